Source: an optimization exercise on an open RTL-to-GDS flow (aim: small area). Production flows keep margins and buffers that such runs may drop. RTL that was checked went through simulation tests only; none was proved equivalent to the original. Order is by start time. A run may have started before the one above it ended, and the first run may already hold edits. Not every run is shown, and edits may drop behaviour that the tests do not exercise. No functional check of the RTL was part of runs 13, 14 and 18 to 20. No driver is modelled on the clock port, so clock power and skew are understated where the tree is cut down; a real chip needs a root buffer or a tree. Power is estimated from default activity; no workload was simulated.

==> config.mk <==
export PLATFORM = sky130hd
export DESIGN_NAME = elevator_controller
export DESIGN_NICKNAME = elevator_controller
export VERILOG_FILES = /design/flow/design.v
export SDC_FILE = /design/flow/constraint.sdc
export NUM_CORES = 4
export LEC_CHECK = 0
export CAP_MARGIN = 20
export CORE_MARGIN = 2
export CORE_UTILIZATION = 40
export SLEW_MARGIN = 20
==> constraint.sdc <==
create_clock -name core_clock -period 10.0 [get_ports {clk}]
set_input_delay 2.0000 -clock core_clock [delete_from_list [all_inputs] [get_ports {clk}]]
set_output_delay 2.0000 -clock core_clock [all_outputs]
set_load 0.01 [all_outputs]
==> design.v <==
module elevator_controller #(
  parameter N = 8,
  parameter NUM_CLK_DELAY = 1024
  )(
  input                    clk,     
  input                    rst_n,   
  input  [N-1:0]           button_up,
  input  [N-1:0]           button_down,
  input                    button_close,
  input                    button_open,
  input  [N-1:0]           button_select_floor,
  input  [N-1:0]           floor_sensor,
  input                    overweight_sensor,
  input                    fire_alert,
  output                   close_door,
  output                   open_door,
  output                   motor_up,
  output                   motor_down,
  output reg               direction_up,
  output reg               direction_down
);
  localparam CHECK = 2'b00, UP = 2'b01, DOWN = 2'b10, OPEN = 2'b11;
  localparam CW = $clog2(NUM_CLK_DELAY);
  reg  [1:0] state;
  reg  [2:0] floor_reg;
  reg  [CW-1:0] elapsed;
  reg           done;
  reg  [2:0] cf;
  integer i;
  always @(*) begin
    cf = floor_reg;
    for (i = 0; i < N; i = i + 1)
      if (floor_sensor[i]) cf = i;
  end
  wire [N-1:0] rq = button_select_floor | button_up | button_down;
  reg higher, lower;
  always @(*) begin
    higher = 1'b0;
    lower  = 1'b0;
    for (i = 0; i < N; i = i + 1) begin
      if (i > cf) higher = higher | rq[i];
      if (i < cf) lower  = lower  | rq[i];
    end
  end
  wire rq_c   = rq[cf];
  wire up_c   = button_up[cf];
  wire down_c = button_down[cf];
  wire up_floor   = ({1'b0, cf} == {1'b0, floor_reg} + 4'd1);
  wire down_floor = ({1'b0, cf} + 4'd1 == {1'b0, floor_reg});
  wire s_check = (state == CHECK);
  wire s_open  = (state == OPEN);
  assign motor_up   = (state == UP);
  assign motor_down = (state == DOWN);
  wire hold = overweight_sensor | button_open;
  assign close_door = s_open & ~hold & (button_close | done);
  assign open_door  = s_open & ~close_door;
  wire dec = s_open & ~hold & ~button_close & ~done;
  wire open_req = rq_c & (up_c ? ~direction_down : (~down_c | ~direction_up));
  wire init = s_check & ~fire_alert & open_req;
  reg [1:0] next_state;
  always @(*) begin
    case (state)
      CHECK:
        if (fire_alert | open_req)               next_state = OPEN;
        else if (higher & ~direction_down)       next_state = UP;
        else if (lower & ~higher & ~direction_up) next_state = DOWN;
        else                                     next_state = CHECK;
      UP:   next_state = up_floor   ? CHECK : UP;
      DOWN: next_state = down_floor ? CHECK : DOWN;
      default: next_state = close_door ? CHECK : OPEN;
    endcase
  end
  always @(posedge clk or negedge rst_n) begin
    if (~rst_n) begin
      state          <= CHECK;
      floor_reg      <= 3'd0;
      direction_up   <= 1'b0;
      direction_down <= 1'b0;
      done           <= 1'b1;
    end else begin
      state     <= next_state;
      floor_reg <= cf;
      if (up_floor) begin
        direction_up   <= (cf != N-1);
        direction_down <= 1'b0;
      end else if (down_floor) begin
        direction_up   <= 1'b0;
        direction_down <= (cf != 0);
      end else begin
        direction_up   <= direction_up & (up_c | higher);
        direction_down <= direction_down & (down_c | lower);
      end
      if (init)
        done <= 1'b0;
      else if (dec)
        done <= &elapsed;
    end
  end
  always @(posedge clk) begin
    if (init)
      elapsed <= {CW{1'b0}};
    else if (dec)
      elapsed <= elapsed + 1'b1;
  end
endmodule
==> run.sh <==
#!/bin/bash
# synth_recipe.tcl (not shown) runs the flow's synth.tcl, then flattens the netlist and writes it again
# the make line also repeats each setting of config.mk as NAME=value (left out here)
make -C /OpenROAD-flow-scripts/flow DESIGN_CONFIG=/design/flow/config.mk WORK_HOME=/design/flow/orfs CLKGATE_MAP_FILE= SYNTH_SCRIPT=/design/flow/synth_recipe.tcl finish
==> results by group, run 1 <==
Finish
  • Max reg flops: 10
  • Multi-input gate area: 1180 µm²
  • N_diodes: 0
  • Filler cell count: 369
  • Nets: 287
  • P&R area growth vs syn: 32.8%
  • Final Util: 55.1%
  • Reg area: 402 µm²
  • Layout cells sized above 1: 14.5%

Yosys
  • Top cell type's share of synthesized area: 12.2%
  • Synth Flop Type: dfxtp_1
  • Syn Std Cell Area: 1650 µm²
  • Area leader, netlist: dfxtp_1
  • Post-synthesis cell type count: 63
  • Seq/Total Area, Yosys: 24.4%
  • Yosys warning count: 1
  • Cells after Synth: 197
  • Flops & latches, synth: 18
  • Mapped Nets: 241
  • Post-synth EDFFs: 0
  • Syn Area/Cell: 8.36 µm²
  • Top area cells in the synthesized netlist: dfxtp_1 12%, dfrtp_1 11%, ha_1 4.6%
  • Post-synth ARST share: 44.4%

Floorplanning
  • Die Wd: 68.2 µm
  • Core Region: 3970 µm²
  • Top-level I/O count: 44
  • Rows: 23
  • Initial Util: 41.5%
  • Die Ht: 68.2 µm
  • Die area: 4650 µm²

Clock tree
  • Clock Path Buffers: 2
  • CTS resizes: 0
  • Setup Buffers After CTS: 0
  • CTS Buf Count: 3
  • H-tree depth: 1
  • CTS root buffer: clkbuf_8
  • CTS tree: built
  • Clock tree sinks: 18
  • Clk slew on worst S/H paths: 0.07 ns
  • Hold_buf cts: 0
  • Clock Latency Late Sink: 0.25 ns

Global routing
  • Global Route Usage Sum: 20.0%
  • Grt total ovfl: 0
  • First-pass GRT wire length: 7170 µm
  • Vias in the first global route: 1,617
  • Largest net degree at the start of global routing: 12
  • Initial antenna violation count: 0

STA
  • Final Slew Violations: 0
  • Max Fclk: 182 MHz
  • RSZ-0062 raised after global routing: false
  • Final worst path period need: 5.49 ns
  • Clock skew: 0.000699 ns
  • Setup TNS: 0 ns
  • Endpoints failing setup: 0
  • Max-slew headroom: 31.0%
  • Hold Fails Final Rpt: 0
  • Worst Tran Pin Value: 1.02 ns
  • Final worst path period share: 54.9%

Setup path
  • Critical-path cell list: clkdlybuf4s50_1 -> nor2_1 -> nor4_1 -> or2_2 -> inv_1 -> clkdlybuf4s50_1
  • Crit path buf inv count: 3
  • Critical Path Sink: open_door
  • Critical path peak fanout: 3
  • Top cell family by delay on the critical path: buffers and inverters
  • Crit path top cell by count: clkdlybuf4s50_1
  • Critical path data required time: 8.00 ns
  • Reg2reg start: floor_reg[1]
  • Flop-to-flop setup slack: 7.08 ns
  • Arr. time, crit path: 3.49 ns
  • FF-to-FF End: direction_up
  • Kind of critical path: input pin to output pin
  • CP startpoint: button_close
  • CP Capture Type: output pin
  • Delay of the slowest critical-path stage: 0.52 ns
  • Startpoint Class: input pin
  • Crit path depth: 6
  • Reg2reg path depth: 11
  • Slowest CP cell: clkdlybuf4s50_1

Min path
  • HP Class: flip-flop to flip-flop

Drt
  • Remaining antenna violation count: 0
  • Residual DRC: 0
  • Via Count: 1,658
  • DRT Wirelength: 4260 µm
  • Routed vias/inst: 5.68
  • Drt first pass iters: 5
  • DRT iter0 DRCs: 117
  • WL/cell: 14.6 µm

Place
  • Routability Congestion: 0.825
  • Post-DP HPWL: 3490 µm
  • PortBufs: 43

Run
  • Max cap viols: 0

Power and ir drop
  • P per Cell Area: 128 nW/µm²
  • Leak: 0.000800 µW
  • Peak VDD IR: 0.000134 V

Outcome
  • Outcome: timing/DRC/antenna clean
## final cells by class
class / instances / area share, %
clock buffers: 4 / 2.52
inverters: 14 / 2.40
multi-input cells: 163 / 54.2
flip-flops and latches: 18 / 18.4
well taps: 50 / 2.86
repair buffers: 43 / 19.7
## worst min-delay path by stage
stage	end	from	slack, ns	cells past startpoint
6_report	elapsed[9]	elapsed[9]	0.53	2
5_1_grt	elapsed[6]	elapsed[6]	0.56	2
4_1_cts	elapsed[9]	elapsed[9]	0.53	2
3_5_place_dp	elapsed[9]	elapsed[9]	0.51	2
3_3_place_gp	elapsed[9]	elapsed[9]	0.50	2
2_1_floorplan	elapsed[9]	elapsed[9]	0.48	2
## per-stage QoR
stage	setup WS, ns	cell area, µm²	hold WS, ns	total power [µW]	instances
3_5_place_dp	4.54	2120	0.511	219	288
5_1_grt	4.41	2190	0.561	299	292
6_report	4.51	2190	0.526	279	292
2_1_floorplan	5.23	1650	0.484	166	197
4_1_cts	4.52	2180	0.534	280	292
3_3_place_gp	4.51	2120	0.502	216	288
## cell usage in the layout, fill, tap and decap left out, types with 2 or more instances in the layout
master	instances
clkbuf_8	4
o22ai_1	8
xnor2_1	6
dfrtp_1	7
nor4b_1	3
nand2_1	12
a31oi_1	2
nor2b_1	3
ha_1	6
nor3_1	12
mux2i_1	3
nor2_2	10
or2_1	2
nor4_4	2
nand2b_1	2
nand3_1	6
inv_1	13
a22oi_1	2
o21ai_0	11
a211o_1	2
xor2_1	8
a211oi_1	2
nor2_1	18
clkdlybuf4s50_1	43
dfxtp_1	10
a21oi_1	8
## where the power goes
group / switching, µW / internal (µW)
Combinational: 58.2 / 62.8
Clock: 24.3 / 35.0
Sequential: 14.4 / 84.5
Total: 96.9 / 182
## synthesized netlist by cell type, drive strengths merged (6+ instances only)
cell type and n:
o22ai 8, nor3 12, xor2 8, xnor2 6, dfrtp 7, nand3 6
o21ai 12, a21oi 8, nand2 13, ha 6, inv 14, nor2 28
dfxtp 10
## worst min-delay path, cell delays in order (launching register included)
cell and delay, ns:
dfxtp_1 0.34, xnor2_1 0.07, nor2_1 0.07
## metal layers
layer,up-vias,GRT usage [%],wire (µm)
met3,4,2.63,172
met5,-,0,0
met1,771,27.2,2040
met2,60,33.6,2020
li1,823,-,-
met4,0,4.75,31
## cell families after synthesis
kind of cell	synth area share, %
AND/OR/NAND/NOR	27.3
flip-flops	24.4
buffers and inverters	4.33
adder cells (fa/ha/maj)	4.56
AO/OA/AOI/OAI	28.6
multiplexers	3.42
XOR/XNOR	7.45
==> run 2, diff against run 1 <==
--- a/config.mk
+++ b/config.mk
@@ -5,7 +5,10 @@
 export SDC_FILE = /design/flow/constraint.sdc
 export NUM_CORES = 4
 export LEC_CHECK = 0
+export ABC_AREA = 1
 export CAP_MARGIN = 20
 export CORE_MARGIN = 2
-export CORE_UTILIZATION = 40
+export CORE_UTILIZATION = 70
+export CTS_BUF_LIST = sky130_fd_sc_hd__clkbuf_1 sky130_fd_sc_hd__clkbuf_2
+export PLACE_DENSITY = 0.8
 export SLEW_MARGIN = 20
==> run 2 against run 1 <==
Synthesized cell count rose by 39%; area after synthesis rose by 3.2%; the flow now stops in 3_3_place_gp.
==> results by group, run 2 <==
Outcome
  • Outcome: stopped before the end
  • Stopped at: 3_3_place_gp
  • Err: [ERROR GPL-0301] Utilization 104.407 % exceeds 100%.

Yosys
  • Count leader, synth: nand2_1
  • Cells after Synth: 273 (+39%)
  • Compound-Gate Fraction of Synth Area: 7.44% (-21 points)
  • Area share of and/or/nand/nor cells after synthesis: 42.0% (+15 points)
  • Largest family of logic cells by synthesized area: simple AND/OR/NAND/NOR gates
  • Flops & latches, synth: 18 (unchanged)
  • Mapped Nets: 317 (+32%)
  • Synth Flop Type: dfxtp_1
  • Top area cells in the synthesized netlist: nand2_1 15%, inv_1 12%, dfxtp_1 12%
  • Post-synth EDFFs: 0 (unchanged)
  • Yosys warning count: 1 (unchanged)
  • Post-synth ARST share: 44.4% (unchanged)
  • Post-synthesis cell type count: 31 (-51%)
  • Post-synth top cells: 70 x nand2_1, 55 x inv_1, 28 x nand3_1
  • Area leader, netlist: nand2_1
  • Area share of fa/ha/maj cells after synthesis: 4.42% (-0.14 points)
  • Top cell type's share of synthesized area: 15.5% (+3.3 points)
  • Xor/xnor share of the synthesized area: 7.22% (-0.23 points)
  • Mux contribution to synthesized area: 0% (-3.4 points)
  • Syn Std Cell Area: 1700 µm² (+3.2%)
  • Seq/Total Area, Yosys: 23.6% (-0.75 points)
  • Syn Area/Cell: 6.22 µm² (-26%)

Floorplanning
  • Die Ht: 53.3 µm (-22%)
  • Top-level I/O count: 44 (unchanged)
  • Initial Util: 75.4% (+34 points)
  • Die Wd: 53.3 µm (-22%)
  • Rows: 17 (-26%)

Place
  • PortBufs: 43 (unchanged)
run 2: cell count changes after synthesis, moves of 4 or more:
cell,delta
nor2_2,-6
nor2_1,+4
nand3_1,+22
nand4_1,+8
o22ai_1,-8
o21ai_0,-6
nand2_1,+58
inv_1,+42
run 2: kinds of logic after synthesis:
family,Yosys count
AND/OR/NAND/NOR,153
buffers and inverters,62
AO/OA/AOI/OAI,20
flip-flops,18
XOR/XNOR,14
adder cells (fa/ha/maj),6
==> run 3, diff against run 2 <==
--- a/config.mk
+++ b/config.mk
@@ -8,7 +8,5 @@
 export ABC_AREA = 1
 export CAP_MARGIN = 20
 export CORE_MARGIN = 2
-export CORE_UTILIZATION = 70
-export CTS_BUF_LIST = sky130_fd_sc_hd__clkbuf_1 sky130_fd_sc_hd__clkbuf_2
-export PLACE_DENSITY = 0.8
+export CORE_UTILIZATION = 40
 export SLEW_MARGIN = 20
==> run 3 against run 2 <==
Now clean on timing, DRC and antenna; area after synthesis did not move; synthesized cell count did not move.
==> results by group, run 3 <==
STA
  • Final worst path period need: 5.41 ns
  • Max-slew headroom: 66.7%
  • RSZ-0062 raised after global routing: false
  • Final worst path period share: 54.1%
  • Endpoints failing setup: 0
  • Final Slew Violations: 0
  • Hold Fails Final Rpt: 0
  • Clock skew: 0.00595 ns
  • Setup TNS: 0 ns
  • Max Fclk: 185 MHz
  • Worst Tran Pin Value: 0.498 ns
  • Hold Slack: 0.502 ns

Yosys
  • Top area cells in the synthesized netlist: nand2_1 15%, inv_1 12%, dfxtp_1 12%
  • Cells after Synth: 273 (unchanged)
  • Post-synth top cells: 70 x nand2_1, 55 x inv_1, 28 x nand3_1
  • Seq/Total Area, Yosys: 23.6% (unchanged)
  • Synth Flop Type: dfxtp_1
  • Post-synthesis cell type count: 31 (unchanged)
  • Flops & latches, synth: 18 (unchanged)
  • Post-synth EDFFs: 0 (unchanged)
  • Syn Std Cell Area: 1700 µm² (unchanged)
  • Post-synth ARST share: 44.4% (unchanged)
  • Yosys warning count: 1 (unchanged)
  • Count leader, synth: nand2_1
  • Mapped Nets: 317 (unchanged)
  • Top cell type's share of synthesized area: 15.5% (unchanged)
  • Syn Area/Cell: 6.22 µm² (unchanged)
  • Area leader, netlist: nand2_1

Clock tree
  • H-tree depth: 1
  • Setup Buffers After CTS: 0
  • CTS resizes: 0
  • Clk slew on worst S/H paths: 0.07 ns
  • Clock Latency Late Sink: 0.25 ns
  • CTS tree: built
  • Clock Path Buffers: 2
  • CTS root buffer: clkbuf_8
  • CTS Buf Count: 3
  • Hold_buf cts: 0
  • Clock tree sinks: 18

Drt
  • DRT Wirelength: 4050 µm
  • Routed vias/inst: 4.71
  • Drt first pass iters: 4
  • DRT iter0 DRCs: 94
  • Residual DRC: 0
  • WL/cell: 11.1 µm
  • Remaining antenna violation count: 0
  • Via Count: 1,719

Setup path
  • Reg2reg start: floor_reg[0]
  • CP Capture Type: output pin
  • Crit path buf inv count: 3
  • FF-to-FF End: state[1]
  • Startpoint Class: input pin
  • Critical-path cell list: clkdlybuf4s50_1 -> nor3_2 -> inv_1 -> nor2_1 -> nor2_1 -> clkdlybuf4s50_1
  • Critical path peak fanout: 3
  • Arr. time, crit path: 3.41 ns
  • Kind of critical path: input pin to output pin
  • Top cell family by delay on the critical path: buffers and inverters
  • Crit path depth: 6
  • Reg2reg path depth: 19
  • Delay of the slowest critical-path stage: 0.57 ns
  • Flop-to-flop setup slack: 7.18 ns
  • Critical path data required time: 8.00 ns
  • Slowest CP cell: clkdlybuf4s50_1

Floorplanning
  • Die area: 4790 µm²
  • Core Region: 4060 µm²
  • Rows: 23 (+6)
  • Die Wd: 69.2 µm (+30%)
  • Top-level I/O count: 44 (unchanged)
  • Die Ht: 69.2 µm (+30%)
  • Initial Util: 41.9% (-33 points)

Place
  • Post-DP HPWL: 3280 µm
  • PortBufs: 43 (unchanged)
  • Routability Congestion: 0.780
  • Placed insts: 361

Min path
  • Hold Crit Endpoint: done
  • HP Class: flip-flop to flip-flop
  • Hold_sp: elapsed[9]
  • Worst hold stages: 4

Finish
  • Max reg flops: 10
  • P&R area growth vs syn: 29.5%
  • Nets: 360
  • Most common cell after layout, fill and taps aside: nand2_1
  • Commonest cells after routing, fill and taps aside: 70 x nand2_1, 55 x inv_1, 43 x clkdlybuf4s50_1
  • N_diodes: 0
  • Non-filler instance count after layout: 365
  • Layout cells sized above 1: 7.62%

Global routing
  • Grt total ovfl: 0
  • Vias in the first global route: 1,587
  • Global Route Usage Sum: 17.5%
  • Initial antenna violation count: 0
  • First-pass GRT wire length: 7040 µm
  • Largest net degree at the start of global routing: 20

Run
  • Max cap viols: 0

Power and ir drop
  • Leak: 0.00109 µW
  • Peak VDD IR: 0.0000849 V
  • P per Cell Area: 142 nW/µm²

Outcome
  • Outcome: timing/DRC/antenna clean
## run 3: cell counts after synthesis
Identical to the previous run, type by type.
## run 3: final cells by class
class / count / area [µm²]
tap: 50 / 62.6
fill: 403 / 1860
inverter: 57 / 214
multi-input combinational: 193 / 1040
timing repair buffer: 43 / 430
sequential: 18 / 402
clock buffer: 4 / 55.1
## run 3: worst max-delay path by stage
stage | startpoint | to | slack (ns)
2_1_floorplan | button_open | open_door | 5.44
3_3_place_gp | overweight_sensor | open_door | 4.61
3_5_place_dp | overweight_sensor | open_door | 4.58
4_1_cts | overweight_sensor | open_door | 4.58
5_1_grt | button_open | open_door | 4.50
6_report | overweight_sensor | open_door | 4.59
## run 3: through the flow
| stage | area, µm² | setup slack (ns) | total power (µW) | util (%) |
|---|---|---|---|---|
| 5_1_grt | 2200 | 4.50 | 341 | 54.2 |
| 3_3_place_gp | 2150 | 4.61 | 258 | 52.9 |
| 4_1_cts | 2200 | 4.58 | 316 | 54.2 |
| 2_1_floorplan | 1700 | 5.44 | 204 | - |
| 6_report | 2200 | 4.59 | 313 | 54.2 |
| 3_5_place_dp | 2150 | 4.58 | 256 | 52.9 |
## run 3: cells by family after synthesis
family,after synthesis,synth area share [%]
AND/OR/NAND/NOR,153,42.0
AO/OA/AOI/OAI,20,7.44
adder cells (fa/ha/maj),6,4.42
flip-flops,18,23.6
XOR/XNOR,14,7.22
buffers and inverters,62,15.3
## run 3: worst min-delay path, cell delays in order (launching register included)
cell	delay (ns)
dfxtp_1	0.32
nand2_1	0.06
nand2_1	0.04
nand2_1	0.05
inv_1	0.03
## run 3: per-layer routing
metal  vias up  share of wire, %  GRT usage [%]
li1        934                 -              -
met1       749                52           25.0
met2        32                43           28.0
met3         4               4.3           3.34
met4         0              0.67           2.61
met5         -                 0              0
## run 3: power by group
| part | leakage (µW) | internal, µW | switching, µW |
|---|---|---|---|
| Clock | 0.0000288 | 35.0 | 23.7 |
| Combinational | 0.000886 | 65.8 | 74.1 |
| Sequential | 0.000170 | 96.1 | 18.5 |
| Total | 0.00109 | 197 | 116 |
==> run 4, diff against run 3 <==
==> flow/run.sh (new file) <==
#!/bin/bash
# Own layout flow: the standard ORFS flow, with three changes:
#  - synthesis maps logic with an area-oriented ABC script (flow/abc.script)
#  - port buffers use the smallest buffer cell
#  - clock tree built from small clock buffers
set -euo pipefail
W=$PWD
rm -rf "$W/scripts"
cp -r "$FLOW_HOME/scripts" "$W/scripts"
cp "$W/flow/abc.script" "$W/scripts/abc_speed.script"
CTS="-sink_clustering_enable -repair_clock_nets -buf_list {sky130_fd_sc_hd__clkbuf_2 sky130_fd_sc_hd__clkbuf_4} -root_buf sky130_fd_sc_hd__clkbuf_4 -dont_use_dummy_load"
bash standard.sh "SCRIPTS_DIR=$W/scripts" \
  "BUFFER_PORTS_ARGS=-buffer_cell sky130_fd_sc_hd__buf_1" \
  "CTS_ARGS=$CTS" finish > "$W/flow.log" 2>&1
==> flow/abc.script (new file) <==
strash
&get -n
&deepsyn -T 30
&put
&get -n
&nf -R 1000
&put
==> standard.sh (new file) <==
#!/bin/bash
# synth_recipe.tcl (not shown) runs the flow's synth.tcl, then flattens the netlist and writes it again
# the make line also repeats each setting of config.mk as NAME=value (left out here)
make -C /OpenROAD-flow-scripts/flow DESIGN_CONFIG=/design/flow/config.mk WORK_HOME=/design/flow/orfs CLKGATE_MAP_FILE= SYNTH_SCRIPT=/design/flow/synth_recipe.tcl "${@:-finish}"
--- a/config.mk
+++ b/config.mk
@@ -5,7 +5,6 @@
 export SDC_FILE = /design/flow/constraint.sdc
 export NUM_CORES = 4
 export LEC_CHECK = 0
-export ABC_AREA = 1
 export CAP_MARGIN = 20
 export CORE_MARGIN = 2
 export CORE_UTILIZATION = 40
removed: run.sh
==> run 4 against run 3 <==
Via count fell by 23%; flip-flop and latch count stayed put; still clean on timing, DRC and antenna; hold slack better by 0.020 ns; cell area shrank 32%; die area down 25%; non-clock buffer count is 2 higher; final cell count down 35%; core utilization down 4.6 points; clock-buffer cell count is 1 lower; register-to-register slack lost 0.21 ns; area after synthesis decreased by 26%.
==> results by group, run 4 <==
Outcome
  • Outcome: timing/DRC/antenna clean

Finish
  • Most common cell after layout, fill and taps aside: buf_1
  • Nets: 250 (-31%)
  • Max reg flops: 10 (unchanged)
  • Commonest cells after routing, fill and taps aside: 43 x buf_1, 29 x nor2_1, 14 x nor3_1
  • Non-filler instance count after layout: 237 (-35%)
  • Layout cells sized above 1: 3.43% (-4.2 points)
  • P&R area growth vs syn: 19.2%
  • Final Util: 49.7% (-4.6 points)
  • N_diodes: 0 (unchanged)
  • Filler cell count: 307 (-24%)

Global routing
  • Initial antenna violation count: 0 (unchanged)
  • Vias in the first global route: 1,194 (-25%)
  • First-pass GRT wire length: 5160 µm (-27%)
  • Global Route Usage Sum: 18.7% (+1.2 points)
  • Largest net degree at the start of global routing: 12 (-40%)
  • Grt total ovfl: 0 (unchanged)

Yosys
  • Seq/Total Area, Yosys: 32.1% (+8.5 points)
  • Synth Flop Type: dfxtp_1
  • Top cell type's share of synthesized area: 16.0% (+0.54 points)
  • Post-synth top cells: 29 x nor2_1, 14 x nor3_1, 13 x nand2_1
  • Mapped Nets: 200 (-37%)
  • Area leader, netlist: dfxtp_1
  • Syn Area/Cell: 8.02 µm² (+29%)
  • Yosys warning count: 1 (unchanged)
  • Post-synth EDFFs: 0 (unchanged)
  • Top area cells in the synthesized netlist: dfxtp_1 16%, dfrtp_1 14%, nor2_1 8.7%
  • Post-synthesis cell type count: 37 (+19%)
  • Syn Std Cell Area: 1250 µm² (-26%)
  • Post-synth ARST share: 44.4% (unchanged)
  • Cells after Synth: 156 (-43%)
  • Count leader, synth: nor2_1
  • Flops & latches, synth: 18 (unchanged)

Power and ir drop
  • Peak VDD IR: 0.000143 V (+68%)
  • P per Cell Area: 142 nW/µm² (-0.55%)
  • Leak: 0.000558 µW (-49%)

Place
  • Post-DP HPWL: 2600 µm (-21%)
  • Routability Congestion: 0.910 (+17%)
  • PortBufs: 43 (unchanged)
  • Placed insts: 234 (-35%)

Clock tree
  • H-tree depth: 1 (unchanged)
  • CTS root buffer: clkbuf_4
  • Clock Latency Late Sink: 0.28 ns (+0.03 ns)
  • CTS tree: built
  • Clock tree sinks: 18 (unchanged)
  • Clk slew on worst S/H paths: 0.10 ns (+0.03 ns)
  • Hold_buf cts: 0 (unchanged)
  • CTS resizes: 0 (unchanged)
  • CTS Buf Count: 3 (unchanged)
  • Setup Buffers After CTS: 0 (unchanged)
  • Clock Path Buffers: 2 (unchanged)

STA
  • Max Fclk: 212 MHz (+15%)
  • Setup TNS: 0 ns (unchanged)
  • Hold Fails Final Rpt: 0 (unchanged)
  • Final worst path period share: 47.1% (-7.1 points)
  • Clock skew: 0.00153 ns (-0.00442 ns)
  • RSZ-0062 raised after global routing: false
  • Final Slew Violations: 0 (unchanged)
  • Max-slew headroom: 39.6% (-27 points)
  • Endpoints failing setup: 0 (unchanged)
  • Final worst path period need: 4.71 ns (-0.706 ns)
  • Worst Tran Pin Value: 0.893 ns (+0.394 ns)

Setup path
  • Reg2reg path depth: 16 (-3)
  • Arr. time, crit path: 2.71 ns (-0.70 ns)
  • Startpoint Class: input pin
  • CP Capture Type: output pin
  • Critical path peak fanout: 3 (unchanged)
  • Kind of critical path: input pin to output pin
  • Critical path data required time: 8.00 ns (about the same)

Run
  • Max cap viols: 0 (unchanged)

Floorplanning
  • Rows: 20 (-13%)
  • Die Wd: 59.9 µm (-13%)
  • Die area: 3590 µm² (-25%)
  • Initial Util: 41.7% (-0.21 points)
  • Die Ht: 59.9 µm (-13%)
  • Top-level I/O count: 44 (unchanged)
  • Core Region: 3000 µm² (-26%)

Drt
  • WL/cell: 13.3 µm (+20%)
  • Residual DRC: 0 (unchanged)
  • DRT Wirelength: 3150 µm (-22%)
  • Remaining antenna violation count: 0 (unchanged)
  • Routed vias/inst: 5.57 (+18%)
  • DRT iter0 DRCs: 60 (-36%)
  • Drt first pass iters: 4 (unchanged)
  • Via Count: 1,319 (-23%)

Min path
  • HP Class: flip-flop to flip-flop
  • Worst hold stages: 2 (-2)
run 4: where the power goes:
group	total [µW]	internal (µW)	switching (µW)
clock	35.7	14.0	21.7
combinational	78.5	34.6	43.9
sequential	96.9	84.3	12.7
run 4: worst paths after layout:
check / from / end / slack [ns]
worst max-delay path: button_open / open_door / 5.29
worst min-delay path: elapsed[9] / elapsed[9] / 0.52
worst max register to register: floor_reg[0] / state[0] / 6.97
worst min register to register: elapsed[9] / elapsed[9] / 0.52
max in group asynchronous: rst_n / done / 8.02
min in group asynchronous: rst_n / direction_down / 1.63
run 4: worst max-delay path: stages:
cell and delay, ns:
buf_1 0.08, nor4_1 0.35, nor2_1 0.12, buf_1 0.15
run 4: layer usage:
layer  GRT usage (%)  up-vias  share of wire, %
li1                -      675                 -
met4            3.49        0                 0
met1            27.5      592                50
met2            28.0       52                42
met3            4.33        0               7.9
met5               0        -                 0
run 4: cells by family (layout without fill, tap and decap cells):
family                   after synthesis  after routing  share of synthesized area, %
AND/OR/NAND/NOR                       76             76                          28.2
AO/OA/AOI/OAI                         34             34                          19.1
flip-flops                            18             18                          32.1
XOR/XNOR                               9              9                          6.30
buffers and inverters                  7             55                          2.10
adder cells (fa/ha/maj)                6              6                          6.00
multiplexers                           6              6                          6.20
run 4: area by class of cell:
class	instances	area, µm²	area share (%)
multi-input cells	131	823	55.2
flip-flops and latches	18	402	26.9
repair buffers	45	176	11.8
well taps	33	41.3	2.77
inverters	7	26.3	1.76
clock buffers	3	22.5	1.51
run 4: per-stage QoR:
step / instance area, µm² / hold slack [ns] / setup WS (ns) / power [µW]
2_1_floorplan: 1250 / 0.478 / 4.92 / 149
3_3_place_gp: 1470 / 0.497 / 5.27 / 175
3_5_place_dp: 1470 / 0.502 / 5.25 / 176
4_1_cts: 1490 / 0.527 / 5.28 / 213
5_1_grt: 1490 / 0.560 / 5.23 / 227
6_report: 1490 / 0.522 / 5.29 / 211
==> run 5, diff against run 4 <==
==> flow/run.sh (replaced) <==
#!/bin/bash
# Own layout flow: the standard ORFS flow (standard.sh), with these changes:
#  - synthesis maps logic with an area-oriented ABC script (flow/abc.script)
#    and without the half/full-adder extraction step
#  - port buffers use the smallest buffer cell
#  - the clock tree uses small clock buffers and no dummy loads
# Each tool's full output goes to the ORFS logs under orfs/logs; make's own
# output goes to flow.log.
set -euo pipefail
W=$PWD
rm -rf "$W/scripts"
cp -r "$FLOW_HOME/scripts" "$W/scripts"
cp "$W/flow/abc.script" "$W/scripts/abc_speed.script"
CTS="-sink_clustering_enable -repair_clock_nets -buf_list {sky130_fd_sc_hd__clkbuf_2 sky130_fd_sc_hd__clkbuf_4} -root_buf sky130_fd_sc_hd__clkbuf_4 -sink_clustering_size 30 -sink_clustering_max_diameter 200 -dont_use_dummy_load"
bash standard.sh "SCRIPTS_DIR=$W/scripts" "ADDER_MAP_FILE=" \
  "BUFFER_PORTS_ARGS=-buffer_cell sky130_fd_sc_hd__buf_1" \
  "CTS_ARGS=$CTS" finish > "$W/flow.log" 2>&1
==> flow/abc.script (replaced) <==
strash
&get -n
&deepsyn -T 60
&put
&get -n
&dch -f
&nf -R 1000
&put
--- a/config.mk
+++ b/config.mk
@@ -8,4 +8,5 @@
 export CAP_MARGIN = 20
 export CORE_MARGIN = 2
 export CORE_UTILIZATION = 40
+export GPL_TIMING_DRIVEN = 0
 export SLEW_MARGIN = 20
==> run 5 against run 4 <==
Sequential share of layout area up 1.9 points; clock skew about the same; non-clock buffer count down 1; clock power down 7.0%; critical endpoint unchanged; register-to-register slack worse by 0.20 ns; clock-buffer cell count unchanged; still clean; hold slack worse by 0.028 ns; highest routed layer is now met4; global-route usage down 0.33 points.
==> results by group, run 5 <==
Finish
  • Nets: 247 (-1.2%)
  • P&R area growth vs syn: 20.2%
  • Filler cell count: 298 (-2.9%)
  • Commonest cells after routing, fill and taps aside: 43 x buf_1, 36 x nor2_1, 16 x nand2_1, 16 x nor3_1, 13 x a21oi_1
  • Non-filler instance count after layout: 238 (+0.42%)
  • N_diodes: 0 (unchanged)
  • Most common cell after layout, fill and taps aside: buf_1
  • Max reg flops: 10 (unchanged)
  • Final Util: 50.6% (+0.92 points)
  • Layout cells sized above 1: 2.90% (-0.53 points)
  • Final Instance Area: 1400 µm² (-6.5%)

Yosys
  • Cells after Synth: 160 (+2.6%)
  • Syn Area/Cell: 7.26 µm² (-9.5%)
  • Post-synthesis cell type count: 31 (-16%)
  • Area leader, netlist: dfxtp_1
  • Synth Flop Type: dfxtp_1
  • Count leader, synth: nor2_1
  • Yosys warning count: 1 (unchanged)
  • Flops & latches, synth: 18 (unchanged)
  • Top cell type's share of synthesized area: 17.2% (+1.2 points)
  • Top area cells in the synthesized netlist: dfxtp_1 17%, dfrtp_1 15%, nor2_1 12%
  • Syn Std Cell Area: 1160 µm² (-7.2%)
  • Post-synth ARST share: 44.4% (unchanged)
  • Post-synth EDFFs: 0 (unchanged)
  • Seq/Total Area, Yosys: 34.6% (+2.5 points)
  • Post-synth top cells: 36 x nor2_1, 16 x nand2_1, 16 x nor3_1
  • Mapped Nets: 198 (-1.0%)

Outcome
  • Outcome: timing/DRC/antenna clean

Setup path
  • FF-to-FF End: elapsed[5]
  • Startpoint Class: input pin
  • Delay of the slowest critical-path stage: 0.33 ns (-0.02 ns)
  • Arr. time, crit path: 2.83 ns (+0.12 ns)
  • Reg2reg path depth: 12 (-4)
  • Crit path top cell by count: buf_1
  • Critical-path cell list: buf_1 -> nor4_1 -> or2_0 -> clkinv_1 -> buf_1
  • Slowest CP cell: nor4_1
  • Reg2reg start: floor_reg[1]
  • Critical path data required time: 8.00 ns (about the same)
  • Critical path peak fanout: 3 (unchanged)
  • Kind of critical path: input pin to output pin
  • CP Capture Type: output pin
  • Flop-to-flop setup slack: 6.77 ns (-0.20 ns)
  • Critical Path Sink: open_door
  • CP startpoint: button_open

Clock tree
  • Hold_buf cts: 0 (unchanged)
  • Clock Path Buffers: 2 (unchanged)
  • H-tree depth: 1 (unchanged)
  • CTS resizes: 0 (unchanged)
  • CTS root buffer: clkbuf_4
  • Clock tree sinks: 18 (unchanged)
  • Clk slew on worst S/H paths: 0.09 ns (about the same)
  • Setup Buffers After CTS: 0 (unchanged)
  • Clock Latency Late Sink: 0.27 ns (about the same)
  • CTS tree: built
  • CTS Buf Count: 3 (unchanged)

Power and ir drop
  • Sw Share: 36.8% (-0.25 points)
  • Logic gate share of total power: 34.6% (-2.6 points)
  • P per Cell Area: 140 nW/µm² (-0.86%)
  • Leak: 0.000513 µW (-8.0%)
  • Seq pwr share: 48.4% (+2.5 points)
  • Peak VDD IR: 0.0000992 V (-31%)
  • Clock share of power: 17.0% (about the same)
  • Internal power: 124 µW (-6.9%)
  • Sw power: 72.1 µW (-7.9%)

STA
  • Max Fclk: 207 MHz (-2.6%)
  • Worst Tran Pin Value: 0.766 ns (-0.127 ns)
  • Endpoints failing setup: 0 (unchanged)
  • RSZ-0062 raised after global routing: false
  • Final worst path period share: 48.3% (+1.2 points)
  • Final Slew Violations: 0 (unchanged)
  • Final worst path period need: 4.83 ns (+0.124 ns)
  • Hold Fails Final Rpt: 0 (unchanged)
  • Setup TNS: 0 ns (unchanged)
  • Max-slew headroom: 48.5% (+8.8 points)
  • Clock skew: 0.00181 ns (+0.000281 ns)

Place
  • Post-Place Cell Area: 1370 µm² (-6.6%)
  • PortBufs: 43 (unchanged)
  • Post-DP HPWL: 2480 µm (-4.3%)
  • Placed insts: 235 (+0.43%)
  • Routability Congestion: 0.855 (-6.0%)

Global routing
  • Grt total ovfl: 0 (unchanged)
  • Largest net degree at the start of global routing: 12 (unchanged)
  • Global Route Usage Sum: 18.3% (-0.33 points)
  • Initial antenna violation count: 0 (unchanged)
  • Vias in the first global route: 1,254 (+5.0%)
  • First-pass GRT wire length: 4910 µm (-5.0%)

Floorplanning
  • Top-level I/O count: 44 (unchanged)
  • Die area: 3350 µm² (-6.7%)
  • Core Region: 2760 µm² (-8.2%)
  • Initial Util: 42.1% (+0.44 points)
  • Die Wd: 57.9 µm (-3.4%)
  • Die Ht: 57.9 µm (-3.4%)
  • Rows: 19 (-5.0%)

Run
  • Max cap viols: 0 (unchanged)

Drt
  • Residual DRC: 0 (unchanged)
  • WL/cell: 12.7 µm (-4.7%)
  • Via Count: 1,352 (+2.5%)
  • Remaining antenna violation count: 0 (unchanged)
  • Routed vias/inst: 5.68 (+2.1%)
  • Drt first pass iters: 4 (unchanged)
  • DRT Wirelength: 3010 µm (-4.3%)
  • DRT iter0 DRCs: 92 (+53%)

Min path
  • HP Class: flip-flop to flip-flop
## run 5: cell count changes after synthesis, sizes merged, moves of 3 or more
cell    previous run  this run
a221oi             2         5
nand2             13        16
ha                 6         0
mux2               4         0
nor2              29        36
xor2               5         1
nand2b             0         4
a22oi              0         5
a21oi             10        13
## run 5: worst max-delay path: cells and delay by family
family        cells  cell delay, ns
simple gates      2            0.55
buf+inv           3            0.27
## run 5: power groups by stage
stage	Combinational [µW]	Sequential [µW]	Clock (µW)
6_report	67.7	94.8	33.2
5_1_grt	78.1	96.1	38.4
2_1_floorplan	44.0	93.6	0
3_5_place_dp	67.7	96.1	0
4_1_cts	68.1	94.5	34.9
3_3_place_gp	65.0	94.4	0
## run 5: final cells by class
type / instances / area [µm²] / share of cell area [%]
multi-input cells: 137 / 747 / 53.5
flip-flops and latches: 18 / 402 / 28.8
well taps: 31 / 38.8 / 2.78
inverters: 5 / 18.8 / 1.35
repair buffers: 44 / 166 / 11.9
clock buffers: 3 / 22.5 / 1.61
## run 5: worst min path at each step
stage               cells past startpoint          to  startpoint
floorplan                               2  elapsed[5]  elapsed[5]
global placement                        2  elapsed[8]  elapsed[8]
detailed placement                      2        done  elapsed[9]
CTS                                     2        done  elapsed[9]
global route                            2  elapsed[8]  elapsed[8]
finish                                  2  elapsed[8]  elapsed[8]
## run 5: cells by family after synthesis
| group | Yosys count | share of synthesized area (%) |
|---|---|---|
| compound gates | 40 | 23.4 |
| flops | 18 | 34.6 |
| buf+inv | 5 | 1.62 |
| simple gates | 92 | 36.6 |
| xor+xnor | 5 | 3.77 |
## run 5: per-layer routing
metal,track usage (%),up-vias,wire [µm]
li1,-,687,-
met1,21.1,631,1310
met2,34.6,28,1510
met3,2.46,6,139
met4,5.98,0,57
met5,0,-,0
## run 5: stage by stage
| step | hold slack (ns) | setup WS (ns) | total power [µW] |
|---|---|---|---|
| global placement | 0.474 | 4.21 | 159 |
| floorplan | 0.465 | 5.16 | 138 |
| detailed placement | 0.485 | 4.89 | 164 |
| finish | 0.494 | 5.17 | 196 |
| global route | 0.518 | 4.80 | 213 |
| CTS | 0.497 | 5.16 | 197 |
==> run 6, diff against run 5 <==
--- a/design.v
+++ b/design.v
@@ -54,7 +54,7 @@
   wire hold = overweight_sensor | button_open;
   assign close_door = s_open & ~hold & (button_close | done);
   assign open_door  = s_open & ~close_door;
-  wire dec = s_open & ~hold & ~button_close & ~done;
+  wire inc = s_open & ~hold & ~button_close;
   wire open_req = rq_c & (up_c ? ~direction_down : (~down_c | ~direction_up));
   wire init = s_check & ~fire_alert & open_req;
   reg [1:0] next_state;
@@ -90,16 +90,13 @@
         direction_up   <= direction_up & (up_c | higher);
         direction_down <= direction_down & (down_c | lower);
       end
-      if (init)
-        done <= 1'b0;
-      else if (dec)
-        done <= &elapsed;
+      done <= ~init & (done | (inc & (&elapsed)));
     end
   end
   always @(posedge clk) begin
     if (init)
       elapsed <= {CW{1'b0}};
-    else if (dec)
+    else if (inc)
       elapsed <= elapsed + 1'b1;
   end
 endmodule
==> flow/abc.script (replaced) <==
strash
&get -n
&deepsyn -T 60
&put
&get -n
&dch -f
&nf -R 1000 -p
&put
--- a/config.mk
+++ b/config.mk
@@ -5,8 +5,8 @@
 export SDC_FILE = /design/flow/constraint.sdc
 export NUM_CORES = 4
 export LEC_CHECK = 0
-export CAP_MARGIN = 20
+export CAP_MARGIN = 0
 export CORE_MARGIN = 2
 export CORE_UTILIZATION = 40
 export GPL_TIMING_DRIVEN = 0
-export SLEW_MARGIN = 20
+export SLEW_MARGIN = 0
==> run 6 against run 5 <==
Still clean on timing, DRC and antenna; area after synthesis decreased by 2.3%; sequential share of layout area increased by 0.66 points; setup slack got worse by 0.30 ns; global-route usage decreased by 0.51 points; power increased by 3.9%; critical path type is now input pin to flip-flop; largest cell class unchanged; largest power group unchanged.
==> results by group, run 6 <==
Setup path
  • Slowest CP cell: or4b_1
  • Kind of critical path: input pin to flip-flop
  • CP Capture Type: flip-flop
  • Startpoint Class: input pin
  • Reg2reg path depth: 13 (+1)
  • Critical Path Sink: state[1]
  • Arr. time, crit path: 5.30 ns (+2.47 ns)
  • Flop-to-flop setup slack: 6.43 ns (-0.34 ns)
  • Delay of the slowest critical-path stage: 0.52 ns (+0.19 ns)
  • Critical path data required time: 10.17 ns (+2.17 ns)
  • FF-to-FF End: state[1]
  • Reg2reg start: floor_reg[1]
  • Critical path peak fanout: 11 (+8)
  • Crit path top cell by count: o22a_1
  • Critical-path cell list: buf_1 -> nor2_1 -> a21boi_0 -> or3_1 -> and2_0 -> clkinv_1 -> nand2_1 -> o22a_1 -> o221ai_1 -> o22a_1 -> or4b_1 -> o2111ai_1 -> nor2b_1 -> o31ai_1 -> a221o_1
  • CP startpoint: floor_sensor[2]

Yosys
  • Area share of fa/ha/maj cells after synthesis: 0% (unchanged)
  • Post-synthesis cell type count: 34 (+9.7%)
  • Post-synth ARST share: 44.4% (unchanged)
  • Area leader, netlist: dfxtp_1
  • Largest family of logic cells by synthesized area: simple AND/OR/NAND/NOR gates
  • Flops & latches, synth: 18 (unchanged)
  • Cells after Synth: 150 (-6.3%)
  • Top area cells in the synthesized netlist: dfxtp_1 18%, dfrtp_1 15%, nor2_1 8.6%
  • Count leader, synth: nor2_1
  • Area share of and/or/nand/nor cells after synthesis: 34.5% (-2.1 points)
  • Xor/xnor share of the synthesized area: 5.40% (+1.6 points)
  • Post-synth top cells: 26 x nor2_1, 15 x nor3_1, 13 x nand2_1
  • Post-synth EDFFs: 0 (unchanged)
  • Top cell type's share of synthesized area: 17.6% (+0.40 points)
  • Yosys warning count: 1 (unchanged)
  • Mux contribution to synthesized area: 0.882% (+0.88 points)
  • Synth Flop Type: dfxtp_1
  • Compound-Gate Fraction of Synth Area: 22.5% (-0.89 points)
  • Syn Area/Cell: 7.57 µm² (+4.3%)
  • Syn Std Cell Area: 1130 µm² (-2.3%)
  • Seq/Total Area, Yosys: 35.4% (+0.80 points)
  • Mapped Nets: 188 (-5.1%)

Floorplanning
  • Die Ht: 57.3 µm (-1.1%)
  • Top-level I/O count: 44 (unchanged)
  • Rows: 19 (unchanged)
  • Die area: 3280 µm² (-2.1%)
  • Initial Util: 41.5% (-0.59 points)
  • Die Wd: 57.3 µm (-1.1%)
  • Core Region: 2730 µm² (-0.86%)

Drt
  • Routed vias/inst: 5.57 (-1.9%)
  • Drt first pass iters: 4 (unchanged)
  • Via Count: 1,265 (-6.4%)
  • Remaining antenna violation count: 0 (unchanged)
  • WL/cell: 13.0 µm (+2.3%)
  • DRT Wirelength: 2940 µm (-2.4%)
  • Residual DRC: 0 (unchanged)
  • DRT iter0 DRCs: 43 (-53%)

Clock tree
  • CTS resizes: 0 (unchanged)
  • CTS root buffer: clkbuf_4
  • Clock tree sinks: 18 (unchanged)
  • Setup Buffers After CTS: 0 (unchanged)
  • Clock Latency Late Sink: 0.29 ns (+0.02 ns)
  • CTS tree: built
  • CTS Buf Count: 3 (unchanged)
  • Clk slew on worst S/H paths: 0.10 ns (about the same)
  • H-tree depth: 1 (unchanged)
  • Clock Path Buffers: 2 (unchanged)
  • Hold_buf cts: 0 (unchanged)

Finish
  • N_diodes: 0 (unchanged)
  • Final Instance Area: 1360 µm² (-2.2%)
  • Max reg flops: 10 (unchanged)
  • P&R area growth vs syn: 20.2% (about the same)
  • Commonest cells after routing, fill and taps aside: 43 x buf_1, 26 x nor2_1, 15 x nor3_1
  • Layout cells sized above 1: 2.55% (-0.35 points)
  • Nets: 236 (-4.5%)
  • Most common cell after layout, fill and taps aside: buf_1

STA
  • Clock skew: 0.00799 ns (+0.00617 ns)
  • Final worst path period share: 51.3% (+3.0 points)
  • Final Slew Violations: 0 (unchanged)
  • PnR worst setup slack: 4.87 ns (-0.296 ns)
  • Hold Fails Final Rpt: 0 (unchanged)
  • Endpoints failing setup: 0 (unchanged)
  • Worst Tran Pin Value: 0.987 ns (+0.221 ns)
  • Max Fclk: 195 MHz (-5.8%)
  • Hold Slack: 0.491 ns (-0.00302 ns)
  • RSZ-0062 raised after global routing: false
  • Max-slew headroom: 33.6% (-15 points)
  • Final worst path period need: 5.13 ns (+0.296 ns)
  • Setup TNS: 0 ns (unchanged)

Place
  • Post-DP HPWL: 2370 µm (-4.7%)
  • Routability Congestion: 0.896 (+4.8%)
  • Post-Place Cell Area: 1340 µm² (-2.3%)
  • Setup slack at placement: 4.60 ns (-0.296 ns)
  • PortBufs: 43 (unchanged)

Global routing
  • Grt total ovfl: 0 (unchanged)
  • Global Route Usage Sum: 17.8% (-0.51 points)
  • Initial antenna violation count: 0 (unchanged)
  • Vias in the first global route: 1,111 (-11%)
  • Largest net degree at the start of global routing: 12 (unchanged)
  • First-pass GRT wire length: 4680 µm (-4.6%)

Power and ir drop
  • Peak VDD IR: 0.000111 V (+12%)
  • P per Cell Area: 149 nW/µm² (+6.3%)
  • Pwr Total: 203 µW (+3.9%)
  • Leak: 0.000485 µW (-5.5%)

Outcome
  • Outcome: timing/DRC/antenna clean

Min path
  • HP Class: flip-flop to flip-flop

Run
  • Max cap viols: 0 (unchanged)
run 6: cell types whose count changed in the layout (fill, tap and decap cells not counted), sizes merged, moves of 3 or more:
cell,delta
a22oi,-5
a21oi,-4
nand2,-3
nor2,-10
o21ai,+3
o22ai,+5
a221oi,-5
nand2b,-3
run 6: per-stage QoR:
step	util [%]	cells
floorplan	-	150
global placement	48.8	224
detailed placement	49.1	224
CTS	49.9	227
global route	49.9	227
finish	49.9	227
run 6: worst max-delay path: cells and delay by family:
family | cells | cell delay (ns)
AO/OA/AOI/OAI | 7 | 1.35
buffers and inverters | 2 | 0.28
AND/OR/NAND/NOR | 6 | 1.65
run 6: worst min path at each step:
stage	from	to	slack (ns)	cells past startpoint
final	elapsed[0]	elapsed[0]	0.49	2
after global routing	elapsed[9]	elapsed[9]	0.53	2
after CTS	elapsed[0]	elapsed[0]	0.50	2
after detailed placement	elapsed[0]	elapsed[0]	0.48	2
after global placement	elapsed[5]	elapsed[5]	0.47	2
after floorplan	elapsed[5]	elapsed[5]	0.46	2
run 6: cell families after synthesis:
family	after synthesis
and+or+nand+nor	81
AOI/OAI and AO/OA	39
DFF	18
xor gates and xnor gates	7
buffers and inverters	4
muxes	1
run 6: area by class of cell:
type | instances | area [µm²]
timing repair buffer | 43 | 161
clock buffer | 3 | 22.5
fill | 280 | 1370
tap | 31 | 38.8
sequential | 18 | 402
inverter | 4 | 15.0
multi-input combinational | 128 | 724
run 6: power breakdown:
| part | internal, µW | switching, µW |
|---|---|---|
| Sequential | 84.3 | 11.2 |
| Combinational | 30.5 | 42.1 |
| Clock | 14.0 | 21.3 |
| Total | 129 | 74.6 |
run 6: per-layer routing:
metal  routed length (µm)  vias up  global-route usage, %
li1                     -      662                      -
met2                 1310       28                   28.6
met1                 1480      573                   25.5
met3                  139        2                   2.04
met4                   11        0                   4.98
met5                    0        -                      0
==> run 7, diff against run 6 <==
==> flow/run.sh (replaced) <==
#!/bin/bash
# Own layout flow: the standard ORFS flow (standard.sh), with these changes:
#  - synthesis maps logic with an area-oriented ABC script (flow/abc.script)
#    and without the half/full-adder extraction step
#  - port buffers use the smallest buffer cell
#  - the clock tree is one clock buffer driving all flip-flops
#    (flow/post_cts.tcl collapses the tree CTS builds)
# Each tool's full output goes to the ORFS logs under orfs/logs; make's own
# output goes to flow.log.
set -euo pipefail
W=$PWD
rm -rf "$W/scripts"
cp -r "$FLOW_HOME/scripts" "$W/scripts"
cp "$W/flow/abc.script" "$W/scripts/abc_speed.script"
CTS="-sink_clustering_enable -repair_clock_nets -buf_list {sky130_fd_sc_hd__clkbuf_4} -root_buf sky130_fd_sc_hd__clkbuf_4 -dont_use_dummy_load"
bash standard.sh "SCRIPTS_DIR=$W/scripts" "ADDER_MAP_FILE=" \
  "BUFFER_PORTS_ARGS=-buffer_cell sky130_fd_sc_hd__buf_1" \
  "CTS_ARGS=$CTS" "POST_CTS_TCL=$W/flow/post_cts.tcl" \
  "POST_CTS_ROOT_CELL=sky130_fd_sc_hd__clkbuf_4" finish > "$W/flow.log" 2>&1
==> flow/post_cts.tcl (new file) <==
# Collapse the clock tree that CTS built (a root buffer feeding a few leaf
# buffers) into the root buffer alone, driving every flip-flop directly.
# Every flip-flop still gets its clock through the same single buffer.
set block [ord::get_db_block]
set clk_port_net [$block findNet clk]
set root ""
foreach it [$clk_port_net getITerms] {
  if { [[$it getMTerm] getIoType] == "INPUT" } {
    set inst [$it getInst]
    if { [string match "sky130_fd_sc_hd__clkbuf_*" [[$inst getMaster] getName]] } {
      if { $root != "" } { puts "post_cts: more than one buffer on clk, leaving the tree"; set root "x" }
      if { $root == "" } { set root $inst }
    }
  }
}
if { $root != "" && $root != "x" } {
  set rnet [[$root findITerm X] getNet]
  set leaves {}
  foreach it [$rnet getITerms] {
    set inst [$it getInst]
    if { $inst == $root } { continue }
    if { [string match "sky130_fd_sc_hd__clkbuf_*" [[$inst getMaster] getName]] } {
      lappend leaves $inst
    }
  }
  foreach leaf $leaves {
    set lnet [[$leaf findITerm X] getNet]
    set sinks {}
    foreach it [$lnet getITerms] {
      if { [$it getInst] != $leaf } { lappend sinks $it }
    }
    foreach it $sinks {
      $it disconnect
      $it connect $rnet
    }
    puts "post_cts: removed [$leaf getName], moved [llength $sinks] sinks to [$rnet getName]"
    odb::dbInst_destroy $leaf
    odb::dbNet_destroy $lnet
  }
  replace_cell $root $::env(POST_CTS_ROOT_CELL)
  detailed_placement
  check_placement -verbose
  estimate_parasitics -placement
  report_clock_skew
  report_checks -path_delay min_max
}
--- a/config.mk
+++ b/config.mk
@@ -5,8 +5,8 @@
 export SDC_FILE = /design/flow/constraint.sdc
 export NUM_CORES = 4
 export LEC_CHECK = 0
-export CAP_MARGIN = 0
+export CAP_MARGIN = 20
 export CORE_MARGIN = 2
 export CORE_UTILIZATION = 40
 export GPL_TIMING_DRIVEN = 0
-export SLEW_MARGIN = 0
+export SLEW_MARGIN = 20
==> run 7 against run 6 <==
The flow now stops in 4_1_cts; area after synthesis down 0.22%; synthesized cell count rose by 2.0%.
==> results by group, run 7 <==
Yosys
  • Post-synth EDFFs: 0 (unchanged)
  • Mapped Nets: 191 (+1.6%)
  • Seq/Total Area, Yosys: 35.5% (+0.078 points)
  • Post-synth top cells: 32 x nor2_1, 17 x nor3_1, 15 x nand2_1
  • Flops & latches, synth: 18 (unchanged)
  • Post-synthesis cell type count: 30 (-12%)
  • Syn Std Cell Area: 1130 µm² (-0.22%)
  • Area leader, netlist: dfxtp_1
  • Top cell type's share of synthesized area: 17.7% (+0.039 points)
  • Top area cells in the synthesized netlist: dfxtp_1 18%, dfrtp_1 15%, nor2_1 11%
  • Synth Flop Type: dfxtp_1
  • Post-synth ARST share: 44.4% (unchanged)
  • Count leader, synth: nor2_1
  • Syn Area/Cell: 7.40 µm² (-2.2%)
  • Cells after Synth: 153 (+2.0%)
  • Yosys warning count: 1 (unchanged)

Floorplanning
  • Top-level I/O count: 44 (unchanged)
  • Die Wd: 57.2 µm (-0.10%)
  • Die Ht: 57.2 µm (-0.10%)
  • Rows: 19 (unchanged)
  • Initial Util: 41.4% (-0.092 points)

Outcome
  • Stopped at: 4_1_cts
  • Err: [ERROR STA-0124] instance type 'odb__dbInst' is not an instance.
  • Outcome: stopped before the end

Place
  • Routability Congestion: 0.863 (-3.7%)
  • PortBufs: 43 (unchanged)
  • Post-DP HPWL: 2350 µm (-0.82%)

Clock tree
  • Clock tree sinks: 18 (unchanged)
## run 7: worst max-delay path by stage
stage                     from         end  slack [ns]  cells after the start
2_1_floorplan  floor_sensor[0]  elapsed[1]        5.20                     15
3_3_place_gp   floor_sensor[0]  elapsed[6]        4.23                     16
3_5_place_dp   floor_sensor[0]  elapsed[5]        4.96                     17
## run 7: power groups by stage
stage	Sequential [µW]	Clock [µW]	Combinational (µW)
after floorplan	96.3	0	41.1
after global placement	97.9	0	59.9
after detailed placement	99.6	0	61.7
## run 7: metrics by stage
stage	cell area, µm²	hold WS (ns)	setup slack (ns)	total power, µW	cells
3_5_place_dp	1340	0.480	4.96	161	228
2_1_floorplan	1130	0.465	5.20	137	153
3_3_place_gp	1330	0.474	4.23	158	227
## run 7: cells by family after synthesis
group | share of synthesized area [%]
and+or+nand+nor | 33.6
buffers and inverters | 1.99
DFF | 35.5
muxes | 4.75
AOI/OAI and AO/OA | 20.3
xor gates and xnor gates | 3.87
==> run 8, diff against run 7 <==
==> flow/run.sh (replaced) <==
#!/bin/bash
# Own layout flow: the standard ORFS flow (standard.sh), with these changes:
#  - synthesis maps logic with an area-oriented ABC script (flow/abc.script)
#    and without the half/full-adder extraction step
#  - port buffers use the smallest buffer cell
#  - the clock tree uses small clock buffers and no dummy loads
# Each tool's full output goes to the ORFS logs under orfs/logs; make's own
# output goes to flow.log.
set -euo pipefail
W=$PWD
rm -rf "$W/scripts"
cp -r "$FLOW_HOME/scripts" "$W/scripts"
cp "$W/flow/abc.script" "$W/scripts/abc_speed.script"
CTS="-sink_clustering_enable -repair_clock_nets -buf_list {sky130_fd_sc_hd__clkbuf_2 sky130_fd_sc_hd__clkbuf_4} -root_buf sky130_fd_sc_hd__clkbuf_4 -sink_clustering_size 30 -sink_clustering_max_diameter 200 -dont_use_dummy_load"
bash standard.sh "SCRIPTS_DIR=$W/scripts" "ADDER_MAP_FILE=" \
  "BUFFER_PORTS_ARGS=-buffer_cell sky130_fd_sc_hd__buf_1" \
  "CTS_ARGS=$CTS" finish > "$W/flow.log" 2>&1
--- a/config.mk
+++ b/config.mk
@@ -7,6 +7,6 @@
 export LEC_CHECK = 0
 export CAP_MARGIN = 20
 export CORE_MARGIN = 2
-export CORE_UTILIZATION = 40
+export CORE_UTILIZATION = 25
 export GPL_TIMING_DRIVEN = 0
 export SLEW_MARGIN = 20
removed: flow/post_cts.tcl
==> run 8 against run 7 <==
Now clean on timing, DRC and antenna; synthesized cell count stayed put; area after synthesis unchanged.
==> results by group, run 8 <==
Setup path
  • Crit path top cell by count: buf_1
  • Critical path peak fanout: 4
  • Crit path buf inv count: 2
  • Reg2reg start: floor_reg[0]
  • Kind of critical path: input pin to output pin
  • Critical-path cell list: buf_1 -> nor2_1 -> nand3_1 -> o21bai_1 -> and3_1 -> buf_1
  • Critical path data required time: 8.00 ns
  • Slowest CP cell: o21bai_1
  • Delay of the slowest critical-path stage: 0.24 ns
  • Top cell family by delay on the critical path: simple AND/OR/NAND/NOR gates
  • Arr. time, crit path: 2.84 ns
  • CP Capture Type: output pin
  • CP startpoint: button_open
  • Startpoint Class: input pin

Drt
  • DRT iter0 DRCs: 37
  • Routed vias/inst: 4.94
  • Via Count: 1,245
  • Remaining antenna violation count: 0
  • DRT Wirelength: 2950 µm
  • Drt first pass iters: 4
  • Residual DRC: 0
  • WL/cell: 11.7 µm

Yosys
  • Flops & latches, synth: 18 (unchanged)
  • Post-synth EDFFs: 0 (unchanged)
  • Seq/Total Area, Yosys: 35.5% (unchanged)
  • Syn Std Cell Area: 1130 µm² (unchanged)
  • Xor/xnor share of the synthesized area: 3.87% (unchanged)
  • Cells after Synth: 153 (unchanged)
  • Post-synthesis cell type count: 30 (unchanged)
  • Mux contribution to synthesized area: 4.75% (unchanged)
  • Top cell type's share of synthesized area: 17.7% (unchanged)
  • Area share of fa/ha/maj cells after synthesis: 0% (unchanged)
  • Largest family of logic cells by synthesized area: simple AND/OR/NAND/NOR gates
  • Post-synth top cells: 32 x nor2_1, 17 x nor3_1, 15 x nand2_1
  • Top area cells in the synthesized netlist: dfxtp_1 18%, dfrtp_1 15%, nor2_1 11%
  • Area share of and/or/nand/nor cells after synthesis: 33.6% (unchanged)
  • Mapped Nets: 191 (unchanged)
  • Syn Area/Cell: 7.40 µm² (unchanged)
  • Compound-Gate Fraction of Synth Area: 20.3% (unchanged)
  • Synth Flop Type: dfxtp_1
  • Post-synth ARST share: 44.4% (unchanged)
  • Yosys warning count: 1 (unchanged)
  • Area leader, netlist: dfxtp_1
  • Count leader, synth: nor2_1

Power and ir drop
  • Peak VDD IR: 0.0000659 V
  • Clock share of power: 17.9%
  • P per Cell Area: 140 nW/µm²
  • Sw Share: 35.8%
  • Logic gate share of total power: 31.8%
  • Sw power: 69.9 µW
  • Internal power: 126 µW
  • Leak: 0.000499 µW
  • Seq pwr share: 50.3%

Clock tree
  • Clock Latency Late Sink: 0.29 ns
  • H-tree depth: 1
  • CTS resizes: 0
  • Hold_buf cts: 0
  • CTS Buf Count: 3
  • Clk slew on worst S/H paths: 0.09 ns
  • CTS tree: built
  • Clock tree sinks: 18 (unchanged)
  • Setup Buffers After CTS: 0
  • CTS root buffer: clkbuf_4
  • Clock Path Buffers: 2

Finish
  • Nets: 240
  • Final Instance Area: 1400 µm²
  • Layout cells sized above 1: 3.50%
  • N_diodes: 0
  • Filler cell count: 476
  • Max reg flops: 10
  • P&R area growth vs syn: 23.2%
  • Most common cell after layout, fill and taps aside: buf_1
  • Commonest cells after routing, fill and taps aside: 43 x buf_1, 32 x nor2_1, 17 x nor3_1

Min path
  • HP Class: flip-flop to flip-flop
  • Hold_sp: elapsed[0]

Outcome
  • Outcome: timing/DRC/antenna clean

STA
  • Worst Tran Pin Value: 0.792 ns
  • Max-slew headroom: 46.8%
  • Hold Fails Final Rpt: 0
  • Final Slew Violations: 0
  • Endpoints failing setup: 0
  • Hold Slack: 0.492 ns
  • Setup TNS: 0 ns
  • RSZ-0062 raised after global routing: false
  • Clock skew: 0.00144 ns
  • Final worst path period need: 4.84 ns
  • Final worst path period share: 48.4%
  • Max Fclk: 207 MHz
  • PnR worst setup slack: 5.16 ns

Floorplanning
  • Die Ht: 71.3 µm (+25%)
  • Rows: 24 (+5)
  • Die Wd: 71.3 µm (+25%)
  • Core Region: 4350 µm²
  • Initial Util: 26.0% (-15 points)
  • Top-level I/O count: 44 (unchanged)
  • Die area: 5080 µm²

Global routing
  • First-pass GRT wire length: 4870 µm
  • Largest net degree at the start of global routing: 10
  • Initial antenna violation count: 0
  • Grt total ovfl: 0
  • Global Route Usage Sum: 11.8%
  • Vias in the first global route: 1,140

Place
  • Post-Place Cell Area: 1370 µm² (+2.1%)
  • Setup slack at placement: 4.85 ns (-0.104 ns)
  • PortBufs: 43 (unchanged)
  • Post-DP HPWL: 2440 µm (+3.7%)
  • Routability Congestion: 0.885 (+2.5%)

Run
  • Max cap viols: 0
## run 8: cell counts after synthesis
Identical to the previous run, type by type.
## run 8: layout make-up
type                            count  area, µm²  share of cell area [%]
Multi-Input combinational cell    129        714                    51.2
Sequential cell                    18        402                    28.8
Timing Repair Buffer               44        169                    12.1
Tap cell                           52       65.1                    4.66
Clock buffer                        3       22.5                    1.61
Inverter                            6       22.5                    1.61
## run 8: per-stage QoR
step / utilization, % / cells / total power (µW)
after floorplan: - / 153 / 137
after global placement: 31.2 / 248 / 160
after detailed placement: 31.5 / 249 / 163
after CTS: 32.0 / 252 / 198
after global routing: 32.0 / 252 / 210
final: 32.0 / 252 / 196
## run 8: final timing paths
check / endpoint / slack, ns / depth (start not counted)
max in group asynchronous: done / 8.09 / 1
min in group asynchronous: state[0] / 1.59 / 1
min reg2reg: elapsed[0] / 0.49 / 2
max reg2reg: elapsed[5] / 6.64 / 15
max: open_door / 5.16 / 6
min: elapsed[0] / 0.49 / 2
## run 8: cells by family after synthesis
kind of cell    after synthesis
simple gates                 84
compound gates               36
flops                        18
xor+xnor                      5
buf+inv                       6
mux                           4
## run 8: worst register-to-register path, delay by kind of cell (launching register included)
family          cells  cell delay [ns]
flops               1             0.41
simple gates        9             1.58
buf+inv             2             0.58
compound gates      4             0.69
## run 8: routing by layer
metal | GRT usage, % | up-vias | part of all wire [%]
met1 | 15.2 | 562 | 46
met4 | 2.52 | 0 | 1.2
li1 | - | 649 | -
met5 | 0 | - | 0
met3 | 3.38 | 4 | 5.0
met2 | 19.7 | 30 | 47
## run 8: power by group through the flow
stage / logic (µW) / registers, µW / clock network (µW)
after floorplan: 41.1 / 96.3 / 0
after global placement: 60.5 / 99.2 / 0
after detailed placement: 62.7 / 99.8 / 0
after CTS: 63.1 / 98.3 / 36.4
after global routing: 70.5 / 101 / 39.2
final: 62.3 / 98.4 / 34.9
==> run 9, diff against run 8 <==
==> flow/run.sh (replaced) <==
#!/bin/bash
# Own layout flow: the standard ORFS flow (standard.sh), with these changes:
#  - synthesis maps logic with an area-oriented ABC script (flow/abc.script)
#    and without the half/full-adder extraction step
#  - port buffers use the smallest buffer cell
#  - the clock tree is one clock buffer driving all flip-flops
#    (flow/post_cts.tcl collapses the tree CTS builds)
# Each tool's full output goes to the ORFS logs under orfs/logs; make's own
# output goes to flow.log.
set -euo pipefail
W=$PWD
rm -rf "$W/scripts"
cp -r "$FLOW_HOME/scripts" "$W/scripts"
cp "$W/flow/abc.script" "$W/scripts/abc_speed.script"
CTS="-sink_clustering_enable -repair_clock_nets -buf_list {sky130_fd_sc_hd__clkbuf_4} -root_buf sky130_fd_sc_hd__clkbuf_4 -dont_use_dummy_load"
bash standard.sh "SCRIPTS_DIR=$W/scripts" "ADDER_MAP_FILE=" \
  "BUFFER_PORTS_ARGS=-buffer_cell sky130_fd_sc_hd__buf_1" \
  "CTS_ARGS=$CTS" "POST_CTS_TCL=$W/flow/post_cts.tcl" \
  "POST_CTS_ROOT_CELL=sky130_fd_sc_hd__clkbuf_8" finish > "$W/flow.log" 2>&1
==> flow/post_cts.tcl (new file) <==
# Collapse the clock tree that CTS built (a root buffer feeding a few leaf
# buffers) into the root buffer alone, driving every flip-flop directly.
# Every flip-flop still gets its clock through the same single buffer.
set block [ord::get_db_block]
set clk_port_net [$block findNet clk]
set root ""
foreach it [$clk_port_net getITerms] {
  if { [[$it getMTerm] getIoType] == "INPUT" } {
    set inst [$it getInst]
    if { [string match "sky130_fd_sc_hd__clkbuf_*" [[$inst getMaster] getName]] } {
      if { $root != "" } { puts "post_cts: more than one buffer on clk, leaving the tree"; set root "x" }
      if { $root == "" } { set root $inst }
    }
  }
}
if { $root != "" && $root != "x" } {
  set rnet [[$root findITerm X] getNet]
  set leaves {}
  foreach it [$rnet getITerms] {
    set inst [$it getInst]
    if { $inst == $root } { continue }
    if { [string match "sky130_fd_sc_hd__clkbuf_*" [[$inst getMaster] getName]] } {
      lappend leaves $inst
    }
  }
  foreach leaf $leaves {
    set lnet [[$leaf findITerm X] getNet]
    set sinks {}
    foreach it [$lnet getITerms] {
      if { [$it getInst] != $leaf } { lappend sinks $it }
    }
    foreach it $sinks {
      $it disconnect
      $it connect $rnet
    }
    puts "post_cts: removed [$leaf getName], moved [llength $sinks] sinks to [$rnet getName]"
    odb::dbInst_destroy $leaf
    odb::dbNet_destroy $lnet
  }
  if { [[$root getMaster] getName] != $::env(POST_CTS_ROOT_CELL) } {
    replace_cell [$root getName] $::env(POST_CTS_ROOT_CELL)
  }
  detailed_placement
  check_placement -verbose
  estimate_parasitics -placement
  report_clock_skew
  report_checks -path_delay min_max
}
==> run 9 against run 8 <==
Core utilization shrank 0.20 points; area after synthesis did not move; largest power group unchanged; synthesized cell count unchanged; still clean; cell area is 0.63% lower.
==> results by group, run 9 <==
Outcome
  • Outcome: timing/DRC/antenna clean

Global routing
  • Largest net degree at the start of global routing: 19 (+9)
  • Vias in the first global route: 1,124 (-1.4%)
  • Global Route Usage Sum: 12.8% (+1.0 points)
  • Grt total ovfl: 0 (unchanged)
  • Initial antenna violation count: 0 (unchanged)
  • First-pass GRT wire length: 4850 µm (-0.43%)

Yosys
  • Flops & latches, synth: 18 (unchanged)
  • Post-synth ARST share: 44.4% (unchanged)
  • Top cell type's share of synthesized area: 17.7% (unchanged)
  • Post-synth EDFFs: 0 (unchanged)
  • Top area cells in the synthesized netlist: dfxtp_1 18%, dfrtp_1 15%, nor2_1 11%
  • Seq/Total Area, Yosys: 35.5% (unchanged)
  • Yosys warning count: 1 (unchanged)
  • Syn Std Cell Area: 1130 µm² (unchanged)
  • Syn Area/Cell: 7.40 µm² (unchanged)
  • Area leader, netlist: dfxtp_1
  • Post-synthesis cell type count: 30 (unchanged)
  • Synth Flop Type: dfxtp_1
  • Count leader, synth: nor2_1
  • Post-synth top cells: 32 x nor2_1, 17 x nor3_1, 15 x nand2_1
  • Mapped Nets: 191 (unchanged)
  • Cells after Synth: 153 (unchanged)

Power and ir drop
  • Peak VDD IR: 0.0000381 V (-42%)
  • P per Cell Area: 136 nW/µm² (-3.1%)
  • Leak: 0.000492 µW (-1.3%)

Setup path
  • Crit path buf inv count: 4 (+2)
  • Crit path top cell by count: nor2_1
  • Slowest CP cell: nor2_1
  • Arr. time, crit path: 4.99 ns (+2.15 ns)
  • Critical-path cell list: buf_1 -> clkinv_1 -> a21oi_1 -> nor2_1 -> nor2_1 -> nor2_1 -> nor2_1 -> nor2_1 -> nor2_1 -> clkinv_1 -> nand2_1 -> a21oi_1 -> a221oi_1 -> o21ai_0 -> nor4_2 -> buf_4 -> nor3_1
  • Critical path peak fanout: 8 (+4)
  • Top cell family by delay on the critical path: simple AND/OR/NAND/NOR gates
  • Critical path data required time: 10.06 ns (+2.06 ns)
  • Startpoint Class: input pin
  • Delay of the slowest critical-path stage: 0.39 ns (+0.15 ns)
  • Kind of critical path: input pin to flip-flop
  • CP Capture Type: flip-flop

Floorplanning
  • Die area: 5080 µm² (unchanged)
  • Initial Util: 26.0% (unchanged)
  • Top-level I/O count: 44 (unchanged)
  • Rows: 24 (unchanged)
  • Core Region: 4350 µm² (unchanged)
  • Die Ht: 71.3 µm (unchanged)
  • Die Wd: 71.3 µm (unchanged)

Place
  • Routability Congestion: 0.885 (unchanged)
  • Placed insts: 249 (unchanged)
  • Post-DP HPWL: 2440 µm (unchanged)
  • Post-Place Cell Area: 1370 µm² (unchanged)
  • PortBufs: 43 (unchanged)

Run
  • Max cap viols: 0 (unchanged)

Drt
  • Via Count: 1,256 (+0.88%)
  • Drt first pass iters: 5 (+1)
  • DRT iter0 DRCs: 100 (+170%)
  • Routed vias/inst: 5.02 (+1.7%)
  • Residual DRC: 0 (unchanged)
  • DRT Wirelength: 2950 µm (unchanged)
  • Remaining antenna violation count: 0 (unchanged)
  • WL/cell: 11.8 µm (+0.80%)

Min path
  • HP Class: flip-flop to flip-flop

STA
  • Max Fclk: 203 MHz (-1.8%)
  • Final worst path period need: 4.93 ns (+0.0872 ns)
  • Worst Tran Pin Value: 0.737 ns (-0.0551 ns)
  • RSZ-0062 raised after global routing: false
  • Hold Fails Final Rpt: 0 (unchanged)
  • Final worst path period share: 49.3% (+0.87 points)
  • Max-slew headroom: 50.5% (+3.7 points)
  • Final Slew Violations: 0 (unchanged)
  • Setup TNS: 0 ns (unchanged)
  • Clock skew: 0.00122 ns (-0.000227 ns)
  • Endpoints failing setup: 0 (unchanged)

Finish
  • Final Instance Area: 1390 µm² (-0.63%)
  • Layout cells sized above 1: 2.53% (-0.97 points)
  • P&R area growth vs syn: 22.4%
  • Commonest cells after routing, fill and taps aside: 43 x buf_1, 32 x nor2_1, 17 x nor3_1
  • Most common cell after layout, fill and taps aside: buf_1
  • Non-filler instance count after layout: 250 (-0.79%)
  • Max reg flops: 10 (unchanged)
  • N_diodes: 0 (unchanged)
  • Nets: 238 (-0.83%)
  • Filler cell count: 479 (+0.63%)

Clock tree
  • Clk slew on worst S/H paths: 0.11 ns (+0.02 ns)
  • Clock tree sinks: 18 (unchanged)
  • Clock Latency Late Sink: 0.16 ns (-0.13 ns)
-- run 9: cell counts after synthesis --
No cell type changed its count.
-- run 9: tightest hold or removal path: stages, from the launching register on --
cell and delay (ns):
dfxtp_1 0.32, nor2_1 0.09, nor3_1 0.05
-- run 9: final timing paths --
path | startpoint | to | slack, ns | cells past startpoint
worst max-delay path | floor_sensor[0] | elapsed[5] | 5.07 | 17
worst min-delay path | elapsed[0] | elapsed[0] | 0.49 | 2
worst max register to register | floor_reg[0] | elapsed[5] | 6.65 | 15
worst min register to register | elapsed[0] | elapsed[0] | 0.49 | 2
max in group asynchronous | rst_n | done | 7.97 | 1
min in group asynchronous | rst_n | state[0] | 1.71 | 1
-- run 9: layout make-up --
cell class,instances,area [µm²],share of cell area [%]
timing repair buffer,44,169,12.2
inverter,6,22.5,1.62
sequential,18,402,29.0
multi-input combinational,129,714,51.5
clock buffer,1,13.8,0.993
tap,52,65.1,4.69
-- run 9: cell families (layout without fill, tap and decap cells) --
family / count (synthesis) / after routing / share of synthesized area [%]
compound gates: 36 / 36 / 20.3
flops: 18 / 18 / 35.5
simple gates: 84 / 84 / 33.6
xor+xnor: 5 / 5 / 3.87
mux: 4 / 4 / 4.75
buf+inv: 6 / 51 / 1.99
-- run 9: power breakdown --
group | total [µW] | switching (µW) | internal (µW)
sequential | 98.3 | 14.8 | 83.5
combinational | 62.3 | 34.2 | 28.1
clock | 27.7 | 18.4 | 9.35
-- run 9: layer usage --
layer / global-route usage [%] / up-vias / part of all wire, %
met3: 2.11 / 2 / 5.7
met5: 0 / - / 0
met2: 21.0 / 42 / 48
met4: 1.26 / 0 / 0.92
li1: - / 643 / -
met1: 18.3 / 569 / 46
-- run 9: stage by stage --
step	utilization (%)	hold WS (ns)	setup WS [ns]	power (µW)
after detailed placement	31.5	0.482	4.85	163
after global placement	31.2	0.473	4.11	160
after global routing	31.8	0.516	4.65	203
final	31.8	0.495	5.07	188
after floorplan	-	0.465	5.20	137
==> run 10, diff against run 9 <==
--- a/config.mk
+++ b/config.mk
@@ -5,8 +5,8 @@
 export SDC_FILE = /design/flow/constraint.sdc
 export NUM_CORES = 4
 export LEC_CHECK = 0
-export CAP_MARGIN = 20
+export CAP_MARGIN = 0
 export CORE_MARGIN = 2
 export CORE_UTILIZATION = 25
 export GPL_TIMING_DRIVEN = 0
-export SLEW_MARGIN = 20
+export SLEW_MARGIN = 0
==> run 10 against run 9 <==
Non-clock buffer count shrank 1; sequential power about the same; core utilization fell by 0.17 points; area after synthesis unchanged; synthesized cell count unchanged; die area unchanged; first-iteration DRC count shrank 19%; highest routed layer unchanged.
==> results by group, run 10 <==
Setup path
  • Crit path depth: 16 (-1)
  • Kind of critical path: input pin to flip-flop
  • Arr. time, crit path: 5.14 ns (+0.15 ns)
  • Critical-path cell list: buf_1 -> clkinv_1 -> a21oi_1 -> nor2_1 -> nor2_1 -> nor2_1 -> nor2_1 -> nor2_1 -> nor2_1 -> clkinv_1 -> nand2_1 -> a21oi_1 -> a221oi_1 -> o21ai_0 -> nor4_2 -> nor3_1
  • Crit path buf inv count: 3 (-1)
  • CP Capture Type: flip-flop
  • Slowest CP cell: nor4_2
  • Critical path peak fanout: 11 (+3)
  • Delay of the slowest critical-path stage: 0.73 ns (+0.34 ns)
  • Top cell family by delay on the critical path: simple AND/OR/NAND/NOR gates
  • Flop-to-flop setup slack: 6.46 ns (-0.19 ns)
  • Reg2reg path depth: 14 (-1)
  • Crit path top cell by count: nor2_1
  • Critical path data required time: 10.02 ns (-0.04 ns)
  • Startpoint Class: input pin

Finish
  • Commonest cells after routing, fill and taps aside: 43 x buf_1, 32 x nor2_1, 17 x nor3_1
  • P&R area growth vs syn: 21.8%
  • Nets: 237 (-0.42%)
  • Reg area: 402 µm² (unchanged)
  • Layout cells sized above 1: 2.03% (-0.49 points)
  • Filler cell count: 472 (-1.5%)
  • Max reg flops: 10 (unchanged)
  • Final Instance Area: 1380 µm² (-0.54%)
  • Multi-input gate area: 714 µm² (unchanged)
  • Most common cell after layout, fill and taps aside: buf_1
  • N_diodes: 0 (unchanged)

Yosys
  • Area leader, netlist: dfxtp_1
  • Count leader, synth: nor2_1
  • Top area cells in the synthesized netlist: dfxtp_1 18%, dfrtp_1 15%, nor2_1 11%
  • Post-synth top cells: 32 x nor2_1, 17 x nor3_1, 15 x nand2_1
  • Post-synth ARST share: 44.4% (unchanged)
  • Top cell type's share of synthesized area: 17.7% (unchanged)
  • Syn Area/Cell: 7.40 µm² (unchanged)
  • Mapped Nets: 191 (unchanged)
  • Cells after Synth: 153 (unchanged)
  • Flops & latches, synth: 18 (unchanged)
  • Synth Flop Type: dfxtp_1
  • Seq/Total Area, Yosys: 35.5% (unchanged)
  • Post-synthesis cell type count: 30 (unchanged)
  • Yosys warning count: 1 (unchanged)
  • Syn Std Cell Area: 1130 µm² (unchanged)
  • Post-synth EDFFs: 0 (unchanged)

Place
  • PortBufs: 43 (unchanged)
  • Setup slack at placement: 4.61 ns (-0.243 ns)
  • Post-DP HPWL: 2430 µm (-0.43%)
  • Routability Congestion: 0.885 (unchanged)
  • Post-Place Cell Area: 1370 µm² (-0.55%)

Floorplanning
  • Core Region: 4350 µm² (unchanged)
  • Top-level I/O count: 44 (unchanged)
  • Initial Util: 26.0% (unchanged)
  • Die Wd: 71.3 µm (unchanged)
  • Die area: 5080 µm² (unchanged)
  • Rows: 24 (unchanged)
  • Die Ht: 71.3 µm (unchanged)

STA
  • Clock skew: 0.00227 ns (+0.00105 ns)
  • Hold Fails Final Rpt: 0 (unchanged)
  • Final worst path period share: 51.2% (+2.0 points)
  • Final Slew Violations: 0 (unchanged)
  • PnR worst setup slack: 4.88 ns (-0.196 ns)
  • Max-slew headroom: 36.8% (-14 points)
  • Final worst path period need: 5.12 ns (+0.196 ns)
  • RSZ-0062 raised after global routing: false
  • Endpoints failing setup: 0 (unchanged)
  • Max Fclk: 195 MHz (-3.8%)
  • Setup TNS: 0 ns (unchanged)
  • Worst Tran Pin Value: 0.940 ns (+0.203 ns)

Global routing
  • First-pass GRT wire length: 4850 µm (unchanged)
  • Largest net degree at the start of global routing: 19 (unchanged)
  • GR Layer Usage met2: 21.5% (+0.51 points)
  • GRT met3 Usage: 2.67% (+0.56 points)
  • Grt total ovfl: 0 (unchanged)
  • GRT met1 Usage: 17.1% (-1.2 points)
  • Vias in the first global route: 1,138 (+1.2%)
  • Initial antenna violation count: 0 (unchanged)
  • GRT busiest layer: met2
  • Global Route Usage Sum: 12.7% (-0.055 points)

Power and ir drop
  • Peak VDD IR: 0.0000411 V (+7.9%)
  • P per Cell Area: 135 nW/µm² (-0.30%)
  • Leak: 0.000487 µW (-1.1%)

Drt
  • WL/cell: 11.6 µm (-1.6%)
  • Drt first pass iters: 5 (unchanged)
  • Residual DRC: 0 (unchanged)
  • DRT Wirelength: 2890 µm (-2.0%)
  • Via Count: 1,246 (-0.80%)
  • Routed vias/inst: 5.00 (-0.40%)
  • DRT iter0 DRCs: 81 (-19%)
  • Remaining antenna violation count: 0 (unchanged)

Clock tree
  • Clk slew on worst S/H paths: 0.11 ns (about the same)
  • Clock Latency Late Sink: 0.16 ns (about the same)
  • Clock tree sinks: 18 (unchanged)

Run
  • Max cap viols: 0 (unchanged)

Outcome
  • Outcome: timing/DRC/antenna clean

Min path
  • HP Class: flip-flop to flip-flop
  • Worst hold stages: 2 (unchanged)
[run 10: layout make-up]
class / count / area share (%)
Multi-Input combinational cell: 129 / 51.8
Sequential cell: 18 / 29.1
Timing Repair Buffer: 43 / 11.7
Tap cell: 52 / 4.72
Inverter: 6 / 1.63
Clock buffer: 1 / 0.998
[run 10: power breakdown]
group          internal [µW]  switching (µW)
registers               83.6            14.7
logic                   27.4            34.0
clock network           9.33            17.8
[run 10: worst paths after layout]
check,start,end
min in group asynchronous,rst_n,state[0]
max in group asynchronous,rst_n,done
setup / recovery,floor_sensor[0],elapsed[7]
hold / removal,elapsed[8],elapsed[8]
setup reg to reg,floor_reg[0],elapsed[7]
hold reg to reg,elapsed[8],elapsed[8]
[run 10: kinds of logic after synthesis]
family | synth area share (%)
AND/OR/NAND/NOR | 33.6
multiplexers | 4.75
AO/OA/AOI/OAI | 20.3
XOR/XNOR | 3.87
buffers and inverters | 1.99
flip-flops | 35.5
[run 10: tightest hold or removal path, stage by stage, from the launching register on]
cell and delay [ns]:
dfxtp_1 0.32, nor2_1 0.09, nor3_1 0.05
[run 10: stage by stage]
step,total power (µW),utilization [%],cells,hold slack [ns]
after global placement,160,31.2,248,0.473
after detailed placement,162,31.4,248,0.479
after floorplan,137,-,153,0.465
final,187,31.7,249,0.496
after global routing,202,31.7,249,0.508
[run 10: metal layers]
layer  routed length (µm)  part of all wire [%]
met5                    0                     0
met4                   46                   1.6
met3                  175                   6.1
met2                 1370                    47
met1                 1300                    45
==> run 11, diff against run 10 <==
==> flow/abc.script (replaced) <==
strash
&get -n
&deepsyn -J 300 -T 600
&put
&get -n
&dch -f
&nf -R 1000 -p -F 10 -C 32
&put
==> run 11 against run 10 <==
Still clean; synthesized cell count increased by 1.3%; clock power about the same; wire length increased by 3.1%; hold slack about the same; sequential power decreased by 2%; clock skew decreased by 0.0019 ns; flip-flop and latch count unchanged; area after synthesis increased by 0.11%; first-iteration DRC count increased by 73%; cell area increased by 1.0%; power increased by 5.4%; core utilization increased by 0.32 points; largest cell class unchanged; highest routed layer unchanged.
==> results by group, run 11 <==
Drt
  • Routed vias/inst: 5.07 (+1.3%)
  • WL/cell: 11.8 µm (+1.9%)
  • DRT Wirelength: 2980 µm (+3.1%)
  • Via Count: 1,278 (+2.6%)
  • DRT iter0 DRCs: 140 (+73%)
  • Drt first pass iters: 6 (+1)
  • Remaining antenna violation count: 0 (unchanged)
  • Residual DRC: 0 (unchanged)

Power and ir drop
  • Clock share of power: 13.8% (-0.7 points)
  • P per Cell Area: 141 nW/µm² (+4.3%)
  • Seq pwr share: 49.1% (-3.5 points)
  • Peak VDD IR: 0.000162 V (+290%)
  • Sw power: 73.6 µW (+11%)
  • Internal power: 123 µW (+2.4%)
  • Leak: 0.000497 µW (+2.1%)
  • Sw Share: 37.4% (+1.8 points)
  • Pwr Total: 197 µW (+5.4%)
  • Logic gate share of total power: 37.1% (+4.2 points)

Floorplanning
  • Die area: 5090 µm² (about the same)
  • Top-level I/O count: 44 (unchanged)
  • Die Wd: 71.3 µm (about the same)
  • Initial Util: 26.0% (+0.029 points)
  • Core Region: 4350 µm² (unchanged)
  • Die Ht: 71.3 µm (about the same)
  • Rows: 24 (unchanged)

STA
  • Final worst path period share: 47.4% (-3.8 points)
  • Worst Tran Pin Value: 0.789 ns (-0.151 ns)
  • Max-slew headroom: 47.1% (+10 points)
  • RSZ-0062 raised after global routing: false
  • Final Slew Violations: 0 (unchanged)
  • Hold Fails Final Rpt: 0 (unchanged)
  • Final worst path period need: 4.74 ns (-0.383 ns)
  • Max Fclk: 211 MHz (+8.1%)
  • Clock skew: 0.000323 ns (-0.00195 ns)
  • Setup TNS: 0 ns (unchanged)
  • Endpoints failing setup: 0 (unchanged)

Finish
  • P&R area growth vs syn: 22.8%
  • N_diodes: 0 (unchanged)
  • Nets: 240 (+1.3%)
  • Final Instance Area: 1390 µm² (+1.0%)
  • Max reg flops: 10 (unchanged)
  • Final Util: 32.0% (+0.32 points)
  • Filler cell count: 485 (+2.8%)
  • Non-filler instance count after layout: 252 (+1.2%)
  • Layout cells sized above 1: 2.50% (+0.47 points)
  • Most common cell after layout, fill and taps aside: buf_1
  • Commonest cells after routing, fill and taps aside: 43 x buf_1, 31 x nor2_1, 17 x nand2_1

Setup path
  • Kind of critical path: input pin to flip-flop
  • FF-to-FF End: elapsed[5]
  • Reg2reg start: floor_reg[0]
  • CP Capture Type: flip-flop
  • Flop-to-flop setup slack: 6.84 ns (+0.38 ns)
  • Arr. time, crit path: 4.80 ns (-0.34 ns)
  • Reg2reg path depth: 15 (+1)
  • Critical path data required time: 10.06 ns (+0.04 ns)
  • Startpoint Class: input pin
  • Critical path peak fanout: 11 (unchanged)

Yosys
  • Count leader, synth: nor2_1
  • Top cell type's share of synthesized area: 17.7% (-0.020 points)
  • Area leader, netlist: dfxtp_1
  • Post-synth top cells: 31 x nor2_1, 17 x nand2_1, 16 x a21oi_1
  • Top area cells in the synthesized netlist: dfxtp_1 18%, dfrtp_1 15%, nor2_1 10%
  • Flops & latches, synth: 18 (unchanged)
  • Seq/Total Area, Yosys: 35.4% (-0.039 points)
  • Syn Area/Cell: 7.31 µm² (-1.2%)
  • Mapped Nets: 193 (+1.0%)
  • Post-synthesis cell type count: 30 (unchanged)
  • Cells after Synth: 155 (+1.3%)
  • Post-synth ARST share: 44.4% (unchanged)
  • Syn Std Cell Area: 1130 µm² (+0.11%)
  • Yosys warning count: 1 (unchanged)
  • Post-synth EDFFs: 0 (unchanged)
  • Synth Flop Type: dfxtp_1

Place
  • Post-DP HPWL: 2420 µm (-0.16%)
  • PortBufs: 43 (unchanged)
  • Placed insts: 251 (+1.2%)
  • Post-Place Cell Area: 1370 µm² (+0.64%)
  • Routability Congestion: 0.812 (-8.3%)

Min path
  • Worst hold stages: 2 (unchanged)
  • HP Class: flip-flop to flip-flop
  • Hold_sp: elapsed[0]
  • Hold Crit Endpoint: elapsed[0]

Clock tree
  • Clock tree sinks: 18 (unchanged)
  • Clk slew on worst S/H paths: 0.11 ns (about the same)
  • Clock Latency Late Sink: 0.16 ns (about the same)

Global routing
  • Largest net degree at the start of global routing: 19 (unchanged)
  • Grt total ovfl: 0 (unchanged)
  • Initial antenna violation count: 0 (unchanged)
  • Vias in the first global route: 1,103 (-3.1%)
  • Global Route Usage Sum: 12.6% (-0.081 points)
  • First-pass GRT wire length: 4880 µm (+0.58%)

Run
  • Max cap viols: 0 (unchanged)

Outcome
  • Outcome: timing/DRC/antenna clean
==> run 11: cell types whose count changed after synthesis, sizes merged, moves of 2 or more <==
| cell | previous run | this run |
|---|---|---|
| nor4 | 2 | 5 |
| mux2i | 2 | 0 |
| nand3 | 5 | 1 |
| nor3 | 17 | 13 |
| nand2 | 15 | 17 |
| and2 | 5 | 2 |
| clkinv | 6 | 4 |
| xor2 | 0 | 2 |
| o31ai | 2 | 4 |
| and3 | 4 | 7 |
| o211ai | 3 | 0 |
| a21oi | 10 | 16 |
| o221ai | 1 | 3 |
==> run 11: worst max-delay path by stage <==
stage / from / endpoint / cells after the start
final: floor_sensor[0] / elapsed[5] / 17
after global routing: floor_sensor[0] / elapsed[2] / 17
after detailed placement: floor_sensor[0] / elapsed[5] / 11
after global placement: floor_sensor[0] / elapsed[9] / 10
after floorplan: floor_sensor[0] / elapsed[0] / 15
==> run 11: power by group through the flow <==
stage          registers (µW)  logic (µW)  clock network (µW)
2_1_floorplan            96.1        46.4                   0
3_3_place_gp             97.6        71.1                   0
3_5_place_dp             98.4        73.4                   0
5_1_grt                  99.1        82.8                31.0
6_report                 96.6        73.1                27.2
==> run 11: stage by stage <==
stage	hold WS, ns	worst slack, ns
after floorplan	0.465	5.29
after global routing	0.530	4.86
after detailed placement	0.476	4.94
after global placement	0.474	4.09
final	0.497	5.26
==> run 11: cells by family (layout without fill, tap and decap cells) <==
group                  Yosys count  count (layout)  synth area share [%]
XOR/XNOR                         7               7                  5.41
buffers and inverters            4              49                  1.32
flip-flops                      18              18                  35.4
AO/OA/AOI/OAI                   42              42                  23.3
AND/OR/NAND/NOR                 84              84                  34.5
==> run 11: worst max-delay path, stage by stage <==
cell,delay (ns)
buf_1,0.09
clkinv_1,0.04
a21oi_1,0.05
nor2_1,0.08
nor2_1,0.04
nor2_1,0.08
nor2_1,0.07
o21bai_1,0.45
nand2_1,0.38
o221ai_1,0.28
nor2_1,0.09
o21ai_0,0.15
o311a_1,0.17
o21ai_0,0.13
nor4_2,0.38
buf_4,0.25
nor3_1,0.06
==> run 11: cell type report <==
cell class / count / area, µm² / share of cell area [%]
tap: 52 / 65.1 / 4.67
sequential: 18 / 402 / 28.8
timing repair buffer: 44 / 169 / 12.1
multi-input combinational: 133 / 728 / 52.3
clock buffer: 1 / 13.8 / 0.988
inverter: 4 / 15.0 / 1.08
==> run 11: routing by layer <==
metal / vias to the layer above / GRT usage (%) / part of all wire [%]
met5: - / 0 / 0
met4: 0 / 1.26 / 0.40
met3: 2 / 1.27 / 8.8
met2: 52 / 20.3 / 44
met1: 561 / 19.1 / 47
li1: 663 / - / -
==> run 12, diff against run 11 <==
--- a/config.mk
+++ b/config.mk
@@ -6,7 +6,7 @@
 export NUM_CORES = 4
 export LEC_CHECK = 0
 export CAP_MARGIN = 0
-export CORE_MARGIN = 2
-export CORE_UTILIZATION = 25
+export CORE_AREA = 2.3 2.72 59.8 59.84
+export DIE_AREA = 0 0 62 62
 export GPL_TIMING_DRIVEN = 0
 export SLEW_MARGIN = 0
==> run 12 against run 11 <==
Wire length shrank 8.5%; flip-flop and latch count stayed put; via count down 0.16%; critical path depth shrank 12; setup slack gained 0.052 ns; critical endpoint is now open_door; combinational power fell by 2%; maximum frequency grew 1.1%; die area decreased by 24%; highest routed layer unchanged.
==> results by group, run 12 <==
Setup path
  • Startpoint Class: input pin
  • Flop-to-flop setup slack: 6.99 ns (+0.15 ns)
  • Crit path buf inv count: 2 (-1)
  • Reg2reg path depth: 15 (unchanged)
  • Arr. time, crit path: 2.69 ns (-2.11 ns)
  • Slowest CP cell: nor4_1
  • Top cell family by delay on the critical path: simple AND/OR/NAND/NOR gates
  • FF-to-FF End: elapsed[0]
  • Critical-path cell list: buf_1 -> nor2_1 -> nor4_1 -> nor2_1 -> buf_1
  • Critical path peak fanout: 3 (-8)
  • CP Capture Type: output pin
  • Critical path data required time: 8.00 ns (-2.06 ns)
  • Kind of critical path: input pin to output pin
  • Delay of the slowest critical-path stage: 0.29 ns (-0.16 ns)
  • Reg2reg start: floor_reg[0]

Power and ir drop
  • P per Cell Area: 142 nW/µm² (+0.23%)
  • Clock share of power: 13.9% (about the same)
  • Pwr Total: 195 µW (-0.67%)
  • Sw power: 72.2 µW (-1.8%)
  • Sw Share: 37.0% (-0.43 points)
  • Seq pwr share: 49.5% (+0.4 points)
  • Peak VDD IR: 0.000126 V (-22%)
  • Leak: 0.000497 µW (about the same)
  • Internal power: 123 µW (about the same)
  • Logic gate share of total power: 36.6% (-0.5 points)

Floorplanning
  • Die Wd: 62 µm (-13%)
  • Die Ht: 62 µm (-13%)
  • Die area: 3840 µm² (-24%)
  • Top-level I/O count: 44 (unchanged)
  • Core Region: 3280 µm² (-25%)
  • Rows: 21 (-13%)
  • Initial Util: 34.5% (+8.5 points)

Yosys
  • Post-synth ARST share: 44.4% (unchanged)
  • Yosys warning count: 1 (unchanged)
  • Count leader, synth: nor2_1
  • Top cell type's share of synthesized area: 17.7% (unchanged)
  • Post-synth top cells: 31 x nor2_1, 17 x nand2_1, 16 x a21oi_1
  • Top area cells in the synthesized netlist: dfxtp_1 18%, dfrtp_1 15%, nor2_1 10%
  • Syn Std Cell Area: 1130 µm² (unchanged)
  • Post-synth EDFFs: 0 (unchanged)
  • Cells after Synth: 155 (unchanged)
  • Syn Area/Cell: 7.31 µm² (unchanged)
  • Area leader, netlist: dfxtp_1
  • Flops & latches, synth: 18 (unchanged)
  • Post-synthesis cell type count: 30 (unchanged)
  • Seq/Total Area, Yosys: 35.4% (unchanged)
  • Synth Flop Type: dfxtp_1
  • Mapped Nets: 193 (unchanged)

Global routing
  • Initial antenna violation count: 0 (unchanged)
  • Grt total ovfl: 0 (unchanged)
  • Largest net degree at the start of global routing: 19 (unchanged)
  • First-pass GRT wire length: 4130 µm (-15%)
  • Global Route Usage Sum: 15.2% (+2.5 points)
  • Vias in the first global route: 933 (-15%)

Drt
  • Routed vias/inst: 5.19 (+2.3%)
  • WL/cell: 11.1 µm (-6.3%)
  • Residual DRC: 0 (unchanged)
  • Drt first pass iters: 4 (-2)
  • DRT Wirelength: 2720 µm (-8.5%)
  • Via Count: 1,276 (-0.16%)
  • Remaining antenna violation count: 0 (unchanged)
  • DRT iter0 DRCs: 90 (-36%)

STA
  • Max-slew headroom: 13.7% (-33 points)
  • Clock skew: 0.00146 ns (+0.00113 ns)
  • Max Fclk: 213 MHz (+1.1%)
  • RSZ-0062 raised after global routing: false
  • Final worst path period share: 46.9% (-0.52 points)
  • Final worst path period need: 4.69 ns (-0.0522 ns)
  • Setup TNS: 0 ns (unchanged)
  • Worst Tran Pin Value: 1.28 ns (+0.494 ns)
  • Final Slew Violations: 0 (unchanged)
  • Hold Fails Final Rpt: 0 (unchanged)
  • Endpoints failing setup: 0 (unchanged)

Min path
  • Hold Crit Endpoint: elapsed[5]
  • Hold_sp: elapsed[5]
  • HP Class: flip-flop to flip-flop
  • Worst hold stages: 2 (unchanged)

Finish
  • Most common cell after layout, fill and taps aside: buf_1
  • P&R area growth vs syn: 21.7%
  • Layout cells sized above 1: 2.00% (-0.50 points)
  • N_diodes: 0 (unchanged)
  • Max reg flops: 10 (unchanged)
  • Commonest cells after routing, fill and taps aside: 43 x buf_1, 31 x nor2_1, 17 x nand2_1
  • Nets: 240 (unchanged)

Clock tree
  • Clock tree sinks: 18 (unchanged)
  • Clock Latency Late Sink: 0.16 ns (about the same)
  • Clk slew on worst S/H paths: 0.11 ns (about the same)

Run
  • Max cap viols: 0 (unchanged)

Place
  • Routability Congestion: 0.816 (+0.54%)
  • Post-DP HPWL: 2220 µm (-8.3%)
  • PortBufs: 43 (unchanged)

Outcome
  • Outcome: timing/DRC/antenna clean
run 12: cell count changes in the layout (fill, tap and decap cells not counted):
cell / change
o31ai_2: -1
o31ai_1: +1
run 12: cells by family (layout without fill, tap and decap cells):
family	Yosys count	in the layout	synth area share [%]
AOI/OAI and AO/OA	42	42	23.3
DFF	18	18	35.4
buffers and inverters	4	49	1.32
and+or+nand+nor	84	84	34.5
xor gates and xnor gates	7	7	5.41
run 12: area by class of cell:
type / count / area, µm²
clock buffers: 1 / 13.8
fillers: 359 / 1900
well taps: 46 / 57.6
inverters: 4 / 15.0
repair buffers: 44 / 169
flip-flops and latches: 18 / 402
multi-input cells: 133 / 723
run 12: power by group through the flow:
stage               combinational [µW]  sequential [µW]  clock [µW]
finish                            71.6             96.7        27.1
global route                      81.0             99.1        30.2
detailed placement                72.3             98.3           0
global placement                  70.3             97.5           0
floorplan                         46.4             96.1           0
run 12: tightest hold or removal path, delay by kind of cell, from the launching register on:
family / cells / cell delay (ns)
flops: 1 / 0.33
simple gates: 2 / 0.14
run 12: per-stage QoR:
step                setup slack (ns)  hold WS, ns  cells  util, %  cell area, µm²
floorplan                       5.29        0.465    155        -            1130
detailed placement              5.24        0.482    245     41.6            1370
finish                          5.31        0.497    246     42.0            1380
global placement                4.11        0.475    244     41.2            1350
global route                    5.12        0.520    246     42.0            1380
run 12: how the worst max path moves through the flow:
stage          depth (start not counted)             from         end
2_1_floorplan                         15  floor_sensor[0]  elapsed[0]
3_3_place_gp                          16  floor_sensor[0]  elapsed[2]
3_5_place_dp                          17  floor_sensor[0]  elapsed[5]
5_1_grt                               10  floor_sensor[0]  elapsed[9]
6_report                               5     button_close   open_door
run 12: metal layers:
metal | GRT usage [%] | up-vias | wire length, µm
li1 | - | 663 | -
met2 | 22.2 | 54 | 1140
met1 | 25.1 | 554 | 1340
met5 | 0 | - | 0
met4 | 0.912 | 0 | 21
met3 | 1.24 | 5 | 223
==> run 13, diff against run 12 <==
--- a/design.v
+++ b/design.v
@@ -24,7 +24,8 @@
   reg  [1:0] state;
   reg  [2:0] floor_reg;
   reg  [CW-1:0] elapsed;
-  reg           done;
+  reg           running;
+  wire          done = ~running;
   reg  [2:0] cf;
   integer i;
   always @(*) begin
@@ -76,7 +77,7 @@
       floor_reg      <= 3'd0;
       direction_up   <= 1'b0;
       direction_down <= 1'b0;
-      done           <= 1'b1;
+      running        <= 1'b0;
     end else begin
       state     <= next_state;
       floor_reg <= cf;
@@ -90,7 +91,7 @@
         direction_up   <= direction_up & (up_c | higher);
         direction_down <= direction_down & (down_c | lower);
       end
-      done <= ~init & (done | (inc & (&elapsed)));
+      running <= init | (running & ~(inc & (&elapsed)));
     end
   end
   always @(posedge clk) begin
--- a/flow/run.sh
+++ b/flow/run.sh
@@ -16,4 +16,4 @@
 bash standard.sh "SCRIPTS_DIR=$W/scripts" "ADDER_MAP_FILE=" \
   "BUFFER_PORTS_ARGS=-buffer_cell sky130_fd_sc_hd__buf_1" \
   "CTS_ARGS=$CTS" "POST_CTS_TCL=$W/flow/post_cts.tcl" \
-  "POST_CTS_ROOT_CELL=sky130_fd_sc_hd__clkbuf_8" finish > "$W/flow.log" 2>&1
+  "POST_CTS_ROOT_CELL=sky130_fd_sc_hd__buf_6" finish > "$W/flow.log" 2>&1
==> run 13 against run 12 <==
Critical path type is now input pin to flip-flop; still clean on timing, DRC and antenna; die area unchanged; critical endpoint is now elapsed[9]; largest cell class unchanged; sequential power down 0.9%; global-route usage up 2.2 points.
==> results by group, run 13 <==
Outcome
  • Outcome: timing/DRC/antenna clean

Setup path
  • CP startpoint: floor_sensor[2]
  • Slowest CP cell: nor3_1
  • CP Capture Type: flip-flop
  • Delay of the slowest critical-path stage: 0.89 ns (+0.60 ns)
  • Critical path data required time: 10.00 ns (+2.00 ns)
  • Flop-to-flop setup slack: 5.66 ns (-1.33 ns)
  • Crit path top cell by count: nor3_1
  • Critical path peak fanout: 11 (+8)
  • Arr. time, crit path: 5.98 ns (+3.29 ns)
  • Critical-path cell list: buf_1 -> nor2_1 -> a21boi_0 -> nor3_1 -> nor3_1 -> clkinv_1 -> mux4_2 -> o22ai_1 -> a211oi_1 -> o221ai_1 -> nor4_2 -> nor3b_1
  • Top cell family by delay on the critical path: simple AND/OR/NAND/NOR gates
  • Startpoint Class: input pin
  • Kind of critical path: input pin to flip-flop
  • Crit path buf inv count: 2 (unchanged)
  • Reg2reg start: floor_reg[1]

Yosys
  • Area leader, netlist: dfrtp_1
  • Yosys warning count: 1 (unchanged)
  • Synth Flop Type: dfxtp_1
  • Syn Std Cell Area: 1180 µm² (+3.8%)
  • Post-synth top cells: 21 x nand2_1, 21 x nor2_1, 17 x nor3_1
  • Post-synth EDFFs: 0 (unchanged)
  • Post-synthesis cell type count: 33 (+10%)
  • Top area cells in the synthesized netlist: dfrtp_1 17%, dfxtp_1 17%, nor3_1 7.2%
  • Cells after Synth: 157 (+1.3%)
  • Mapped Nets: 195 (+1.0%)
  • Syn Area/Cell: 7.49 µm² (+2.4%)
  • Flops & latches, synth: 18 (unchanged)
  • Post-synth ARST share: 44.4% (unchanged)
  • Seq/Total Area, Yosys: 34.0% (-1.4 points)
  • Top cell type's share of synthesized area: 17.0% (-0.64 points)

Drt
  • Via Count: 1,319 (+3.4%)
  • DRT Wirelength: 2910 µm (+6.8%)
  • DRT iter0 DRCs: 77 (-14%)
  • Residual DRC: 0 (unchanged)
  • Remaining antenna violation count: 0 (unchanged)
  • Routed vias/inst: 5.34 (+3.0%)
  • Drt first pass iters: 4 (unchanged)
  • WL/cell: 11.8 µm (+6.4%)

Place
  • PortBufs: 43 (unchanged)
  • Routability Congestion: 0.904 (+11%)
  • Post-DP HPWL: 2380 µm (+7.1%)
  • Setup slack at placement: 3.82 ns (-1.42 ns)
  • Post-Place Cell Area: 1400 µm² (+2.6%)

Power and ir drop
  • Leak: 0.000481 µW (-3.1%)
  • Peak VDD IR: 0.0000465 V (-63%)
  • P per Cell Area: 135 nW/µm² (-4.9%)

Finish
  • Filler cell count: 364 (+1.4%)
  • Final Instance Area: 1410 µm² (+2.4%)
  • Multi-input gate area: 752 µm² (+4.0%)
  • Most common cell after layout, fill and taps aside: buf_1
  • N_diodes: 0 (unchanged)
  • Commonest cells after routing, fill and taps aside: 43 x buf_1, 21 x nand2_1, 21 x nor2_1
  • Max reg flops: 10 (unchanged)
  • Reg area: 400 µm² (-0.31%)
  • Layout cells sized above 1: 1.49% (-0.51 points)
  • P&R area growth vs syn: 20.1%
  • Nets: 241 (+0.42%)

Min path
  • Hold_sp: elapsed[0]
  • HP Class: flip-flop to flip-flop

Global routing
  • Largest net degree at the start of global routing: 19 (unchanged)
  • First-pass GRT wire length: 4780 µm (+16%)
  • Vias in the first global route: 1,124 (+20%)
  • Grt total ovfl: 0 (unchanged)
  • Global Route Usage Sum: 17.4% (+2.2 points)
  • Initial antenna violation count: 0 (unchanged)

Floorplanning
  • Die Wd: 62 µm (unchanged)
  • Die Ht: 62 µm (unchanged)
  • Die area: 3840 µm² (unchanged)
  • Core Region: 3280 µm² (unchanged)
  • Rows: 21 (unchanged)
  • Top-level I/O count: 44 (unchanged)
  • Initial Util: 35.8% (+1.3 points)

STA
  • Hold Fails Final Rpt: 0 (unchanged)
  • Max Fclk: 167 MHz (-22%)
  • PnR worst setup slack: 4.01 ns (-1.30 ns)
  • Worst Tran Pin Value: 1.14 ns (-0.139 ns)
  • Hold Slack: 0.494 ns (-0.00331 ns)
  • Max-slew headroom: 23.1% (+9.4 points)
  • Final worst path period need: 5.99 ns (+1.30 ns)
  • Final worst path period share: 59.9% (+13 points)
  • Clock skew: 0.000763 ns (-0.000695 ns)
  • Setup TNS: 0 ns (unchanged)
  • Final Slew Violations: 0 (unchanged)
  • RSZ-0062 raised after global routing: false
  • Endpoints failing setup: 0 (unchanged)

Clock tree
  • Clk slew on worst S/H paths: 0.11 ns (about the same)
  • Clock tree sinks: 18 (unchanged)
  • Clock Latency Late Sink: 0.14 ns (-0.02 ns)

Run
  • Max cap viols: 0 (unchanged)
run 13: kinds of logic after synthesis:
group                     count (synthesis)  synth area share (%)
and+or+nand+nor                          85                  34.7
AOI/OAI and AO/OA                        40                  23.0
DFF                                      18                  34.0
buffers and inverters                     8                  2.55
xor gates and xnor gates                  4                  2.98
muxes                                     2                  2.77
run 13: worst min-delay path, cell delays in order (launching register included):
cell	delay, ns
dfxtp_1	0.32
nor2_1	0.09
nor3_1	0.05
run 13: area by class of cell:
cell class,instances,area share (%)
repair buffers,43,11.4
clock buffers,1,0.797
inverters,8,2.13
flip-flops and latches,18,28.3
multi-input cells,131,53.2
well taps,46,4.07
run 13: per-layer routing:
| metal | up-vias | GRT usage (%) | wire (µm) |
|---|---|---|---|
| met4 | 0 | 3.65 | 14 |
| met1 | 585 | 26.5 | 1480 |
| met3 | 2 | 1.66 | 232 |
| li1 | 674 | - | - |
| met2 | 58 | 26.6 | 1180 |
| met5 | - | 0 | 0 |
run 13: path summary, 6_finish.rpt:
path                             endpoint  cells past startpoint
max                            elapsed[9]                     12
min                            elapsed[0]                      2
max reg2reg                    elapsed[9]                     10
min reg2reg                    elapsed[0]                      2
max in group asynchronous  direction_down                      1
min in group asynchronous        state[1]                      1
run 13: through the flow:
step	instances	utilization, %	power (µW)
global placement	246	42.5	165
global route	247	43.0	206
floorplan	157	-	141
detailed placement	246	42.7	167
finish	247	43.0	190
run 13: power breakdown:
group | internal [µW] | total, µW | switching (µW)
combinational | 29.9 | 69.4 | 39.6
clock | 8.11 | 25.1 | 16.9
sequential | 84.6 | 95.8 | 11.1
total | 123 | 190 | 67.6
==> run 14, diff against run 13 <==
--- a/flow/run.sh
+++ b/flow/run.sh
@@ -16,4 +16,4 @@
 bash standard.sh "SCRIPTS_DIR=$W/scripts" "ADDER_MAP_FILE=" \
   "BUFFER_PORTS_ARGS=-buffer_cell sky130_fd_sc_hd__buf_1" \
   "CTS_ARGS=$CTS" "POST_CTS_TCL=$W/flow/post_cts.tcl" \
-  "POST_CTS_ROOT_CELL=sky130_fd_sc_hd__buf_6" finish > "$W/flow.log" 2>&1
+  "POST_CTS_ROOT_CELL=sky130_fd_sc_hd__clkbuf_8" finish > "$W/flow.log" 2>&1
==> run 14 against run 13 <==
Critical endpoint unchanged; area after synthesis is the same; flip-flop and latch count is the same; largest cell class unchanged; still clean on timing, DRC and antenna; clock-buffer cell count is the same.
==> results by group, run 14 <==
Min path
  • Hold Crit Endpoint: elapsed[0]
  • HP Class: flip-flop to flip-flop
  • Worst hold stages: 2 (unchanged)
  • Hold_sp: elapsed[0]

STA
  • Hold Slack: 0.492 ns (-0.00128 ns)
  • Hold Fails Final Rpt: 0 (unchanged)
  • PnR worst setup slack: 4.05 ns (+0.0339 ns)
  • RSZ-0062 raised after global routing: false
  • Final worst path period share: 59.5% (-0.34 points)
  • Clock skew: 0.00187 ns (+0.00111 ns)
  • Max-slew headroom: 22.6% (-0.52 points)
  • Max Fclk: 168 MHz (+0.57%)
  • Final Slew Violations: 0 (unchanged)
  • Endpoints failing setup: 0 (unchanged)
  • Setup TNS: 0 ns (unchanged)
  • Worst Tran Pin Value: 1.15 ns (+0.00772 ns)
  • Final worst path period need: 5.95 ns (-0.0339 ns)

Drt
  • Via Count: 1,325 (+0.45%)
  • Remaining antenna violation count: 0 (unchanged)
  • WL/cell: 11.8 µm (about the same)
  • Detail Route met3 WL: 246 µm (+6.0%)
  • DR top layer: met4
  • Routed vias/inst: 5.36 (+0.45%)
  • Drt first pass iters: 4 (unchanged)
  • DRT iter0 DRCs: 67 (-13%)
  • Residual DRC: 0 (unchanged)
  • M1 WL: 1470 µm (-1.1%)
  • Metal2 WL: 1160 µm (-2.0%)
  • DRT Wirelength: 2910 µm (about the same)

Setup path
  • FF-to-FF End: elapsed[9]
  • Delay of the slowest critical-path stage: 0.90 ns (about the same)
  • Top cell family by delay on the critical path: simple AND/OR/NAND/NOR gates
  • Reg2reg path depth: 10 (unchanged)
  • Crit path buf inv count: 2 (unchanged)
  • Reg2reg start: floor_reg[1]
  • Slowest CP cell: nor3_1
  • Flop-to-flop setup slack: 5.67 ns (about the same)
  • Startpoint Class: input pin
  • CP Capture Type: flip-flop
  • Critical path peak fanout: 11 (unchanged)
  • Arr. time, crit path: 5.97 ns (about the same)
  • Critical path data required time: 10.02 ns (+0.02 ns)
  • Critical-path cell list: buf_1 -> nor2_1 -> a21boi_0 -> nor3_1 -> nor3_1 -> clkinv_1 -> mux4_2 -> o22ai_1 -> a211oi_1 -> o221ai_1 -> nor4_2 -> nor3b_1
  • Crit path top cell by count: nor3_1
  • Kind of critical path: input pin to flip-flop

Finish
  • Filler cell count: 364 (unchanged)
  • Reg area: 400 µm² (unchanged)
  • Commonest cells after routing, fill and taps aside: 43 x buf_1, 21 x nand2_1, 21 x nor2_1
  • Most common cell after layout, fill and taps aside: buf_1
  • Nets: 241 (unchanged)
  • Max reg flops: 10 (unchanged)
  • Non-filler instance count after layout: 247 (unchanged)
  • Layout cells sized above 1: 1.49% (unchanged)
  • Final Util: 43.1% (+0.076 points)
  • P&R area growth vs syn: 20.3%
  • Multi-input gate area: 752 µm² (unchanged)
  • N_diodes: 0 (unchanged)

Power and ir drop
  • P per Cell Area: 135 nW/µm² (+0.59%)
  • Clock share of power: 13.8% (+0.6 points)
  • Seq pwr share: 50.0% (-0.3 points)
  • Sw Share: 35.4% (-0.14 points)
  • Leak: 0.000482 µW (+0.24%)
  • Logic gate share of total power: 36.2% (-0.3 points)
  • Peak VDD IR: 0.0000488 V (+4.9%)
  • Internal power: 124 µW (+0.99%)
  • Sw power: 67.9 µW (+0.38%)

Floorplanning
  • Top-level I/O count: 44 (unchanged)
  • Die area: 3840 µm² (unchanged)
  • Core Region: 3280 µm² (unchanged)
  • Rows: 21 (unchanged)
  • Die Wd: 62 µm (unchanged)
  • Initial Util: 35.8% (unchanged)
  • Die Ht: 62 µm (unchanged)

Yosys
  • Top cell type's share of synthesized area: 17.0% (unchanged)
  • Post-synthesis cell type count: 33 (unchanged)
  • Seq/Total Area, Yosys: 34.0% (unchanged)
  • Syn Area/Cell: 7.49 µm² (unchanged)
  • Area leader, netlist: dfrtp_1
  • Syn Std Cell Area: 1180 µm² (unchanged)
  • Synth Flop Type: dfxtp_1
  • Mapped Nets: 195 (unchanged)
  • Post-synth EDFFs: 0 (unchanged)
  • Flops & latches, synth: 18 (unchanged)
  • Top area cells in the synthesized netlist: dfrtp_1 17%, dfxtp_1 17%, nor3_1 7.2%
  • Yosys warning count: 1 (unchanged)
  • Post-synth ARST share: 44.4% (unchanged)
  • Cells after Synth: 157 (unchanged)
  • Post-synth top cells: 21 x nand2_1, 21 x nor2_1, 17 x nor3_1

Place
  • PortBufs: 43 (unchanged)
  • Setup slack at placement: 3.82 ns (unchanged)
  • Post-DP HPWL: 2380 µm (unchanged)
  • Placed insts: 246 (unchanged)
  • Routability Congestion: 0.904 (unchanged)

Outcome
  • Outcome: timing/DRC/antenna clean

Global routing
  • Vias in the first global route: 1,123 (-0.089%)
  • First-pass GRT wire length: 4790 µm (+0.15%)
  • Global Route Usage Sum: 17.5% (+0.13 points)
  • Initial antenna violation count: 0 (unchanged)
  • Largest net degree at the start of global routing: 19 (unchanged)
  • Grt total ovfl: 0 (unchanged)

Clock tree
  • Clock tree sinks: 18 (unchanged)
  • Clk slew on worst S/H paths: 0.10 ns (about the same)
  • Clock Latency Late Sink: 0.16 ns (+0.02 ns)

Run
  • Max cap viols: 0 (unchanged)
-- run 14: cell counts after synthesis --
Identical to the previous run, type by type.
-- run 14: logic make-up after synthesis --
logic type      after synthesis  synth area share [%]
compound gates               40                  23.0
buf+inv                       8                  2.55
mux                           2                  2.77
xor+xnor                      4                  2.98
flops                        18                  34.0
simple gates                 85                  34.7
-- run 14: area by class of cell --
class / instances / share of cell area [%]
Timing Repair Buffer: 43 / 11.4
Multi-Input combinational cell: 131 / 53.1
Sequential cell: 18 / 28.3
Tap cell: 46 / 4.07
Inverter: 8 / 2.12
Clock buffer: 1 / 0.973
-- run 14: power groups by stage --
stage | combinational (µW) | sequential [µW] | clock (µW)
final | 69.5 | 95.8 | 26.5
after global routing | 80.0 | 96.9 | 30.0
after detailed placement | 69.4 | 97.2 | 0
after global placement | 68.7 | 96.3 | 0
after floorplan | 46.5 | 95.0 | 0
-- run 14: tightest hold or removal path: stages, from the launching register on --
cell     delay, ns
dfxtp_1       0.32
nor2_1        0.09
nor3_1        0.05
-- run 14: metrics by stage --
stage | area, µm² | total power (µW)
floorplan | 1180 | 141
global placement | 1400 | 165
detailed placement | 1400 | 167
global route | 1420 | 207
finish | 1420 | 192
-- run 14: worst max-delay path by stage --
stage | from | to | cells after the start
2_1_floorplan | floor_sensor[2] | elapsed[9] | 11
6_report | floor_sensor[2] | elapsed[9] | 12
5_1_grt | floor_sensor[2] | elapsed[8] | 12
3_5_place_dp | floor_sensor[2] | elapsed[7] | 12
3_3_place_gp | floor_sensor[2] | elapsed[6] | 12
-- run 14: per-layer routing --
layer	up-vias	global-route usage (%)
met1	579	26.5
met3	4	2.28
li1	676	-
met2	66	26.6
met5	-	0
met4	0	3.65
==> run 15, diff against run 14 <==
--- a/design.v
+++ b/design.v
@@ -24,8 +24,7 @@
   reg  [1:0] state;
   reg  [2:0] floor_reg;
   reg  [CW-1:0] elapsed;
-  reg           running;
-  wire          done = ~running;
+  reg           done;
   reg  [2:0] cf;
   integer i;
   always @(*) begin
@@ -77,7 +76,7 @@
       floor_reg      <= 3'd0;
       direction_up   <= 1'b0;
       direction_down <= 1'b0;
-      running        <= 1'b0;
+      done           <= 1'b1;
     end else begin
       state     <= next_state;
       floor_reg <= cf;
@@ -91,7 +90,7 @@
         direction_up   <= direction_up & (up_c | higher);
         direction_down <= direction_down & (down_c | lower);
       end
-      running <= init | (running & ~(inc & (&elapsed)));
+      done <= ~init & (done | (inc & (&elapsed)));
     end
   end
   always @(posedge clk) begin
==> flow/run.sh (replaced) <==
#!/bin/bash
# Own layout flow: the standard ORFS flow (standard.sh), with these changes:
#  - synthesis maps logic with an area-oriented ABC script (flow/abc.script.in):
#    it is run with several deepsyn seeds, and the seed giving the smallest
#    netlist is used for the layout; no half/full-adder extraction step
#  - port buffers use the smallest buffer cell
#  - the clock tree is one buffer driving all flip-flops
#    (flow/post_cts.tcl collapses the tree CTS builds)
# Each tool's full output goes to the ORFS logs under orfs/logs (and
# trial_N/orfs/logs for the synthesis trials); make's own output goes to
# flow.log and trial_N/make.log.
set -euo pipefail
W=$PWD
SEEDS="0 1 2 3 4 5 6 7"
JOBS=${NUM_CORES:-4}

make_scripts() {  # $1 = folder, $2 = seed
  rm -rf "$1/scripts"
  mkdir -p "$1"
  cp -r "$FLOW_HOME/scripts" "$1/scripts"
  sed "s/@SEED@/$2/" "$W/flow/abc.script.in" > "$1/scripts/abc_speed.script"
}

# synthesis trials, JOBS at a time
n=0
for S in $SEEDS; do
  T="$W/trial_$S"
  make_scripts "$T" "$S"
  ( bash standard.sh "SCRIPTS_DIR=$T/scripts" "ADDER_MAP_FILE=" "WORK_HOME=$T/orfs" synth \
      > "$T/make.log" 2>&1 || true ) &
  n=$((n + 1))
  if (( n % JOBS == 0 )); then wait; fi
done
wait

BEST=""; BEST_AREA=""
for S in $SEEDS; do
  R="$W/trial_$S/orfs/reports/sky130hd/elevator_controller/base/synth_stat.txt"
  [[ -f $R ]] || continue
  A=$(awk '/Chip area for module/ {print $NF}' "$R" | tail -1)
  echo "trial seed $S: synth area $A" | tee -a "$W/trials.log"
  if [[ -z $BEST ]] || awk -v a="$A" -v b="$BEST_AREA" 'BEGIN{exit !(a < b)}'; then
    BEST=$S; BEST_AREA=$A
  fi
done
[[ -n $BEST ]] || { echo "no synthesis trial finished"; exit 1; }
echo "using seed $BEST (synth area $BEST_AREA)" | tee -a "$W/trials.log"

make_scripts "$W" "$BEST"
CTS="-sink_clustering_enable -repair_clock_nets -buf_list {sky130_fd_sc_hd__clkbuf_4} -root_buf sky130_fd_sc_hd__clkbuf_4 -dont_use_dummy_load"
bash standard.sh "SCRIPTS_DIR=$W/scripts" "ADDER_MAP_FILE=" \
  "BUFFER_PORTS_ARGS=-buffer_cell sky130_fd_sc_hd__buf_1" \
  "CTS_ARGS=$CTS" "POST_CTS_TCL=$W/flow/post_cts.tcl" \
  "POST_CTS_ROOT_CELL=sky130_fd_sc_hd__buf_6" finish > "$W/flow.log" 2>&1
# trial folders are only needed for their logs
for S in $SEEDS; do rm -rf "$W/trial_$S/orfs/results" "$W/trial_$S/orfs/objects" "$W/trial_$S/scripts"; done
==> flow/abc.script.in (new file) <==
strash
&get -n
&deepsyn -J 300 -T 600 -S @SEED@
&put
&get -n
&dch -f
&nf -R 1000 -p -F 10 -C 32
&put
removed: flow/abc.script
==> run 15 against run 14 <==
Critical path depth down 2; sequential power is 2% higher; flip-flop and latch count stayed put; via count decreased by 3.4%; final cell count down 4.5%; register-to-register slack improved by 0.74 ns; setup slack better by 0.62 ns; power decreased by 0.88%.
==> results by group, run 15 <==
Yosys
  • Post-synthesis cell type count: 32 (-3.0%)
  • Post-synth ARST share: 44.4% (unchanged)
  • Top area cells in the synthesized netlist: dfxtp_1 18%, dfrtp_1 16%, nor2_1 6.7%
  • Count leader, synth: nor2_1
  • Top cell type's share of synthesized area: 17.9% (+0.88 points)
  • Syn Area/Cell: 7.66 µm² (+2.3%)
  • Post-synth EDFFs: 0 (unchanged)
  • Post-synth top cells: 20 x nor2_1, 13 x nor3_1, 12 x a21oi_1
  • Area leader, netlist: dfxtp_1
  • Cells after Synth: 146 (-7.0%)
  • Yosys warning count: 1 (unchanged)
  • Syn Std Cell Area: 1120 µm² (-4.9%)
  • Seq/Total Area, Yosys: 35.9% (+1.9 points)
  • Flops & latches, synth: 18 (unchanged)
  • Mapped Nets: 184 (-5.6%)
  • Synth Flop Type: dfxtp_1

Global routing
  • Global Route Usage Sum: 17.4% (-0.098 points)
  • Grt total ovfl: 0 (unchanged)
  • Initial antenna violation count: 0 (unchanged)
  • First-pass GRT wire length: 4650 µm (-2.9%)
  • Largest net degree at the start of global routing: 19 (unchanged)
  • Vias in the first global route: 1,148 (+2.2%)

Finish
  • Layout cells sized above 1: 1.58% (+0.086 points)
  • Final Util: 41.3% (-1.8 points)
  • P&R area growth vs syn: 21.1%
  • Max reg flops: 10 (unchanged)
  • Reg area: 402 µm² (+0.31%)
  • Nets: 230 (-4.6%)
  • Most common cell after layout, fill and taps aside: buf_1
  • Multi-input gate area: 697 µm² (-7.3%)
  • Commonest cells after routing, fill and taps aside: 43 x buf_1, 20 x nor2_1, 13 x nor3_1
  • N_diodes: 0 (unchanged)
  • Filler cell count: 352 (-3.3%)

Floorplanning
  • Die Wd: 62 µm (unchanged)
  • Initial Util: 34.1% (-1.8 points)
  • Rows: 21 (unchanged)
  • Die Ht: 62 µm (unchanged)
  • Core Region: 3280 µm² (unchanged)
  • Top-level I/O count: 44 (unchanged)
  • Die area: 3840 µm² (unchanged)

Setup path
  • Critical path peak fanout: 13 (+2)
  • Kind of critical path: input pin to flip-flop
  • Critical-path cell list: buf_1 -> nor4_1 -> and2_0 -> clkinv_1 -> o221ai_1 -> o21ai_0 -> a221oi_1 -> o21ai_0 -> nor4_2 -> nor3_1
  • CP Capture Type: flip-flop
  • Arr. time, crit path: 5.33 ns (-0.64 ns)
  • Critical path data required time: 10.00 ns (-0.02 ns)
  • Delay of the slowest critical-path stage: 0.73 ns (-0.17 ns)
  • Slowest CP cell: nor4_2
  • Startpoint Class: input pin
  • Crit path top cell by count: o21ai_0

Drt
  • Residual DRC: 0 (unchanged)
  • WL/cell: 12.5 µm (+6.0%)
  • DRT Wirelength: 2940 µm (+1.2%)
  • Routed vias/inst: 5.42 (+1.1%)
  • Via Count: 1,280 (-3.4%)
  • Drt first pass iters: 4 (unchanged)
  • Remaining antenna violation count: 0 (unchanged)
  • DRT iter0 DRCs: 83 (+24%)

Place
  • Routability Congestion: 0.800 (-11%)
  • Post-DP HPWL: 2440 µm (+2.4%)
  • PortBufs: 43 (unchanged)
  • Setup slack at placement: 4.47 ns (+0.654 ns)

STA
  • Final worst path period share: 53.3% (-6.2 points)
  • PnR worst setup slack: 4.67 ns (+0.623 ns)
  • Max-slew headroom: 38.1% (+15 points)
  • Clock skew: 0.00213 ns (+0.000260 ns)
  • Hold Slack: 0.514 ns (+0.0216 ns)
  • Worst Tran Pin Value: 0.921 ns (-0.231 ns)
  • Endpoints failing setup: 0 (unchanged)
  • Max Fclk: 188 MHz (+12%)
  • Setup TNS: 0 ns (unchanged)
  • Hold Fails Final Rpt: 0 (unchanged)
  • Final worst path period need: 5.33 ns (-0.623 ns)
  • RSZ-0062 raised after global routing: false
  • Final Slew Violations: 0 (unchanged)

Power and ir drop
  • Peak VDD IR: 0.0000911 V (+87%)
  • P per Cell Area: 140 nW/µm² (+3.5%)
  • Leak: 0.000456 µW (-5.4%)

Clock tree
  • Clock tree sinks: 18 (unchanged)
  • Clk slew on worst S/H paths: 0.11 ns (about the same)
  • Clock Latency Late Sink: 0.14 ns (-0.02 ns)

Run
  • Max cap viols: 0 (unchanged)

Outcome
  • Outcome: timing/DRC/antenna clean

Min path
  • HP Class: flip-flop to flip-flop
[run 15: final timing paths]
kind                                  from  slack, ns  cells after the start        endpoint
max                        floor_sensor[7]       4.67                     10      elapsed[4]
min                             elapsed[5]       0.51                      2      elapsed[5]
max reg2reg                   floor_reg[1]       6.41                     12      elapsed[4]
min reg2reg                     elapsed[5]       0.51                      2      elapsed[5]
max in group asynchronous            rst_n       7.89                      1            done
min in group asynchronous            rst_n       1.76                      1  direction_down
[run 15: power breakdown]
part | leakage, µW | internal, µW | switching (µW) | total, µW
logic | 0.000281 | 27.8 | 39.4 | 67.2
registers | 0.000169 | 85.5 | 11.9 | 97.3
clock network | 0.00000605 | 8.12 | 17.4 | 25.5
total | 0.000456 | 121 | 68.7 | 190
[run 15: critical path: cells and delay by family]
kind	cells	cell delay, ns
AOI/OAI and AO/OA	4	0.88
buffers and inverters	2	0.51
and+or+nand+nor	4	1.93
[run 15: cell families after synthesis]
logic type / synth area share, %
compound gates: 26.8
xor+xnor: 4.70
buf+inv: 2.35
flops: 35.9
simple gates: 30.2
[run 15: layout make-up]
class / instances / area share (%)
clock buffer: 1 / 0.831
timing repair buffer: 43 / 11.9
tap: 46 / 4.25
sequential: 18 / 29.6
inverter: 7 / 1.94
multi-input combinational: 121 / 51.4
[run 15: through the flow]
step	cells	power [µW]	cell area (µm²)
floorplan	146	140	1120
global placement	235	162	1340
detailed placement	235	166	1340
global route	236	208	1360
finish	236	190	1360
[run 15: metal layers]
layer / vias to the layer above / global-route usage [%] / routed length, µm
met1: 604 / 23.4 / 1240
met2: 36 / 31.0 / 1520
li1: 640 / - / -
met4: 0 / 1.82 / 0
met3: 0 / 2.07 / 182
met5: - / 0 / 0
==> run 16, diff against run 15 <==
--- a/flow/run.sh
+++ b/flow/run.sh
@@ -11,7 +11,7 @@
 # flow.log and trial_N/make.log.
 set -euo pipefail
 W=$PWD
-SEEDS="0 1 2 3 4 5 6 7"
+SEEDS="$(seq -s " " 0 31)"
 JOBS=${NUM_CORES:-4}
 
 make_scripts() {  # $1 = folder, $2 = seed
==> run 16 against run 15 <==
Still clean; sequential power is 1% lower; clock skew is 0.00081 ns lower; register-to-register slack worse by 0.08 ns; clock-buffer cell count stayed put; wire length is 3.1% higher; final cell count is 1.3% lower; synthesized cell count is 2.1% lower; via count is 0.55% lower; area after synthesis is 1.1% lower.
==> results by group, run 16 <==
STA
  • Max-slew headroom: 38.6% (+0.52 points)
  • Final worst path period share: 52.7% (-0.61 points)
  • Worst Tran Pin Value: 0.913 ns (-0.00778 ns)
  • Setup TNS: 0 ns (unchanged)
  • RSZ-0062 raised after global routing: false
  • Endpoints failing setup: 0 (unchanged)
  • Max Fclk: 190 MHz (+1.2%)
  • Final Slew Violations: 0 (unchanged)
  • Final worst path period need: 5.27 ns (-0.0614 ns)
  • Hold Fails Final Rpt: 0 (unchanged)
  • Clock skew: 0.00132 ns (-0.000808 ns)

Clock tree
  • Clk slew on worst S/H paths: 0.11 ns (about the same)
  • Clock Latency Late Sink: 0.14 ns (about the same)
  • Clock tree sinks: 18 (unchanged)

Floorplanning
  • Die Ht: 62 µm (unchanged)
  • Die Wd: 62 µm (unchanged)
  • Core Region: 3280 µm² (unchanged)
  • Initial Util: 33.7% (-0.38 points)
  • Rows: 21 (unchanged)
  • Die area: 3840 µm² (unchanged)
  • Top-level I/O count: 44 (unchanged)

Drt
  • DRT Wirelength: 3030 µm (+3.1%)
  • WL/cell: 13.0 µm (+4.4%)
  • DRT iter0 DRCs: 136 (+64%)
  • Routed vias/inst: 5.46 (+0.73%)
  • Via Count: 1,273 (-0.55%)
  • Residual DRC: 0 (unchanged)
  • Drt first pass iters: 4 (unchanged)
  • Remaining antenna violation count: 0 (unchanged)

Setup path
  • Delay of the slowest critical-path stage: 0.69 ns (-0.04 ns)
  • Critical-path cell list: buf_1 -> clkinv_1 -> a21oi_1 -> nor2_1 -> nor2_1 -> nor2_1 -> nor2_1 -> nor2_1 -> nor2_1 -> clkinv_1 -> o221ai_1 -> a221oi_1 -> a221oi_1 -> nand2_1 -> nor4_2 -> nor2_1
  • Crit path buf inv count: 3 (+1)
  • Slowest CP cell: nor4_2
  • Top cell family by delay on the critical path: simple AND/OR/NAND/NOR gates
  • Critical path data required time: 10.00 ns (about the same)
  • Kind of critical path: input pin to flip-flop
  • Reg2reg path depth: 14 (+2)
  • FF-to-FF End: elapsed[6]
  • Flop-to-flop setup slack: 6.33 ns (-0.08 ns)
  • Startpoint Class: input pin
  • CP Capture Type: flip-flop
  • Reg2reg start: floor_reg[0]
  • Crit path top cell by count: nor2_1
  • Arr. time, crit path: 5.27 ns (-0.06 ns)
  • Critical path peak fanout: 11 (-2)

Place
  • PortBufs: 43 (unchanged)
  • Post-DP HPWL: 2480 µm (+1.8%)
  • Routability Congestion: 0.999 (+25%)

Power and ir drop
  • P per Cell Area: 138 nW/µm² (-1.8%)
  • Pwr Total: 185 µW (-2.7%)
  • Peak VDD IR: 0.0000839 V (-7.9%)
  • Leak: 0.000462 µW (+1.3%)

Finish
  • Commonest cells after routing, fill and taps aside: 43 x buf_1, 24 x nor2_1, 17 x nor3_1
  • Layout cells sized above 1: 1.60% (+0.025 points)
  • Multi-input gate area: 688 µm² (-1.3%)
  • Reg area: 402 µm² (unchanged)
  • Nets: 227 (-1.3%)
  • P&R area growth vs syn: 21.4%
  • Most common cell after layout, fill and taps aside: buf_1
  • Max reg flops: 10 (unchanged)
  • N_diodes: 0 (unchanged)
  • Filler cell count: 351 (-0.28%)

Yosys
  • Seq/Total Area, Yosys: 36.3% (+0.41 points)
  • Yosys warning count: 1 (unchanged)
  • Syn Std Cell Area: 1110 µm² (-1.1%)
  • Post-synth EDFFs: 0 (unchanged)
  • Cells after Synth: 143 (-2.1%)
  • Post-synthesis cell type count: 33 (+3.1%)
  • Area leader, netlist: dfxtp_1
  • Count leader, synth: nor2_1
  • Top area cells in the synthesized netlist: dfxtp_1 18%, dfrtp_1 16%, nor2_1 8.1%
  • Mapped Nets: 181 (-1.6%)
  • Syn Area/Cell: 7.73 µm² (+0.96%)
  • Post-synth top cells: 24 x nor2_1, 17 x nor3_1, 12 x a21oi_1, 12 x nand2_1, 10 x dfxtp_1
  • Top cell type's share of synthesized area: 18.1% (+0.20 points)
  • Flops & latches, synth: 18 (unchanged)
  • Post-synth ARST share: 44.4% (unchanged)
  • Synth Flop Type: dfxtp_1

Global routing
  • Largest net degree at the start of global routing: 19 (unchanged)
  • Global Route Usage Sum: 17.9% (+0.51 points)
  • Grt total ovfl: 0 (unchanged)
  • Vias in the first global route: 1,100 (-4.2%)
  • First-pass GRT wire length: 4900 µm (+5.4%)
  • Initial antenna violation count: 0 (unchanged)

Outcome
  • Outcome: timing/DRC/antenna clean

Min path
  • Hold Crit Endpoint: elapsed[5]
  • Worst hold stages: 2 (unchanged)
  • HP Class: flip-flop to flip-flop
  • Hold_sp: elapsed[5]

Run
  • Max cap viols: 0 (unchanged)
## run 16: cell count changes in the layout (fill, tap and decap cells not counted), sizes merged, moves of 3 or more
cell   previous run  this run
o21ai            11         3
nand2             9        12
nor3             13        17
or3               3         0
nor4              5         2
nor2             20        24
## run 16: kinds of logic (layout without fill, tap and decap cells)
group,Yosys count,count (layout),share of synthesized area (%)
and+or+nand+nor,71,71,30.1
AOI/OAI and AO/OA,41,41,25.6
xor gates and xnor gates,5,5,3.96
muxes,2,2,2.04
buffers and inverters,6,50,2.04
DFF,18,18,36.3
## run 16: worst max path at each step
| stage | cells past startpoint | end | startpoint |
|---|---|---|---|
| 6_report | 16 | elapsed[6] | floor_sensor[0] |
| 5_1_grt | 13 | elapsed[6] | floor_sensor[0] |
| 3_3_place_gp | 11 | elapsed[1] | floor_sensor[7] |
| 2_1_floorplan | 15 | elapsed[1] | floor_sensor[0] |
| 3_5_place_dp | 16 | elapsed[1] | floor_sensor[0] |
## run 16: report_power, final
group | leakage, µW | total, µW | internal [µW] | switching [µW]
sequential | 0.000168 | 96.3 | 84.4 | 11.8
combinational | 0.000288 | 62.9 | 26.4 | 36.5
clock | 0.00000605 | 25.7 | 8.13 | 17.6
total | 0.000462 | 185 | 119 | 65.9
## run 16: cell type report
class / count / share of cell area (%)
Multi-Input combinational cell: 119 / 51.3
Timing Repair Buffer: 43 / 12.0
Sequential cell: 18 / 29.9
Inverter: 6 / 1.68
Clock buffer: 1 / 0.839
Tap cell: 46 / 4.29
## run 16: per-stage QoR
stage	setup slack [ns]	hold slack (ns)	instance area (µm²)	std cells	util (%)
3_3_place_gp	4.19	0.473	1330	232	40.3
5_1_grt	4.33	0.517	1340	233	40.9
6_report	4.73	0.494	1340	233	40.9
2_1_floorplan	5.12	0.465	1110	143	-
3_5_place_dp	4.63	0.485	1330	232	40.5
## run 16: worst min-delay path: cells and delay by family, from the launching register on
| family | cells | cell delay, ns |
|---|---|---|
| flip-flops | 1 | 0.32 |
| AND/OR/NAND/NOR | 2 | 0.14 |
## run 16: metal layers
layer | wire length [µm] | share of wire, % | GRT usage (%)
met1 | 1310 | 43 | 25.9
met2 | 1420 | 47 | 29.6
met3 | 287 | 9.5 | 2.28
met4 | 13 | 0.43 | 1.82
met5 | 0 | 0 | 0
==> run 17, diff against run 16 <==
--- a/flow/run.sh
+++ b/flow/run.sh
@@ -11,7 +11,7 @@
 # flow.log and trial_N/make.log.
 set -euo pipefail
 W=$PWD
-SEEDS="$(seq -s " " 0 31)"
+SEEDS="$(seq -s " " 0 63)"
 JOBS=${NUM_CORES:-4}
 
 make_scripts() {  # $1 = folder, $2 = seed
==> run 17 against run 16 <==
Register-to-register slack is essentially flat; hold slack is the same; final cell count is the same; global-route usage is the same; highest routed layer unchanged; sequential power is essentially flat.
==> results by group, run 17 <==
Drt
  • Routed vias/inst: 5.46 (unchanged)
  • WL/cell: 13.0 µm (unchanged)
  • Via Count: 1,273 (unchanged)
  • Residual DRC: 0 (unchanged)
  • Remaining antenna violation count: 0 (unchanged)
  • DRT Wirelength: 3030 µm (unchanged)
  • DRT iter0 DRCs: 136 (unchanged)
  • Drt first pass iters: 4 (unchanged)

Yosys
  • Post-synth EDFFs: 0 (unchanged)
  • Flops & latches, synth: 18 (unchanged)
  • Area leader, netlist: dfxtp_1
  • Compound-Gate Fraction of Synth Area: 25.6% (unchanged)
  • Count leader, synth: nor2_1
  • Seq/Total Area, Yosys: 36.3% (unchanged)
  • Synth Flop Type: dfxtp_1
  • Syn Area/Cell: 7.73 µm² (unchanged)
  • Xor/xnor share of the synthesized area: 3.96% (unchanged)
  • Post-synthesis cell type count: 33 (unchanged)
  • Syn Std Cell Area: 1110 µm² (unchanged)
  • Top area cells in the synthesized netlist: dfxtp_1 18%, dfrtp_1 16%, nor2_1 8.1%
  • Mux contribution to synthesized area: 2.04% (unchanged)
  • Post-synth ARST share: 44.4% (unchanged)
  • Post-synth top cells: 24 x nor2_1, 17 x nor3_1, 12 x a21oi_1, 12 x nand2_1, 10 x dfxtp_1
  • Largest family of logic cells by synthesized area: simple AND/OR/NAND/NOR gates
  • Cells after Synth: 143 (unchanged)
  • Area share of and/or/nand/nor cells after synthesis: 30.1% (unchanged)
  • Area share of fa/ha/maj cells after synthesis: 0% (unchanged)
  • Mapped Nets: 181 (unchanged)
  • Yosys warning count: 1 (unchanged)
  • Top cell type's share of synthesized area: 18.1% (unchanged)

Floorplanning
  • Rows: 21 (unchanged)
  • Core Region: 3280 µm² (unchanged)
  • Die Wd: 62 µm (unchanged)
  • Initial Util: 33.7% (unchanged)
  • Die area: 3840 µm² (unchanged)
  • Top-level I/O count: 44 (unchanged)
  • Die Ht: 62 µm (unchanged)

STA
  • Hold Slack: 0.494 ns (unchanged)
  • PnR worst setup slack: 4.73 ns (unchanged)
  • RSZ-0062 raised after global routing: false
  • Clock skew: 0.00132 ns (unchanged)
  • Final Slew Violations: 0 (unchanged)
  • Final worst path period need: 5.27 ns (unchanged)
  • Max-slew headroom: 38.6% (unchanged)
  • Setup TNS: 0 ns (unchanged)
  • Worst Tran Pin Value: 0.913 ns (unchanged)
  • Final worst path period share: 52.7% (unchanged)
  • Max Fclk: 190 MHz (unchanged)
  • Endpoints failing setup: 0 (unchanged)
  • Hold Fails Final Rpt: 0 (unchanged)

Place
  • PortBufs: 43 (unchanged)
  • Routability Congestion: 0.999 (unchanged)
  • Setup slack at placement: 4.63 ns (unchanged)
  • Post-Place Cell Area: 1330 µm² (unchanged)
  • Post-DP HPWL: 2480 µm (unchanged)

Power and ir drop
  • Pwr Total: 185 µW (unchanged)
  • Leak: 0.000462 µW (unchanged)
  • Peak VDD IR: 0.0000839 V (unchanged)
  • P per Cell Area: 138 nW/µm² (unchanged)

Setup path
  • Slowest CP cell: nor4_2
  • Top cell family by delay on the critical path: simple AND/OR/NAND/NOR gates
  • Delay of the slowest critical-path stage: 0.69 ns (about the same)
  • Startpoint Class: input pin
  • Critical-path cell list: buf_1 -> clkinv_1 -> a21oi_1 -> nor2_1 -> nor2_1 -> nor2_1 -> nor2_1 -> nor2_1 -> nor2_1 -> clkinv_1 -> o221ai_1 -> a221oi_1 -> a221oi_1 -> nand2_1 -> nor4_2 -> nor2_1
  • Crit path top cell by count: nor2_1
  • Critical path peak fanout: 11 (unchanged)
  • Crit path buf inv count: 3 (unchanged)
  • CP Capture Type: flip-flop
  • Arr. time, crit path: 5.27 ns (about the same)
  • Kind of critical path: input pin to flip-flop
  • Critical path data required time: 10.00 ns (about the same)

Finish
  • Final Instance Area: 1340 µm² (unchanged)
  • Filler cell count: 351 (unchanged)
  • Nets: 227 (unchanged)
  • Max reg flops: 10 (unchanged)
  • N_diodes: 0 (unchanged)
  • Reg area: 402 µm² (unchanged)
  • P&R area growth vs syn: 21.4% (unchanged)
  • Most common cell after layout, fill and taps aside: buf_1
  • Commonest cells after routing, fill and taps aside: 43 x buf_1, 24 x nor2_1, 17 x nor3_1
  • Multi-input gate area: 688 µm² (unchanged)
  • Layout cells sized above 1: 1.60% (unchanged)

Global routing
  • Largest net degree at the start of global routing: 19 (unchanged)
  • Vias in the first global route: 1,100 (unchanged)
  • Grt total ovfl: 0 (unchanged)
  • First-pass GRT wire length: 4900 µm (unchanged)
  • Initial antenna violation count: 0 (unchanged)
  • Global Route Usage Sum: 17.9% (unchanged)

Outcome
  • Outcome: timing/DRC/antenna clean

Clock tree
  • Clk slew on worst S/H paths: 0.11 ns (about the same)
  • Clock Latency Late Sink: 0.14 ns (about the same)
  • Clock tree sinks: 18 (unchanged)

Min path
  • HP Class: flip-flop to flip-flop

Run
  • Max cap viols: 0 (unchanged)
run 17: cell counts in the layout (fill, tap and decap cells not counted):
Identical to the previous run, type by type.
run 17: cell type report:
cell class                 count  share of cell area [%]
tap                           46                    4.29
multi-input combinational    119                    51.3
sequential                    18                    29.9
clock buffer                   1                   0.839
inverter                       6                    1.68
timing repair buffer          43                    12.0
run 17: tightest hold or removal path, cell delays in order, from the launching register on:
cell and delay (ns):
dfxtp_1 0.32, nor2_1 0.09, nor3_1 0.05
run 17: path summary, 6_finish.rpt:
check	slack, ns	to	cells after the start	start
max in group asynchronous	7.90	done	1	rst_n
min	0.49	elapsed[5]	2	elapsed[5]
min reg2reg	0.49	elapsed[5]	2	elapsed[5]
min in group asynchronous	1.76	floor_reg[1]	1	rst_n
max	4.73	elapsed[6]	16	floor_sensor[0]
max reg2reg	6.33	elapsed[6]	14	floor_reg[0]
run 17: cells by family (layout without fill, tap and decap cells):
kind of cell	after synthesis	after routing
simple gates	71	71
mux	2	2
buf+inv	6	50
flops	18	18
xor+xnor	5	5
compound gates	41	41
run 17: power breakdown:
group	total (µW)	switching (µW)	internal, µW
Sequential	96.3	11.8	84.4
Clock	25.7	17.6	8.13
Combinational	62.9	36.5	26.4
run 17: through the flow:
stage / utilization (%) / instances
global route: 40.9 / 233
floorplan: - / 143
finish: 40.9 / 233
global placement: 40.3 / 232
detailed placement: 40.5 / 232
run 17: layer usage:
| metal | GRT usage (%) | part of all wire (%) | vias up |
|---|---|---|---|
| met3 | 2.28 | 9.5 | 4 |
| li1 | - | - | 626 |
| met4 | 1.82 | 0.43 | 0 |
| met5 | 0 | 0 | - |
| met2 | 29.6 | 47 | 56 |
| met1 | 25.9 | 43 | 587 |
==> run 18, diff against run 17 <==
--- a/design.v
+++ b/design.v
@@ -19,7 +19,7 @@
   output reg               direction_up,
   output reg               direction_down
 );
-  localparam CHECK = 2'b00, UP = 2'b01, DOWN = 2'b10, OPEN = 2'b11;
+  localparam CHECK = 2'b00, UP = 2'b10, DOWN = 2'b11, OPEN = 2'b01;
   localparam CW = $clog2(NUM_CLK_DELAY);
   reg  [1:0] state;
   reg  [2:0] floor_reg;
--- a/flow/run.sh
+++ b/flow/run.sh
@@ -11,7 +11,7 @@
 # flow.log and trial_N/make.log.
 set -euo pipefail
 W=$PWD
-SEEDS="$(seq -s " " 0 63)"
+SEEDS="$(seq -s " " 0 31)"
 JOBS=${NUM_CORES:-4}
 
 make_scripts() {  # $1 = folder, $2 = seed
==> run 18 against run 17 <==
Final cell count rose by 1.3%; power decreased by 3.8%; sequential share of layout area shrank 0.14 points; critical path type is now input pin to output pin.
==> results by group, run 18 <==
Run
  • Max cap viols: 0 (unchanged)

Finish
  • Commonest cells after routing, fill and taps aside: 43 x buf_1, 24 x nor2_1, 18 x nor3_1
  • P&R area growth vs syn: 22.1%
  • Layout cells sized above 1: 2.11% (+0.50 points)
  • Multi-input gate area: 694 µm² (+0.91%)
  • Max reg flops: 10 (unchanged)
  • Most common cell after layout, fill and taps aside: buf_1
  • Filler cell count: 346 (-1.4%)
  • Reg area: 402 µm² (unchanged)
  • Final Util: 41.1% (+0.19 points)
  • N_diodes: 0 (unchanged)
  • Nets: 230 (+1.3%)

Power and ir drop
  • Peak VDD IR: 0.0000531 V (-37%)
  • Leak: 0.000473 µW (+2.4%)
  • P per Cell Area: 132 nW/µm² (-4.3%)

Floorplanning
  • Die Wd: 62 µm (unchanged)
  • Core Region: 3280 µm² (unchanged)
  • Rows: 21 (unchanged)
  • Top-level I/O count: 44 (unchanged)
  • Die area: 3840 µm² (unchanged)
  • Die Ht: 62 µm (unchanged)
  • Initial Util: 33.6% (-0.038 points)

Clock tree
  • Clk slew on worst S/H paths: 0.11 ns (about the same)
  • Clock Latency Late Sink: 0.14 ns (about the same)
  • Clock tree sinks: 18 (unchanged)

Setup path
  • Arr. time, crit path: 3.11 ns (-2.16 ns)
  • Kind of critical path: input pin to output pin
  • CP Capture Type: output pin
  • Critical path data required time: 8.00 ns (-2.00 ns)
  • Critical path peak fanout: 2 (-9)
  • Startpoint Class: input pin

STA
  • Final worst path period share: 51.1% (-1.6 points)
  • Max Fclk: 196 MHz (+3.1%)
  • Max-slew headroom: 39.0% (+0.32 points)
  • RSZ-0062 raised after global routing: false
  • Endpoints failing setup: 0 (unchanged)
  • Clock skew: 0.00375 ns (+0.00243 ns)
  • Setup TNS: 0 ns (unchanged)
  • Worst Tran Pin Value: 0.912 ns (-0.000579 ns)
  • Final worst path period need: 5.11 ns (-0.158 ns)
  • Final Slew Violations: 0 (unchanged)
  • Hold Fails Final Rpt: 0 (unchanged)

Drt
  • WL/cell: 11.4 µm (-13%)
  • Routed vias/inst: 5.11 (-6.5%)
  • Remaining antenna violation count: 0 (unchanged)
  • DRT iter0 DRCs: 49 (-64%)
  • Drt first pass iters: 4 (unchanged)
  • Residual DRC: 0 (unchanged)
  • DRT Wirelength: 2690 µm (-11%)
  • Via Count: 1,205 (-5.3%)

Yosys
  • Post-synth EDFFs: 0 (unchanged)
  • Count leader, synth: nor2_1
  • Top area cells in the synthesized netlist: dfxtp_1 18%, dfrtp_1 16%, nor3_1 8.2%
  • Cells after Synth: 145 (+1.4%)
  • Mapped Nets: 183 (+1.1%)
  • Flops & latches, synth: 18 (unchanged)
  • Syn Std Cell Area: 1100 µm² (-0.11%)
  • Seq/Total Area, Yosys: 36.4% (+0.041 points)
  • Syn Area/Cell: 7.62 µm² (-1.5%)
  • Post-synth ARST share: 44.4% (unchanged)
  • Yosys warning count: 1 (unchanged)
  • Post-synthesis cell type count: 32 (-3.0%)
  • Area leader, netlist: dfxtp_1
  • Post-synth top cells: 24 x nor2_1, 18 x nor3_1, 13 x nand2_1
  • Top cell type's share of synthesized area: 18.1% (+0.020 points)
  • Synth Flop Type: dfxtp_1

Place
  • PortBufs: 43 (unchanged)
  • Routability Congestion: 0.849 (-15%)
  • Post-DP HPWL: 2150 µm (-13%)

Global routing
  • Global Route Usage Sum: 17.0% (-0.93 points)
  • Vias in the first global route: 999 (-9.2%)
  • First-pass GRT wire length: 4380 µm (-11%)
  • Largest net degree at the start of global routing: 19 (unchanged)
  • Initial antenna violation count: 0 (unchanged)
  • Grt total ovfl: 0 (unchanged)

Min path
  • HP Class: flip-flop to flip-flop

Outcome
  • Outcome: timing/DRC/antenna clean
-- run 18: cell types whose count changed after synthesis, moves of 3 or more --
cell      change
o21ai_0       +5
mux2i_1       +4
a221oi_1      -3
and2_0        +3
nor2b_1       -3
-- run 18: routing by layer --
layer / part of all wire, % / wire length, µm / vias up / GRT usage [%]
met5: 0 / 0 / - / 0
met4: 0.71 / 19 / 0 / 2.74
met3: 5.6 / 151 / 2 / 3.52
met2: 44 / 1170 / 33 / 26.2
met1: 50 / 1340 / 545 / 24.9
li1: - / - / 625 / -
-- run 18: where the power goes --
group / switching, µW / internal [µW]
logic: 32.1 / 25.4
clock network: 17.6 / 8.13
registers: 10.5 / 84.0
-- run 18: layout make-up --
cell class | count | area share [%]
inverter | 4 | 1.11
multi-input combinational | 123 | 51.5
clock buffer | 1 | 0.835
timing repair buffer | 44 | 12.5
tap | 46 | 4.27
sequential | 18 | 29.8
-- run 18: critical path, cell delays in order --
cell	delay, ns
buf_1	0.07
or4b_1	0.52
nor2_1	0.18
nor2_1	0.07
and2_0	0.15
buf_1	0.12
-- run 18: kinds of logic after synthesis --
logic type / synth area share [%]
XOR/XNOR: 3.96
flip-flops: 36.4
buffers and inverters: 1.36
AO/OA/AOI/OAI: 21.3
AND/OR/NAND/NOR: 33.4
multiplexers: 3.62
-- run 18: path summary, 6_finish.rpt --
path	startpoint	endpoint	slack [ns]	cells past startpoint
hold reg to reg	elapsed[5]	elapsed[5]	0.50	2
hold / removal	elapsed[5]	elapsed[5]	0.50	2
min in group asynchronous	rst_n	floor_reg[2]	1.76	1
setup reg to reg	floor_reg[1]	state[1]	6.76	12
max in group asynchronous	rst_n	done	7.89	1
setup / recovery	button_open	open_door	4.89	6
-- run 18: per-stage QoR --
step / hold WS [ns] / power (µW) / setup WS, ns / std cells / area (µm²)
after floorplan: 0.465 / 132 / 4.98 / 145 / 1100
after global placement: 0.478 / 151 / 4.06 / 234 / 1320
after detailed placement: 0.485 / 154 / 4.88 / 235 / 1340
after global routing: 0.526 / 194 / 4.71 / 236 / 1350
final: 0.500 / 178 / 4.89 / 236 / 1350
==> run 19, diff against run 18 <==
--- a/design.v
+++ b/design.v
@@ -19,7 +19,7 @@
   output reg               direction_up,
   output reg               direction_down
 );
-  localparam CHECK = 2'b00, UP = 2'b10, DOWN = 2'b11, OPEN = 2'b01;
+  localparam CHECK = 2'b00, UP = 2'b01, DOWN = 2'b10, OPEN = 2'b11;
   localparam CW = $clog2(NUM_CLK_DELAY);
   reg  [1:0] state;
   reg  [2:0] floor_reg;
@@ -27,8 +27,9 @@
   reg           done;
   reg  [2:0] cf;
   integer i;
+  wire [2:0] fr_bin = ~floor_reg;
   always @(*) begin
-    cf = floor_reg;
+    cf = fr_bin;
     for (i = 0; i < N; i = i + 1)
       if (floor_sensor[i]) cf = i;
   end
@@ -45,8 +46,8 @@
   wire rq_c   = rq[cf];
   wire up_c   = button_up[cf];
   wire down_c = button_down[cf];
-  wire up_floor   = ({1'b0, cf} == {1'b0, floor_reg} + 4'd1);
-  wire down_floor = ({1'b0, cf} + 4'd1 == {1'b0, floor_reg});
+  wire up_floor   = ({1'b0, cf} == {1'b0, fr_bin} + 4'd1);
+  wire down_floor = ({1'b0, cf} + 4'd1 == {1'b0, fr_bin});
   wire s_check = (state == CHECK);
   wire s_open  = (state == OPEN);
   assign motor_up   = (state == UP);
@@ -73,13 +74,13 @@
   always @(posedge clk or negedge rst_n) begin
     if (~rst_n) begin
       state          <= CHECK;
-      floor_reg      <= 3'd0;
+      floor_reg      <= 3'b111;
       direction_up   <= 1'b0;
       direction_down <= 1'b0;
       done           <= 1'b1;
     end else begin
       state     <= next_state;
-      floor_reg <= cf;
+      floor_reg <= ~cf;
       if (up_floor) begin
         direction_up   <= (cf != N-1);
         direction_down <= 1'b0;
==> run 19 against run 18 <==
Wire length is 1.6% lower; largest power group unchanged; flip-flop and latch count stayed put; critical path type unchanged; critical path depth fell by 1; critical endpoint unchanged; first-iteration DRC count grew 41%.
==> results by group, run 19 <==
Yosys
  • Count leader, synth: nor2_1
  • Seq/Total Area, Yosys: 36.5% (+0.17 points)
  • Synth Flop Type: dfxtp_1
  • Flops & latches, synth: 18 (unchanged)
  • Syn Std Cell Area: 1110 µm² (+0.45%)
  • Syn Area/Cell: 7.45 µm² (-2.2%)
  • Post-synthesis cell type count: 32 (unchanged)
  • Yosys warning count: 1 (unchanged)
  • Post-synth ARST share: 44.4% (unchanged)
  • Area leader, netlist: dfxtp_1
  • Mapped Nets: 187 (+2.2%)
  • Top area cells in the synthesized netlist: dfxtp_1 18%, dfstp_2 9.5%, dfrtp_1 9.0%
  • Post-synth top cells: 26 x nor2_1, 20 x nand2_1, 16 x nor3_1
  • Top cell type's share of synthesized area: 18.0% (-0.082 points)
  • Cells after Synth: 149 (+2.8%)
  • Post-synth EDFFs: 0 (unchanged)

Power and ir drop
  • P per Cell Area: 138 nW/µm² (+4.5%)
  • Peak VDD IR: 0.0000545 V (+2.7%)
  • Leak: 0.000489 µW (+3.4%)

Finish
  • Nets: 234 (+1.7%)
  • Most common cell after layout, fill and taps aside: buf_1
  • P&R area growth vs syn: 22.0% (about the same)
  • Commonest cells after routing, fill and taps aside: 43 x buf_1, 26 x nor2_1, 20 x nand2_1
  • Layout cells sized above 1: 3.61% (+1.5 points)
  • N_diodes: 0 (unchanged)
  • Final Instance Area: 1350 µm² (+0.37%)
  • Max reg flops: 10 (unchanged)

Place
  • PortBufs: 43 (unchanged)
  • Post-Place Cell Area: 1340 µm² (+0.37%)
  • Post-DP HPWL: 2230 µm (+3.7%)
  • Routability Congestion: 0.826 (-2.7%)

Global routing
  • First-pass GRT wire length: 4340 µm (-0.94%)
  • Grt total ovfl: 0 (unchanged)
  • Initial antenna violation count: 0 (unchanged)
  • Vias in the first global route: 1,072 (+7.3%)
  • Global Route Usage Sum: 16.3% (-0.71 points)
  • Largest net degree at the start of global routing: 19 (unchanged)

Floorplanning
  • Die Ht: 62 µm (unchanged)
  • Core Region: 3280 µm² (unchanged)
  • Rows: 21 (unchanged)
  • Die Wd: 62 µm (unchanged)
  • Die area: 3840 µm² (unchanged)
  • Top-level I/O count: 44 (unchanged)
  • Initial Util: 33.8% (+0.15 points)

Drt
  • Drt first pass iters: 5 (+1)
  • DRT Wirelength: 2640 µm (-1.6%)
  • Remaining antenna violation count: 0 (unchanged)
  • WL/cell: 11.0 µm (-3.2%)
  • Via Count: 1,225 (+1.7%)
  • DRT iter0 DRCs: 69 (+41%)
  • Routed vias/inst: 5.10 (about the same)
  • Residual DRC: 0 (unchanged)

Clock tree
  • Clk slew on worst S/H paths: 0.12 ns (about the same)
  • Clock Latency Late Sink: 0.14 ns (about the same)
  • Clock tree sinks: 18 (unchanged)

Setup path
  • Critical path peak fanout: 3 (+1)
  • Kind of critical path: input pin to output pin
  • Arr. time, crit path: 2.76 ns (-0.35 ns)
  • Critical path data required time: 8.00 ns (about the same)
  • Startpoint Class: input pin
  • CP Capture Type: output pin

STA
  • Final Slew Violations: 0 (unchanged)
  • Max Fclk: 210 MHz (+7.4%)
  • Endpoints failing setup: 0 (unchanged)
  • Hold Fails Final Rpt: 0 (unchanged)
  • RSZ-0062 raised after global routing: false
  • Setup TNS: 0 ns (unchanged)
  • Max-slew headroom: 63.1% (+24 points)
  • Clock skew: 0.00127 ns (-0.00248 ns)
  • Final worst path period share: 47.6% (-3.5 points)
  • Worst Tran Pin Value: 0.554 ns (-0.358 ns)
  • Final worst path period need: 4.76 ns (-0.353 ns)

Min path
  • HP Class: flip-flop to flip-flop

Outcome
  • Outcome: timing/DRC/antenna clean

Run
  • Max cap viols: 0 (unchanged)
run 19: critical path, stage by stage:
cell	delay, ns
buf_1	0.07
nor3_1	0.29
o21a_1	0.21
nor2_1	0.06
buf_1	0.12
run 19: report_power, final:
part / switching, µW / leakage (µW) / internal, µW / total (µW)
registers: 11.4 / 0.000170 / 85.4 / 96.8
clock network: 17.9 / 0.00000605 / 8.14 / 26.1
logic: 36.3 / 0.000313 / 27.2 / 63.5
run 19: path summary, 6_finish.rpt:
check,start,cells after the start,endpoint,slack (ns)
min in group asynchronous,rst_n,1,direction_down,1.77
worst max register to register,floor_reg[2],11,state[1],6.93
worst min-delay path,elapsed[8],2,elapsed[8],0.50
max in group asynchronous,rst_n,1,done,7.88
worst min register to register,elapsed[8],2,elapsed[8],0.50
worst max-delay path,button_open,5,open_door,5.24
run 19: cells by family after synthesis:
| group | Yosys count | share of synthesized area [%] |
|---|---|---|
| buffers and inverters | 3 | 1.01 |
| AND/OR/NAND/NOR | 91 | 39.0 |
| flip-flops | 18 | 36.5 |
| AO/OA/AOI/OAI | 32 | 19.3 |
| XOR/XNOR | 4 | 3.16 |
| multiplexers | 1 | 1.01 |
run 19: area by class of cell:
class | count | area (µm²)
fillers | 360 | 1930
multi-input cells | 128 | 699
flip-flops and latches | 18 | 405
repair buffers | 44 | 169
well taps | 46 | 57.6
clock buffers | 1 | 11.3
inverters | 3 | 11.3
run 19: metal layers:
metal	part of all wire (%)	up-vias	routed length, µm	GRT usage (%)
met5	0	-	0	0
met4	2.0	0	54	4.86
met3	4.8	6	128	2.48
met2	49	42	1290	27.5
met1	44	541	1170	21.4
li1	-	636	-	-
run 19: stage by stage:
step           hold WS (ns)  std cells  util (%)  worst slack (ns)  power [µW]
2_1_floorplan         0.465        149         -              5.39         138
3_3_place_gp          0.477        238      40.5              4.44         160
3_5_place_dp          0.478        239      40.9              5.23         162
5_1_grt               0.515        240      41.2              5.02         204
6_report              0.497        240      41.2              5.24         186
==> run 20, diff against run 19 <==
--- a/design.v
+++ b/design.v
@@ -23,13 +23,12 @@
   localparam CW = $clog2(NUM_CLK_DELAY);
   reg  [1:0] state;
   reg  [2:0] floor_reg;
-  reg  [CW-1:0] elapsed;
+  reg  [CW-1:0] left;
   reg           done;
   reg  [2:0] cf;
   integer i;
-  wire [2:0] fr_bin = ~floor_reg;
   always @(*) begin
-    cf = fr_bin;
+    cf = floor_reg;
     for (i = 0; i < N; i = i + 1)
       if (floor_sensor[i]) cf = i;
   end
@@ -46,8 +45,8 @@
   wire rq_c   = rq[cf];
   wire up_c   = button_up[cf];
   wire down_c = button_down[cf];
-  wire up_floor   = ({1'b0, cf} == {1'b0, fr_bin} + 4'd1);
-  wire down_floor = ({1'b0, cf} + 4'd1 == {1'b0, fr_bin});
+  wire up_floor   = ({1'b0, cf} == {1'b0, floor_reg} + 4'd1);
+  wire down_floor = ({1'b0, cf} + 4'd1 == {1'b0, floor_reg});
   wire s_check = (state == CHECK);
   wire s_open  = (state == OPEN);
   assign motor_up   = (state == UP);
@@ -74,13 +73,13 @@
   always @(posedge clk or negedge rst_n) begin
     if (~rst_n) begin
       state          <= CHECK;
-      floor_reg      <= 3'b111;
+      floor_reg      <= 3'd0;
       direction_up   <= 1'b0;
       direction_down <= 1'b0;
       done           <= 1'b1;
     end else begin
       state     <= next_state;
-      floor_reg <= ~cf;
+      floor_reg <= cf;
       if (up_floor) begin
         direction_up   <= (cf != N-1);
         direction_down <= 1'b0;
@@ -91,13 +90,13 @@
         direction_up   <= direction_up & (up_c | higher);
         direction_down <= direction_down & (down_c | lower);
       end
-      done <= ~init & (done | (inc & (&elapsed)));
+      done <= ~init & (done | (inc & ~(|left)));
     end
   end
   always @(posedge clk) begin
     if (init)
-      elapsed <= {CW{1'b0}};
+      left <= {CW{1'b1}};
     else if (inc)
-      elapsed <= elapsed + 1'b1;
+      left <= left - 1'b1;
   end
 endmodule
==> run 20 against run 19 <==
Maximum frequency is 6.0% lower; critical endpoint is now done; non-clock buffer count is 1 lower; largest power group unchanged; sequential share of layout area is 0.084 points lower; register-to-register slack worse by 0.40 ns; critical path type is now input pin to flip-flop; power grew 17%.
==> results by group, run 20 <==
STA
  • Final worst path period share: 50.6% (+3.0 points)
  • Clock skew: 0.00135 ns (+0.0000789 ns)
  • Final worst path period need: 5.06 ns (+0.304 ns)
  • Max-slew headroom: 33.1% (-30 points)
  • Final Slew Violations: 0 (unchanged)
  • Hold Slack: 0.480 ns (-0.0164 ns)
  • Hold Fails Final Rpt: 0 (unchanged)
  • Setup TNS: 0 ns (unchanged)
  • RSZ-0062 raised after global routing: false
  • Endpoints failing setup: 0 (unchanged)
  • Worst Tran Pin Value: 0.995 ns (+0.441 ns)
  • Max Fclk: 198 MHz (-6.0%)

Floorplanning
  • Die Ht: 62 µm (unchanged)
  • Top-level I/O count: 44 (unchanged)
  • Die area: 3840 µm² (unchanged)
  • Rows: 21 (unchanged)
  • Core Region: 3280 µm² (unchanged)
  • Die Wd: 62 µm (unchanged)
  • Initial Util: 33.9% (+0.15 points)

Setup path
  • Critical path data required time: 10.09 ns (+2.09 ns)
  • Flop-to-flop setup slack: 6.53 ns (-0.40 ns)
  • Arr. time, crit path: 5.15 ns (+2.39 ns)
  • Reg2reg path depth: 13 (+2)
  • Reg2reg start: floor_reg[0]
  • CP Capture Type: flip-flop
  • Kind of critical path: input pin to flip-flop
  • Startpoint Class: input pin
  • Critical path peak fanout: 11 (+8)
  • FF-to-FF End: done

Global routing
  • GRT met1 Usage: 25.1% (+3.7 points)
  • Largest net degree at the start of global routing: 19 (unchanged)
  • Global Route Usage Sum: 17.2% (+0.94 points)
  • GRT busiest layer: met2
  • Vias in the first global route: 1,069 (-0.28%)
  • Initial antenna violation count: 0 (unchanged)
  • First-pass GRT wire length: 4580 µm (+5.6%)
  • GR Layer Usage met2: 27.4% (-0.15 points)
  • Grt total ovfl: 0 (unchanged)
  • GRT met3 Usage: 1.86% (-0.62 points)

Yosys
  • Area share of fa/ha/maj cells after synthesis: 0% (unchanged)
  • Area share of and/or/nand/nor cells after synthesis: 30.5% (-8.5 points)
  • Syn Area/Cell: 7.85 µm² (+5.4%)
  • Synth Flop Type: dfxtp_1
  • Mux contribution to synthesized area: 1.80% (+0.78 points)
  • Yosys warning count: 1 (unchanged)
  • Largest family of logic cells by synthesized area: simple AND/OR/NAND/NOR gates
  • Top area cells in the synthesized netlist: dfxtp_1 18%, dfrtp_1 16%, nor3_1 5.4%
  • Post-synthesis cell type count: 34 (+6.3%)
  • Top cell type's share of synthesized area: 18.0% (-0.081 points)
  • Post-synth top cells: 16 x nor2_1, 15 x nand2_1, 12 x nor3_1
  • Flops & latches, synth: 18 (unchanged)
  • Post-synth ARST share: 44.4% (unchanged)
  • Area leader, netlist: dfxtp_1
  • Seq/Total Area, Yosys: 36.0% (-0.50 points)
  • Syn Std Cell Area: 1110 µm² (+0.45%)
  • Cells after Synth: 142 (-4.7%)
  • Post-synth EDFFs: 0 (unchanged)
  • Count leader, synth: nor2_1
  • Mapped Nets: 180 (-3.7%)
  • Xor/xnor share of the synthesized area: 3.93% (+0.77 points)
  • Compound-Gate Fraction of Synth Area: 26.4% (+7.1 points)

Finish
  • Most common cell after layout, fill and taps aside: buf_1
  • Max reg flops: 10 (unchanged)
  • N_diodes: 0 (unchanged)
  • Commonest cells after routing, fill and taps aside: 43 x buf_1, 16 x nor2_1, 15 x nand2_1
  • P&R area growth vs syn: 20.7%
  • Layout cells sized above 1: 1.08% (-2.5 points)
  • Nets: 226 (-3.4%)

Drt
  • Residual DRC: 0 (unchanged)
  • Remaining antenna violation count: 0 (unchanged)
  • Via Count: 1,262 (+3.0%)
  • Routed vias/inst: 5.44 (+6.6%)
  • WL/cell: 12.5 µm (+14%)
  • DRT Wirelength: 2910 µm (+10%)
  • DRT iter0 DRCs: 106 (+54%)
  • Drt first pass iters: 7 (+2)

Min path
  • Hold_sp: left[5]
  • Hold Crit Endpoint: left[5]
  • Worst hold stages: 2 (unchanged)
  • HP Class: flip-flop to flip-flop

Run
  • Max cap viols: 0 (unchanged)

Place
  • PortBufs: 43 (unchanged)
  • Post-DP HPWL: 2330 µm (+4.7%)
  • Routability Congestion: 0.892 (+8.0%)

Clock tree
  • Clk slew on worst S/H paths: 0.12 ns (about the same)
  • Clock tree sinks: 18 (unchanged)
  • Clock Latency Late Sink: 0.14 ns (about the same)

Power and ir drop
  • Peak VDD IR: 0.0000523 V (-4.1%)
  • Leak: 0.000456 µW (-6.7%)
  • P per Cell Area: 163 nW/µm² (+18%)

Outcome
  • Outcome: timing/DRC/antenna clean
run 20: changes by cell type after synthesis, sizes merged, moves of 4 or more:
cell    delta
or3        +4
xor2       +4
a21oi      -7
o221ai     +5
o22ai      +6
o21ai      +7
a222oi     -5
nand2      -5
nor3       -4
nor2      -10
run 20: cell families (layout without fill, tap and decap cells):
| family | after synthesis | count (layout) |
|---|---|---|
| compound gates | 43 | 43 |
| mux | 2 | 2 |
| buf+inv | 4 | 48 |
| xor+xnor | 5 | 5 |
| flops | 18 | 18 |
| simple gates | 70 | 70 |
run 20: area by class of cell:
cell class / count / area [µm²]
multi-input combinational: 120 / 698
clock buffer: 1 / 11.3
timing repair buffer: 43 / 161
sequential: 18 / 402
fill: 351 / 1940
inverter: 4 / 15.0
tap: 46 / 57.6
run 20: worst max-delay path by stage:
stage                         start         to  cells past startpoint
finish              floor_sensor[0]       done                     12
global route        floor_sensor[0]    left[9]                     13
detailed placement  floor_sensor[0]       done                     12
global placement    floor_sensor[0]       done                     13
floorplan               button_open  open_door                      3
run 20: per-layer routing:
layer / share of wire, % / vias up / wire length, µm
met5: 0 / - / 0
met1: 49 / 582 / 1410
li1: - / 629 / -
met4: 0.93 / 0 / 27
met3: 7.0 / 2 / 204
met2: 43 / 49 / 1260
run 20: critical path: stages:
cell and delay, ns:
buf_1 0.08, nor2_1 0.14, a211oi_1 0.14, o31ai_1 0.82
or2_0 0.36, o22ai_1 0.13, or3_1 0.32, o31ai_1 0.13
nor2b_1 0.09, a221oi_1 0.33, nand3b_1 0.38, o21a_1 0.22
run 20: power by group:
group / total, µW / leakage, µW / internal [µW] / switching (µW)
Sequential: 114 / 0.000171 / 97.2 / 16.3
Clock: 26.6 / 0.00000605 / 8.15 / 18.5
Combinational: 78.6 / 0.000280 / 35.2 / 43.5
Total: 219 / 0.000456 / 141 / 78.2
run 20: per-stage QoR:
stage | util, % | instances | setup slack, ns | power (µW) | cell area [µm²]
global placement | 40.6 | 231 | 4.88 | 188 | 1330
global route | 41.0 | 232 | 4.54 | 238 | 1350
detailed placement | 40.6 | 231 | 4.75 | 193 | 1330
floorplan | - | 142 | 5.26 | 166 | 1110
finish | 41.0 | 232 | 4.94 | 219 | 1350

## re-timing with driven ports
The results above use ideal ports. As a check the final layouts listed here were re-extracted and re-timed, cells and wires unchanged.
Step 1: set_driving_cell puts a clkbuf_16 on clk and a buf_2 on each other input, an assumption about the parent block.
Step 2, shift: input delay + t, output delay - t, t = (earliest + latest rising clock arrival at the registers) / 2. This alone moves slack from input paths to output paths.
a / b / c = no drivers / after step 1 / after step 2; a / b = the first two.
run	t, ns	setup WS [ns]	latest minus earliest clock arrival (ns)	worst data-port slew with drivers (ns)	pins driven straight from the clock port
run 1	0.275	4.509 / 4.487 / 4.487	0.001 / 0.001	0.04	1
run 3	0.274	4.587 / 4.558 / 4.558	0.006 / 0.006	0.04	1
run 4	0.304	5.294 / 5.273 / 5.241	0.002 / 0.002	0.03	1
run 5	0.292	5.170 / 5.148 / 4.922	0.002 / 0.002	0.04	1
run 6	0.302	4.874 / 4.870 / 4.568	0.008 / 0.008	0.03	1
run 8	0.305	5.160 / 5.140 / 4.869	0.002 / 0.001	0.05	1
run 9	0.183	5.073 / 5.068 / 4.885	0.001 / 0.001	0.05	1
run 10	0.182	4.876 / 4.873 / 4.691	0.002 / 0.003	0.05	1
run 11	0.181	5.259 / 5.246 / 5.080	0.000 / 0.001	0.04	1
run 12	0.180	5.312 / 5.290 / 5.245	0.002 / 0.002	0.03	1
run 13	0.158	4.015 / 4.019 / 3.861	0.001 / 0.001	0.03	1
run 14	0.180	4.049 / 4.053 / 3.873	0.002 / 0.002	0.03	1
run 15	0.159	4.671 / 4.671 / 4.512	0.002 / 0.002	0.03	1
run 16	0.161	4.733 / 4.727 / 4.566	0.001 / 0.002	0.03	1
run 17	0.161	4.733 / 4.727 / 4.566	0.001 / 0.002	0.03	1
run 18	0.164	4.891 / 4.868 / 4.868	0.004 / 0.004	0.04	1
run 19	0.163	5.244 / 5.222 / 5.203	0.002 / 0.001	0.03	1
run 20	0.166	4.939 / 4.943 / 4.777	0.002 / 0.001	0.04	1
After both steps setup and hold are still met in every run listed. The setup slack of run 6, which loses most, moves by -0.004 ns with the drivers and by -0.306 ns with both steps.
